This design comes from an exercise in tuning for small area, a short achievable clock period and few clock cycles on the open sky130 flow, not from production work.
RTL that was checked went through simulation tests only; none was proved equivalent to the original.
Runs are listed by start time; runs that overlapped did not see each other's results, and the first one shown may already differ from the original design.
Some runs may be left out. An edit can pass the tests and still lose a function that they never use.
For runs 9, 12 to 19, 21, 25 and 28, only the layout was checked, not whether the RTL still works.
Power and IR drop assume default switching activity.

===== design/flow/constraint.sdc =====
create_clock -name core_clock -period 5.0 [get_ports {clk}]
set_input_delay 1.0000 -clock core_clock [delete_from_list [all_inputs] [get_ports {clk}]]
set_output_delay 1.0000 -clock core_clock [all_outputs]
set_load 0.01 [all_outputs]

===== design/flow/run.sh =====
#!/bin/bash
# synth_recipe.tcl (not shown) runs the flow's synth.tcl, then flattens the netlist and writes it again
# the make line also repeats each setting of config.mk as NAME=value (left out here)
make -C /OpenROAD-flow-scripts/flow DESIGN_CONFIG=/design/flow/config.mk WORK_HOME=/design/flow/orfs CLKGATE_MAP_FILE= SYNTH_SCRIPT=/design/flow/synth_recipe.tcl finish

===== design/flow/config.mk =====
export PLATFORM = sky130hd
export DESIGN_NAME = bubble_sort
export DESIGN_NICKNAME = bubble_sort
export VERILOG_FILES = /design/flow/design.v
export SDC_FILE = /design/flow/constraint.sdc
export NUM_CORES = 4
export LEC_CHECK = 0
export CAP_MARGIN = 20
export CORE_MARGIN = 2
export CORE_UTILIZATION = 40
export SLEW_MARGIN = 20

===== design/flow/design.v =====
module bubble_sort(
input clk,
input rst_n,
input [63:0] data,
input en,
output logic [7:0] data_o,
output logic [63:0] data_sort_o,  
output logic wr_en, 
output logic last
);
logic [7:0]L,H; 
logic [7:0]L_nxt,H_nxt;
logic [1:0] state;
logic [1:0] state_nxt;
logic last_nxt;
logic wr_en_nxt;
logic [63:0] data_o_nxt;
logic [7:0] A_nxt;
logic [7:0] A;
logic [7:0] B_nxt;
logic [7:0] B;
logic en_reg;
logic [7:0] _max_nxt;
logic [7:0] _max_;
logic [63:0] data_in;
logic [63:0] data_in_reg;
logic [63:0] data_reg;
logic [63:0] data_reg0,data_reg1;
logic rdy_nxt;
logic rdy;
assign data_sort_o=data_in_reg;
assign state_nxt[0]=(B_nxt>=A_nxt);
assign state_nxt[1]=B_nxt<A_nxt;
assign last_nxt=(_max_==8'd1)&&(H==_max_); 
assign rdy_nxt=en_reg?1'b0:(last)?1'b1:rdy;
always@(*) begin
  data_in=data_in_reg;
  H_nxt=H;
  L_nxt=L;
  wr_en_nxt=1'b0;
  data_o_nxt=data_o;
  _max_nxt=_max_;
  if(H!=_max_) begin
    case(state)
    2'b01:begin
            H_nxt=H+1'b1; L_nxt=L;   
          end
    2'b10:begin
            L_nxt=H;H_nxt=H+1'b1;
          end
    endcase
  end
  else begin 
            H_nxt=1'b1;L_nxt=0;_max_nxt=_max_-1;
            wr_en_nxt=1'b1;
      case(state)
      2'b01:begin  
              data_o_nxt=A;
              case(H)
              'd0:data_in[7:0]=A;
              'd1:data_in[15:8]=A;
              'd2:data_in[23:16]=A; 
              'd3:data_in[31:24]=A;
              'd4:data_in[39:32]=A;
              'd5:data_in[47:40]=A;
              'd6:data_in[55:48]=A;
              'd7:data_in[63:56]=A;
              endcase
              case(L)
               'd0:data_in[7:0]=B;              
               'd1:data_in[15:8]=B;
               'd2:data_in[23:16]=B;
               'd3:data_in[31:24]=B;
               'd4:data_in[39:32]=B;
               'd5:data_in[47:40]=B;
               'd6:data_in[55:48]=B;
               'd7:data_in[63:56]=B;
              endcase
            end
        2'b10: begin
              data_in=data_in_reg;
                data_o_nxt= B;              
              end
       endcase
       end
end
always@(*) begin
  case(L_nxt)
    'd0:A_nxt=data_in[7:0];
    'd1:A_nxt=data_in[15:8];
    'd2:A_nxt=data_in[23:16]; 
    'd3:A_nxt=data_in[31:24];
    'd4:A_nxt=data_in[39:32];
    'd5:A_nxt=data_in[47:40];
    'd6:A_nxt=data_in[55:48];
    'd7:A_nxt=data_in[63:56];
    default:A_nxt=8'h00;
  endcase
  case(H_nxt) 
     'd0:B_nxt=data_in[7:0];    
     'd1:B_nxt=data_in[15:8];
     'd2:B_nxt=data_in[23:16];
     'd3:B_nxt=data_in[31:24];
     'd4:B_nxt=data_in[39:32];
     'd5:B_nxt=data_in[47:40];
     'd6:B_nxt=data_in[55:48];
     'd7:B_nxt=data_in[63:56];
     default:B_nxt=8'h00;
  endcase
end
always@(posedge clk or  negedge rst_n) begin
  if(!rst_n) begin
    last<=1'b1;
    state<=2'd0;
    data_reg0<=64'd0;
    data_reg1<=64'd0;
    data_o<=64'd0;  
    H<=8'd1;
    L<=8'd0;
    _max_<=8'd7;
    A<=8'h0;
    B<=8'h0;
    wr_en<=1'b0;
    en_reg<=1'b0;
    rdy<=1'b1;
  end
  else begin
    en_reg<=en;
    rdy<=rdy_nxt;
    last<=rdy_nxt?last:last_nxt;
    data_reg0<=data;
    data_reg1<=data_reg0;
    data_o<=rdy?data_o:data_o_nxt; 
    wr_en<=(en_reg|rdy)?1'b0:wr_en_nxt;
    state<=en_reg?2'd0:state_nxt;
    H<=(en_reg)?8'd1:(rdy_nxt)?H:H_nxt;
    L<=(en_reg)?8'd0:(rdy_nxt)?L:L_nxt; 
    _max_<=(en_reg)?'d7:(rdy_nxt)?_max_:_max_nxt;
    A<=(rdy_nxt)?A:A_nxt;
    B<=(rdy_nxt)?B:B_nxt;
    data_in_reg<=(en_reg)?data_reg0:data_in;
  end 
end
endmodule

==> impl_metrics.toml, run 1 <==
[outcome]
status = "finished clean"

[cells_and_area]
final-seq-area_um2 = 4886
final_nets = 1204
stdcell_count = 1458
multiInputGateArea_um2 = 4604
syn2layout_area_growth_pct = 26.23
diodes = 0
post-route-util_pct = 51.16
nFillCells = 2250
drive_gt1_share_pct = 10.93

[clock_network]
cts_tree = "built"
clk-insertion-delay-late_ns = 0.45
numCtsBuffers = 17
numClockSinks = 182
cts_hold_buf = 0
htreeDepth = 4
root_buffer = "clkbuf_16"
cts.clk_slew.worst_paths_ns = 0.08
cts_max_path_buffers = 2

[setup_path]
worstSetupStartpointType = "register"
arrival_ns = 4.91
cp_cell_sequence = "or4b_1 > or2_0 > o22a_1 > o22ai_1 > a2bb2o_1 > nor2_1 > and2_1 > ha_1 > nor2b_1 > o21a_1 > o21a_1 > o21a_1 > o21ai_0 > a21oi_1 > a2111oi_0"
path_buf_inv = 0
cp.required_ns = 5.33
cpMostUsedCell = "o21a_1"
crit_slowest_cell = "or4b_1"
slowest_delay_ns = 0.69
crit_fanout = 9
cp-end-kind = "register"
worstSetupPathType = "reg -> reg"
crit_family = "compound AO/OA/AOI/OAI gates"

[drt]
wl_met3_um = 3380
wl_met1_um = 15620
ant_nets = 0
wl_met2_um = 17030
routed_wl_um = 37770
wire_per_inst_um = 25.90
highest_layer = "met5"
viasPerCell = 6.202
first_pass_iters = 9
drtIter0Drc = 1241
route.detailed.drc = 0
vias = 9043

[synth]
synth_top_area_share_pct = 28.60
synth_edf_count = 64
yosys.area.top_type = "dfrtp_1"
yosysUniqueCellTypes = 68
synth.area.top_cells = "dfrtp_1 29%, edfxtp_1 20%, nand2_1 3.8%"
post-synth-top-count-cell = "dfrtp_1"
syn_inst = 983
dominantRegCellSynth = "dfrtp_1"
synth_area_um2 = 9799
synth_common_cells = "112 x dfrtp_1, 100 x nand2_1, 87 x nor2_1"
synthArstFlopShare_pct = 64.84
syn_area_per_cell_um2 = 9.969
yosys_warnings = 1
ys_seq_elements = 182
seq_area_frac_synth_pct = 49.82
synth_nets = 1066

[timing]
fin_crit_ns = 4.583
slew_violations = 0
post-route-period-util_pct = 91.67
tns_ns = 0
worst_pin_slew_ns = 1.150
finalHoldViolations = 0
fmax_ghz = 0.2182
slew_headroom_pct = 23.25
clock_skew_ns = 0.01570
timing.final.ws_setup_ns = 0.4167
setup_viol = 0
rsz0062_at_grt = "false"

[grt]
overflow = 0
first_global_vias = 8763
antenna_found_initial = 1
grt_max_degree = 98
grt_pass1_wl_um = 55600
grt_usage_pct = 29.30

[placement]
io_buffers = 140
place_congestion = 1.026
placed_cells = 1424
dpl.hpwl_um = 27980
dp_slack_ns = 0.05180

[pwr]
power_density_nw_per_um2 = 474.5
finalPower_mw = 5.869
p_leak_nw = 4.773
peakVddDrop_v = 0.0002383

[floorplanning]
die_area_um2 = 25770
initial_utilization_pct = 40.53
coreArea_um2 = 24180
die-width_um = 160.5
die_y_um = 160.5
io-pin-count = 141
placementRows = 57

[run]
maxCapViolCount = 0

[worst_hold_path]
hold_path_class = "in -> async"
-- per-layer routing --
metal	vias to the layer above	track usage, %
met2	513	45.06
met5	-	0
met3	100	6.457
li1	3991	-
met1	4437	39.62
met4	2	13.68
-- cells by family after synthesis --
kind of cell	after synthesis	synth area share, %
compound gates	337	24.21
simple gates	313	15.83
flops	182	49.82
buf+inv	88	3.511
xor+xnor	27	2.413
mux	20	2.171
fa+ha+maj	16	2.043
-- what timing repair did --
action                     4_1_cts  5_1_grt
resized for setup                0        4
setup endpoints to repair        0        2
setup buffers                    0        2
-- per-stage QoR --
step	hold WS [ns]	area [um^2]
2_1_floorplan	0.4872	9799
3_3_place_gp	0.5034	11760
3_5_place_dp	0.5110	11760
4_1_cts	0.5249	12340
5_1_grt	0.5443	12370
6_report	0.5157	12370
-- cells in the final DEF (no fill, tap or decap), types with 8 or more instances in the layout --
master | Yosys | layout
a21oi_1 | 46 | 46
a221oi_1 | 9 | 9
a22o_1 | 12 | 12
a22oi_1 | 41 | 41
a2bb2oi_1 | 10 | 10
a31oi_1 | 9 | 9
buf_4 | 0 | 51
clkbuf_16 | 0 | 17
clkdlybuf4s50_1 | 0 | 139
dfrtp_1 | 112 | 111
edfxtp_1 | 64 | 64
ha_1 | 16 | 16
inv_1 | 13 | 13
mux2_2 | 10 | 10
mux2i_1 | 10 | 10
nand2_1 | 100 | 100
nand2b_1 | 9 | 9
nand3_1 | 20 | 19
nand4_1 | 8 | 8
nor2_1 | 87 | 87
nor3_1 | 23 | 22
nor3b_1 | 8 | 8
o21ai_0 | 74 | 73
o22a_1 | 34 | 34
o22ai_1 | 49 | 49
xnor2_1 | 15 | 15
xor2_1 | 12 | 12
-- power breakdown --
| part | switching [mW] | internal, mW | leakage, nW |
|---|---|---|---|
| registers | 0.495 | 1.73 | 2.08 |
| logic | 1.28 | 0.994 | 2.41 |
| clock network | 0.698 | 0.674 | 0.287 |
| total | 2.47 | 3.40 | 4.77 |
-- worst paths after layout --
| kind | from | to | slack [ns] | cells after the start |
|---|---|---|---|---|
| setup reg to reg | L[3] | state[1] | 0.42 | 15 |
| min in group core_clock | data_reg0[23] | data_in_reg[23] | 0.52 | 2 |
| hold / removal | rst_n | data_o[1] | 0.52 | 1 |
| max in group asynchronous | rst_n | en_reg | 3.65 | 2 |
| hold reg to reg | data_reg0[23] | data_in_reg[23] | 0.52 | 2 |
| setup / recovery | L[3] | state[1] | 0.42 | 15 |
-- layout make-up --
type                       count  share of cell area [%]
inverter                      13                  0.3945
multi-input combinational    713                   37.22
sequential                   182                   39.50
tap                          324                   3.277
clock inverter                14                   1.214
clock buffer                  18                   3.470
timing repair buffer         194                   14.92
Testbench counts, summed over its fixed seeds: cycles 49,600.
==> run 2: changes to the inputs <==
==> design/flow/design.v (replaced) <==
module bubble_sort(
input clk,
input rst_n,
input [63:0] data,
input en,
output logic [7:0] data_o,
output logic [63:0] data_sort_o,
output logic wr_en,
output logic last
);
logic [7:0] lo [4];      
logic [7:0] hi [4];      
logic [3:0] lov, hiv;    
logic [55:0] srt;        
logic [7:0] rem;         
logic [2:0] cnt;         
logic busy;
logic [7:0] pa [4], pb [4];
logic [3:0] ple;
always_comb
  for (int i = 0; i < 4; i++) begin
    pa[i] = data[16*i +: 8];
    pb[i] = data[16*i+8 +: 8];
    ple[i] = pa[i] <= pb[i];
  end
logic [8:0] key [4];
logic lt [4][4];
logic [3:0] win;
logic [7:0] m;
always_comb begin
  for (int i = 0; i < 4; i++) key[i] = {~lov[i], lo[i]};
  for (int i = 0; i < 4; i++)
    for (int j = 0; j < 4; j++)
      lt[i][j] = (i < j) ? (key[i] <= key[j]) : (key[i] < key[j]);
  for (int i = 0; i < 4; i++) begin
    win[i] = busy;
    for (int j = 0; j < 4; j++)
      if (j != i) win[i] = win[i] & lt[i][j];
  end
  m = 8'd0;
  for (int i = 0; i < 4; i++) m = m | (lo[i] & {8{win[i]}});
end
logic [7:0] lo_adv [4];
logic [7:0] rem_nxt;
always_comb begin
  rem_nxt = 8'd0;
  for (int i = 0; i < 4; i++) begin
    lo_adv[i] = win[i] ? hi[i] : lo[i];
    rem_nxt = rem_nxt | lo_adv[i];
  end
end
always_ff @(posedge clk) begin
  for (int i = 0; i < 4; i++) begin
    if (en) begin
      lo[i]  <= ple[i] ? pa[i] : pb[i];
      hi[i]  <= ple[i] ? pb[i] : pa[i];
      lov[i] <= 1'b1;
      hiv[i] <= 1'b1;
    end else if (win[i]) begin
      lo[i]  <= hi[i];
      hi[i]  <= 8'd0;
      lov[i] <= hiv[i];
      hiv[i] <= 1'b0;
    end
  end
  if (busy) srt <= {srt[47:0], m};
  rem <= rem_nxt;
  cnt <= en ? 3'd0 : cnt + 3'd1;
end
always_ff @(posedge clk or negedge rst_n)
  if (!rst_n) begin
    busy  <= 1'b0;
    wr_en <= 1'b0;
    last  <= 1'b1;
  end else begin
    busy  <= en | (busy & (cnt != 3'd6));
    wr_en <= busy;
    last  <= ~(en | (busy & (cnt != 3'd6)));
  end
assign data_o = srt[7:0];
assign data_sort_o = {srt, rem};
endmodule
==> run 2 against run 1 <==
Synthesized cell count shrank 31%. Largest power group unchanged. Count of clock-buffer cells in the layout grew 3. Sequential cell count shrank 40. Sequential share of layout area shrank 2.2 points. Sequential power is essentially flat. Maximum frequency grew 32%. Highest routed layer is now met4. Combinational power grew 37%. Largest cell class unchanged. Final area shrank 19%. Worst hold slack lost 0.077 ns. Register-to-register slack gained 1.1 ns. Critical path depth shrank 6. Routed wire length shrank 50%.
==> impl_metrics.toml, run 2 <==
[floorplanning]
die_y_um = 144.3
coreArea_um2 = 19400
die-width_um = 144.3
die_area_um2 = 20820
initial_utilization_pct = 40.58
io-pin-count = 141
placementRows = 51

[pwr]
p_leak_nw = 4.492
power.share.switching_pct = 39.18
power_density_nw_per_um2 = 650.0
power.switching_mw = 2.554
peakVddDrop_v = 0.0002294
comb_power_share_pct = 47.8
finalPower_mw = 6.519
seq_power_share_pct = 33.8
intPower_mw = 3.965
pwr-share-clk_pct = 18.4

[cells_and_area]
most-common-layout-cells = "139 x clkdlybuf4s50_1, 128 x mux2i_1, 88 x ha_1, 88 x edfxtp_1, 66 x inv_1"
stdcell_count = 1085
multiInputGateArea_um2 = 3717
regMostFlops = "srt"
diodes = 0
drive_gt1_share_pct = 5.366
nFillCells = 1778
largest_reg_flops = 56
final_nets = 962
final_common_cell = "clkdlybuf4s50_1"
syn2layout_area_growth_pct = 27.40
final-seq-area_um2 = 3741

[clock_network]
numClockSinks = 142
numCtsBuffers = 17
clk-insertion-delay-late_ns = 0.42
htreeDepth = 4
postCtsResizedCells = 0
cts_max_path_buffers = 2
post_cts_buffers = 0
cts_hold_buf = 0
cts.clk_slew.worst_paths_ns = 0.06
root_buffer = "clkbuf_16"
cts_tree = "built"

[drt]
ant_nets = 0
wire_per_inst_um = 17.54
route.detailed.drc = 0
routed_wl_um = 19030
viasPerCell = 5.184
drtIter0Drc = 295
vias = 5625
first_pass_iters = 6

[synth]
synth_area_um2 = 7873
post-synth-top-count-cell = "mux2i_1"
synth_nets = 830
syn_inst = 675
yosys.area.top_type = "edfxtp_1"
ys_seq_elements = 142
synth_top_area_share_pct = 33.57
seq_area_frac_synth_pct = 47.50
yosysUniqueCellTypes = 52
syn_area_per_cell_um2 = 11.66
synth_edf_count = 88
synth_common_cells = "128 x mux2i_1, 88 x edfxtp_1, 88 x ha_1"
synth.area.top_cells = "edfxtp_1 34%, mux2i_1 16%, ha_1 14%"
yosys_warnings = 8
dominantRegCellSynth = "edfxtp_1"
synthArstFlopShare_pct = 2.113

[grt]
grt_usage_pct = 18.98
grt_pass1_wl_um = 30060
antenna_found_initial = 0
first_global_vias = 5680
overflow = 0
grt_max_degree = 59

[timing]
fmax_ghz = 0.2887
slew_headroom_pct = 34.64
finalHoldViolations = 0
worst_pin_slew_ns = 0.9804
timing.final.ws_setup_ns = 1.537
post-route-period-util_pct = 69.27
fin_crit_ns = 3.463
setup_viol = 0
rsz0062_at_grt = "false"
clock_skew_ns = 0.007889
slew_violations = 0
tns_ns = 0

[setup_path]
arrival_ns = 3.74
crit_fanout = 20
r2r_slack_ns = 1.54
ff2ff_path_depth = 9
worstSetupStartpointType = "register"
r2r_end = "rem[2]"
cp.required_ns = 5.28
r2r-start = "lo[1][2]"
worstSetupPathType = "reg -> reg"
cp-end-kind = "register"

[placement]
dp_slack_ns = 1.240
dpl.hpwl_um = 14960
place_congestion = 0.8830
placed_cells = 1053
io_buffers = 140

[run]
maxCapViolCount = 0

[outcome]
status = "finished clean"

[worst_hold_path]
hold_start = "cnt[0]"
hold_depth = 1
hold_end = "cnt[0]"
hold_path_class = "reg -> reg"
[run 2: per-stage QoR]
step	instance area [um^2]	hold slack [ns]	util (%)
CTS	10030	0.4408	51.70
detailed placement	9472	0.4325	48.83
global route	10030	0.4461	51.70
global placement	9472	0.4109	48.83
floorplan	7873	0.4019	-
finish	10030	0.4389	51.70
[run 2: worst max-delay path by stage]
| stage | start | end | slack [ns] | cells after the start |
|---|---|---|---|---|
| 6_report | lo[1][2] | rem[2] | 1.54 | 9 |
| 5_1_grt | lo[1][2] | rem[0] | 1.30 | 9 |
| 4_1_cts | lo[0][6] | rem[0] | 1.55 | 9 |
| 3_5_place_dp | data[25] | hi[1][6] | 1.24 | 10 |
| 3_3_place_gp | data[13] | hi[0][1] | 1.33 | 10 |
| 2_1_floorplan | busy | hi[2][0] | 1.93 | 4 |
[run 2: worst max-delay path, stage by stage (launching register included)]
cell      delay (ns)
dfxtp_1         0.41
inv_1           0.09
ha_1            0.33
nor2_1          0.12
a211oi_1        0.08
o41ai_1         0.52
and3_1          0.26
and3_1          0.81
mux2i_1         0.53
nand4_1         0.18
[run 2: layer usage]
layer	part of all wire (%)	vias up	track usage, %
li1	-	2758	-
met1	46	2680	24.11
met2	47	164	31.80
met3	5.3	23	4.503
met4	2.4	0	6.438
met5	0	-	0
[run 2: kinds of logic after synthesis]
group | share of synthesized area, %
multiplexers | 16.27
AO/OA/AOI/OAI | 7.915
buffers and inverters | 5.277
flip-flops | 47.50
AND/OR/NAND/NOR | 8.932
adder cells (fa/ha/maj) | 13.99
XOR/XNOR | 0.1113
[run 2: power groups by stage]
stage	logic [mW]	registers, mW	clock network [mW]
2_1_floorplan	1.88	2.18	0
3_3_place_gp	3.06	2.22	0
3_5_place_dp	3.11	2.23	0
4_1_cts	3.13	2.21	1.22
5_1_grt	3.45	2.26	1.28
6_report	3.12	2.20	1.20
[run 2: layout make-up]
type	count	area share, %
flip-flops and latches	142	37.30
multi-input cells	435	37.06
repair buffers	145	14.30
clock buffers	21	4.391
well taps	265	3.306
inverters	66	2.470
clock inverters	11	1.173
Testbench counts for the RTL of run 2, summed over its fixed seeds: cycles 12,800.
==> run 3: changes to the inputs <==
==> design/flow/design.v (replaced) <==
module bubble_sort(
input clk,
input rst_n,
input [63:0] data,
input en,
output logic [7:0] data_o,
output logic [63:0] data_sort_o,
output logic wr_en,
output logic last
);
function automatic logic le8(input logic [7:0] x, input logic [7:0] y);
  logic [7:0] g, l;
  logic [3:0] g2, l2;
  logic [1:0] g4, l4;
  g = x & ~y;
  l = ~x & y;
  for (int k = 0; k < 4; k++) begin
    g2[k] = g[2*k+1] | (~l[2*k+1] & g[2*k]);
    l2[k] = l[2*k+1] | (~g[2*k+1] & l[2*k]);
  end
  for (int k = 0; k < 2; k++) begin
    g4[k] = g2[2*k+1] | (~l2[2*k+1] & g2[2*k]);
    l4[k] = l2[2*k+1] | (~g2[2*k+1] & l2[2*k]);
  end
  le8 = ~(g4[1] | (~l4[1] & g4[0]));
endfunction
logic [7:0] a [4];       
logic [7:0] b [4];
logic [3:0] sela;        
logic [3:0] h1;          
logic [3:0] e;           
logic [55:0] srt;        
logic [7:0] rem;         
logic [2:0] cnt;         
logic busy;
logic [7:0] hd [4];
always_comb
  for (int i = 0; i < 4; i++) hd[i] = sela[i] ? a[i] : b[i];
logic c [4][4];          
logic [3:0] win;
always_comb begin
  for (int i = 0; i < 4; i++)
    for (int j = 0; j < 4; j++)
      c[i][j] = e[j] | (~e[i] & le8(hd[i], hd[j]));
  for (int i = 0; i < 4; i++) begin
    win[i] = busy;
    for (int j = 0; j < 4; j++)
      if (j > i) win[i] = win[i] & c[i][j];
      else if (j < i) win[i] = win[i] & ~c[j][i];
  end
end
logic [7:0] m, rem_nxt;
always_comb begin
  m = 8'd0;
  rem_nxt = 8'd0;
  for (int i = 0; i < 4; i++) begin
    m = m | ({8{win[i] & sela[i]}} & a[i]) | ({8{win[i] & ~sela[i]}} & b[i]);
    rem_nxt = rem_nxt
      | ({8{(win[i] & ~h1[i] & ~sela[i]) | (~win[i] & ~e[i] & sela[i])}} & a[i])
      | ({8{(win[i] & ~h1[i] & sela[i]) | (~win[i] & ~e[i] & ~sela[i])}} & b[i]);
  end
end
always_ff @(posedge clk) begin
  for (int i = 0; i < 4; i++) begin
    if (!busy) begin
      a[i]    <= data[16*i +: 8];
      b[i]    <= data[16*i+8 +: 8];
      sela[i] <= le8(data[16*i +: 8], data[16*i+8 +: 8]);
      h1[i]   <= 1'b0;
      e[i]    <= 1'b0;
    end else if (win[i]) begin
      sela[i] <= ~sela[i];
      h1[i]   <= 1'b1;
      e[i]    <= h1[i];
    end
  end
  if (busy) srt <= {srt[47:0], m};
  if (busy && cnt == 3'd6) rem <= rem_nxt;
  cnt <= en ? 3'd0 : cnt + 3'd1;
end
always_ff @(posedge clk or negedge rst_n)
  if (!rst_n) begin
    busy  <= 1'b0;
    wr_en <= 1'b0;
    last  <= 1'b1;
  end else begin
    busy  <= en | (busy & (cnt != 3'd6));
    wr_en <= busy;
    last  <= ~(en | (busy & (cnt != 3'd6)));
  end
assign data_o = srt[7:0];
assign data_sort_o = {srt, rem};
endmodule
==> run 3 against run 2 <==
Routed wire length is 9.4% higher. Setup slack worse by 0.83 ns. Count of clock-buffer cells in the layout is 3 lower. Via count is 0.84% higher. Worst hold slack better by 0.015 ns. Sequential power is about 10% lower. Register-to-register slack worse by 0.83 ns. Maximum frequency is 19% lower. Largest cell class unchanged.
==> impl_metrics.toml, run 3 <==
[timing]
post-route-period-util_pct = 85.97
tns_ns = 0
slew_headroom_pct = 35.28
fin_crit_ns = 4.298
slew_violations = 0
timing.final.ws_setup_ns = 0.7016
rsz0062_at_grt = "false"
setup_viol = 0
fmax_ghz = 0.2326
finalHoldViolations = 0
worst_pin_slew_ns = 0.9672
clock_skew_ns = 0.009481

[synth]
dominantRegCellSynth = "edfxtp_1"
synthArstFlopShare_pct = 2.055
synth_top_area_share_pct = 53.61
yosys_warnings = 5
post-synth-top-count-cell = "edfxtp_1"
synth_nets = 654
ys_seq_elements = 146
seq_area_frac_synth_pct = 57.62
synth.area.top_cells = "edfxtp_1 54%, mux2i_1 5.1%, mux2_2 4.0%"
yosysUniqueCellTypes = 66
syn_inst = 585
yosys.area.top_type = "edfxtp_1"
syn_area_per_cell_um2 = 12.64
synth_area_um2 = 7393
synth_edf_count = 132
synth_common_cells = "132 x edfxtp_1, 38 x mux2i_1, 37 x o21ai_0"

[drt]
wl_met3_um = 1315
first_pass_iters = 5
wl_met1_um = 9085
viasPerCell = 5.811
highest_layer = "met4"
wire_per_inst_um = 21.32
vias = 5672
route.detailed.drc = 0
wl_met2_um = 9935
drtIter0Drc = 424
ant_nets = 0
routed_wl_um = 20810

[setup_path]
crit_fanout = 20
worstSetupPathType = "reg -> reg"
cp-end-kind = "register"
cp.required_ns = 5.12
arrival_ns = 4.42
worstSetupStartpointType = "register"

[worst_hold_path]
hold_path_class = "reg -> reg"

[clock_network]
cts.clk_slew.worst_paths_ns = 0.06
root_buffer = "clkbuf_16"
numCtsBuffers = 17
cts_hold_buf = 0
post_cts_buffers = 0
numClockSinks = 146
htreeDepth = 4
cts_tree = "built"
postCtsResizedCells = 0
cts_max_path_buffers = 2
clk-insertion-delay-late_ns = 0.42

[floorplanning]
die_area_um2 = 19590
coreArea_um2 = 18020
initial_utilization_pct = 41.02
die-width_um = 140.0
placementRows = 49
die_y_um = 140.0
io-pin-count = 141

[cells_and_area]
drive_gt1_share_pct = 12.72
nFillCells = 1566
largest_reg_flops = 56
diodes = 0
regMostFlops = "srt"
final_common_cell = "clkdlybuf4s50_1"
most-common-layout-cells = "140 x clkdlybuf4s50_1, 132 x edfxtp_1, 38 x mux2i_1"
final_nets = 803
syn2layout_area_growth_pct = 30.61

[grt]
antenna_found_initial = 0
grt_max_degree = 68
overflow = 0
grt_usage_pct = 21.40
first_global_vias = 5549
grt_pass1_wl_um = 31890

[placement]
io_buffers = 140
dp_slack_ns = 0.6720
place_congestion = 0.9488
dpl.hpwl_um = 15640

[outcome]
status = "finished clean"

[pwr]
p_leak_nw = 3.435
peakVddDrop_v = 0.0004296
power_density_nw_per_um2 = 528.7

[run]
maxCapViolCount = 0
==> run 3: stage by stage <==
stage	power [mW]	instances	area, um^2	hold WS [ns]	utilization [%]
after global routing	5.343	976	9657	0.4647	53.57
after detailed placement	3.825	944	9057	0.4366	50.25
after CTS	5.130	976	9657	0.4527	53.57
after global placement	3.808	944	9057	0.4261	50.25
final	5.106	976	9657	0.4539	53.57
after floorplan	2.921	585	7393	0.4154	-
==> run 3: critical path: stages, from the launching register on <==
cell	delay, ns
edfxtp_1	0.84
mux2i_1	0.37
a221oi_1	0.38
a311oi_1	0.09
maj3_2	0.35
a211oi_2	0.38
nor4_4	0.09
buf_4	0.24
and3b_1	0.28
a22o_1	0.26
a221oi_1	0.47
nand4_1	0.24
==> run 3: layout make-up <==
type | instances | area (um^2) | share of cell area (%)
inverters | 33 | 123.9 | 1.283
multi-input cells | 375 | 2826 | 29.27
clock inverters | 14 | 170.2 | 1.762
well taps | 229 | 286.5 | 2.967
repair buffers | 161 | 1559 | 16.14
flip-flops and latches | 146 | 4262 | 44.13
clock buffers | 18 | 429.2 | 4.444
==> run 3: worst paths after layout <==
path	cells after the start	slack (ns)	endpoint	from
max in group asynchronous	1	4.02	last	rst_n
max	11	0.70	rem[4]	sela[3]
min reg2reg	0	0.45	srt[40]	srt[32]
min	0	0.45	srt[40]	srt[32]
min in group asynchronous	1	0.76	busy	rst_n
max reg2reg	11	0.70	rem[4]	sela[3]
==> run 3: report_power, final <==
part | switching [mW] | internal, mW
Clock | 0.537 | 0.753
Combinational | 0.899 | 0.938
Sequential | 0.255 | 1.72
==> run 3: logic make-up (layout without fill, tap and decap cells) <==
kind of cell             Yosys count  count (layout)  share of synthesized area, %
AND/OR/NAND/NOR                  114             114                         8.885
buffers and inverters             64             226                         4.146
flip-flops                       146             146                         57.62
multiplexers                      66              66                         9.494
XOR/XNOR                           1               1                        0.1185
AO/OA/AOI/OAI                    164             164                         15.59
adder cells (fa/ha/maj)           30              30                         4.146
==> run 3: metal layers <==
layer | up-vias | GRT usage [%]
met2 | 262 | 35.20
met4 | 0 | 8.000
li1 | 2618 | -
met1 | 2760 | 27.99
met5 | - | 0
met3 | 32 | 4.581
Testbench counts for the RTL of run 3, summed over its fixed seeds: cycles 12,800.
==> run 4: changes to the inputs <==
--- a/design/flow/config.mk
+++ b/design/flow/config.mk
@@ -5,7 +5,9 @@
 export SDC_FILE = /design/flow/constraint.sdc
 export NUM_CORES = 4
 export LEC_CHECK = 0
+export ABC_CLOCK_PERIOD_IN_PS = 2200
 export CAP_MARGIN = 20
 export CORE_MARGIN = 2
 export CORE_UTILIZATION = 40
+export SETUP_SLACK_MARGIN = 2.8
 export SLEW_MARGIN = 20
==> run 4 against run 3 <==
Still clean. Worst hold slack lost 0.0065 ns. First-iteration DRC count grew 33%. Maximum frequency grew 25%. Die area is the same. Critical path type unchanged. Largest power group is now combinational logic.
==> impl_metrics.toml, run 4 <==
[setup_path]
cp-end-kind = "register"
arrival_ns = 3.73
path_buf_inv = 2
crit_slowest_cell = "nor3b_2"
worstSetupPathType = "reg -> reg"
worstSetupStartpointType = "register"
crit_family = "compound AO/OA/AOI/OAI gates"
slowest_delay_ns = 0.44
cp.required_ns = 5.29
cp_cell_sequence = "buf_6 > mux2_4 > a22oi_2 > a221oi_2 > a2bb2oi_2 > or3_4 > a2111oi_4 > o21ai_4 > buf_4 > nor3b_2 > o21ai_1 > nand4_1"
crit_fanout = 9

[cells_and_area]
largest_reg_flops = 56
post-route-util_pct = 62.56
drive_gt1_share_pct = 39.81
final_nets = 885
finalInstanceArea_um2 = 11280
regMostFlops = "srt"
syn2layout_area_growth_pct = 52.51
final_common_cell = "edfxtp_1"
nFillCells = 1378
diodes = 0
most-common-layout-cells = "132 x edfxtp_1, 64 x dlygate4sd2_1, 64 x buf_4"

[clock_network]
cts_tree = "built"
clk-insertion-delay-late_ns = 0.44
htreeDepth = 4
cts.clk_slew.worst_paths_ns = 0.06
cts_hold_buf = 0
numCtsBuffers = 17
root_buffer = "clkbuf_16"
cts_max_path_buffers = 2
numClockSinks = 146

[drt]
viasPerCell = 5.933
ant_nets = 0
vias = 6277
wire_per_inst_um = 22.24
drtIter0Drc = 563
route.detailed.drc = 0
routed_wl_um = 23530
first_pass_iters = 7

[grt]
grt_usage_pct = 23.49
antenna_found_initial = 0
overflow = 0
grt_max_degree = 68
first_global_vias = 6001
grt_pass1_wl_um = 35020

[synth]
yosys.area.top_type = "edfxtp_1"
syn_area_per_cell_um2 = 12.64
yosys_warnings = 5
yosysUniqueCellTypes = 66
synth_common_cells = "132 x edfxtp_1, 38 x mux2i_1, 37 x o21ai_0"
synth_edf_count = 132
post-synth-top-count-cell = "edfxtp_1"
synth.area.top_cells = "edfxtp_1 54%, mux2i_1 5.1%, mux2_2 4.0%"
synth_nets = 654
ys_seq_elements = 146
synth_top_area_share_pct = 53.61
syn_inst = 585
synth_area_um2 = 7393
synthArstFlopShare_pct = 2.055
seq_area_frac_synth_pct = 57.62
dominantRegCellSynth = "edfxtp_1"

[pwr]
power_density_nw_per_um2 = 532.0
p_leak_nw = 4.268
finalPower_mw = 5.998
peakVddDrop_v = 0.0003906

[worst_hold_path]
hold_path_class = "reg -> reg"

[placement]
dpl.hpwl_um = 16150
placedInstanceArea_um2 = 9387
io_buffers = 140
place_congestion = 0.9307

[timing]
setup_viol = 0
slew_violations = 0
finalHoldViolations = 0
fmax_ghz = 0.2901
post-route-period-util_pct = 68.93
finalHoldWorstSlack_ns = 0.4475
fin_crit_ns = 3.447
clock_skew_ns = 0.02141
worst_pin_slew_ns = 0.9191
rsz0062_at_grt = "true"
slew_headroom_pct = 38.73
tns_ns = 0

[floorplanning]
initial_utilization_pct = 41.02
placementRows = 49
io-pin-count = 141
die-width_um = 140.0
die_area_um2 = 19590
coreArea_um2 = 18020
die_y_um = 140.0

[run]
maxCapViolCount = 0

[outcome]
status = "finished clean"
[run 4: layout make-up]
| class | count | area (um^2) | area share, % |
|---|---|---|---|
| Timing Repair Buffer | 243 | 2281 | 20.23 |
| Multi-Input combinational cell | 375 | 3704 | 32.85 |
| Clock inverter | 14 | 173.9 | 1.542 |
| Clock buffer | 18 | 439.2 | 3.895 |
| Tap cell | 229 | 286.5 | 2.541 |
| Sequential cell | 146 | 4264 | 37.82 |
| Inverter | 33 | 127.6 | 1.132 |
[run 4: metal layers]
layer | global-route usage (%) | vias up | wire length, um
li1 | - | 2800 | -
met1 | 30.30 | 3049 | 9532
met2 | 38.28 | 360 | 11160
met3 | 4.957 | 68 | 1849
met4 | 10.63 | 0 | 995
met5 | 0 | - | 0
[run 4: power breakdown]
| group | internal (mW) | leakage (nW) | switching, mW |
|---|---|---|---|
| sequential | 1.72 | 1.41 | 0.233 |
| clock | 0.806 | 0.303 | 0.535 |
| combinational | 1.44 | 2.55 | 1.26 |
[run 4: cells by family after synthesis]
| kind of cell | after synthesis | share of synthesized area [%] |
|---|---|---|
| compound gates | 164 | 15.59 |
| flops | 146 | 57.62 |
| simple gates | 114 | 8.885 |
| mux | 66 | 9.494 |
| buf+inv | 64 | 4.146 |
| fa+ha+maj | 30 | 4.146 |
| xor+xnor | 1 | 0.1185 |
[run 4: stage by stage]
stage / setup slack (ns) / instances
2_1_floorplan: 1.605 / 585
3_3_place_gp: 0.6842 / 937
3_5_place_dp: 0.6774 / 937
4_1_cts: 1.600 / 1028
5_1_grt: 1.494 / 1058
6_report: 1.553 / 1058
[run 4: worst register-to-register path: stages (launching register included)]
cell       delay [ns]
edfxtp_1         0.43
buf_6            0.18
mux2_4           0.35
a22oi_2          0.18
a221oi_2         0.06
a2bb2oi_2        0.17
or3_4            0.41
a2111oi_4        0.40
o21ai_4          0.14
buf_4            0.19
nor3b_2          0.44
o21ai_1          0.20
nand4_1          0.14
[run 4: worst paths after layout]
kind	start	endpoint	slack [ns]	cells past startpoint
max	sela[1]	rem[7]	1.55	12
min	srt[27]	srt[35]	0.45	0
min reg2reg	srt[27]	srt[35]	0.45	0
max reg2reg	sela[1]	rem[7]	1.55	12
max in group asynchronous	rst_n	last	4.01	1
min in group asynchronous	rst_n	wr_en	0.76	1
[run 4: repair_timing]
| action | CTS | global route |
|---|---|---|
| setup endpoints to repair | 114 | 48 |
| setup buffers | 58 | 29 |
| resized for setup | 221 | 75 |
| pin swaps | 48 | 35 |
| cloned | 1 | 1 |
==> run 5: changes to the inputs <==
==> design/flow/flow/run.sh (new file) <==
#!/bin/bash
set -euo pipefail
export BUFFER_PORTS_ARGS="-buffer_cell sky130_fd_sc_hd__buf_1"
bash standard.sh > flow_standard.log 2>&1
==> design/flow/standard.sh (new file) <==
#!/bin/bash
# synth_recipe.tcl (not shown) runs the flow's synth.tcl, then flattens the netlist and writes it again
# the make line also repeats each setting of config.mk as NAME=value (left out here)
make -C /OpenROAD-flow-scripts/flow DESIGN_CONFIG=/design/flow/config.mk WORK_HOME=/design/flow/orfs CLKGATE_MAP_FILE= SYNTH_SCRIPT=/design/flow/synth_recipe.tcl "${@:-finish}"
==> design/flow/config.mk (replaced) <==
export PLATFORM = sky130hd
export DESIGN_NAME = bubble_sort
export DESIGN_NICKNAME = bubble_sort
export VERILOG_FILES = /design/flow/design.v
export SDC_FILE = /design/flow/constraint.sdc
export NUM_CORES = 4
export LEC_CHECK = 0
export CAP_MARGIN = 20
export CORE_MARGIN = 2
export CORE_UTILIZATION = 40
export SLEW_MARGIN = 20
removed: design/flow/run.sh
==> run 5 against run 4 <==
Maximum frequency down 21%. Count of clock-buffer cells in the layout up 1. Critical path depth down 1. Utilization down 14 points. Sequential power up 2%. Routed wire length down 10%. Largest cell class unchanged. Largest power group is now sequential cells.
==> impl_metrics.toml, run 5 <==
[setup_path]
cpMostUsedCell = "a221oi_1"
slowest_delay_ns = 0.97
crit_fanout = 23
cp.required_ns = 5.28
cp_cell_sequence = "mux2_2 > a221oi_1 > a311oi_1 > maj3_2 > a211oi_2 > o22ai_1 > nor3_2 > buf_4 > nor4bb_1 > a221oi_1 > nand4_1"
worstSetupPathType = "reg -> reg"
cp-end-kind = "register"
crit_slowest_cell = "edfxtp_1"
arrival_ns = 4.66
worstSetupStartpointType = "register"

[clock_network]
root_buffer = "clkbuf_16"
postCtsResizedCells = 0
cts_tree = "built"
post_cts_buffers = 0
cts.clk_slew.worst_paths_ns = 0.06
clk-insertion-delay-late_ns = 0.43
htreeDepth = 4
numClockSinks = 146
cts_max_path_buffers = 2
cts_hold_buf = 0
numCtsBuffers = 17

[timing]
tns_ns = 0
fmax_ghz = 0.2282
slew_violations = 0
setup_viol = 0
worst_pin_slew_ns = 1.025
fin_crit_ns = 4.383
finalHoldWorstSlack_ns = 0.3854
post-route-period-util_pct = 87.66
rsz0062_at_grt = "false"
clock_skew_ns = 0.007893
slew_headroom_pct = 31.38
finalHoldViolations = 0

[synth]
yosys_warnings = 5
yosys.area_share.simple_pct = 8.885
synthArstFlopShare_pct = 2.055
muxShareOfSynthArea_pct = 9.494
synth_top_family_by_area = "compound AO/OA/AOI/OAI gates"
synth_common_cells = "132 x edfxtp_1, 38 x mux2i_1, 37 x o21ai_0"
synth_nets = 654
seq_area_frac_synth_pct = 57.62
yosys.area.top_type = "edfxtp_1"
synth_area_um2 = 7393
post-synth-top-count-cell = "edfxtp_1"
syn_area_per_cell_um2 = 12.64
synth_adder_area_share_pct = 4.146
synth-xor-area-share_pct = 0.1185
synth_top_area_share_pct = 53.61
synth-compound-area-share_pct = 15.59
dominantRegCellSynth = "edfxtp_1"
syn_inst = 585
yosysUniqueCellTypes = 66
synth_edf_count = 132
synth.area.top_cells = "edfxtp_1 54%, mux2i_1 5.1%, mux2_2 4.0%"
ys_seq_elements = 146

[cells_and_area]
final_common_cell = "buf_1"
regMostFlops = "srt"
stdcell_count = 978
syn2layout_area_growth_pct = 19.02
final_nets = 805
drive_gt1_share_pct = 13.08
most-common-layout-cells = "140 x buf_1, 132 x edfxtp_1, 38 x mux2i_1"
diodes = 0
largest_reg_flops = 56

[grt]
overflow = 0
grt_pass1_wl_um = 31880
antenna_found_initial = 0
first_global_vias = 5378
grt_max_degree = 80
grt_usage_pct = 21.61

[pwr]
power_density_nw_per_um2 = 539.6
finalPower_mw = 4.749
peakVddDrop_v = 0.0004420
p_leak_nw = 3.076

[drt]
vias = 5759
ant_nets = 0
wire_per_inst_um = 21.57
viasPerCell = 5.889
drtIter0Drc = 556
routed_wl_um = 21100
first_pass_iters = 8
route.detailed.drc = 0

[worst_hold_path]
hold_path_class = "in -> async"

[placement]
place_congestion = 1.037
io_buffers = 140
placed_cells = 946
dpl.hpwl_um = 15800

[floorplanning]
placementRows = 49
coreArea_um2 = 18020
die-width_um = 140.0
io-pin-count = 141
initial_utilization_pct = 41.02
die_area_um2 = 19590
die_y_um = 140.0

[run]
maxCapViolCount = 0

[outcome]
status = "finished clean"
run 5: final cells by class:
cell class              count  area [um^2]
flip-flops and latches    146         4262
well taps                 229        286.5
clock buffers              19        452.9
fillers                  1656         9225
repair buffers            163        698.2
inverters                  33        123.9
clock inverters            13        150.1
multi-input cells         375         2826
run 5: worst max-delay path: cells and delay by family, from the launching register on:
kind	cells	cell delay, ns
flops	1	0.97
compound gates	5	1.14
simple gates	3	0.94
buf+inv	1	0.31
mux	1	0.52
fa+ha+maj	1	0.34
run 5: logic make-up (layout without fill, tap and decap cells):
kind of cell,count (synthesis),after routing
adder cells (fa/ha/maj),30,30
buffers and inverters,64,228
AO/OA/AOI/OAI,164,164
AND/OR/NAND/NOR,114,114
multiplexers,66,66
XOR/XNOR,1,1
flip-flops,146,146
run 5: worst paths after layout:
kind | cells past startpoint | to | from | slack, ns
hold / removal | 1 | busy | rst_n | 0.39
min in group core_clock | 1 | cnt[0] | cnt[0] | 0.45
setup reg to reg | 11 | rem[4] | sela[0] | 0.62
hold reg to reg | 1 | cnt[0] | cnt[0] | 0.45
setup / recovery | 11 | rem[4] | sela[0] | 0.62
max in group asynchronous | 1 | last | rst_n | 4.37
run 5: power breakdown:
part           switching, mW  leakage (nW)  internal [mW]
Combinational          0.868          1.37          0.592
Sequential             0.277          1.41           1.72
Clock                  0.518         0.291          0.768
Total                   1.66          3.08           3.09
run 5: layer usage:
metal / track usage [%] / routed length (um) / up-vias
met5: 0 / 0 / -
met4: 6.737 / 520 / 0
met3: 5.026 / 1913 / 38
li1: - / - / 2628
met2: 36.17 / 10160 / 326
met1: 28.02 / 8500 / 2767
run 5: through the flow:
step	utilization, %	setup slack (ns)	area, um^2
floorplan	-	0.5121	7393
global placement	45.47	0.7939	8197
detailed placement	45.47	0.7088	8197
CTS	48.82	0.6963	8800
global route	48.82	0.3648	8800
finish	48.82	0.6171	8800
==> run 6: changes to the inputs <==
==> design/flow/design.v (replaced) <==
module bubble_sort(
input clk,
input rst_n,
input [63:0] data,
input en,
output logic [7:0] data_o,
output logic [63:0] data_sort_o,
output logic wr_en,
output logic last
);
function automatic logic le8(input logic [7:0] x, input logic [7:0] y);
  logic [7:0] g, l;
  logic [3:0] g2, l2;
  logic [1:0] g4, l4;
  g = x & ~y;
  l = ~x & y;
  for (int k = 0; k < 4; k++) begin
    g2[k] = g[2*k+1] | (~l[2*k+1] & g[2*k]);
    l2[k] = l[2*k+1] | (~g[2*k+1] & l[2*k]);
  end
  for (int k = 0; k < 2; k++) begin
    g4[k] = g2[2*k+1] | (~l2[2*k+1] & g2[2*k]);
    l4[k] = l2[2*k+1] | (~g2[2*k+1] & l2[2*k]);
  end
  le8 = ~(g4[1] | (~l4[1] & g4[0]));
endfunction
logic [7:0] lo [4];      
logic [7:0] hi [4];      
logic [55:0] srt;        
logic [7:0] rem;         
logic [2:0] cnt;         
logic busy;
logic [7:0] pa [4], pb [4];
logic [3:0] ple;
always_comb
  for (int i = 0; i < 4; i++) begin
    pa[i] = data[16*i +: 8];
    pb[i] = data[16*i+8 +: 8];
    ple[i] = le8(pa[i], pb[i]);
  end
logic c [4][4];          
logic [3:0] win;
always_comb begin
  for (int i = 0; i < 4; i++)
    for (int j = 0; j < 4; j++)
      c[i][j] = le8(lo[i], lo[j]);
  for (int i = 0; i < 4; i++) begin
    win[i] = busy;
    for (int j = 0; j < 4; j++)
      if (j > i) win[i] = win[i] & c[i][j];
      else if (j < i) win[i] = win[i] & ~c[j][i];
  end
end
logic [7:0] m, rem_nxt;
always_comb begin
  m = 8'd0;
  rem_nxt = 8'hff;
  for (int i = 0; i < 4; i++) begin
    m = m | (lo[i] & {8{win[i]}});
    rem_nxt = rem_nxt & hi[i] & (lo[i] | {8{win[i]}});
  end
end
always_ff @(posedge clk) begin
  for (int i = 0; i < 4; i++)
    if (en) begin
      lo[i] <= ple[i] ? pa[i] : pb[i];
      hi[i] <= ple[i] ? pb[i] : pa[i];
    end else if (win[i]) begin
      lo[i] <= hi[i];
      hi[i] <= 8'hff;
    end
  if (busy) srt <= {srt[47:0], m};
  rem <= rem_nxt;
  cnt <= en ? 3'd0 : cnt + 3'd1;
end
always_ff @(posedge clk or negedge rst_n)
  if (!rst_n) begin
    busy  <= 1'b0;
    wr_en <= 1'b0;
    last  <= 1'b1;
  end else begin
    busy  <= en | (busy & (cnt != 3'd6));
    wr_en <= busy;
    last  <= ~(en | (busy & (cnt != 3'd6)));
  end
assign data_o = srt[7:0];
assign data_sort_o = {srt, rem};
endmodule
--- a/design/flow/config.mk
+++ b/design/flow/config.mk
@@ -8,4 +8,5 @@
 export CAP_MARGIN = 20
 export CORE_MARGIN = 2
 export CORE_UTILIZATION = 40
+export SETUP_SLACK_MARGIN = 2.5
 export SLEW_MARGIN = 20
==> run 6 against run 5 <==
Sequential power fell by 11%. Maximum frequency rose by 52%. Total power fell by 8.3%. Global-route usage fell by 2.4 points. Critical endpoint is now lo[3][3].
==> impl_metrics.toml, run 6 <==
[outcome]
status = "finished clean"

[drt]
routed_wl_um = 19010
viasPerCell = 5.488
ant_nets = 0
drtIter0Drc = 396
wire_per_inst_um = 17.36
first_pass_iters = 5
route.detailed.drc = 0
vias = 6009

[cells_and_area]
most-common-layout-cells = "124 x buf_1, 120 x edfxtp_1, 60 x buf_4"
stdcell_count = 1095
syn2layout_area_growth_pct = 33.86
final_nets = 922
regMostFlops = "srt"
drive_gt1_share_pct = 25.17
post-route-util_pct = 54.21
diodes = 0
largest_reg_flops = 56
final_common_cell = "buf_1"

[run]
maxCapViolCount = 0

[floorplanning]
die-width_um = 138.6
die_y_um = 138.6
placementRows = 49
io-pin-count = 141
die_area_um2 = 19220
coreArea_um2 = 17900
initial_utilization_pct = 40.49

[grt]
antenna_found_initial = 0
grt_pass1_wl_um = 29540
grt_usage_pct = 19.19
overflow = 0
first_global_vias = 5697
grt_max_degree = 59

[timing]
tns_ns = 0
rsz0062_at_grt = "true"
worst_pin_slew_ns = 1.000
slew_headroom_pct = 33.33
finalHoldViolations = 0
fin_crit_ns = 2.879
finalHoldWorstSlack_ns = 0.3769
slew_violations = 0
fmax_ghz = 0.3473
post-route-period-util_pct = 57.58
setup_viol = 0
clock_skew_ns = 0.007590

[clock_network]
cts.clk_slew.worst_paths_ns = 0.06
root_buffer = "clkbuf_16"
numClockSinks = 134
cts_max_path_buffers = 2
cts_tree = "built"
htreeDepth = 4
clk-insertion-delay-late_ns = 0.42
numCtsBuffers = 17

[synth]
synth_nets = 717
syn_area_per_cell_um2 = 11.19
synthArstFlopShare_pct = 2.239
synth_common_cells = "120 x edfxtp_1, 51 x nor2_1, 50 x nand2_1"
synth.area.top_cells = "edfxtp_1 50%, mux2i_1 5.0%, dfxtp_1 3.0%"
yosys_warnings = 6
synth_top_area_share_pct = 49.71
post-synth-top-count-cell = "edfxtp_1"
syn_inst = 648
synth_area_um2 = 7249
dominantRegCellSynth = "edfxtp_1"
seq_area_frac_synth_pct = 53.80
ys_seq_elements = 134
synth_edf_count = 120
yosysUniqueCellTypes = 73
yosys.area.top_type = "edfxtp_1"

[setup_path]
cp-end-kind = "register"
worstSetupPathType = "in -> reg"
cp.required_ns = 5.14
critPathLaunch = "data[56]"
crit_fanout = 6
arrival_ns = 3.02
worstSetupStartpointType = "input pin"
r2r-start = "lo[3][0]"

[pwr]
p_leak_nw = 3.786
power_density_nw_per_um2 = 448.5
peakVddDrop_v = 0.0003408
finalPower_mw = 4.353

[worst_hold_path]
hold_path_class = "in -> async"

[placement]
place_congestion = 0.8488
io_buffers = 140
placed_cells = 979
dpl.hpwl_um = 12670
==> run 6: final timing paths <==
kind	cells after the start	to	slack, ns
worst max register to register	8	lo[3][1]	2.25
worst min register to register	1	cnt[0]	0.44
worst min-delay path	1	wr_en	0.38
min in group core_clock	1	cnt[0]	0.44
max in group asynchronous	1	last	4.40
worst max-delay path	9	lo[3][3]	2.12
==> run 6: final cells by class <==
type | instances | area (um^2)
timing repair buffer | 222 | 1326
clock inverter | 12 | 175.2
tap | 229 | 286.5
sequential | 134 | 3901
fill | 1561 | 8198
inverter | 49 | 183.9
clock buffer | 20 | 466.7
multi-input combinational | 429 | 3364
==> run 6: repair_timing <==
item,CTS,global route
setup buffers,47,31
endpoints found under the setup margin,131,132
hold buffers,0,0
resized for setup,51,44
pin swaps,25,23
gates cloned,5,1
==> run 6: critical path: stages <==
cell and delay, ns:
buf_6 0.09, nand2b_4 0.12, maj3_2 0.29, maj3_2 0.29, maj3_2 0.35, o211ai_4 0.22
o311ai_2 0.25, mux2i_1 0.30, a21oi_1 0.09
==> run 6: metrics by stage <==
| stage | cell area [um^2] | setup WS (ns) |
|---|---|---|
| final | 9704 | 2.121 |
| after global routing | 9704 | 2.031 |
| after CTS | 9253 | 2.121 |
| after detailed placement | 7965 | 1.457 |
| after global placement | 7965 | 1.567 |
| after floorplan | 7408 | 1.906 |
==> run 6: cells by family (layout without fill, tap and decap cells) <==
family	Yosys count	count (layout)	share of synthesized area, %
multiplexers	36	36	4.971
adder cells (fa/ha/maj)	30	30	4.315
flip-flops	134	134	53.80
XOR/XNOR	1	1	0.1208
AO/OA/AOI/OAI	168	170	17.74
AND/OR/NAND/NOR	189	192	13.05
buffers and inverters	90	303	6.006
==> run 6: report_power, final <==
| part | internal [mW] | switching (mW) |
|---|---|---|
| sequential | 1.59 | 0.194 |
| combinational | 0.574 | 0.662 |
| clock | 0.871 | 0.457 |
==> run 6: per-layer routing <==
layer	vias to the layer above	wire length (um)	part of all wire, %	track usage (%)
met5	-	0	0	0
met4	0	757	4.0	9.835
met3	50	1098	5.8	3.971
met1	2862	8174	43	24.15
li1	2855	-	-	-
met2	242	8981	47	31.47
Testbench counts for the RTL of run 6, summed over its fixed seeds: cycles 12,800.
==> run 7: changes to the inputs <==
--- a/design/flow/config.mk
+++ b/design/flow/config.mk
@@ -5,6 +5,7 @@
 export SDC_FILE = /design/flow/constraint.sdc
 export NUM_CORES = 4
 export LEC_CHECK = 0
+export ABC_CLOCK_PERIOD_IN_PS = 1500
 export CAP_MARGIN = 20
 export CORE_MARGIN = 2
 export CORE_UTILIZATION = 40
==> run 7 against run 6 <==
Die area unchanged. Clock skew is the same. Non-clock buffer count unchanged. Synthesized cell count unchanged. Largest power group unchanged. Combinational power hardly changed. Clock power barely moved.
==> impl_metrics.toml, run 7 <==
[floorplanning]
die_y_um = 138.6
die_area_um2 = 19220
coreArea_um2 = 17900
die-width_um = 138.6
placementRows = 49
initial_utilization_pct = 40.49
io-pin-count = 141

[synth]
seq_area_frac_synth_pct = 53.80
yosys.area.top_type = "edfxtp_1"
ys_seq_elements = 134
post-synth-top-count-cell = "edfxtp_1"
yosysUniqueCellTypes = 73
synth_edf_count = 120
synthArstFlopShare_pct = 2.239
yosys_warnings = 6
synth_common_cells = "120 x edfxtp_1, 51 x nor2_1, 50 x nand2_1"
synth_nets = 717
syn_inst = 648
dominantRegCellSynth = "edfxtp_1"
syn_area_per_cell_um2 = 11.19
synth_top_area_share_pct = 49.71
synth_area_um2 = 7249
synth.area.top_cells = "edfxtp_1 50%, mux2i_1 5.0%, dfxtp_1 3.0%"

[cells_and_area]
final_nets = 922
syn2layout_area_growth_pct = 33.86
most-common-layout-cells = "124 x buf_1, 120 x edfxtp_1, 60 x buf_4"
diodes = 0
regMostFlops = "srt"
drive_gt1_share_pct = 25.17
largest_reg_flops = 56
final_common_cell = "buf_1"
finalInstanceArea_um2 = 9704

[grt]
overflow = 0
first_global_vias = 5697
grt_usage_pct = 19.19
grt_pass1_wl_um = 29540
antenna_found_initial = 0
grt_max_degree = 59

[pwr]
p_leak_nw = 3.786
power_density_nw_per_um2 = 448.5
finalPower_mw = 4.353
peakVddDrop_v = 0.0003408

[timing]
worst_pin_slew_ns = 1.000
clock_skew_ns = 0.007590
slew_headroom_pct = 33.33
post-route-period-util_pct = 57.58
timing.final.ws_setup_ns = 2.121
fin_crit_ns = 2.879
rsz0062_at_grt = "true"
finalHoldViolations = 0
fmax_ghz = 0.3473
finalHoldWorstSlack_ns = 0.3769
setup_viol = 0
slew_violations = 0
tns_ns = 0

[clock_network]
numCtsBuffers = 17
cts.clk_slew.worst_paths_ns = 0.06
numClockSinks = 134
clk-insertion-delay-late_ns = 0.42
cts_max_path_buffers = 2
htreeDepth = 4
root_buffer = "clkbuf_16"
cts_tree = "built"

[worst_hold_path]
hold_path_class = "in -> async"

[drt]
ant_nets = 0
viasPerCell = 5.488
routed_wl_um = 19010
drtIter0Drc = 396
first_pass_iters = 5
route.detailed.drc = 0
wire_per_inst_um = 17.36
vias = 6009

[setup_path]
r2r_slack_ns = 2.25
arrival_ns = 3.02
worstSetupPathType = "in -> reg"
ff2ff_path_depth = 8
worstSetupStartpointType = "input pin"
cp-end-kind = "register"
crit_fanout = 6
cp.required_ns = 5.14
r2r-start = "lo[3][0]"
r2r_end = "lo[3][1]"

[run]
maxCapViolCount = 0

[placement]
io_buffers = 140
placedInstanceArea_um2 = 7965
dpl.hpwl_um = 12670
place_congestion = 0.8488
dp_slack_ns = 1.457

[outcome]
status = "finished clean"
## run 7: cell counts after synthesis
Identical to the previous run, type by type.
## run 7: how the worst max path moves through the flow
stage	from	slack (ns)	cells after the start	endpoint
6_report	data[56]	2.12	9	lo[3][3]
5_1_grt	data[56]	2.03	10	hi[3][0]
4_1_cts	data[56]	2.12	10	hi[3][0]
3_5_place_dp	data[0]	1.46	9	lo[0][2]
3_3_place_gp	data[56]	1.57	9	lo[3][0]
2_1_floorplan	data[56]	1.91	9	hi[3][5]
## run 7: kinds of logic (layout without fill, tap and decap cells)
family,count (synthesis),count (layout),synth area share (%)
adder cells (fa/ha/maj),30,30,4.315
buffers and inverters,90,303,6.006
multiplexers,36,36,4.971
AND/OR/NAND/NOR,189,192,13.05
XOR/XNOR,1,1,0.1208
AO/OA/AOI/OAI,168,170,17.74
flip-flops,134,134,53.80
## run 7: layer usage
layer | vias up | global-route usage, % | part of all wire (%)
met5 | - | 0 | 0
met4 | 0 | 9.835 | 4.0
met3 | 50 | 3.971 | 5.8
met2 | 242 | 31.47 | 47
met1 | 2862 | 24.15 | 43
li1 | 2855 | - | -
## run 7: repair_timing
action,4_1_cts,5_1_grt
setup endpoints to repair,131,132
hold buffers,0,0
gates cloned,5,1
buffers inserted,47,31
pin swaps,25,23
gates resized for setup,51,44
hold endpoints to repair,0,0
## run 7: worst max-delay path, stage by stage
cell,delay (ns)
buf_6,0.09
nand2b_4,0.12
maj3_2,0.29
maj3_2,0.29
maj3_2,0.35
o211ai_4,0.22
o311ai_2,0.25
mux2i_1,0.30
a21oi_1,0.09
## run 7: cell type report
type                       instances  area (um^2)
clock buffer                      20        466.7
clock inverter                    12        175.2
fill                            1561         8198
inverter                          49        183.9
multi-input combinational        429         3364
sequential                       134         3901
tap                              229        286.5
timing repair buffer             222         1326
## run 7: stage by stage
| stage | utilization, % | instances |
|---|---|---|
| floorplan | - | 648 |
| global placement | 44.49 | 979 |
| detailed placement | 44.49 | 979 |
| CTS | 51.68 | 1063 |
| global route | 54.21 | 1095 |
| finish | 54.21 | 1095 |
## run 7: power by group
part           switching [mW]  leakage [nW]  internal (mW)
Sequential              0.194          1.35           1.59
Clock                   0.457         0.308          0.871
Combinational           0.662          2.13          0.574
Total                    1.31          3.79           3.04
==> run 8: changes to the inputs <==
==> design/flow/config.mk (replaced) <==
export PLATFORM = sky130hd
export DESIGN_NAME = bubble_sort
export DESIGN_NICKNAME = bubble_sort
export VERILOG_FILES = /design/flow/design.v
export SDC_FILE = /design/flow/constraint.sdc
export NUM_CORES = 4
export LEC_CHECK = 0
export CAP_MARGIN = 20
export CORE_MARGIN = 2
export CORE_UTILIZATION = 40
export SETUP_SLACK_MARGIN = 1.5
export SLEW_MARGIN = 20
==> run 8 against run 7 <==
Still clean. Non-clock buffer count fell by 76. Clock power barely moved. Final area fell by 13%. Sequential power barely moved. Clock skew rose by 0.0020 ns. First-iteration DRC count rose by 2.5%. Critical path type unchanged.
==> impl_metrics.toml, run 8 <==
[drt]
viasPerCell = 5.503
wire_per_inst_um = 17.02
routed_wl_um = 17220
ant_nets = 0
first_pass_iters = 5
drtIter0Drc = 406
route.detailed.drc = 0
vias = 5569

[cells_and_area]
final-seq-area_um2 = 3901
stdcell_count = 1012
post-route-util_pct = 47.43
diodes = 0
multiInputGateArea_um2 = 2914
largest_reg_flops = 56
nFillCells = 1663
syn2layout_area_growth_pct = 17.12
final_common_cell = "buf_1"
drive_gt1_share_pct = 8.174
most-common-layout-cells = "139 x buf_1, 120 x edfxtp_1, 51 x nor2_1"
final_nets = 841
regMostFlops = "srt"

[grt]
gr-usage-met3_pct = 4.040
grt.met1_usage_pct = 23.74
grt_pass1_wl_um = 27830
antenna_found_initial = 0
grt_busiest_layer = "met2"
grt_usage_pct = 18.00
overflow = 0
first_global_vias = 5335
met2_usage_pct = 28.92
grt_max_degree = 62

[floorplanning]
coreArea_um2 = 17900
die-width_um = 138.6
io-pin-count = 141
initial_utilization_pct = 40.49
die_area_um2 = 19220
die_y_um = 138.6
placementRows = 49

[synth]
synth_area_um2 = 7249
syn_area_per_cell_um2 = 11.19
synthArstFlopShare_pct = 2.239
syn_inst = 648
synth_edf_count = 120
yosys_warnings = 6
seq_area_frac_synth_pct = 53.80
dominantRegCellSynth = "edfxtp_1"
synth_top_area_share_pct = 49.71
yosys.area.top_type = "edfxtp_1"
ys_seq_elements = 134
synth_nets = 717
synth_common_cells = "120 x edfxtp_1, 51 x nor2_1, 50 x nand2_1"
yosysUniqueCellTypes = 73
post-synth-top-count-cell = "edfxtp_1"
synth.area.top_cells = "edfxtp_1 50%, mux2i_1 5.0%, dfxtp_1 3.0%"

[pwr]
seq_power_share_pct = 45.0
intPower_mw = 2.815
p_leak_nw = 3.178
peakVddDrop_v = 0.0002917
pwr-share-clk_pct = 33.1
comb_power_share_pct = 21.9
power.switching_mw = 1.187
power.share.switching_pct = 29.67
power_density_nw_per_um2 = 471.4

[timing]
tns_ns = 0
slew_headroom_pct = 43.95
fmax_ghz = 0.3090
worst_pin_slew_ns = 0.8387
post-route-period-util_pct = 64.73
slew_violations = 0
clock_skew_ns = 0.009542
rsz0062_at_grt = "false"
timing.final.ws_setup_ns = 1.763
setup_viol = 0
fin_crit_ns = 3.237
finalHoldViolations = 0

[placement]
dp_slack_ns = 1.386
place_congestion = 0.9094
placed_cells = 982
dpl.hpwl_um = 12790
io_buffers = 140

[setup_path]
worstSetupStartpointType = "input pin"
ff2ff_path_depth = 7
cp_cell_sequence = "buf_1 > nand2b_1 > maj3_1 > o221ai_1 > o311ai_0 > a221oi_2 > and2_1 > mux2i_1 > a21oi_1"
slowest_delay_ns = 0.63
r2r_slack_ns = 1.79
crit_slowest_cell = "and2_1"
arrival_ns = 3.38
r2r_end = "hi[2][4]"
crit_fanout = 15
worstSetupPathType = "in -> reg"
r2r-start = "lo[2][5]"
cp-end-kind = "register"
path_buf_inv = 1
crit_family = "compound AO/OA/AOI/OAI gates"
cp.required_ns = 5.15

[clock_network]
numCtsBuffers = 17
root_buffer = "clkbuf_16"
cts_hold_buf = 0
cts.clk_slew.worst_paths_ns = 0.06
cts_tree = "built"
clk-insertion-delay-late_ns = 0.42
postCtsResizedCells = 0
post_cts_buffers = 0
numClockSinks = 134
htreeDepth = 4
cts_max_path_buffers = 2

[worst_hold_path]
hold_path_class = "in -> async"

[run]
maxCapViolCount = 0

[outcome]
status = "finished clean"
==> run 8: area by class of cell <==
| type | count | share of cell area (%) |
|---|---|---|
| clock buffers | 17 | 5.010 |
| clock inverters | 13 | 2.446 |
| inverters | 49 | 2.166 |
| multi-input cells | 424 | 34.32 |
| flip-flops and latches | 134 | 45.95 |
| well taps | 229 | 3.375 |
| repair buffers | 146 | 6.734 |
==> run 8: power by group through the flow <==
stage / Sequential (mW) / Combinational, mW / Clock [mW]
2_1_floorplan: 1.85 / 0.544 / 0
3_3_place_gp: 1.81 / 0.869 / 0
3_5_place_dp: 1.83 / 0.879 / 0
4_1_cts: 1.80 / 0.881 / 1.35
5_1_grt: 1.84 / 0.968 / 1.40
6_report: 1.80 / 0.876 / 1.33
==> run 8: logic make-up (layout without fill, tap and decap cells) <==
logic type | count (synthesis) | in the layout | synth area share, %
buffers and inverters | 90 | 225 | 6.006
DFF | 134 | 134 | 53.80
AOI/OAI and AO/OA | 168 | 168 | 17.74
and+or+nand+nor | 189 | 189 | 13.05
muxes | 36 | 36 | 4.971
xor gates and xnor gates | 1 | 1 | 0.1208
adders and majority gates | 30 | 30 | 4.315
==> run 8: worst max path at each step <==
stage,to,start,depth (start not counted)
after floorplan,hi[0][0],data[8],10
after global placement,lo[0][0],data[8],9
after detailed placement,lo[0][0],data[8],9
after CTS,lo[0][4],data[8],9
after global routing,lo[2][3],lo[2][2],7
final,lo[0][4],data[8],9
==> run 8: per-layer routing <==
metal | vias to the layer above | wire, um
met4 | 0 | 478
met1 | 2648 | 7689
li1 | 2675 | -
met2 | 215 | 8048
met3 | 31 | 1006
met5 | - | 0
==> run 8: metrics by stage <==
stage | instance area [um^2] | total power [mW] | hold slack [ns]
finish | 8491 | 4.003 | 0.3763
detailed placement | 7858 | 2.704 | 0.4192
CTS | 8491 | 4.040 | 0.3559
global placement | 7858 | 2.677 | 0.4111
global route | 8491 | 4.207 | 0.3661
floorplan | 7249 | 2.396 | 0.4019
==> run 9: changes to the inputs <==
--- a/design/flow/design.v
+++ b/design/flow/design.v
@@ -24,26 +24,22 @@
   end
   le8 = ~(g4[1] | (~l4[1] & g4[0]));
 endfunction
-logic [7:0] lo [4];      
-logic [7:0] hi [4];      
+logic [7:0] x [4];       
+logic [7:0] y [4];
+logic [3:0] s;           
 logic [55:0] srt;        
 logic [7:0] rem;         
 logic [2:0] cnt;         
 logic busy;
-logic [7:0] pa [4], pb [4];
-logic [3:0] ple;
+logic [7:0] hd [4];
 always_comb
-  for (int i = 0; i < 4; i++) begin
-    pa[i] = data[16*i +: 8];
-    pb[i] = data[16*i+8 +: 8];
-    ple[i] = le8(pa[i], pb[i]);
-  end
+  for (int i = 0; i < 4; i++) hd[i] = s[i] ? x[i] : y[i];
 logic c [4][4];          
 logic [3:0] win;
 always_comb begin
   for (int i = 0; i < 4; i++)
     for (int j = 0; j < 4; j++)
-      c[i][j] = le8(lo[i], lo[j]);
+      c[i][j] = le8(hd[i], hd[j]);
   for (int i = 0; i < 4; i++) begin
     win[i] = busy;
     for (int j = 0; j < 4; j++)
@@ -56,19 +52,17 @@
   m = 8'd0;
   rem_nxt = 8'hff;
   for (int i = 0; i < 4; i++) begin
-    m = m | (lo[i] & {8{win[i]}});
-    rem_nxt = rem_nxt & hi[i] & (lo[i] | {8{win[i]}});
+    m = m | (hd[i] & {8{win[i]}});
+    rem_nxt = rem_nxt & (x[i] | {8{win[i] & s[i]}}) & (y[i] | {8{win[i] & ~s[i]}});
   end
 end
 always_ff @(posedge clk) begin
-  for (int i = 0; i < 4; i++)
-    if (en) begin
-      lo[i] <= ple[i] ? pa[i] : pb[i];
-      hi[i] <= ple[i] ? pb[i] : pa[i];
-    end else if (win[i]) begin
-      lo[i] <= hi[i];
-      hi[i] <= 8'hff;
-    end
+  for (int i = 0; i < 4; i++) begin
+    if (en || (win[i] && s[i]))  x[i] <= en ? data[16*i +: 8] : 8'hff;
+    if (en || (win[i] && !s[i])) y[i] <= en ? data[16*i+8 +: 8] : 8'hff;
+    if (en) s[i] <= le8(data[16*i +: 8], data[16*i+8 +: 8]);
+    else if (win[i]) s[i] <= ~s[i];
+  end
   if (busy) srt <= {srt[47:0], m};
   rem <= rem_nxt;
   cnt <= en ? 3'd0 : cnt + 3'd1;
--- a/design/flow/config.mk
+++ b/design/flow/config.mk
@@ -8,5 +8,5 @@
 export CAP_MARGIN = 20
 export CORE_MARGIN = 2
 export CORE_UTILIZATION = 40
-export SETUP_SLACK_MARGIN = 1.5
+export SETUP_SLACK_MARGIN = 2.5
 export SLEW_MARGIN = 20
==> run 9 against run 8 <==
Routed wire length grew 45%. Cell count grew 15%. Final area grew 29%. Area after synthesis grew 5.7%. First-iteration DRC count grew 51%. Die area grew 5.6%. Setup slack lost 0.062 ns. Critical path depth grew 3. Sequential cell count grew 4. Count of clock-buffer cells in the layout grew 2. Critical path type is now reg -> reg. Critical endpoint is now rem[6]. Highest routed layer unchanged.
==> impl_metrics.toml, run 9 <==
[outcome]
status = "finished clean"

[grt]
overflow = 0
first_global_vias = 6648
grt_max_degree = 72
grt_pass1_wl_um = 37000
grt_usage_pct = 23.97
antenna_found_initial = 0

[drt]
viasPerCell = 5.854
routed_wl_um = 24960
wire_per_inst_um = 21.38
route.detailed.drc = 0
ant_nets = 0
vias = 6832
drtIter0Drc = 613
first_pass_iters = 7

[synth]
synth_common_cells = "124 x edfxtp_1, 57 x nand2b_1, 52 x inv_1"
seq_area_frac_synth_pct = 52.44
yosysUniqueCellTypes = 64
dominantRegCellSynth = "edfxtp_1"
synth_nets = 741
post-synth-top-count-cell = "edfxtp_1"
syn_inst = 672
synth_area_um2 = 7666
ys_seq_elements = 138
synth.area.top_cells = "edfxtp_1 49%, nand2b_1 4.7%, mux2_2 3.4%"
yosys.area.top_type = "edfxtp_1"
synth_top_area_share_pct = 48.57
yosys_warnings = 5
synth_edf_count = 124
synthArstFlopShare_pct = 2.174
syn_area_per_cell_um2 = 11.41

[setup_path]
crit_fanout = 5
r2r-start = "s[0]"
slowest_delay_ns = 0.50
path_buf_inv = 4
cpMostUsedCell = "buf_4"
worstSetupStartpointType = "register"
r2r_slack_ns = 1.70
crit_slowest_cell = "edfxtp_1"
arrival_ns = 3.60
ff2ff_path_depth = 12
cp_cell_sequence = "buf_6 > buf_4 > mux2i_4 > buf_4 > a211oi_2 > o22ai_1 > maj3_2 > buf_4 > and2_2 > o41ai_1 > a22oi_1 > nor4_2"
crit_family = "compound AO/OA/AOI/OAI gates"
r2r_end = "rem[6]"
cp-end-kind = "register"
cp.required_ns = 5.30
worstSetupPathType = "reg -> reg"

[timing]
post-route-period-util_pct = 65.97
slew_violations = 0
worst_pin_slew_ns = 1.083
setup_viol = 0
fin_crit_ns = 3.299
tns_ns = 0
slew_headroom_pct = 27.32
rsz0062_at_grt = "true"
fmax_ghz = 0.3032
finalHoldWorstSlack_ns = 0.3706
finalHoldViolations = 0
clock_skew_ns = 0.01221

[cells_and_area]
final_common_cell = "buf_1"
syn2layout_area_growth_pct = 42.83
drive_gt1_share_pct = 35.48
final_nets = 989
regMostFlops = "srt"
most-common-layout-cells = "137 x buf_1, 124 x edfxtp_1, 90 x buf_4"
diodes = 0
largest_reg_flops = 56

[clock_network]
htreeDepth = 4
clk-insertion-delay-late_ns = 0.43
numCtsBuffers = 17
cts_max_path_buffers = 2
cts_tree = "built"
root_buffer = "clkbuf_16"
cts.clk_slew.worst_paths_ns = 0.06
numClockSinks = 138

[floorplanning]
die-width_um = 142.4
die_area_um2 = 20290
placementRows = 50
initial_utilization_pct = 40.85
coreArea_um2 = 18770
die_y_um = 142.4
io-pin-count = 141

[placement]
dpl.hpwl_um = 16470
place_congestion = 0.9905
io_buffers = 140

[pwr]
peakVddDrop_v = 0.0002647
power_density_nw_per_um2 = 485.4
p_leak_nw = 4.113

[worst_hold_path]
hold_path_class = "in -> async"

[run]
maxCapViolCount = 0
run 9: how the worst max path moves through the flow:
stage	start	endpoint	slack, ns	depth (start not counted)
2_1_floorplan	data[40]	s[2]	1.82	8
3_3_place_gp	s[0]	x[0][0]	0.86	7
3_5_place_dp	s[0]	x[0][0]	0.82	8
4_1_cts	s[0]	x[0][2]	1.80	8
5_1_grt	s[0]	rem[6]	1.62	12
6_report	s[0]	rem[6]	1.70	12
run 9: kinds of logic after synthesis:
family,synth area share (%)
and+or+nand+nor,13.66
AOI/OAI and AO/OA,16.62
DFF,52.44
buffers and inverters,6.006
muxes,7.671
adders and majority gates,3.493
xor gates and xnor gates,0.1143
run 9: worst reg2reg max path, cell delays in order (launching register included):
cell and delay [ns]:
edfxtp_1 0.50, buf_6 0.17, buf_4 0.13, mux2i_4 0.20, buf_4 0.17, a211oi_2 0.18, o22ai_1 0.12, maj3_2 0.36
buf_4 0.16, and2_2 0.25, o41ai_1 0.39, a22oi_1 0.18, nor4_2 0.36
run 9: final cells by class:
class | count | area (um^2)
inverter | 55 | 206.4
tap | 234 | 292.8
multi-input combinational | 443 | 4136
clock buffer | 19 | 452.9
fill | 1537 | 7819
timing repair buffer | 265 | 1698
sequential | 138 | 4021
clock inverter | 13 | 141.4
run 9: metal layers:
layer  global-route usage, %  vias up  part of all wire [%]
met5                       0        -                     0
met4                   11.31        0                   4.3
met3                   5.754       71                   8.0
met2                   39.37      372                    47
met1                   29.84     3286                    40
li1                        -     3103                     -
run 9: timing repair:
item                                    4_1_cts  5_1_grt
cloned                                        6        1
hold buffers                                  0        0
setup buffers                                74       36
gates resized for setup                      98       60
endpoints found under the setup margin       88       88
pin swaps                                    50       38
run 9: through the flow:
step	util, %	setup slack [ns]	cell area (um^2)	power (mW)	std cells
after floorplan	-	1.822	7925	2.796	672
after global placement	45.49	0.8555	8538	3.204	1018
after detailed placement	45.49	0.8176	8538	3.225	1018
after CTS	54.84	1.799	10290	4.979	1130
after global routing	58.34	1.617	10950	5.537	1167
final	58.34	1.701	10950	5.315	1167
run 9: power by group:
| part | switching [mW] | total (mW) | internal (mW) |
|---|---|---|---|
| sequential | 0.187 | 1.81 | 1.62 |
| combinational | 1.25 | 2.25 | 0.999 |
| clock | 0.501 | 1.26 | 0.763 |
==> run 10: changes to the inputs <==
--- a/design/flow/design.v
+++ b/design/flow/design.v
@@ -24,22 +24,26 @@
   end
   le8 = ~(g4[1] | (~l4[1] & g4[0]));
 endfunction
-logic [7:0] x [4];       
-logic [7:0] y [4];
-logic [3:0] s;           
+logic [7:0] lo [4];      
+logic [7:0] hi [4];      
 logic [55:0] srt;        
 logic [7:0] rem;         
 logic [2:0] cnt;         
 logic busy;
-logic [7:0] hd [4];
+logic [7:0] pa [4], pb [4];
+logic [3:0] ple;
 always_comb
-  for (int i = 0; i < 4; i++) hd[i] = s[i] ? x[i] : y[i];
+  for (int i = 0; i < 4; i++) begin
+    pa[i] = data[16*i +: 8];
+    pb[i] = data[16*i+8 +: 8];
+    ple[i] = le8(pa[i], pb[i]);
+  end
 logic c [4][4];          
 logic [3:0] win;
 always_comb begin
   for (int i = 0; i < 4; i++)
     for (int j = 0; j < 4; j++)
-      c[i][j] = le8(hd[i], hd[j]);
+      c[i][j] = le8(lo[i], lo[j]);
   for (int i = 0; i < 4; i++) begin
     win[i] = busy;
     for (int j = 0; j < 4; j++)
@@ -52,17 +56,19 @@
   m = 8'd0;
   rem_nxt = 8'hff;
   for (int i = 0; i < 4; i++) begin
-    m = m | (hd[i] & {8{win[i]}});
-    rem_nxt = rem_nxt & (x[i] | {8{win[i] & s[i]}}) & (y[i] | {8{win[i] & ~s[i]}});
+    m = m | (lo[i] & {8{win[i]}});
+    rem_nxt = rem_nxt & hi[i] & (lo[i] | {8{win[i]}});
   end
 end
 always_ff @(posedge clk) begin
-  for (int i = 0; i < 4; i++) begin
-    if (en || (win[i] && s[i]))  x[i] <= en ? data[16*i +: 8] : 8'hff;
-    if (en || (win[i] && !s[i])) y[i] <= en ? data[16*i+8 +: 8] : 8'hff;
-    if (en) s[i] <= le8(data[16*i +: 8], data[16*i+8 +: 8]);
-    else if (win[i]) s[i] <= ~s[i];
-  end
+  for (int i = 0; i < 4; i++)
+    if (en) begin
+      lo[i] <= ple[i] ? pa[i] : pb[i];
+      hi[i] <= ple[i] ? pb[i] : pa[i];
+    end else if (win[i]) begin
+      lo[i] <= hi[i];
+      hi[i] <= 8'hff;
+    end
   if (busy) srt <= {srt[47:0], m};
   rem <= rem_nxt;
   cnt <= en ? 3'd0 : cnt + 3'd1;
--- a/design/flow/config.mk
+++ b/design/flow/config.mk
@@ -8,5 +8,5 @@
 export CAP_MARGIN = 20
 export CORE_MARGIN = 2
 export CORE_UTILIZATION = 40
-export SETUP_SLACK_MARGIN = 2.5
+export SETUP_SLACK_MARGIN = 3.2
 export SLEW_MARGIN = 20
==> run 10 against run 9 <==
Still clean. Synthesized cell count decreased by 3.6%. Routed wire length fell by 19%. Via count is 9.3% lower. Sequential share of layout area grew 0.65 points. Utilization barely moved. Combinational power down 32%. Area after synthesis is 5.4% lower. Total power decreased by 12%. Largest cell class is now flip-flops and latches. Largest power group is now sequential cells.
==> impl_metrics.toml, run 10 <==
[drt]
route.detailed.drc = 0
routed_wl_um = 20330
first_pass_iters = 5
drtIter0Drc = 382
ant_nets = 0
viasPerCell = 5.484
wire_per_inst_um = 17.99
vias = 6197

[synth]
synthArstFlopShare_pct = 2.239
syn_inst = 648
synth_area_um2 = 7249
synth_common_cells = "120 x edfxtp_1, 51 x nor2_1, 50 x nand2_1"
yosysUniqueCellTypes = 73
dominantRegCellSynth = "edfxtp_1"
synth_nets = 717
post-synth-top-count-cell = "edfxtp_1"
synth_top_area_share_pct = 49.71
yosys_warnings = 6
ys_seq_elements = 134
synth_edf_count = 120
seq_area_frac_synth_pct = 53.80
synth.area.top_cells = "edfxtp_1 50%, mux2i_1 5.0%, dfxtp_1 3.0%"
yosys.area.top_type = "edfxtp_1"
syn_area_per_cell_um2 = 11.19

[clock_network]
numClockSinks = 134
cts.clk_slew.worst_paths_ns = 0.06
cts_tree = "built"
numCtsBuffers = 17
clk-insertion-delay-late_ns = 0.42
root_buffer = "clkbuf_16"
cts_max_path_buffers = 2
htreeDepth = 4

[floorplanning]
coreArea_um2 = 17900
die-width_um = 138.6
die_y_um = 138.6
io-pin-count = 141
placementRows = 49
die_area_um2 = 19220
initial_utilization_pct = 40.49

[cells_and_area]
drive_gt1_share_pct = 40.51
stdcell_count = 1130
largest_reg_flops = 56
post-route-util_pct = 58.34
most-common-layout-cells = "120 x edfxtp_1, 87 x buf_4, 52 x buf_1"
final_nets = 957
diodes = 0
regMostFlops = "srt"
final_common_cell = "edfxtp_1"
syn2layout_area_growth_pct = 44.06

[pwr]
power.share.switching_pct = 29.59
power_density_nw_per_um2 = 450.4
power.switching_mw = 1.392
peakVddDrop_v = 0.0003010
p_leak_nw = 4.307
pwr-share-clk_pct = 29.4
seq_power_share_pct = 37.9
intPower_mw = 3.312
comb_power_share_pct = 32.7

[placement]
placed_cells = 979
place_congestion = 0.8745
dpl.hpwl_um = 12720
io_buffers = 140
dp_slack_ns = 1.499

[grt]
grt_pass1_wl_um = 31370
first_global_vias = 5998
overflow = 0
grt_max_degree = 53
antenna_found_initial = 0
grt_usage_pct = 20.55

[timing]
fin_crit_ns = 2.859
fmax_ghz = 0.3497
finalHoldWorstSlack_ns = 0.3782
setup_viol = 0
finalHoldViolations = 0
clock_skew_ns = 0.01677
slew_headroom_pct = 60.00
rsz0062_at_grt = "true"
worst_pin_slew_ns = 0.6000
slew_violations = 0
tns_ns = 0
post-route-period-util_pct = 57.19
timing.final.ws_setup_ns = 2.141

[setup_path]
cp-end-kind = "register"
r2r-start = "lo[1][7]"
worstSetupStartpointType = "input pin"
cp.required_ns = 5.16
arrival_ns = 3.02
worstSetupPathType = "in -> reg"
crit_fanout = 4
critPathLaunch = "data[56]"

[worst_hold_path]
hold_path_class = "in -> async"

[run]
maxCapViolCount = 0

[outcome]
status = "finished clean"
run 10: per-layer routing:
metal	vias up	global-route usage (%)	part of all wire, %
li1	2939	-	-
met1	2971	25.59	43
met2	235	33.79	48
met3	52	4.213	4.8
met4	0	11.06	4.8
met5	-	0	0
run 10: per-stage QoR:
step / power, mW / cell area, um^2
after global placement: 2.715 / 8019
after floorplan: 2.451 / 7483
after global routing: 4.919 / 10440
after CTS: 4.522 / 9958
final: 4.704 / 10440
after detailed placement: 2.740 / 8019
run 10: kinds of logic (layout without fill, tap and decap cells):
logic type                 count (synthesis)  count (layout)  share of synthesized area [%]
AOI/OAI and AO/OA                        168             171                          17.74
xor gates and xnor gates                   1               1                         0.1208
adders and majority gates                 30              30                          4.315
buffers and inverters                     90             334                          6.006
DFF                                      134             134                          53.80
muxes                                     36              36                          4.971
and+or+nand+nor                          189             195                          13.05
run 10: power groups by stage:
| stage | clock [mW] | sequential [mW] | combinational (mW) |
|---|---|---|---|
| after global routing | 1.46 | 1.81 | 1.64 |
| after floorplan | 0 | 1.85 | 0.598 |
| after detailed placement | 0 | 1.82 | 0.916 |
| after CTS | 1.41 | 1.78 | 1.33 |
| final | 1.38 | 1.78 | 1.54 |
| after global placement | 0 | 1.81 | 0.906 |
run 10: final timing paths:
path	end	slack, ns	cells after the start
max in group asynchronous	last	4.40	1
min in group core_clock	cnt[0]	0.44	1
max	hi[3][6]	2.14	9
max reg2reg	rem[1]	2.29	10
min reg2reg	cnt[0]	0.44	1
min	busy	0.38	1
run 10: cell type report:
class	instances	area, um^2
clock buffers	26	596.8
clock inverters	6	92.59
fillers	1471	7458
inverters	49	188.9
multi-input cells	433	3667
flip-flops and latches	134	3904
well taps	229	286.5
repair buffers	253	1708
run 10: what timing repair did:
item | in CTS | in global routing
buffers inserted | 86 | 24
endpoints found under the setup margin | 216 | 215
cloned | 9 | 0
hold buffers | 0 | 0
resized for setup | 133 | 102
pin swaps | 40 | 38
run 10: critical path, cell delays in order:
cell and delay (ns):
buf_6 0.09, nand2b_4 0.12, maj3_2 0.28, maj3_2 0.30, maj3_2 0.37, o211ai_4 0.25
o311ai_2 0.25, mux2i_1 0.27, nand2_1 0.08
Testbench counts for the RTL of run 10, summed over its fixed seeds: cycles 12,800.
==> run 11: changes to the inputs <==
--- a/design/flow/config.mk
+++ b/design/flow/config.mk
@@ -8,5 +8,4 @@
 export CAP_MARGIN = 20
 export CORE_MARGIN = 2
 export CORE_UTILIZATION = 40
-export SETUP_SLACK_MARGIN = 3.2
 export SLEW_MARGIN = 20
==> run 11 against run 10 <==
Still clean on timing, DRC and antenna. Setup slack got worse by 0.38 ns. Register-to-register slack lost 0.50 ns. Routed wire length decreased by 15%. Maximum frequency down 12%. Count of clock-buffer cells in the layout fell by 9. Global-route usage fell by 2.5 points. Cell count down 10%. Sequential power hardly changed. Utilization is 11 points lower. Critical path type unchanged. Critical endpoint is now lo[0][4]. Largest cell class unchanged.
==> impl_metrics.toml, run 11 <==
[timing]
slew_headroom_pct = 43.95
slew_violations = 0
finalHoldViolations = 0
fmax_ghz = 0.3090
post-route-period-util_pct = 64.73
worst_pin_slew_ns = 0.8387
setup_viol = 0
fin_crit_ns = 3.237
rsz0062_at_grt = "false"
clock_skew_ns = 0.009542
finalHoldWorstSlack_ns = 0.3763
tns_ns = 0

[grt]
grt_max_degree = 62
grt.met1_usage_pct = 23.74
overflow = 0
met2_usage_pct = 28.92
grt_pass1_wl_um = 27830
grt_usage_pct = 18.00
first_global_vias = 5335
gr-usage-met3_pct = 4.040
antenna_found_initial = 0
grt_busiest_layer = "met2"

[floorplanning]
die_area_um2 = 19220
initial_utilization_pct = 40.49
die-width_um = 138.6
die_y_um = 138.6
coreArea_um2 = 17900
io-pin-count = 141
placementRows = 49

[setup_path]
worstSetupStartpointType = "input pin"
cp-end-kind = "register"
worstSetupPathType = "in -> reg"
crit_fanout = 15
arrival_ns = 3.38
cp.required_ns = 5.15

[synth]
post-synth-top-count-cell = "edfxtp_1"
dominantRegCellSynth = "edfxtp_1"
synthArstFlopShare_pct = 2.239
synth_edf_count = 120
yosys.area.top_type = "edfxtp_1"
yosysUniqueCellTypes = 73
synth_common_cells = "120 x edfxtp_1, 51 x nor2_1, 50 x nand2_1"
yosys_warnings = 6
synth_top_area_share_pct = 49.71
synth_area_um2 = 7249
seq_area_frac_synth_pct = 53.80
syn_inst = 648
syn_area_per_cell_um2 = 11.19
synth.area.top_cells = "edfxtp_1 50%, mux2i_1 5.0%, dfxtp_1 3.0%"
synth_nets = 717
ys_seq_elements = 134

[pwr]
power_density_nw_per_um2 = 471.4
peakVddDrop_v = 0.0002917
p_leak_nw = 3.178

[clock_network]
clk-insertion-delay-late_ns = 0.42
cts.clk_slew.worst_paths_ns = 0.06
postCtsResizedCells = 0
cts_hold_buf = 0
cts_tree = "built"
numCtsBuffers = 17
root_buffer = "clkbuf_16"
htreeDepth = 4
post_cts_buffers = 0
numClockSinks = 134
cts_max_path_buffers = 2

[placement]
place_congestion = 0.9094
io_buffers = 140
placed_cells = 982
placedInstanceArea_um2 = 7858
dpl.hpwl_um = 12790

[drt]
viasPerCell = 5.503
first_pass_iters = 5
drtIter0Drc = 406
route.detailed.drc = 0
vias = 5569
routed_wl_um = 17220
wire_per_inst_um = 17.02
ant_nets = 0

[cells_and_area]
nFillCells = 1663
stdcell_count = 1012
largest_reg_flops = 56
finalInstanceArea_um2 = 8491
final-seq-area_um2 = 3901
regMostFlops = "srt"
most-common-layout-cells = "139 x buf_1, 120 x edfxtp_1, 51 x nor2_1"
syn2layout_area_growth_pct = 17.12
final_nets = 841
drive_gt1_share_pct = 8.174
final_common_cell = "buf_1"
multiInputGateArea_um2 = 2914
diodes = 0

[run]
maxCapViolCount = 0

[worst_hold_path]
hold_path_class = "in -> async"

[outcome]
status = "finished clean"
run 11: cell counts after synthesis:
No cell type changed its count.
run 11: final cells by class:
cell class                      instances  area share (%)
Sequential cell                       134           45.95
Inverter                               49           2.166
Multi-Input combinational cell        424           34.32
Timing Repair Buffer                  146           6.734
Tap cell                              229           3.375
Clock inverter                         13           2.446
Clock buffer                           17           5.010
run 11: report_power, final:
| group | total (mW) | leakage [nW] | switching, mW | internal, mW |
|---|---|---|---|---|
| logic | 0.876 | 1.53 | 0.532 | 0.344 |
| registers | 1.80 | 1.35 | 0.206 | 1.59 |
| clock network | 1.33 | 0.298 | 0.449 | 0.877 |
| total | 4.00 | 3.18 | 1.19 | 2.82 |
run 11: logic make-up (layout without fill, tap and decap cells):
logic type               count (synthesis)  after routing  synth area share (%)
flip-flops                             134            134                 53.80
AO/OA/AOI/OAI                          168            168                 17.74
XOR/XNOR                                 1              1                0.1208
buffers and inverters                   90            225                 6.006
adder cells (fa/ha/maj)                 30             30                 4.315
AND/OR/NAND/NOR                        189            189                 13.05
multiplexers                            36             36                 4.971
run 11: metrics by stage:
| stage | utilization, % | total power [mW] | setup slack (ns) |
|---|---|---|---|
| after floorplan | - | 2.396 | 1.884 |
| after global placement | 43.89 | 2.677 | 1.483 |
| after detailed placement | 43.89 | 2.704 | 1.386 |
| after CTS | 47.43 | 4.040 | 1.817 |
| after global routing | 47.43 | 4.207 | 1.574 |
| final | 47.43 | 4.003 | 1.763 |
run 11: per-layer routing:
metal / share of wire, % / wire, um
met5: 0 / 0
met4: 2.8 / 478
met3: 5.8 / 1006
met2: 47 / 8048
met1: 45 / 7689
run 11: worst paths after layout:
path / start / to / slack [ns] / cells past startpoint
worst max-delay path: data[8] / lo[0][4] / 1.76 / 9
worst min-delay path: rst_n / wr_en / 0.38 / 1
worst max register to register: lo[2][5] / hi[2][4] / 1.79 / 7
worst min register to register: cnt[0] / cnt[0] / 0.43 / 1
max in group asynchronous: rst_n / last / 4.40 / 1
min in group core_clock: cnt[0] / cnt[0] / 0.43 / 1
run 11: worst max-delay path, stage by stage:
cell,delay [ns]
buf_1,0.10
nand2b_1,0.15
maj3_1,0.35
o221ai_1,0.16
o311ai_0,0.22
a221oi_2,0.41
and2_1,0.63
mux2i_1,0.26
a21oi_1,0.10
==> run 12: changes to the inputs <==
--- a/design/flow/design.v
+++ b/design/flow/design.v
@@ -9,20 +9,18 @@
 output logic last
 );
 function automatic logic le8(input logic [7:0] x, input logic [7:0] y);
-  logic [7:0] g, l;
-  logic [3:0] g2, l2;
-  logic [1:0] g4, l4;
+  logic [7:0] g, e;
+  logic gt;
   g = x & ~y;
-  l = ~x & y;
-  for (int k = 0; k < 4; k++) begin
-    g2[k] = g[2*k+1] | (~l[2*k+1] & g[2*k]);
-    l2[k] = l[2*k+1] | (~g[2*k+1] & l[2*k]);
+  e = ~(x ^ y);
+  gt = 1'b0;
+  for (int i = 0; i < 8; i++) begin
+    logic t;
+    t = g[i];
+    for (int j = i + 1; j < 8; j++) t = t & e[j];
+    gt = gt | t;
   end
-  for (int k = 0; k < 2; k++) begin
-    g4[k] = g2[2*k+1] | (~l2[2*k+1] & g2[2*k]);
-    l4[k] = l2[2*k+1] | (~g2[2*k+1] & l2[2*k]);
-  end
-  le8 = ~(g4[1] | (~l4[1] & g4[0]));
+  le8 = ~gt;
 endfunction
 logic [7:0] lo [4];      
 logic [7:0] hi [4];      
--- a/design/flow/config.mk
+++ b/design/flow/config.mk
@@ -8,4 +8,5 @@
 export CAP_MARGIN = 20
 export CORE_MARGIN = 2
 export CORE_UTILIZATION = 40
+export SETUP_SLACK_MARGIN = 2.8
 export SLEW_MARGIN = 20
==> run 12 against run 11 <==
Critical path depth stayed put. Sequential share of layout area fell by 10 points. Combinational power up 120%. Maximum frequency up 24%. Total power increased by 23%. Sequential cell count unchanged. Sequential power increased by 4%. Cell count is 9.2% higher. Routed wire length increased by 28%. Utilization up 14 points. Via count grew 12%. Final area rose by 28%.
==> impl_metrics.toml, run 12 <==
[synth]
synth_area_um2 = 7229
yosys.area.top_type = "edfxtp_1"
dominantRegCellSynth = "edfxtp_1"
yosys_warnings = 6
post-synth-top-count-cell = "edfxtp_1"
seq_area_frac_synth_pct = 53.95
syn_inst = 617
synth_top_area_share_pct = 49.84
synthArstFlopShare_pct = 2.239
syn_area_per_cell_um2 = 11.72
ys_seq_elements = 134
yosysUniqueCellTypes = 39
synth.area.top_cells = "edfxtp_1 50%, ha_1 12%, mux2i_1 5.0%"
synth_common_cells = "120 x edfxtp_1, 72 x ha_1, 54 x inv_1, 54 x nor2_1, 50 x a21oi_1"
synth_edf_count = 120
synth_nets = 756

[cells_and_area]
stdcell_count = 1105
drive_gt1_share_pct = 37.67
most-common-layout-cells = "120 x edfxtp_1, 112 x buf_1, 75 x buf_4"
regMostFlops = "srt"
largest_reg_flops = 56
diodes = 0
syn2layout_area_growth_pct = 50.48
final_common_cell = "edfxtp_1"
post-route-util_pct = 60.98
final_nets = 1002

[setup_path]
ff2ff_path_depth = 9
r2r_end = "rem[5]"
worstSetupStartpointType = "register"
arrival_ns = 2.92
cp.required_ns = 5.30
cp-end-kind = "register"
worstSetupPathType = "reg -> reg"
r2r-start = "lo[3][5]"
crit_fanout = 5
r2r_slack_ns = 2.38

[clock_network]
cts_tree = "built"
htreeDepth = 4
clk-insertion-delay-late_ns = 0.43
cts_hold_buf = 0
cts_max_path_buffers = 2
root_buffer = "clkbuf_16"
numCtsBuffers = 17
cts.clk_slew.worst_paths_ns = 0.06
numClockSinks = 134

[grt]
overflow = 0
grt_max_degree = 58
grt_pass1_wl_um = 32640
first_global_vias = 6113
antenna_found_initial = 0
grt_usage_pct = 21.76

[drt]
vias = 6237
viasPerCell = 5.644
ant_nets = 0
wire_per_inst_um = 20.03
routed_wl_um = 22130
route.detailed.drc = 0
first_pass_iters = 5
drtIter0Drc = 511

[floorplanning]
initial_utilization_pct = 40.52
placementRows = 49
coreArea_um2 = 17840
die_y_um = 138.4
die_area_um2 = 19170
die-width_um = 138.4
io-pin-count = 141

[timing]
post-route-period-util_pct = 52.36
setup_viol = 0
slew_violations = 0
rsz0062_at_grt = "true"
timing.final.ws_setup_ns = 2.382
finalHoldViolations = 0
fin_crit_ns = 2.618
worst_pin_slew_ns = 0.6429
tns_ns = 0
fmax_ghz = 0.3820
slew_headroom_pct = 57.14
clock_skew_ns = 0.01317

[pwr]
p_leak_nw = 4.139
peakVddDrop_v = 0.0002723
finalPower_mw = 4.919
power_density_nw_per_um2 = 452.2

[placement]
io_buffers = 140
place_congestion = 0.8815
dpl.hpwl_um = 13350
dp_slack_ns = 1.399
placed_cells = 954

[outcome]
status = "finished clean"

[run]
maxCapViolCount = 0

[worst_hold_path]
hold_path_class = "in -> async"
==> run 12: repair_timing <==
item / 4_1_cts / 5_1_grt
gates cloned: 13 / 3
gates resized for setup: 159 / 96
setup buffers: 77 / 26
pin swaps: 61 / 53
endpoints found under the setup margin: 144 / 144
==> run 12: where the power goes <==
part | switching, mW | total (mW) | internal, mW | leakage (nW)
Sequential | 0.229 | 1.87 | 1.64 | 1.35
Clock | 0.464 | 1.14 | 0.678 | 0.257
Combinational | 1.01 | 1.90 | 0.893 | 2.53
==> run 12: metrics by stage <==
stage | instance area [um^2] | hold WS (ns)
floorplan | 7649 | 0.4019
global placement | 8240 | 0.4116
detailed placement | 8240 | 0.4318
CTS | 10280 | 0.3589
global route | 10880 | 0.3672
finish | 10880 | 0.3710
==> run 12: worst max-delay path by stage <==
stage,start,endpoint,slack (ns)
final,lo[3][5],rem[5],2.38
after global routing,lo[3][2],rem[7],2.34
after CTS,lo[0][5],rem[1],2.54
after detailed placement,data[26],lo[1][6],1.40
after global placement,data[26],lo[1][2],1.48
after floorplan,data[9],lo[0][2],2.43
==> run 12: layout make-up <==
class,instances,area (um^2)
multi-input cells,407,4068
flip-flops and latches,134,3904
clock buffers,19,432.9
well taps,229,286.5
inverters,54,297.8
fillers,1364,6962
clock inverters,13,108.9
repair buffers,249,1782
==> run 12: cell families after synthesis <==
| logic type | after synthesis | share of synthesized area [%] |
|---|---|---|
| AOI/OAI and AO/OA | 142 | 13.34 |
| xor gates and xnor gates | 1 | 0.1212 |
| adders and majority gates | 72 | 12.46 |
| buffers and inverters | 88 | 5.400 |
| DFF | 134 | 53.95 |
| muxes | 36 | 4.984 |
| and+or+nand+nor | 144 | 9.744 |
==> run 12: layer usage <==
| metal | global-route usage, % | share of wire (%) | vias up |
|---|---|---|---|
| li1 | - | - | 2838 |
| met1 | 27.35 | 41 | 3032 |
| met2 | 36.37 | 49 | 292 |
| met3 | 5.161 | 6.2 | 75 |
| met4 | 8.700 | 3.7 | 0 |
| met5 | 0 | 0 | - |
==> run 12: critical path: stages, from the launching register on <==
cell and delay, ns:
edfxtp_1 0.48, inv_2 0.17, ha_4 0.24, a2111oi_4 0.28, nand2_1 0.14, o22ai_4 0.26, buf_6 0.14, and4_4 0.28
o22ai_2 0.11, nor4_4 0.38
==> run 13: changes to the inputs <==
--- a/design/flow/config.mk
+++ b/design/flow/config.mk
@@ -8,5 +8,4 @@
 export CAP_MARGIN = 20
 export CORE_MARGIN = 2
 export CORE_UTILIZATION = 40
-export SETUP_SLACK_MARGIN = 2.8
 export SLEW_MARGIN = 20
==> run 13 against run 12 <==
Still clean on timing, DRC and antenna. Clock skew decreased by 0.0025 ns. Synthesized cell count unchanged. Sequential power about the same. Count of clock-buffer cells in the layout decreased by 1. Maximum frequency decreased by 19%. Non-clock buffer count decreased by 106. First-iteration DRC count decreased by 47%. Sequential cell count unchanged. Critical path type unchanged. Highest routed layer unchanged.
==> impl_metrics.toml, run 13 <==
[clock_network]
postCtsResizedCells = 0
numClockSinks = 134
numCtsBuffers = 17
post_cts_buffers = 0
cts_max_path_buffers = 2
cts_hold_buf = 0
cts_tree = "built"
root_buffer = "clkbuf_16"
clk-insertion-delay-late_ns = 0.42
htreeDepth = 4
cts.clk_slew.worst_paths_ns = 0.06

[setup_path]
slowest_delay_ns = 0.69
ff2ff_path_depth = 6
crit_family = "simple AND/OR/NAND/NOR gates"
path_buf_inv = 0
cp-end-kind = "register"
worstSetupStartpointType = "register"
crit_fanout = 17
worstSetupPathType = "reg -> reg"
crit_slowest_cell = "and4b_1"
path_depth = 6
cp.required_ns = 5.08
arrival_ns = 3.31
cp_cell_sequence = "ha_1 > a2111oi_0 > nand2_1 > o22ai_2 > and4b_1 > or2_2"

[synth]
seq_area_frac_synth_pct = 53.95
synth_nets = 756
ys_seq_elements = 134
syn_area_per_cell_um2 = 11.72
yosys.area.top_type = "edfxtp_1"
post-synth-top-count-cell = "edfxtp_1"
synth_edf_count = 120
synth_top_area_share_pct = 49.84
synth_common_cells = "120 x edfxtp_1, 72 x ha_1, 54 x inv_1, 54 x nor2_1, 50 x a21oi_1"
yosysUniqueCellTypes = 39
syn_inst = 617
synth_area_um2 = 7229
synthArstFlopShare_pct = 2.239
dominantRegCellSynth = "edfxtp_1"
yosys_warnings = 6
synth.area.top_cells = "edfxtp_1 50%, ha_1 12%, mux2i_1 5.0%"

[pwr]
power_density_nw_per_um2 = 488.0
p_leak_nw = 3.313
peakVddDrop_v = 0.0004836
finalPower_mw = 4.131

[grt]
antenna_found_initial = 0
grt_usage_pct = 18.05
grt_pass1_wl_um = 27190
first_global_vias = 5225
overflow = 0
grt_max_degree = 57

[cells_and_area]
final_nets = 884
most-common-layout-cells = "139 x buf_1, 120 x edfxtp_1, 72 x ha_1"
drive_gt1_share_pct = 5.937
syn2layout_area_growth_pct = 17.08
post-route-util_pct = 47.44
finalInstanceArea_um2 = 8464
diodes = 0
nFillCells = 1633
final_common_cell = "buf_1"
regMostFlops = "srt"
stdcell_count = 987
largest_reg_flops = 56

[placement]
dp_slack_ns = 1.524
dpl.hpwl_um = 12830
placed_cells = 955
placedInstanceArea_um2 = 7879
io_buffers = 140
place_congestion = 0.9094

[drt]
viasPerCell = 5.348
route.detailed.drc = 0
routed_wl_um = 16990
vias = 5278
first_pass_iters = 5
ant_nets = 0
wire_per_inst_um = 17.21
drtIter0Drc = 272

[floorplanning]
die_area_um2 = 19170
initial_utilization_pct = 40.52
placementRows = 49
coreArea_um2 = 17840
die-width_um = 138.4
die_y_um = 138.4
io-pin-count = 141

[timing]
worst_pin_slew_ns = 1.074
tns_ns = 0
slew_headroom_pct = 28.38
fmax_ghz = 0.3090
rsz0062_at_grt = "false"
clock_skew_ns = 0.01070
slew_violations = 0
finalHoldViolations = 0
post-route-period-util_pct = 64.73
timing.final.ws_setup_ns = 1.763
setup_viol = 0
finalHoldWorstSlack_ns = 0.3772
fin_crit_ns = 3.237

[outcome]
status = "finished clean"

[run]
maxCapViolCount = 0

[worst_hold_path]
hold_path_class = "in -> async"
-- run 13: path summary, 6_finish.rpt --
check                      startpoint        to  slack (ns)
setup / recovery             lo[0][5]  lo[0][5]        1.76
hold / removal                  rst_n     wr_en        0.38
setup reg to reg             lo[0][5]  lo[0][5]        1.76
hold reg to reg                cnt[0]    cnt[0]        0.44
max in group asynchronous       rst_n      last        4.40
min in group core_clock        cnt[0]    cnt[0]        0.44
-- run 13: cells by family (layout without fill, tap and decap cells) --
kind of cell | Yosys count | count (layout) | share of synthesized area [%]
XOR/XNOR | 1 | 1 | 0.1212
adder cells (fa/ha/maj) | 72 | 72 | 12.46
buffers and inverters | 88 | 229 | 5.400
multiplexers | 36 | 36 | 4.984
AO/OA/AOI/OAI | 142 | 142 | 13.34
AND/OR/NAND/NOR | 144 | 144 | 9.744
flip-flops | 134 | 134 | 53.95
-- run 13: worst register-to-register path: stages (launching register included) --
cell and delay (ns):
edfxtp_1 0.51, ha_1 0.38, a2111oi_0 0.48, nand2_1 0.12
o22ai_2 0.23, and4b_1 0.69, or2_2 0.48
-- run 13: area by class of cell --
cell class,count,area (um^2),share of cell area (%)
clock buffers,18,429.2,5.070
repair buffers,143,549.3,6.489
well taps,229,286.5,3.385
clock inverters,14,133.9,1.582
inverters,54,202.7,2.395
multi-input cells,395,2962,34.99
flip-flops and latches,134,3901,46.09
-- run 13: routing by layer --
| layer | vias up | wire [um] | part of all wire (%) | track usage (%) |
|---|---|---|---|---|
| li1 | 2571 | - | - | - |
| met1 | 2460 | 7494 | 44 | 22.65 |
| met2 | 207 | 7958 | 47 | 29.42 |
| met3 | 40 | 970 | 5.7 | 4.226 |
| met4 | 0 | 564 | 3.3 | 8.969 |
| met5 | - | 0 | 0 | 0 |
-- run 13: where the power goes --
| part | leakage, nW | internal, mW | switching, mW |
|---|---|---|---|
| Sequential | 1.35 | 1.65 | 0.242 |
| Combinational | 1.70 | 0.390 | 0.670 |
| Clock | 0.268 | 0.727 | 0.455 |
| Total | 3.31 | 2.76 | 1.37 |
==> run 14: changes to the inputs <==
--- a/design/flow/config.mk
+++ b/design/flow/config.mk
@@ -8,4 +8,6 @@
 export CAP_MARGIN = 20
 export CORE_MARGIN = 2
 export CORE_UTILIZATION = 40
+export SETUP_SLACK_MARGIN = 2.0
 export SLEW_MARGIN = 20
+export TNS_END_PERCENT = 5
==> run 14 against run 13 <==
Synthesized cell count unchanged. Total power down 1.5%. Clock skew fell by 0.00072 ns. Setup slack improved by 0.32 ns. Routed wire length decreased by 0.21%. Largest cell class unchanged. Highest routed layer unchanged.
==> impl_metrics.toml, run 14 <==
[outcome]
status = "finished clean"

[setup_path]
r2r_end = "lo[3][0]"
r2r-start = "lo[0][5]"
crit_family = "simple AND/OR/NAND/NOR gates"
critPathCapture = "lo[3][0]"
path_depth = 6
cp.required_ns = 5.08
crit_slowest_cell = "nor4b_4"
crit_fanout = 17
cp-end-kind = "register"
ff2ff_path_depth = 6
worstSetupStartpointType = "register"
worstSetupPathType = "reg -> reg"
critPathLaunch = "lo[0][5]"
slowest_delay_ns = 0.78
cp_cell_sequence = "ha_1 > nand3_1 > a21oi_1 > o22ai_2 > nor4b_4 > or2_2"
path_buf_inv = 0
r2r_slack_ns = 2.08
arrival_ns = 3.00

[cells_and_area]
syn2layout_area_growth_pct = 17.22
largest_reg_flops = 56
most-common-layout-cells = "139 x buf_1, 120 x edfxtp_1, 72 x ha_1"
regMostFlops = "srt"
final_nets = 889
drive_gt1_share_pct = 6.684
final_common_cell = "buf_1"
diodes = 0
finalInstanceArea_um2 = 8474

[synth]
yosys.area.top_type = "edfxtp_1"
muxShareOfSynthArea_pct = 4.984
synth_edf_count = 120
synth.area.top_cells = "edfxtp_1 50%, ha_1 12%, mux2i_1 5.0%"
synth_top_family_by_area = "compound AO/OA/AOI/OAI gates"
synthArstFlopShare_pct = 2.239
synth_area_um2 = 7229
yosys.area_share.simple_pct = 9.744
seq_area_frac_synth_pct = 53.95
yosys_warnings = 6
synth_top_area_share_pct = 49.84
syn_inst = 617
synth-xor-area-share_pct = 0.1211
syn_area_per_cell_um2 = 11.72
synth_adder_area_share_pct = 12.46
post-synth-top-count-cell = "edfxtp_1"
yosysUniqueCellTypes = 39
synth-compound-area-share_pct = 13.34
synth_nets = 756
synth_common_cells = "120 x edfxtp_1, 72 x ha_1, 54 x inv_1, 54 x nor2_1, 50 x a21oi_1"
ys_seq_elements = 134
dominantRegCellSynth = "edfxtp_1"

[clock_network]
numClockSinks = 134
clk-insertion-delay-late_ns = 0.42
root_buffer = "clkbuf_16"
cts_tree = "built"
cts_max_path_buffers = 2
cts.clk_slew.worst_paths_ns = 0.05
numCtsBuffers = 17
cts_hold_buf = 0
htreeDepth = 4

[grt]
overflow = 0
antenna_found_initial = 0
first_global_vias = 5077
grt_pass1_wl_um = 27040
grt_max_degree = 37
grt_usage_pct = 17.95

[floorplanning]
placementRows = 49
initial_utilization_pct = 40.52
die_y_um = 138.4
die-width_um = 138.4
coreArea_um2 = 17840
die_area_um2 = 19170
io-pin-count = 141

[placement]
placedInstanceArea_um2 = 7894
dpl.hpwl_um = 12870
place_congestion = 0.8709
io_buffers = 140

[drt]
ant_nets = 0
wire_per_inst_um = 17.09
drtIter0Drc = 332
viasPerCell = 5.292
first_pass_iters = 5
route.detailed.drc = 0
vias = 5250
routed_wl_um = 16950

[pwr]
p_leak_nw = 3.325
power_density_nw_per_um2 = 480.4
peakVddDrop_v = 0.0002692

[timing]
setup_viol = 0
clock_skew_ns = 0.009987
fin_crit_ns = 2.919
fmax_ghz = 0.3426
tns_ns = 0
rsz0062_at_grt = "true"
slew_violations = 0
post-route-period-util_pct = 58.39
worst_pin_slew_ns = 0.8615
finalHoldViolations = 0
slew_headroom_pct = 42.32

[worst_hold_path]
hold_path_class = "in -> async"

[run]
maxCapViolCount = 0
run 14: cell counts after synthesis:
No cell type changed its count.
run 14: metal layers:
layer / GRT usage [%] / wire, um
met1: 23.49 / 7501
met2: 29.55 / 8185
met3: 4.364 / 960
met4: 5.747 / 305
met5: 0 / 0
run 14: cells by family after synthesis:
group                    count (synthesis)
multiplexers                            36
buffers and inverters                   88
adder cells (fa/ha/maj)                 72
AO/OA/AOI/OAI                          142
AND/OR/NAND/NOR                        144
XOR/XNOR                                 1
flip-flops                             134
run 14: what timing repair did:
action,4_1_cts,5_1_grt
gates resized for setup,3,2
endpoints found under the setup margin,40,70
buffers inserted,0,3
pin swaps,0,1
run 14: power by group:
part,switching [mW],internal [mW]
Combinational,0.664,0.403
Sequential,0.240,1.65
Clock,0.436,0.681
Total,1.34,2.73
run 14: worst min-delay path by stage:
stage | from | endpoint | slack [ns]
floorplan | cnt[0] | cnt[0] | 0.40
global placement | cnt[0] | cnt[0] | 0.41
detailed placement | srt[21] | srt[29] | 0.43
CTS | rst_n | wr_en | 0.36
global route | rst_n | wr_en | 0.38
finish | rst_n | wr_en | 0.38
run 14: through the flow:
stage          instances  hold slack [ns]  total power [mW]  setup slack [ns]  util (%)
2_1_floorplan        617           0.4019             2.582             2.297         -
3_3_place_gp         957           0.4126             2.922             1.639     44.25
3_5_place_dp         957           0.4323             2.962             1.522     44.25
4_1_cts              989           0.3585             4.096             1.945     47.23
5_1_grt              992           0.3758             4.314             1.982     47.50
6_report             992           0.3759             4.071             2.081     47.50
run 14: final cells by class:
class                      instances  area, um^2
timing repair buffer             148       586.8
clock buffer                      24       451.7
fill                            1668        9366
sequential                       134        3901
inverter                          54       202.7
clock inverter                     8       77.57
tap                              229       286.5
multi-input combinational        395        2968
==> run 15: changes to the inputs <==
--- a/design/flow/config.mk
+++ b/design/flow/config.mk
@@ -8,6 +8,6 @@
 export CAP_MARGIN = 20
 export CORE_MARGIN = 2
 export CORE_UTILIZATION = 40
-export SETUP_SLACK_MARGIN = 2.0
+export SETUP_SLACK_MARGIN = 2.4
 export SLEW_MARGIN = 20
 export TNS_END_PERCENT = 5
==> run 15 against run 14 <==
Still clean. Synthesized cell count unchanged. Setup slack improved by 0.26 ns. Global-route usage increased by 0.22 points. Sequential power about the same. Final area increased by 2.7%. Register-to-register slack improved by 0.26 ns. Largest power group unchanged.
==> impl_metrics.toml, run 15 <==
[outcome]
status = "finished clean"

[setup_path]
crit_slowest_cell = "edfxtp_1"
crit_family = "simple AND/OR/NAND/NOR gates"
cp.required_ns = 5.28
path_buf_inv = 1
cp-end-kind = "register"
worstSetupStartpointType = "register"
slowest_delay_ns = 0.43
cp_cell_sequence = "buf_4 > ha_1 > a2111oi_2 > nand2_1 > o22ai_2 > and4_4 > o22ai_1 > nor4_1"
arrival_ns = 2.94
worstSetupPathType = "reg -> reg"
crit_fanout = 14

[synth]
muxShareOfSynthArea_pct = 4.984
synth_top_area_share_pct = 49.84
yosysUniqueCellTypes = 39
synth_top_family_by_area = "compound AO/OA/AOI/OAI gates"
syn_area_per_cell_um2 = 11.72
post-synth-top-count-cell = "edfxtp_1"
yosys.area_share.simple_pct = 9.744
synth_nets = 756
synth-xor-area-share_pct = 0.1211
synthArstFlopShare_pct = 2.239
ys_seq_elements = 134
synth-compound-area-share_pct = 13.34
synth_adder_area_share_pct = 12.46
dominantRegCellSynth = "edfxtp_1"
syn_inst = 617
yosys.area.top_type = "edfxtp_1"
synth_area_um2 = 7229
seq_area_frac_synth_pct = 53.95
yosys_warnings = 6
synth_common_cells = "120 x edfxtp_1, 72 x ha_1, 54 x inv_1, 54 x nor2_1, 50 x a21oi_1"
synth_edf_count = 120
synth.area.top_cells = "edfxtp_1 50%, ha_1 12%, mux2i_1 5.0%"

[timing]
fin_crit_ns = 2.658
fmax_ghz = 0.3762
finalHoldViolations = 0
slew_violations = 0
rsz0062_at_grt = "true"
worst_pin_slew_ns = 0.7100
post-route-period-util_pct = 53.17
setup_viol = 0
clock_skew_ns = 0.01069
finalHoldWorstSlack_ns = 0.3754
slew_headroom_pct = 52.57
tns_ns = 0

[clock_network]
cts.clk_slew.worst_paths_ns = 0.05
root_buffer = "clkbuf_16"
cts_max_path_buffers = 2
clk-insertion-delay-late_ns = 0.42
numClockSinks = 134
cts_tree = "built"
numCtsBuffers = 17
htreeDepth = 4

[pwr]
pwr-share-clk_pct = 26.8
power.switching_mw = 1.384
power_density_nw_per_um2 = 480.3
p_leak_nw = 3.429
power.share.switching_pct = 33.11
finalPower_mw = 4.179
peakVddDrop_v = 0.0002698
comb_power_share_pct = 28.1
intPower_mw = 2.795
seq_power_share_pct = 45.1

[grt]
antenna_found_initial = 0
grt_usage_pct = 18.18
grt_pass1_wl_um = 27400
overflow = 0
grt_max_degree = 38
first_global_vias = 5110

[cells_and_area]
most-common-layout-cells = "139 x buf_1, 120 x edfxtp_1, 72 x ha_1"
syn2layout_area_growth_pct = 20.34
largest_reg_flops = 56
diodes = 0
final_nets = 909
nFillCells = 1659
regMostFlops = "srt"
final_common_cell = "buf_1"
drive_gt1_share_pct = 9.579

[drt]
drtIter0Drc = 364
ant_nets = 0
route.detailed.drc = 0
viasPerCell = 5.339
first_pass_iters = 6
vias = 5403
routed_wl_um = 17920
wire_per_inst_um = 17.70

[worst_hold_path]
hold_path_class = "in -> async"

[floorplanning]
die-width_um = 138.4
placementRows = 49
initial_utilization_pct = 40.52
die_area_um2 = 19170
io-pin-count = 141
die_y_um = 138.4
coreArea_um2 = 17840

[placement]
dpl.hpwl_um = 12870
place_congestion = 0.8709
io_buffers = 140

[run]
maxCapViolCount = 0
-- run 15: cell types whose count changed in the layout (fill, tap and decap cells not counted), sizes merged --
cell   previous run  this run
buf             148       162
or2               4         6
a21oi            54        58
-- run 15: power by group through the flow --
stage          clock network [mW]  registers (mW)  logic, mW
3_5_place_dp                    0            1.91       1.05
4_1_cts                      1.15            1.89       1.10
6_report                     1.12            1.88       1.17
5_1_grt                      1.20            1.92       1.30
3_3_place_gp                    0            1.90       1.02
2_1_floorplan                   0            1.93      0.656
-- run 15: final timing paths --
kind                       cells after the start  endpoint  slack (ns)  startpoint
min in group core_clock                        0   srt[29]        0.45     srt[21]
min reg2reg                                    0   srt[29]        0.45     srt[21]
max                                            8    rem[2]        2.34    lo[1][5]
max in group asynchronous                      1      last        4.40       rst_n
min                                            1     wr_en        0.38       rst_n
max reg2reg                                    8    rem[2]        2.34    lo[1][5]
-- run 15: final cells by class --
cell class                      count  area [um^2]  area share (%)
Tap cell                          229        286.5           3.294
Clock buffer                       24        451.7           5.192
Sequential cell                   134         3901           44.84
Inverter                           54        202.7           2.330
Timing Repair Buffer              162        729.5           8.385
Clock inverter                      8        77.57          0.8917
Multi-Input combinational cell    401         3050           35.06
-- run 15: worst reg2reg max path, delay by kind of cell (launching register included) --
family	cells	cell delay [ns]
AO/OA/AOI/OAI	3	0.65
adder cells (fa/ha/maj)	1	0.34
buffers and inverters	1	0.18
flip-flops	1	0.43
AND/OR/NAND/NOR	3	0.92
-- run 15: cells by family (layout without fill, tap and decap cells) --
kind of cell,count (synthesis),after routing
buffers and inverters,88,248
xor gates and xnor gates,1,1
AOI/OAI and AO/OA,142,146
and+or+nand+nor,144,146
DFF,134,134
adders and majority gates,72,72
muxes,36,36
-- run 15: stage by stage --
stage,worst slack (ns),instances,util (%),area (um^2)
5_1_grt,2.246,1012,48.76,8700
2_1_floorplan,2.297,617,-,7231
3_5_place_dp,1.522,957,44.25,7894
4_1_cts,2.063,996,47.67,8504
6_report,2.342,1012,48.76,8700
3_3_place_gp,1.639,957,44.25,7894
-- run 15: per-layer routing --
layer  global-route usage (%)  part of all wire, %
met5                        0                    0
met4                    5.639                  1.9
met3                    4.364                  6.2
met2                    29.89                   48
met1                    23.92                   43
-- run 15: what timing repair did --
item | in CTS | in global routing
endpoints found under the hold margin | 0 | 0
pin swaps | 2 | 5
buffers inserted | 6 | 11
cloned | 1 | 5
resized for setup | 8 | 12
hold buffers | 0 | 0
endpoints found under the setup margin | 128 | 137
==> run 16: changes to the inputs <==
--- a/design/flow/config.mk
+++ b/design/flow/config.mk
@@ -8,6 +8,6 @@
 export CAP_MARGIN = 20
 export CORE_MARGIN = 2
 export CORE_UTILIZATION = 40
-export SETUP_SLACK_MARGIN = 2.4
+export SETUP_SLACK_MARGIN = 2.8
 export SLEW_MARGIN = 20
 export TNS_END_PERCENT = 5
==> run 16 against run 15 <==
Still clean. Final area up 7.0%. Synthesized cell count unchanged. Die area unchanged. Largest cell class unchanged. Highest routed layer unchanged.
==> impl_metrics.toml, run 16 <==
[synth]
syn_area_per_cell_um2 = 11.72
synth_top_family_by_area = "compound AO/OA/AOI/OAI gates"
yosys.area_share.simple_pct = 9.744
dominantRegCellSynth = "edfxtp_1"
synth_common_cells = "120 x edfxtp_1, 72 x ha_1, 54 x inv_1, 54 x nor2_1, 50 x a21oi_1"
ys_seq_elements = 134
yosys.area.top_type = "edfxtp_1"
synthArstFlopShare_pct = 2.239
post-synth-top-count-cell = "edfxtp_1"
synth-xor-area-share_pct = 0.1211
synth_edf_count = 120
yosys_warnings = 6
yosysUniqueCellTypes = 39
synth_top_area_share_pct = 49.84
synth-compound-area-share_pct = 13.34
synth_nets = 756
muxShareOfSynthArea_pct = 4.984
synth_area_um2 = 7229
syn_inst = 617
synth.area.top_cells = "edfxtp_1 50%, ha_1 12%, mux2i_1 5.0%"
synth_adder_area_share_pct = 12.46
seq_area_frac_synth_pct = 53.95

[timing]
worst_pin_slew_ns = 0.8073
tns_ns = 0
slew_headroom_pct = 46.18
timing.final.ws_setup_ns = 2.485
post-route-period-util_pct = 50.29
rsz0062_at_grt = "true"
fin_crit_ns = 2.515
fmax_ghz = 0.3977
finalHoldViolations = 0
slew_violations = 0
clock_skew_ns = 0.01110
setup_viol = 0

[setup_path]
cp-end-kind = "register"
cp_cell_sequence = "buf_4 > ha_4 > a2111oi_2 > nand2_1 > o22ai_4 > and4_4 > o22ai_1 > nor4_2"
path_buf_inv = 1
crit_family = "simple AND/OR/NAND/NOR gates"
ff2ff_path_depth = 8
worstSetupPathType = "reg -> reg"
cp.required_ns = 5.31
slowest_delay_ns = 0.44
crit_slowest_cell = "edfxtp_1"
r2r-start = "lo[1][5]"
r2r_end = "rem[3]"
crit_fanout = 7
arrival_ns = 2.82
worstSetupStartpointType = "register"
r2r_slack_ns = 2.49

[cells_and_area]
syn2layout_area_growth_pct = 28.71
most-common-layout-cells = "131 x buf_1, 120 x edfxtp_1, 59 x ha_1"
final_common_cell = "buf_1"
drive_gt1_share_pct = 19.08
stdcell_count = 1031
post-route-util_pct = 52.16
diodes = 0
final_nets = 928
largest_reg_flops = 56
regMostFlops = "srt"

[placement]
placed_cells = 954
place_congestion = 0.8807
dpl.hpwl_um = 12870
io_buffers = 140
dp_slack_ns = 1.508

[grt]
gr-usage-met3_pct = 4.226
first_global_vias = 5523
overflow = 0
grt_max_degree = 64
met2_usage_pct = 32.31
grt_busiest_layer = "met2"
grt_usage_pct = 19.34
grt_pass1_wl_um = 29230
antenna_found_initial = 0
grt.met1_usage_pct = 24.64

[floorplanning]
placementRows = 49
initial_utilization_pct = 40.52
die_y_um = 138.4
die_area_um2 = 19170
die-width_um = 138.4
coreArea_um2 = 17840
io-pin-count = 141

[clock_network]
root_buffer = "clkbuf_16"
cts_tree = "built"
cts.clk_slew.worst_paths_ns = 0.06
htreeDepth = 4
cts_max_path_buffers = 2
cts_hold_buf = 0
clk-insertion-delay-late_ns = 0.43
numClockSinks = 134
numCtsBuffers = 17

[pwr]
p_leak_nw = 3.575
power_density_nw_per_um2 = 480.5
peakVddDrop_v = 0.0003172

[drt]
viasPerCell = 5.443
ant_nets = 0
vias = 5612
routed_wl_um = 18450
route.detailed.drc = 0
wire_per_inst_um = 17.90
drtIter0Drc = 376
first_pass_iters = 6

[run]
maxCapViolCount = 0

[worst_hold_path]
hold_path_class = "in -> async"

[outcome]
status = "finished clean"
-- run 16: cell counts after synthesis --
Identical to the previous run, type by type.
-- run 16: stage by stage --
step / area (um^2) / hold WS, ns / power, mW
after floorplan: 7437 / 0.4019 / 2.605
after global placement: 8050 / 0.4146 / 2.941
after detailed placement: 8050 / 0.4304 / 2.988
after CTS: 9200 / 0.3538 / 4.456
after global routing: 9305 / 0.3687 / 4.714
final: 9305 / 0.3667 / 4.472
-- run 16: worst max-delay path by stage --
| stage | endpoint | slack (ns) | cells after the start | from |
|---|---|---|---|---|
| floorplan | lo[0][2] | 2.43 | 9 | data[9] |
| global placement | lo[2][0] | 1.57 | 9 | data[41] |
| detailed placement | lo[0][5] | 1.51 | 9 | data[9] |
| CTS | lo[0][4] | 2.56 | 7 | lo[0][5] |
| global route | srt[5] | 2.45 | 10 | lo[0][5] |
| finish | rem[3] | 2.49 | 8 | lo[1][5] |
-- run 16: kinds of logic after synthesis --
logic type                 after synthesis
DFF                                    134
adders and majority gates               72
AOI/OAI and AO/OA                      142
muxes                                   36
xor gates and xnor gates                 1
and+or+nand+nor                        144
buffers and inverters                   88
-- run 16: area by class of cell --
cell class              instances  area [um^2]
fillers                      1555         8536
multi-input cells             405         3440
flip-flops and latches        134         3904
inverters                      54        250.2
clock buffers                  17        425.4
clock inverters                15        132.6
repair buffers                177        867.1
well taps                     229        286.5
-- run 16: per-layer routing --
metal	routed length, um	vias up	share of wire (%)
met5	0	-	0
met4	585	0	3.2
met3	1091	47	5.9
met2	8960	245	49
met1	7814	2635	42
li1	-	2685	-
-- run 16: worst register-to-register path, stage by stage (launching register included) --
cell and delay, ns:
edfxtp_1 0.44, buf_4 0.19, ha_4 0.22, a2111oi_2 0.29, nand2_1 0.15, o22ai_4 0.27
and4_4 0.35, o22ai_1 0.12, nor4_2 0.36
-- run 16: what timing repair did --
| item | CTS | global route |
|---|---|---|
| gates resized for setup | 50 | 14 |
| gates cloned | 8 | 2 |
| setup buffers | 32 | 3 |
| hold endpoints to repair | 0 | 0 |
| setup endpoints to repair | 144 | 144 |
| pin swaps | 24 | 10 |
-- run 16: where the power goes --
part | internal (mW) | switching (mW)
registers | 1.64 | 0.233
clock network | 0.654 | 0.517
logic | 0.607 | 0.817
==> run 17: changes to the inputs <==
--- a/design/flow/config.mk
+++ b/design/flow/config.mk
@@ -7,7 +7,8 @@
 export LEC_CHECK = 0
 export CAP_MARGIN = 20
 export CORE_MARGIN = 2
-export CORE_UTILIZATION = 40
-export SETUP_SLACK_MARGIN = 2.8
+export CORE_UTILIZATION = 60
+export CTS_BUF_LIST = sky130_fd_sc_hd__clkbuf_8
+export SETUP_SLACK_MARGIN = 2.6
 export SLEW_MARGIN = 20
 export TNS_END_PERCENT = 5
==> run 17 against run 16 <==
Utilization grew 27 points. Still clean on timing, DRC and antenna. Sequential power is essentially flat. Die area decreased by 32%.
==> impl_metrics.toml, run 17 <==
[timing]
rsz0062_at_grt = "true"
tns_ns = 0
finalHoldViolations = 0
slew_violations = 0
fmax_ghz = 0.3926
setup_viol = 0
post-route-period-util_pct = 50.94
slew_headroom_pct = 47.52
clock_skew_ns = 0.01288
fin_crit_ns = 2.547
worst_pin_slew_ns = 0.7872

[grt]
met2_usage_pct = 48.62
grt_pass1_wl_um = 28770
first_global_vias = 5608
grt.met1_usage_pct = 38.36
gr-usage-met3_pct = 6.323
overflow = 0
grt_busiest_layer = "met2"
grt_max_degree = 64
grt_usage_pct = 29.46
antenna_found_initial = 0

[setup_path]
critPathCapture = "rem[4]"
ff2ff_path_depth = 11
critPathLaunch = "lo[1][5]"
r2r-start = "lo[1][5]"
r2r_slack_ns = 2.45
r2r_end = "rem[4]"
arrival_ns = 2.86
cp.required_ns = 5.32
worstSetupStartpointType = "register"
cp-end-kind = "register"
crit_fanout = 7
worstSetupPathType = "reg -> reg"

[drt]
route.detailed.drc = 0
wire_per_inst_um = 20.13
viasPerCell = 6.104
routed_wl_um = 19550
vias = 5927
drtIter0Drc = 432
ant_nets = 0
first_pass_iters = 6

[floorplanning]
io-pin-count = 141
placementRows = 40
initial_utilization_pct = 60.95
die-width_um = 113.8
coreArea_um2 = 11860
die_area_um2 = 12940
die_y_um = 113.8

[pwr]
peakVddDrop_v = 0.0002111
power_density_nw_per_um2 = 467.4
pwr-share-clk_pct = 20.7
power.share.switching_pct = 34.70
intPower_mw = 2.867
seq_power_share_pct = 42.5
power.switching_mw = 1.524
comb_power_share_pct = 36.9
p_leak_nw = 3.646

[synth]
synthArstFlopShare_pct = 2.239
synth_common_cells = "120 x edfxtp_1, 72 x ha_1, 54 x inv_1, 54 x nor2_1, 50 x a21oi_1"
ys_seq_elements = 134
yosys.area_share.simple_pct = 9.744
seq_area_frac_synth_pct = 53.95
synth_top_area_share_pct = 49.84
syn_inst = 617
synth-compound-area-share_pct = 13.34
synth_edf_count = 120
muxShareOfSynthArea_pct = 4.984
yosysUniqueCellTypes = 39
synth-xor-area-share_pct = 0.1211
synth.area.top_cells = "edfxtp_1 50%, ha_1 12%, mux2i_1 5.0%"
dominantRegCellSynth = "edfxtp_1"
post-synth-top-count-cell = "edfxtp_1"
synth_nets = 756
synth_adder_area_share_pct = 12.46
yosys_warnings = 6
synth_top_family_by_area = "compound AO/OA/AOI/OAI gates"
syn_area_per_cell_um2 = 11.72
synth_area_um2 = 7229
yosys.area.top_type = "edfxtp_1"

[run]
maxCapViolCount = 0

[clock_network]
htreeDepth = 4
numClockSinks = 134
cts_tree = "built"
cts_max_path_buffers = 2
clk-insertion-delay-late_ns = 0.45
cts.clk_slew.worst_paths_ns = 0.07
numCtsBuffers = 17
root_buffer = "clkbuf_8"

[cells_and_area]
most-common-layout-cells = "133 x buf_1, 120 x edfxtp_1, 54 x ha_1"
final_nets = 950
drive_gt1_share_pct = 22.94
regMostFlops = "srt"
nFillCells = 743
syn2layout_area_growth_pct = 29.94
largest_reg_flops = 56
finalInstanceArea_um2 = 9394
final_common_cell = "buf_1"
diodes = 0

[outcome]
status = "finished clean"

[placement]
io_buffers = 140
dpl.hpwl_um = 12420
placedInstanceArea_um2 = 7891
place_congestion = 0.9119

[worst_hold_path]
hold_path_class = "in -> async"
run 17: worst min path at each step:
stage / slack [ns] / cells past startpoint / endpoint / startpoint
floorplan: 0.40 / 1 / cnt[0] / cnt[0]
global placement: 0.41 / 1 / cnt[0] / cnt[0]
detailed placement: 0.42 / 1 / cnt[0] / cnt[0]
CTS: 0.33 / 1 / busy / rst_n
global route: 0.34 / 1 / busy / rst_n
finish: 0.35 / 1 / busy / rst_n
run 17: per-layer routing:
| metal | vias to the layer above | routed length (um) | part of all wire (%) |
|---|---|---|---|
| met5 | - | 0 | 0 |
| met4 | 0 | 654 | 3.3 |
| met3 | 67 | 1647 | 8.4 |
| met2 | 323 | 9508 | 49 |
| met1 | 2816 | 7736 | 40 |
| li1 | 2721 | - | - |
run 17: cell families after synthesis:
| kind of cell | after synthesis |
|---|---|
| XOR/XNOR | 1 |
| flip-flops | 134 |
| multiplexers | 36 |
| AO/OA/AOI/OAI | 142 |
| buffers and inverters | 88 |
| AND/OR/NAND/NOR | 144 |
| adder cells (fa/ha/maj) | 72 |
run 17: timing repair:
action	in CTS	in global routing
setup buffers	45	15
hold buffers	0	0
gates resized for setup	63	52
pin swaps	32	23
endpoints found under the setup margin	144	144
cloned	8	0
run 17: power groups by stage:
stage / registers (mW) / logic, mW / clock network, mW
after floorplan: 1.93 / 0.672 / 0
after global placement: 1.88 / 1.03 / 0
after detailed placement: 1.90 / 1.06 / 0
after CTS: 1.86 / 1.46 / 0.912
after global routing: 1.90 / 1.74 / 0.950
final: 1.86 / 1.62 / 0.908
run 17: cell type report:
type	count	area (um^2)	area share, %
inverter	54	222.7	2.371
tap	147	183.9	1.958
timing repair buffer	201	1117	11.89
multi-input combinational	403	3565	37.95
clock inverter	13	140.1	1.492
clock buffer	19	261.5	2.784
sequential	134	3904	41.56
run 17: stage by stage:
stage	setup WS, ns	total power [mW]	util [%]	hold slack (ns)	cells
6_report	2.453	4.391	79.20	0.3488	971
5_1_grt	2.419	4.585	79.20	0.3445	971
4_1_cts	2.547	4.232	76.45	0.3299	956
3_5_place_dp	1.503	2.964	66.53	0.4196	871
3_3_place_gp	1.542	2.906	66.53	0.4106	871
2_1_floorplan	2.427	2.597	-	0.4019	617
run 17: worst max-delay path, stage by stage (launching register included):
cell and delay [ns]:
edfxtp_1 0.48, buf_4 0.18, buf_4 0.15, ha_1 0.29, inv_1 0.05, o21ai_2 0.19, o22ai_4 0.13, nor4_4 0.24
buf_6 0.18, buf_6 0.12, nor2_1 0.05, nor4_2 0.37
==> run 18: changes to the inputs <==
--- a/design/flow/design.v
+++ b/design/flow/design.v
@@ -25,9 +25,8 @@
 logic [7:0] lo [4];      
 logic [7:0] hi [4];      
 logic [55:0] srt;        
-logic [7:0] rem;         
 logic [2:0] cnt;         
-logic busy;
+logic busy;              
 logic [7:0] pa [4], pb [4];
 logic [3:0] ple;
 always_comb
@@ -49,13 +48,13 @@
       else if (j < i) win[i] = win[i] & ~c[j][i];
   end
 end
-logic [7:0] m, rem_nxt;
+logic [7:0] m, rem;
 always_comb begin
   m = 8'd0;
-  rem_nxt = 8'hff;
+  rem = 8'hff;
   for (int i = 0; i < 4; i++) begin
     m = m | (lo[i] & {8{win[i]}});
-    rem_nxt = rem_nxt & hi[i] & (lo[i] | {8{win[i]}});
+    rem = rem & lo[i];
   end
 end
 always_ff @(posedge clk) begin
@@ -68,19 +67,17 @@
       hi[i] <= 8'hff;
     end
   if (busy) srt <= {srt[47:0], m};
-  rem <= rem_nxt;
   cnt <= en ? 3'd0 : cnt + 3'd1;
 end
 always_ff @(posedge clk or negedge rst_n)
   if (!rst_n) begin
-    busy  <= 1'b0;
     wr_en <= 1'b0;
     last  <= 1'b1;
   end else begin
-    busy  <= en | (busy & (cnt != 3'd6));
     wr_en <= busy;
     last  <= ~(en | (busy & (cnt != 3'd6)));
   end
+assign busy = ~last;
 assign data_o = srt[7:0];
 assign data_sort_o = {srt, rem};
 endmodule
--- a/design/flow/config.mk
+++ b/design/flow/config.mk
@@ -7,8 +7,7 @@
 export LEC_CHECK = 0
 export CAP_MARGIN = 20
 export CORE_MARGIN = 2
-export CORE_UTILIZATION = 60
-export CTS_BUF_LIST = sky130_fd_sc_hd__clkbuf_8
-export SETUP_SLACK_MARGIN = 2.6
+export CORE_UTILIZATION = 40
+export SETUP_SLACK_MARGIN = 2.4
 export SLEW_MARGIN = 20
 export TNS_END_PERCENT = 5
==> run 18 against run 17 <==
Maximum frequency down 3.8%. Utilization is 31 points lower. Routed wire length up 2.5%. Clock skew is 0.00077 ns higher. Critical path depth is 5 lower. Via count is 8.4% higher. Critical endpoint is now hi[3][4]. Highest routed layer unchanged.
==> impl_metrics.toml, run 18 <==
[outcome]
status = "finished clean"

[drt]
vias = 6426
viasPerCell = 5.842
wire_per_inst_um = 18.21
ant_nets = 0
routed_wl_um = 20040
first_pass_iters = 5
route.detailed.drc = 0
drtIter0Drc = 429

[placement]
placedInstanceArea_um2 = 8539
place_congestion = 0.8886
io_buffers = 140
dpl.hpwl_um = 13910
dp_slack_ns = 1.657

[floorplanning]
die-width_um = 144.4
die_area_um2 = 20860
initial_utilization_pct = 40.67
placementRows = 51
io-pin-count = 141
die_y_um = 144.4
coreArea_um2 = 19400

[synth]
yosys.area.top_type = "edfxtp_1"
synthArstFlopShare_pct = 1.600
post-synth-top-count-cell = "edfxtp_1"
synth_nets = 850
seq_area_frac_synth_pct = 47.09
synth_common_cells = "120 x edfxtp_1, 79 x ha_1, 64 x o211ai_1"
syn_area_per_cell_um2 = 11.21
synth.area.top_cells = "edfxtp_1 46%, ha_1 13%, o211ai_1 6.1%"
dominantRegCellSynth = "edfxtp_1"
ys_seq_elements = 125
yosys_warnings = 6
yosysUniqueCellTypes = 42
synth_edf_count = 120
synth_top_area_share_pct = 45.68
synth_area_um2 = 7889
syn_inst = 704

[timing]
rsz0062_at_grt = "true"
clock_skew_ns = 0.01365
worst_pin_slew_ns = 0.8912
post-route-period-util_pct = 52.93
slew_violations = 0
fin_crit_ns = 2.646
setup_viol = 0
tns_ns = 0
fmax_ghz = 0.3779
finalHoldViolations = 0
timing.final.ws_setup_ns = 2.354
slew_headroom_pct = 40.46

[grt]
antenna_found_initial = 0
grt_usage_pct = 19.14
overflow = 0
first_global_vias = 5891
grt_pass1_wl_um = 30970
grt_max_degree = 73

[pwr]
p_leak_nw = 3.451
finalPower_mw = 4.726
power_density_nw_per_um2 = 502.9
peakVddDrop_v = 0.0002909

[setup_path]
cp.required_ns = 5.25
crit_fanout = 9
arrival_ns = 2.90
worstSetupStartpointType = "input pin"
critPathLaunch = "data[53]"
worstSetupPathType = "in -> reg"
cp-end-kind = "register"
r2r-start = "lo[2][4]"

[cells_and_area]
final_common_cell = "buf_1"
syn2layout_area_growth_pct = 19.13
final_nets = 969
most-common-layout-cells = "139 x buf_1, 120 x edfxtp_1, 78 x ha_1"
largest_reg_flops = 56
diodes = 0
regMostFlops = "srt"
finalInstanceArea_um2 = 9398
drive_gt1_share_pct = 11.14

[clock_network]
clk-insertion-delay-late_ns = 0.42
cts_tree = "built"
cts.clk_slew.worst_paths_ns = 0.06
root_buffer = "clkbuf_16"
numClockSinks = 125
htreeDepth = 4
cts_max_path_buffers = 2
numCtsBuffers = 17

[worst_hold_path]
hold_path_class = "in -> async"

[run]
maxCapViolCount = 0
[run 18: cell count changes after synthesis, sizes merged, moves of 32 or more]
cell     before  now
a21oi        54   17
a31oi         0   32
mux2i        36    0
nand2        45    9
nand3        10   47
nand4         7   56
nor2         54    5
nor2b         0   44
o2111ai       0   44
o211ai       32   64
[run 18: worst max-delay path, stage by stage]
cell       delay [ns]
buf_1            0.12
ha_1             0.37
a2111oi_0        0.59
and2_2           0.40
a21oi_2          0.18
o211ai_1         0.24
[run 18: what timing repair did]
| action | in CTS | in global routing |
|---|---|---|
| cloned | 2 | 1 |
| endpoints found under the setup margin | 135 | 136 |
| setup buffers | 5 | 4 |
| pin swaps | 4 | 7 |
| gates resized for setup | 16 | 30 |
| hold buffers | 0 | 0 |
[run 18: layout make-up]
cell class | count | area [um^2]
fillers | 1778 | 10000
multi-input cells | 471 | 3958
flip-flops and latches | 125 | 3715
repair buffers | 152 | 631.9
clock buffers | 17 | 425.4
well taps | 265 | 331.6
inverters | 56 | 214.0
clock inverters | 14 | 122.6
[run 18: power breakdown]
| group | switching (mW) | total, mW | internal, mW |
|---|---|---|---|
| combinational | 1.07 | 1.73 | 0.652 |
| clock | 0.461 | 1.14 | 0.679 |
| sequential | 0.246 | 1.86 | 1.61 |
| total | 1.78 | 4.73 | 2.95 |
[run 18: per-layer routing]
metal  up-vias  track usage (%)  share of wire, %
met3        34            3.808               6.5
met5         -                0                 0
met1      3034            27.12                46
met2       266            28.79                45
met4         0            7.460               2.3
li1       3092                -                 -
[run 18: logic make-up after synthesis]
logic type	count (synthesis)	share of synthesized area (%)
and+or+nand+nor	189	14.16
DFF	125	47.09
xor gates and xnor gates	1	0.1110
buffers and inverters	111	5.821
adders and majority gates	79	12.53
AOI/OAI and AO/OA	199	20.29
[run 18: stage by stage]
step | util [%] | hold slack, ns | std cells
2_1_floorplan | - | 0.4019 | 704
3_3_place_gp | 44.02 | 0.4165 | 1057
3_5_place_dp | 44.02 | 0.4344 | 1057
4_1_cts | 47.51 | 0.3434 | 1095
5_1_grt | 48.45 | 0.3467 | 1100
6_report | 48.45 | 0.3571 | 1100
[run 18: path summary, 6_finish.rpt]
check                      endpoint  slack [ns]  depth (start not counted)
min in group core_clock      cnt[0]        0.44                          1
min                           wr_en        0.36                          1
max in group asynchronous      last        4.43                          1
max reg2reg                lo[2][5]        2.40                          7
min reg2reg                  cnt[0]        0.44                          1
max                        hi[3][4]        2.35                          6
==> run 19: changes to the inputs <==
--- a/design/flow/config.mk
+++ b/design/flow/config.mk
@@ -7,7 +7,8 @@
 export LEC_CHECK = 0
 export CAP_MARGIN = 20
 export CORE_MARGIN = 2
-export CORE_UTILIZATION = 40
+export CORE_UTILIZATION = 60
+export CTS_BUF_LIST = sky130_fd_sc_hd__clkbuf_8
 export SETUP_SLACK_MARGIN = 2.4
 export SLEW_MARGIN = 20
 export TNS_END_PERCENT = 5
==> run 19 against run 18 <==
Worst hold slack worse by 0.033 ns. Critical path depth stayed put. Routed wire length is 4.9% lower. Die area is 33% lower. Clock skew is 0.0016 ns higher. Clock power is about 30% lower. Critical endpoint is now lo[1][2]. Largest power group unchanged. Highest routed layer unchanged.
==> impl_metrics.toml, run 19 <==
[floorplanning]
initial_utilization_pct = 62.01
coreArea_um2 = 12720
die_area_um2 = 14080
io-pin-count = 141
die-width_um = 118.7
die_y_um = 118.7
placementRows = 41

[drt]
drtIter0Drc = 421
route.detailed.drc = 0
vias = 6500
viasPerCell = 6.513
wire_per_inst_um = 19.09
ant_nets = 0
routed_wl_um = 19050
first_pass_iters = 5

[pwr]
p_leak_nw = 3.320
power_density_nw_per_um2 = 473.9
finalPower_mw = 4.218
peakVddDrop_v = 0.0002989

[setup_path]
worstSetupPathType = "in -> reg"
cp-end-kind = "register"
arrival_ns = 2.95
cp.required_ns = 5.17
crit_slowest_cell = "a2111oi_1"
r2r-start = "lo[0][5]"
cp_cell_sequence = "buf_1 > ha_1 > a2111oi_1 > nand2_2 > o2111ai_1 > nand3_1"
r2r_slack_ns = 2.36
ff2ff_path_depth = 5
slowest_delay_ns = 0.63
worstSetupStartpointType = "input pin"
crit_fanout = 16
r2r_end = "hi[0][7]"

[synth]
synth_nets = 850
yosys_warnings = 6
yosys.area.top_type = "edfxtp_1"
synth_common_cells = "120 x edfxtp_1, 79 x ha_1, 64 x o211ai_1"
yosysUniqueCellTypes = 42
syn_inst = 704
synth_edf_count = 120
synth.area.top_cells = "edfxtp_1 46%, ha_1 13%, o211ai_1 6.1%"
ys_seq_elements = 125
syn_area_per_cell_um2 = 11.21
synth_top_area_share_pct = 45.68
seq_area_frac_synth_pct = 47.09
synthArstFlopShare_pct = 1.600
post-synth-top-count-cell = "edfxtp_1"
dominantRegCellSynth = "edfxtp_1"
synth_area_um2 = 7889

[cells_and_area]
final_nets = 959
nFillCells = 1019
drive_gt1_share_pct = 8.838
largest_reg_flops = 56
regMostFlops = "srt"
diodes = 0
syn2layout_area_growth_pct = 12.83
final_common_cell = "buf_1"
most-common-layout-cells = "139 x buf_1, 120 x edfxtp_1, 79 x ha_1"

[timing]
post-route-period-util_pct = 55.71
setup_viol = 0
clock_skew_ns = 0.01521
fmax_ghz = 0.3590
slew_violations = 0
worst_pin_slew_ns = 0.7386
finalHoldViolations = 0
tns_ns = 0
slew_headroom_pct = 50.76
fin_crit_ns = 2.785
rsz0062_at_grt = "true"

[grt]
grt_pass1_wl_um = 30570
grt_max_degree = 70
grt_usage_pct = 27.44
antenna_found_initial = 0
overflow = 0
first_global_vias = 6085

[clock_network]
cts.clk_slew.worst_paths_ns = 0.07
root_buffer = "clkbuf_8"
htreeDepth = 4
clk-insertion-delay-late_ns = 0.45
cts_tree = "built"
numCtsBuffers = 17
cts_max_path_buffers = 2
cts_hold_buf = 0
numClockSinks = 125

[worst_hold_path]
hold_path_class = "in -> async"

[placement]
io_buffers = 140
place_congestion = 0.9848
dpl.hpwl_um = 13750

[run]
maxCapViolCount = 0

[outcome]
status = "finished clean"
[run 19: critical path, delay by kind of cell]
kind / cells / cell delay [ns]
fa+ha+maj: 1 / 0.38
simple gates: 2 / 0.53
compound gates: 2 / 0.91
buf+inv: 1 / 0.13
[run 19: cell type report]
| type | count | area (um^2) | area share, % |
|---|---|---|---|
| Clock buffer | 17 | 234.0 | 2.629 |
| Clock inverter | 15 | 122.6 | 1.378 |
| Inverter | 56 | 214.0 | 2.404 |
| Multi-Input combinational cell | 469 | 3841 | 43.15 |
| Sequential cell | 125 | 3715 | 41.73 |
| Tap cell | 172 | 215.2 | 2.418 |
| Timing Repair Buffer | 144 | 559.3 | 6.283 |
[run 19: worst max path at each step]
stage	from	to	cells after the start
3_5_place_dp	data[13]	lo[0][2]	7
3_3_place_gp	data[21]	lo[1][2]	6
4_1_cts	data[13]	hi[0][6]	7
5_1_grt	data[21]	lo[1][2]	6
2_1_floorplan	data[45]	hi[2][5]	7
6_report	data[21]	lo[1][2]	6
[run 19: layer usage]
| metal | up-vias | wire (um) | share of wire (%) | track usage (%) |
|---|---|---|---|---|
| met5 | - | 0 | 0 | 0 |
| met4 | 0 | 538 | 2.8 | 11.53 |
| met3 | 46 | 1463 | 7.7 | 6.274 |
| met2 | 325 | 9107 | 48 | 43.64 |
| met1 | 3064 | 7940 | 42 | 36.18 |
| li1 | 3065 | - | - | - |
[run 19: logic make-up after synthesis]
family	after synthesis	share of synthesized area [%]
compound gates	199	20.29
xor+xnor	1	0.1110
fa+ha+maj	79	12.53
buf+inv	111	5.821
flops	125	47.09
simple gates	189	14.16
[run 19: where the power goes]
part           leakage [nW]  internal (mW)  switching (mW)
clock                 0.177          0.389           0.408
combinational          1.85          0.582           0.987
sequential             1.29           1.61           0.240
total                  3.32           2.58            1.64
[run 19: per-stage QoR]
stage / cells / worst slack (ns) / util [%] / cell area, um^2 / hold slack (ns)
3_3_place_gp: 964 / 1.848 / 66.11 / 8411 / 0.4150
2_1_floorplan: 704 / 2.265 / - / 7893 / 0.4019
4_1_cts: 997 / 2.298 / 69.33 / 8820 / 0.3050
3_5_place_dp: 964 / 1.749 / 66.11 / 8411 / 0.4309
6_report: 998 / 2.215 / 69.96 / 8901 / 0.3238
5_1_grt: 998 / 2.123 / 69.96 / 8901 / 0.2988
[run 19: timing repair]
| item | in CTS | in global routing |
|---|---|---|
| setup endpoints to repair | 124 | 138 |
| cloned | 1 | 0 |
| pin swaps | 0 | 1 |
| buffers inserted | 0 | 1 |
| resized for setup | 9 | 20 |
==> run 20: changes to the inputs <==
--- a/design/flow/design.v
+++ b/design/flow/design.v
@@ -9,15 +9,15 @@
 output logic last
 );
 function automatic logic le8(input logic [7:0] x, input logic [7:0] y);
-  logic [7:0] g, e;
+  logic [7:0] g, l;
   logic gt;
   g = x & ~y;
-  e = ~(x ^ y);
+  l = ~x & y;
   gt = 1'b0;
   for (int i = 0; i < 8; i++) begin
     logic t;
     t = g[i];
-    for (int j = i + 1; j < 8; j++) t = t & e[j];
+    for (int j = i + 1; j < 8; j++) t = t & ~g[j] & ~l[j];
     gt = gt | t;
   end
   le8 = ~gt;
--- a/design/flow/config.mk
+++ b/design/flow/config.mk
@@ -5,6 +5,7 @@
 export SDC_FILE = /design/flow/constraint.sdc
 export NUM_CORES = 4
 export LEC_CHECK = 0
+export ABC_AREA = 1
 export CAP_MARGIN = 20
 export CORE_MARGIN = 2
 export CORE_UTILIZATION = 60
==> run 20 against run 19 <==
Still clean. Sequential cell count is the same. Combinational power is 44% lower. Worst hold slack gained 0.038 ns. First-iteration DRC count increased by 4.3%. Total power decreased by 18%. Setup slack gained 0.12 ns. Area after synthesis is 15% lower. Count of clock-buffer cells in the layout rose by 1. Sequential share of layout area increased by 6.7 points. Global-route usage fell by 1.9 points. Clock power is 3.3% higher. Register-to-register slack improved by 0.43 ns. Critical path type is now reg -> out. Highest routed layer unchanged.
==> impl_metrics.toml, run 20 <==
[outcome]
status = "finished clean"

[grt]
antenna_found_initial = 0
first_global_vias = 5030
grt_max_degree = 61
overflow = 0
grt_pass1_wl_um = 23390
grt_usage_pct = 25.56

[clock_network]
numCtsBuffers = 17
cts_tree = "built"
htreeDepth = 4
numClockSinks = 125
post_cts_buffers = 0
root_buffer = "clkbuf_8"
cts_hold_buf = 0
clk-insertion-delay-late_ns = 0.43
cts.clk_slew.worst_paths_ns = 0.07
cts_max_path_buffers = 2

[placement]
io_buffers = 140
place_congestion = 0.9125
dpl.hpwl_um = 10960

[timing]
worst_pin_slew_ns = 0.7033
tns_ns = 0
rsz0062_at_grt = "true"
fin_crit_ns = 2.669
finalHoldViolations = 0
slew_headroom_pct = 53.12
setup_viol = 0
post-route-period-util_pct = 53.39
clock_skew_ns = 0.008176
slew_violations = 0
fmax_ghz = 0.3746

[pwr]
power.share.switching_pct = 34.05
comb_power_share_pct = 25.7
power.switching_mw = 1.173
p_leak_nw = 3.471
pwr-share-clk_pct = 23.9
seq_power_share_pct = 50.4
power_density_nw_per_um2 = 448.9
finalPower_mw = 3.445
intPower_mw = 2.272
peakVddDrop_v = 0.0003568

[synth]
synth.area.top_cells = "edfxtp_1 54%, nand2_1 14%, inv_1 7.2%"
ys_seq_elements = 125
synth_common_cells = "244 x nand2_1, 128 x inv_1, 120 x edfxtp_1"
dominantRegCellSynth = "edfxtp_1"
syn_area_per_cell_um2 = 8.508
synth_nets = 855
seq_area_frac_synth_pct = 55.55
syn_inst = 786
synth_edf_count = 120
synth_top_area_share_pct = 53.88
yosys_warnings = 6
yosysUniqueCellTypes = 27
synthArstFlopShare_pct = 1.600
synth_area_um2 = 6688
post-synth-top-count-cell = "nand2_1"
yosys.area.top_type = "edfxtp_1"

[drt]
route.detailed.drc = 0
vias = 5708
wire_per_inst_um = 13.72
ant_nets = 0
first_pass_iters = 5
viasPerCell = 5.310
routed_wl_um = 14750
drtIter0Drc = 439

[cells_and_area]
drive_gt1_share_pct = 6.096
most-common-layout-cells = "242 x nand2_1, 140 x buf_1, 128 x inv_1"
nFillCells = 873
diodes = 0
final_common_cell = "nand2_1"
regMostFlops = "srt"
largest_reg_flops = 56
final_nets = 991
syn2layout_area_growth_pct = 14.74

[floorplanning]
die_y_um = 109.6
die_area_um2 = 12010
io-pin-count = 141
die-width_um = 109.6
placementRows = 38
coreArea_um2 = 10840
initial_utilization_pct = 61.69

[setup_path]
cp_cell_sequence = "inv_2 > nor4_1 > buf_1"
crit_slowest_cell = "edfxtp_1"
arrival_ns = 1.67
slowest_delay_ns = 0.47
worstSetupPathType = "reg -> out"
cp.required_ns = 4.00
worstSetupStartpointType = "register"
cp-end-kind = "primary output"
crit_fanout = 5

[worst_hold_path]
hold_path_class = "in -> async"

[run]
maxCapViolCount = 0
## run 20: logic make-up (layout without fill, tap and decap cells)
group	Yosys count	after routing	synth area share, %
simple gates	380	380	24.64
xor+xnor	1	1	0.1310
fa+ha+maj	2	2	0.3741
buf+inv	162	311	9.747
flops	125	125	55.55
compound gates	116	116	9.560
## run 20: timing repair
| item | 4_1_cts | 5_1_grt |
|---|---|---|
| gates resized for setup | 1 | 3 |
| endpoints found under the setup margin | 37 | 40 |
| gates cloned | 0 | 0 |
## run 20: stage by stage
step                      hold slack [ns]  cell area (um^2)  util, %  cells  setup WS [ns]
final                              0.3616              7674    70.79   1075          2.331
after global routing               0.3339              7674    70.79   1075          2.257
after CTS                          0.3251              7664    70.69   1075          2.335
after detailed placement           0.4344              7281    67.16   1043          1.858
after global placement             0.4283              7281    67.16   1043          1.938
after floorplan                    0.4019              6691        -    786          2.438
## run 20: cell type report
cell class,instances,area (um^2),area share [%]
clock buffers,18,247.7,3.228
repair buffers,145,563.0,7.337
inverters,134,506.7,6.604
clock inverters,14,128.9,1.679
multi-input cells,499,2337,30.46
well taps,140,175.2,2.283
flip-flops and latches,125,3715,48.41
## run 20: worst paths after layout
kind	start	endpoint	slack, ns	cells after the start
worst max-delay path	lo[0][1]	data_sort_o[1]	2.33	3
worst min register to register	srt[31]	srt[39]	0.45	0
worst max register to register	lo[2][1]	hi[2][1]	2.79	13
max in group asynchronous	rst_n	last	4.41	1
worst min-delay path	rst_n	wr_en	0.36	1
min in group core_clock	srt[31]	srt[39]	0.45	0
## run 20: critical path: cells and delay by family, from the launching register on
family        cells  cell delay (ns)
flops             1             0.47
simple gates      1             0.47
buf+inv           2             0.29
## run 20: power by group through the flow
stage	clock network, mW	logic (mW)	registers, mW
global placement	0	0.863	1.73
detailed placement	0	0.882	1.76
finish	0.823	0.885	1.74
CTS	0.842	0.887	1.74
floorplan	0	0.484	1.82
global route	0.888	1.01	1.78
## run 20: layer usage
| metal | vias up | track usage (%) | part of all wire [%] |
|---|---|---|---|
| met1 | 2561 | 33.61 | 44 |
| met3 | 31 | 6.283 | 7.1 |
| met5 | - | 0 | 0 |
| li1 | 2870 | - | - |
| met4 | 0 | 11.48 | 2.0 |
| met2 | 246 | 40.26 | 47 |
Testbench counts for the RTL of run 20, summed over its fixed seeds: cycles 12,800.
==> run 21: changes to the inputs <==
--- a/design/flow/design.v
+++ b/design/flow/design.v
@@ -59,12 +59,9 @@
 end
 always_ff @(posedge clk) begin
   for (int i = 0; i < 4; i++)
-    if (en) begin
-      lo[i] <= ple[i] ? pa[i] : pb[i];
-      hi[i] <= ple[i] ? pb[i] : pa[i];
-    end else if (win[i]) begin
-      lo[i] <= hi[i];
-      hi[i] <= 8'hff;
+    if (en || win[i]) begin
+      lo[i] <= last ? (ple[i] ? pa[i] : pb[i]) : hi[i];
+      hi[i] <= last ? (ple[i] ? pb[i] : pa[i]) : 8'hff;
     end
   if (busy) srt <= {srt[47:0], m};
   cnt <= en ? 3'd0 : cnt + 3'd1;
==> run 21 against run 20 <==
Non-clock buffer count down 1. Highest routed layer unchanged. First-iteration DRC count rose by 4.8%. Register-to-register slack worse by 0.21 ns. Count of clock-buffer cells in the layout shrank 1. Critical path depth is the same. Maximum frequency is 0.83% higher. Critical endpoint is now data_sort_o[3]. Largest cell class unchanged. Critical path type unchanged. Setup slack improved by 0.022 ns. Clock power is 19% higher. Area after synthesis rose by 0.64%.
==> impl_metrics.toml, run 21 <==
[synth]
yosys.area.top_type = "edfxtp_1"
syn_area_per_cell_um2 = 8.552
seq_area_frac_synth_pct = 55.20
synth_top_area_share_pct = 53.54
synth_nets = 856
post-synth-top-count-cell = "nand2_1"
yosys_warnings = 6
synth_common_cells = "244 x nand2_1, 120 x edfxtp_1, 120 x inv_1"
dominantRegCellSynth = "edfxtp_1"
yosysUniqueCellTypes = 31
synthArstFlopShare_pct = 1.600
syn_inst = 787
ys_seq_elements = 125
synth.area.top_cells = "edfxtp_1 54%, nand2_1 14%, inv_1 6.7%"
synth_area_um2 = 6730
synth_edf_count = 120

[cells_and_area]
syn2layout_area_growth_pct = 15.43
most-common-layout-cells = "243 x nand2_1, 140 x buf_1, 121 x inv_1"
final_nets = 991
nFillCells = 852
regMostFlops = "srt"
diodes = 0
drive_gt1_share_pct = 7.487
stdcell_count = 1075
largest_reg_flops = 56
final_common_cell = "nand2_1"

[floorplanning]
placementRows = 38
die_area_um2 = 12080
io-pin-count = 141
die-width_um = 109.9
coreArea_um2 = 10890
initial_utilization_pct = 61.81
die_y_um = 109.9

[drt]
viasPerCell = 5.313
first_pass_iters = 5
route.detailed.drc = 0
ant_nets = 0
wire_per_inst_um = 13.67
routed_wl_um = 14690
vias = 5711
drtIter0Drc = 460

[timing]
slew_headroom_pct = 45.03
worst_pin_slew_ns = 0.8245
post-route-period-util_pct = 52.95
fmax_ghz = 0.3777
rsz0062_at_grt = "true"
fin_crit_ns = 2.647
clock_skew_ns = 0.01194
tns_ns = 0
setup_viol = 0
finalHoldViolations = 0
slew_violations = 0

[pwr]
power_density_nw_per_um2 = 356.1
p_leak_nw = 3.367
peakVddDrop_v = 0.0002660

[grt]
first_global_vias = 5033
grt_max_degree = 77
grt_pass1_wl_um = 23270
antenna_found_initial = 0
grt_usage_pct = 25.14
overflow = 0

[outcome]
status = "finished clean"

[clock_network]
htreeDepth = 4
numClockSinks = 125
cts.clk_slew.worst_paths_ns = 0.08
root_buffer = "clkbuf_8"
cts_tree = "built"
cts_max_path_buffers = 2
cts_hold_buf = 0
clk-insertion-delay-late_ns = 0.43
numCtsBuffers = 17

[worst_hold_path]
hold_path_class = "in -> async"

[setup_path]
crit_family = "flip-flops"
ff2ff_path_depth = 13
crit_fanout = 6
worstSetupPathType = "reg -> out"
cp_cell_sequence = "inv_1 > nor4_1 > buf_1"
path_depth = 3
crit_slowest_cell = "edfxtp_1"
cp-end-kind = "primary output"
critPathLaunch = "lo[1][3]"
r2r_slack_ns = 2.58
r2r-start = "lo[2][1]"
slowest_delay_ns = 0.46
cp.required_ns = 4.00
critPathCapture = "data_sort_o[3]"
path_buf_inv = 2
r2r_end = "hi[2][5]"
worstSetupStartpointType = "register"
arrival_ns = 1.65

[placement]
place_congestion = 0.9150
placed_cells = 1042
io_buffers = 140
dpl.hpwl_um = 10780

[run]
maxCapViolCount = 0
## run 21: through the flow
stage / instance area, um^2 / total power [mW] / hold slack (ns) / utilization (%) / setup WS [ns]
after global placement: 7307 / 1.792 / 0.4125 / 67.11 / 2.327
after global routing: 7769 / 2.900 / 0.3307 / 71.35 / 2.235
after floorplan: 6738 / 1.656 / 0.4019 / - / 2.268
after detailed placement: 7307 / 1.811 / 0.4326 / 67.11 / 2.195
final: 7769 / 2.767 / 0.3433 / 71.35 / 2.353
after CTS: 7766 / 2.784 / 0.3256 / 71.33 / 2.338
## run 21: kinds of logic (layout without fill, tap and decap cells)
logic type      Yosys count  after routing  synth area share [%]
xor+xnor                  1              1                0.1302
simple gates            382            382                 25.08
flops                   125            125                 55.20
compound gates          117            117                 9.649
buf+inv                 160            308                 9.574
fa+ha+maj                 2              2                0.3718
## run 21: worst min-delay path by stage
stage / end / slack, ns / cells after the start
floorplan: cnt[0] / 0.40 / 1
global placement: cnt[0] / 0.41 / 1
detailed placement: srt[28] / 0.43 / 0
CTS: wr_en / 0.33 / 1
global route: wr_en / 0.33 / 1
finish: wr_en / 0.34 / 1
## run 21: timing repair
action / CTS / global route
buffers inserted: 1 / 0
setup endpoints to repair: 18 / 38
resized for setup: 2 / 1
## run 21: per-layer routing
metal | wire length (um) | track usage (%)
met2 | 6921 | 40.89
met1 | 6582 | 33.79
met5 | 0 | 0
met4 | 260 | 9.494
met3 | 928 | 4.386
## run 21: layout make-up
cell class | count | area, um^2 | share of cell area [%]
multi-input combinational | 502 | 2380 | 30.63
timing repair buffer | 144 | 555.5 | 7.151
tap | 140 | 175.2 | 2.255
sequential | 125 | 3719 | 47.87
clock buffer | 17 | 234.0 | 3.012
clock inverter | 15 | 207.7 | 2.674
inverter | 132 | 498.0 | 6.410
## run 21: where the power goes
part / switching, mW / leakage (nW) / internal [mW] / total, mW
sequential: 0.0655 / 1.08 / 1.31 / 1.37
clock: 0.430 / 0.228 / 0.553 / 0.982
combinational: 0.284 / 2.06 / 0.129 / 0.412
==> run 22: changes to the inputs <==
--- a/design/flow/design.v
+++ b/design/flow/design.v
@@ -59,9 +59,12 @@
 end
 always_ff @(posedge clk) begin
   for (int i = 0; i < 4; i++)
-    if (en || win[i]) begin
-      lo[i] <= last ? (ple[i] ? pa[i] : pb[i]) : hi[i];
-      hi[i] <= last ? (ple[i] ? pb[i] : pa[i]) : 8'hff;
+    if (en) begin
+      lo[i] <= ple[i] ? pa[i] : pb[i];
+      hi[i] <= ple[i] ? pb[i] : pa[i];
+    end else if (win[i]) begin
+      lo[i] <= hi[i];
+      hi[i] <= 8'hff;
     end
   if (busy) srt <= {srt[47:0], m};
   cnt <= en ? 3'd0 : cnt + 3'd1;
--- a/design/flow/config.mk
+++ b/design/flow/config.mk
@@ -10,6 +10,6 @@
 export CORE_MARGIN = 2
 export CORE_UTILIZATION = 60
 export CTS_BUF_LIST = sky130_fd_sc_hd__clkbuf_8
-export SETUP_SLACK_MARGIN = 2.4
+export SETUP_SLACK_MARGIN = 2.7
 export SLEW_MARGIN = 20
-export TNS_END_PERCENT = 5
+export TNS_END_PERCENT = 10
==> run 22 against run 21 <==
Via count rose by 5.1%. Worst hold slack got worse by 0.019 ns. Synthesized cell count fell by 0.13%. Critical path type unchanged. Critical endpoint is now data_sort_o[6]. Highest routed layer unchanged.
==> impl_metrics.toml, run 22 <==
[synth]
ys_seq_elements = 125
synth_top_area_share_pct = 53.88
muxShareOfSynthArea_pct = 0
post-synth-top-count-cell = "nand2_1"
yosys.area_share.simple_pct = 24.64
dominantRegCellSynth = "edfxtp_1"
synth_edf_count = 120
synth_area_um2 = 6688
synth_top_family_by_area = "simple AND/OR/NAND/NOR gates"
synthArstFlopShare_pct = 1.600
yosys.area.top_type = "edfxtp_1"
syn_inst = 786
synth-xor-area-share_pct = 0.1310
synth-compound-area-share_pct = 9.560
synth_adder_area_share_pct = 0.3742
synth.area.top_cells = "edfxtp_1 54%, nand2_1 14%, inv_1 7.2%"
synth_nets = 855
synth_common_cells = "244 x nand2_1, 128 x inv_1, 120 x edfxtp_1"
syn_area_per_cell_um2 = 8.508
yosysUniqueCellTypes = 27
yosys_warnings = 6
seq_area_frac_synth_pct = 55.55

[clock_network]
numClockSinks = 125
root_buffer = "clkbuf_8"
clk-insertion-delay-late_ns = 0.45
htreeDepth = 4
cts_tree = "built"
cts.clk_slew.worst_paths_ns = 0.07
cts_max_path_buffers = 2
numCtsBuffers = 17

[grt]
grt_pass1_wl_um = 25190
grt_usage_pct = 27.72
antenna_found_initial = 0
first_global_vias = 5361
grt_max_degree = 56
overflow = 0

[timing]
setup_viol = 0
slew_headroom_pct = 58.35
clock_skew_ns = 0.01135
fin_crit_ns = 2.428
tns_ns = 0
post-route-period-util_pct = 48.57
rsz0062_at_grt = "true"
worst_pin_slew_ns = 0.6248
fmax_ghz = 0.4118
slew_violations = 0
finalHoldViolations = 0

[pwr]
p_leak_nw = 3.694
finalPower_mw = 3.582
peakVddDrop_v = 0.0004440
power_density_nw_per_um2 = 443.4

[run]
maxCapViolCount = 0

[drt]
drtIter0Drc = 601
viasPerCell = 5.397
route.detailed.drc = 0
routed_wl_um = 16470
vias = 6002
ant_nets = 0
first_pass_iters = 6
wire_per_inst_um = 14.81

[cells_and_area]
nFillCells = 807
final_common_cell = "nand2_1"
regMostFlops = "srt"
syn2layout_area_growth_pct = 20.80
diodes = 0
final_nets = 1028
drive_gt1_share_pct = 12.76
most-common-layout-cells = "238 x nand2_1, 134 x buf_1, 120 x edfxtp_1"
largest_reg_flops = 56

[setup_path]
cp-end-kind = "primary output"
r2r_slack_ns = 2.69
crit_slowest_cell = "edfxtp_1"
cp.required_ns = 4.00
r2r-start = "lo[2][1]"
crit_fanout = 4
slowest_delay_ns = 0.45
arrival_ns = 1.43
r2r_end = "hi[2][7]"
worstSetupStartpointType = "register"
cp_cell_sequence = "inv_2 > nor4_2 > buf_2"
worstSetupPathType = "reg -> out"
ff2ff_path_depth = 13
critPathLaunch = "lo[3][6]"

[floorplanning]
die-width_um = 109.6
die_area_um2 = 12010
placementRows = 38
initial_utilization_pct = 61.69
coreArea_um2 = 10840
io-pin-count = 141
die_y_um = 109.6

[placement]
dpl.hpwl_um = 11080
io_buffers = 140
place_congestion = 0.9468

[outcome]
status = "finished clean"

[worst_hold_path]
hold_path_class = "in -> async"
-- run 22: cell count changes after synthesis, moves of 2 or more --
cell / previous run / this run
nand3_1: 63 / 67
inv_2: 9 / 3
o21ai_0: 34 / 29
o22ai_1: 37 / 39
nand2_2: 12 / 8
o21ai_1: 6 / 9
clkbuf_1: 3 / 7
buf_1: 6 / 4
inv_1: 120 / 128
buf_2: 11 / 8
-- run 22: worst max path at each step --
stage                           to  slack [ns]
floorplan                 hi[3][0]        2.53
global placement          hi[3][1]        2.18
detailed placement        hi[3][1]        2.10
CTS                       hi[3][1]        2.51
global route        data_sort_o[6]        2.50
finish              data_sort_o[6]        2.57
-- run 22: routing by layer --
metal | vias up | track usage (%) | share of wire (%)
li1 | 2951 | - | -
met3 | 56 | 8.002 | 8.1
met4 | 0 | 14.38 | 3.6
met1 | 2674 | 35.02 | 41
met5 | - | 0 | 0
met2 | 321 | 43.43 | 48
-- run 22: what timing repair did --
action | in CTS | in global routing
setup endpoints to repair | 85 | 121
buffers inserted | 27 | 11
hold buffers | 0 | 0
resized for setup | 26 | 14
pin swaps | 4 | 2
gates cloned | 0 | 0
-- run 22: power breakdown --
part           internal [mW]  leakage [nW]  switching (mW)
clock network          0.468         0.214           0.374
registers               1.55          1.30           0.183
logic                  0.342          2.18           0.669
total                   2.36          3.69            1.23
-- run 22: kinds of logic after synthesis --
| family | after synthesis |
|---|---|
| buffers and inverters | 162 |
| DFF | 125 |
| and+or+nand+nor | 380 |
| adders and majority gates | 2 |
| AOI/OAI and AO/OA | 116 |
| xor gates and xnor gates | 1 |
-- run 22: metrics by stage --
step                setup slack [ns]  std cells  instance area [um^2]  hold WS [ns]  util, %
global placement               2.184       1042                  7284        0.4121    67.20
detailed placement             2.096       1042                  7284        0.4251    67.20
global route                   2.505       1112                  8079        0.3082    74.53
floorplan                      2.528        786                  6703        0.4019        -
CTS                            2.509       1101                  7960        0.3016    73.43
finish                         2.572       1112                  8079        0.3239    74.53
-- run 22: worst max-delay path, delay by kind of cell (launching register included) --
kind          cells  cell delay, ns
flops             1            0.45
buf+inv           2            0.25
simple gates      1            0.29
-- run 22: cell type report --
| type | count | area, um^2 | area share [%] |
|---|---|---|---|
| sequential | 125 | 3715 | 45.98 |
| clock inverter | 12 | 103.9 | 1.285 |
| clock buffer | 20 | 275.3 | 3.407 |
| timing repair buffer | 182 | 860.8 | 10.66 |
| tap | 140 | 175.2 | 2.168 |
| inverter | 134 | 514.2 | 6.365 |
| multi-input combinational | 499 | 2435 | 30.14 |
Testbench counts for the RTL of run 22, summed over its fixed seeds: cycles 12,800.
==> run 23: changes to the inputs <==
==> design/flow/flow/run.sh (replaced) <==
#!/bin/bash
set -euo pipefail
export BUFFER_PORTS_ARGS="-buffer_cell sky130_fd_sc_hd__buf_1"
export CTS_ARGS="-sink_clustering_enable -repair_clock_nets -dont_use_dummy_load -buf_list sky130_fd_sc_hd__clkbuf_8"
bash standard.sh > flow_standard.log 2>&1
--- a/design/flow/config.mk
+++ b/design/flow/config.mk
@@ -12,4 +12,4 @@
 export CTS_BUF_LIST = sky130_fd_sc_hd__clkbuf_8
 export SETUP_SLACK_MARGIN = 2.7
 export SLEW_MARGIN = 20
-export TNS_END_PERCENT = 10
+export TNS_END_PERCENT = 25
==> run 23 against run 22 <==
Sequential power about the same. Sequential share of layout area up 0.56 points. Clock skew is 0.0034 ns higher. Non-clock buffer count increased by 3. Largest cell class unchanged. Count of clock-buffer cells in the layout shrank 3. Clock power decreased by 27%. Routed wire length down 0.67%. Highest routed layer unchanged. Combinational power barely moved. Sequential cell count unchanged. Worst hold slack improved by 0.0098 ns. First-iteration DRC count is 4.5% lower. Critical path type unchanged. Maximum frequency about the same. Critical endpoint unchanged.
==> impl_metrics.toml, run 23 <==
[timing]
clock_skew_ns = 0.01476
finalHoldViolations = 0
slew_headroom_pct = 57.94
tns_ns = 0
setup_viol = 0
post-route-period-util_pct = 48.60
fmax_ghz = 0.4115
slew_violations = 0
rsz0062_at_grt = "true"
fin_crit_ns = 2.430
finalHoldWorstSlack_ns = 0.3336
worst_pin_slew_ns = 0.6309

[clock_network]
cts_tree = "built"
numClockSinks = 125
root_buffer = "clkbuf_8"
cts.clk_slew.worst_paths_ns = 0.06
cts_max_path_buffers = 2
cts_hold_buf = 0
numCtsBuffers = 17
clk-insertion-delay-late_ns = 0.43
htreeDepth = 4

[pwr]
peakVddDrop_v = 0.0003335
power.share.switching_pct = 34.88
power_density_nw_per_um2 = 421.9
intPower_mw = 2.193
p_leak_nw = 3.624
pwr-share-clk_pct = 18.3
comb_power_share_pct = 30.4
power.switching_mw = 1.174
seq_power_share_pct = 51.3

[setup_path]
r2r-start = "lo[0][4]"
crit_slowest_cell = "edfxtp_1"
arrival_ns = 1.43
crit_fanout = 4
r2r_end = "lo[0][2]"
critPathLaunch = "lo[3][6]"
worstSetupStartpointType = "register"
cp-end-kind = "primary output"
cp_cell_sequence = "inv_2 > nor4_2 > buf_2"
r2r_slack_ns = 2.70
slowest_delay_ns = 0.46
worstSetupPathType = "reg -> out"
cp.required_ns = 4.00
ff2ff_path_depth = 12
critPathCapture = "data_sort_o[6]"

[synth]
synth.area.top_cells = "edfxtp_1 54%, nand2_1 14%, inv_1 7.2%"
syn_inst = 786
post-synth-top-count-cell = "nand2_1"
synth_common_cells = "244 x nand2_1, 128 x inv_1, 120 x edfxtp_1"
ys_seq_elements = 125
seq_area_frac_synth_pct = 55.55
yosysUniqueCellTypes = 27
synthArstFlopShare_pct = 1.600
synth_area_um2 = 6688
synth_edf_count = 120
syn_area_per_cell_um2 = 8.508
synth_nets = 855
yosys_warnings = 6
yosys.area.top_type = "edfxtp_1"
dominantRegCellSynth = "edfxtp_1"
synth_top_area_share_pct = 53.88

[cells_and_area]
drive_gt1_share_pct = 12.79
diodes = 0
nFillCells = 818
syn2layout_area_growth_pct = 19.35
final_nets = 1033
final_common_cell = "nand2_1"
regMostFlops = "srt"
largest_reg_flops = 56
most-common-layout-cells = "237 x nand2_1, 134 x buf_1, 120 x edfxtp_1"

[drt]
wire_per_inst_um = 14.84
vias = 6047
drtIter0Drc = 574
viasPerCell = 5.487
ant_nets = 0
routed_wl_um = 16350
route.detailed.drc = 0
first_pass_iters = 6

[floorplanning]
die_y_um = 109.6
io-pin-count = 141
placementRows = 38
coreArea_um2 = 10840
die_area_um2 = 12010
die-width_um = 109.6
initial_utilization_pct = 61.69

[grt]
first_global_vias = 5276
grt_pass1_wl_um = 25090
grt_usage_pct = 27.60
overflow = 0
gr-usage-met3_pct = 7.706
antenna_found_initial = 0
grt.met1_usage_pct = 35.53
met2_usage_pct = 43.65
grt_max_degree = 56
grt_busiest_layer = "met2"

[worst_hold_path]
hold_path_class = "in -> async"

[placement]
place_congestion = 0.9468
io_buffers = 140
dpl.hpwl_um = 11080

[outcome]
status = "finished clean"

[run]
maxCapViolCount = 0
-- run 23: worst min-delay path by stage --
stage / startpoint / to / slack (ns)
final: rst_n / wr_en / 0.33
after global routing: rst_n / wr_en / 0.31
after CTS: rst_n / wr_en / 0.31
after detailed placement: cnt[0] / cnt[0] / 0.43
after global placement: cnt[0] / cnt[0] / 0.41
after floorplan: cnt[0] / cnt[0] / 0.40
-- run 23: power by group through the flow --
stage	registers, mW	clock network (mW)	logic [mW]
2_1_floorplan	1.82	0	0.488
3_3_place_gp	1.73	0	0.859
3_5_place_dp	1.76	0	0.876
4_1_cts	1.73	0.633	0.970
5_1_grt	1.76	0.672	1.14
6_report	1.73	0.617	1.02
-- run 23: logic make-up after synthesis --
kind of cell	share of synthesized area (%)
flip-flops	55.55
adder cells (fa/ha/maj)	0.3741
AO/OA/AOI/OAI	9.560
AND/OR/NAND/NOR	24.64
XOR/XNOR	0.1310
buffers and inverters	9.747
-- run 23: per-stage QoR --
stage | total power, mW | cells | setup WS, ns | instance area (um^2) | utilization (%)
5_1_grt | 3.577 | 1102 | 2.471 | 7981 | 73.63
3_3_place_gp | 2.594 | 1042 | 2.184 | 7284 | 67.20
4_1_cts | 3.333 | 1089 | 2.495 | 7823 | 72.16
2_1_floorplan | 2.310 | 786 | 2.528 | 6703 | -
6_report | 3.367 | 1102 | 2.570 | 7981 | 73.63
3_5_place_dp | 2.638 | 1042 | 2.096 | 7284 | 67.20
-- run 23: layer usage --
layer | vias to the layer above | part of all wire (%)
met4 | 0 | 3.5
met2 | 328 | 48
li1 | 2940 | -
met1 | 2727 | 40
met3 | 52 | 9.0
met5 | - | 0
-- run 23: final cells by class --
| type | count | area, um^2 | share of cell area, % |
|---|---|---|---|
| Timing Repair Buffer | 185 | 883.3 | 11.07 |
| Timing Repair inverter | 1 | 5.005 | 0.06271 |
| Inverter | 134 | 514.2 | 6.443 |
| Sequential cell | 125 | 3715 | 46.54 |
| Clock buffer | 17 | 234.0 | 2.931 |
| Multi-Input combinational cell | 500 | 2455 | 30.76 |
| Tap cell | 140 | 175.2 | 2.195 |
-- run 23: critical path: cells and delay by family (launching register included) --
kind	cells	cell delay, ns
flops	1	0.46
buf+inv	2	0.26
simple gates	1	0.28
-- run 23: what timing repair did --
| action | in CTS | in global routing |
|---|---|---|
| gates cloned | 0 | 2 |
| gates resized for setup | 25 | 22 |
| pin swaps | 5 | 5 |
| setup endpoints to repair | 89 | 122 |
| buffers inserted | 30 | 11 |
==> run 24: changes to the inputs <==
--- a/design/flow/config.mk
+++ b/design/flow/config.mk
@@ -10,6 +10,6 @@
 export CORE_MARGIN = 2
 export CORE_UTILIZATION = 60
 export CTS_BUF_LIST = sky130_fd_sc_hd__clkbuf_8
-export SETUP_SLACK_MARGIN = 2.7
+export SETUP_SLACK_MARGIN = 3.0
 export SLEW_MARGIN = 20
-export TNS_END_PERCENT = 25
+export TNS_END_PERCENT = 10
==> run 24 against run 23 <==
Still clean. Sequential power is essentially flat. Worst hold slack better by 0.0084 ns. Setup slack improved by 0.0063 ns. Maximum frequency rose by 0.26%. Critical path depth did not move. Synthesized cell count is the same. Combinational power up 7%. Utilization increased by 1.2 points. Sequential cell count unchanged. Final area up 1.6%. Sequential share of layout area is 0.72 points lower. Via count increased by 0.46%.
==> impl_metrics.toml, run 24 <==
[outcome]
status = "finished clean"

[grt]
grt_pass1_wl_um = 25690
overflow = 0
first_global_vias = 5439
grt_max_degree = 51
grt_usage_pct = 27.98
antenna_found_initial = 0

[cells_and_area]
largest_reg_flops = 56
nFillCells = 765
multiInputGateArea_um2 = 2502
diodes = 0
most-common-layout-cells = "233 x nand2_1, 133 x buf_1, 120 x edfxtp_1"
final_nets = 1034
regMostFlops = "srt"
final_common_cell = "nand2_1"
syn2layout_area_growth_pct = 21.22
final-seq-area_um2 = 3715
drive_gt1_share_pct = 13.29

[setup_path]
crit_slowest_cell = "edfxtp_1"
crit_family = "flip-flops"
crit_fanout = 5
cp.required_ns = 4.00
r2r-start = "lo[3][2]"
critPathLaunch = "lo[1][2]"
arrival_ns = 1.42
path_buf_inv = 2
cp_cell_sequence = "inv_2 > nor4_4 > buf_2"
worstSetupStartpointType = "register"
slowest_delay_ns = 0.42
cp-end-kind = "primary output"
worstSetupPathType = "reg -> out"

[drt]
route.detailed.drc = 0
vias = 6075
first_pass_iters = 5
wire_per_inst_um = 14.88
viasPerCell = 5.508
routed_wl_um = 16420
drtIter0Drc = 519
ant_nets = 0

[run]
maxCapViolCount = 0

[timing]
setup_viol = 0
slew_headroom_pct = 66.89
fin_crit_ns = 2.424
fmax_ghz = 0.4126
tns_ns = 0
worst_pin_slew_ns = 0.4948
rsz0062_at_grt = "true"
finalHoldWorstSlack_ns = 0.3420
post-route-period-util_pct = 48.48
clock_skew_ns = 0.02000
finalHoldViolations = 0
slew_violations = 0

[synth]
yosysUniqueCellTypes = 27
synth_common_cells = "244 x nand2_1, 128 x inv_1, 120 x edfxtp_1"
post-synth-top-count-cell = "nand2_1"
synth.area.top_cells = "edfxtp_1 54%, nand2_1 14%, inv_1 7.2%"
dominantRegCellSynth = "edfxtp_1"
seq_area_frac_synth_pct = 55.55
synth_area_um2 = 6688
yosys_warnings = 6
yosys.area.top_type = "edfxtp_1"
ys_seq_elements = 125
syn_area_per_cell_um2 = 8.508
syn_inst = 786
synth_nets = 855
synth_top_area_share_pct = 53.88
synth_edf_count = 120
synthArstFlopShare_pct = 1.600

[floorplanning]
die_y_um = 109.6
coreArea_um2 = 10840
initial_utilization_pct = 61.69
io-pin-count = 141
die_area_um2 = 12010
die-width_um = 109.6
placementRows = 38

[clock_network]
cts_hold_buf = 0
htreeDepth = 4
root_buffer = "clkbuf_8"
numClockSinks = 125
clk-insertion-delay-late_ns = 0.43
cts_max_path_buffers = 2
cts.clk_slew.worst_paths_ns = 0.07
cts_tree = "built"
numCtsBuffers = 17

[placement]
place_congestion = 0.9289
io_buffers = 140
dpl.hpwl_um = 11160

[pwr]
p_leak_nw = 3.677
peakVddDrop_v = 0.0002821
power_density_nw_per_um2 = 424.2

[worst_hold_path]
hold_path_class = "in -> async"
## run 24: through the flow
step / setup WS, ns / std cells / cell area, um^2 / power, mW / utilization, %
after floorplan: 2.767 / 786 / 6800 / 2.338 / -
after global placement: 2.123 / 1041 / 7323 / 2.617 / 67.56
after detailed placement: 2.049 / 1041 / 7323 / 2.665 / 67.56
after CTS: 2.619 / 1097 / 8030 / 3.399 / 74.08
after global routing: 2.509 / 1103 / 8107 / 3.628 / 74.78
final: 2.576 / 1103 / 8107 / 3.439 / 74.78
## run 24: worst reg2reg max path, stage by stage (launching register included)
cell	delay, ns
edfxtp_1	0.43
buf_4	0.16
buf_4	0.12
buf_4	0.14
nand2_1	0.08
nand2_1	0.06
nor2_1	0.08
nand3_1	0.08
nand2_1	0.12
nand2_2	0.07
nand2_2	0.06
nand3_2	0.09
nor2_4	0.25
nand2_2	0.11
nand2_4	0.19
## run 24: worst paths after layout
| kind | slack, ns | depth (start not counted) | to |
|---|---|---|---|
| setup / recovery | 2.58 | 3 | data_sort_o[2] |
| hold / removal | 0.34 | 1 | wr_en |
| setup reg to reg | 2.64 | 14 | hi[3][5] |
| hold reg to reg | 0.44 | 0 | srt[49] |
| max in group asynchronous | 4.45 | 1 | last |
| min in group core_clock | 0.44 | 0 | srt[49] |
## run 24: area by class of cell
| cell class | count | area share (%) |
|---|---|---|
| sequential | 125 | 45.82 |
| multi-input combinational | 499 | 30.87 |
| timing repair buffer | 188 | 11.92 |
| inverter | 134 | 6.344 |
| clock buffer | 17 | 2.886 |
| tap | 140 | 2.161 |
## run 24: cell families after synthesis
family | count (synthesis) | share of synthesized area [%]
and+or+nand+nor | 380 | 24.64
buffers and inverters | 162 | 9.747
DFF | 125 | 55.55
AOI/OAI and AO/OA | 116 | 9.560
adders and majority gates | 2 | 0.3741
xor gates and xnor gates | 1 | 0.1310
## run 24: repair_timing
action | CTS | global route
cloned | 1 | 0
pin swaps | 7 | 3
setup buffers | 38 | 6
setup endpoints to repair | 159 | 173
gates resized for setup | 48 | 6
## run 24: layer usage
layer	GRT usage [%]	vias to the layer above	routed length, um
met3	4.920	63	1587
li1	-	2953	-
met2	46.03	348	7700
met1	36.21	2711	6561
met4	13.02	0	568
met5	0	-	0
## run 24: where the power goes
part | total, mW | switching, mW | internal [mW]
clock network | 0.621 | 0.323 | 0.298
logic | 1.09 | 0.707 | 0.381
registers | 1.73 | 0.184 | 1.55
==> run 25: changes to the inputs <==
--- a/design/flow/design.v
+++ b/design/flow/design.v
@@ -25,6 +25,7 @@
 logic [7:0] lo [4];      
 logic [7:0] hi [4];      
 logic [55:0] srt;        
+logic [7:0] rem;         
 logic [2:0] cnt;         
 logic busy;              
 logic [7:0] pa [4], pb [4];
@@ -48,18 +49,18 @@
       else if (j < i) win[i] = win[i] & ~c[j][i];
   end
 end
-logic [7:0] m, rem;
+logic [7:0] m, rem_nxt;
 always_comb begin
   m = 8'd0;
-  rem = 8'hff;
+  rem_nxt = 8'hff;
   for (int i = 0; i < 4; i++) begin
     m = m | (lo[i] & {8{win[i]}});
-    rem = rem & lo[i];
+    rem_nxt = rem_nxt & hi[i] & (lo[i] | {8{win[i]}});
   end
 end
 always_ff @(posedge clk) begin
   for (int i = 0; i < 4; i++)
-    if (en) begin
+    if (last) begin
       lo[i] <= ple[i] ? pa[i] : pb[i];
       hi[i] <= ple[i] ? pb[i] : pa[i];
     end else if (win[i]) begin
@@ -67,7 +68,8 @@
       hi[i] <= 8'hff;
     end
   if (busy) srt <= {srt[47:0], m};
-  cnt <= en ? 3'd0 : cnt + 3'd1;
+  if (busy && cnt == 3'd6) rem <= rem_nxt;
+  cnt <= last ? 3'd0 : cnt + 3'd1;
 end
 always_ff @(posedge clk or negedge rst_n)
   if (!rst_n) begin
--- a/design/flow/config.mk
+++ b/design/flow/config.mk
@@ -10,6 +10,6 @@
 export CORE_MARGIN = 2
 export CORE_UTILIZATION = 60
 export CTS_BUF_LIST = sky130_fd_sc_hd__clkbuf_8
-export SETUP_SLACK_MARGIN = 3.0
+export SETUP_SLACK_MARGIN = 2.7
 export SLEW_MARGIN = 20
 export TNS_END_PERCENT = 10
==> run 25 against run 24 <==
Largest power group is now combinational logic. Maximum frequency up 3.6%. Sequential power up 38%. Utilization down 5.2 points. Synthesized cell count up 12%. First-iteration DRC count rose by 14%. Die area is 8.6% higher. Via count is 7.4% higher. Register-to-register slack improved by 0.07 ns. Clock skew up 0.00055 ns. Count of clock-buffer cells in the layout did not move.
==> impl_metrics.toml, run 25 <==
[outcome]
status = "finished clean"

[cells_and_area]
largest_reg_flops = 56
drive_gt1_share_pct = 6.022
nFillCells = 979
syn2layout_area_growth_pct = 13.74
final_common_cell = "nand2_1"
multiInputGateArea_um2 = 2724
final_nets = 1084
final-seq-area_um2 = 3955
diodes = 0
regMostFlops = "srt"
most-common-layout-cells = "280 x nand2_1, 153 x nand3_1, 140 x buf_1"

[timing]
slew_violations = 0
finalHoldViolations = 0
fin_crit_ns = 2.341
rsz0062_at_grt = "true"
post-route-period-util_pct = 46.81
slew_headroom_pct = 38.88
worst_pin_slew_ns = 0.9134
setup_viol = 0
clock_skew_ns = 0.02055
timing.final.ws_setup_ns = 2.660
fmax_ghz = 0.4273
tns_ns = 0

[floorplanning]
placementRows = 40
io-pin-count = 141
initial_utilization_pct = 61.18
die_area_um2 = 13040
coreArea_um2 = 11910
die_y_um = 114.2
die-width_um = 114.2

[run]
maxCapViolCount = 0

[placement]
io_buffers = 140
dpl.hpwl_um = 13420
place_congestion = 1.060
dp_slack_ns = 1.939

[drt]
ant_nets = 0
vias = 6522
routed_wl_um = 18090
wire_per_inst_um = 15.60
first_pass_iters = 5
route.detailed.drc = 0
drtIter0Drc = 590
viasPerCell = 5.622

[clock_network]
cts_hold_buf = 0
cts.clk_slew.worst_paths_ns = 0.06
clk-insertion-delay-late_ns = 0.45
root_buffer = "clkbuf_8"
cts_tree = "built"
numCtsBuffers = 17
htreeDepth = 4
cts_max_path_buffers = 2
numClockSinks = 133

[synth]
synth_common_cells = "291 x nand2_1, 153 x nand3_1, 130 x inv_1"
synth.area.top_cells = "edfxtp_1 53%, nand2_1 15%, nand3_1 11%"
synth_nets = 951
yosys_warnings = 6
syn_inst = 882
ys_seq_elements = 133
post-synth-top-count-cell = "nand2_1"
yosys.area.top_type = "edfxtp_1"
synth_top_area_share_pct = 52.75
yosysUniqueCellTypes = 30
dominantRegCellSynth = "edfxtp_1"
synth_edf_count = 128
synth_area_um2 = 7287
seq_area_frac_synth_pct = 54.28
synthArstFlopShare_pct = 1.504
syn_area_per_cell_um2 = 8.262

[pwr]
power_density_nw_per_um2 = 663.5
p_leak_nw = 3.699
peakVddDrop_v = 0.0003651
finalPower_mw = 5.499

[setup_path]
worstSetupStartpointType = "register"
cp-end-kind = "primary output"
worstSetupPathType = "reg -> out"
cp.required_ns = 4.00
crit_fanout = 18
arrival_ns = 1.34

[grt]
first_global_vias = 5942
grt_pass1_wl_um = 28990
antenna_found_initial = 0
overflow = 0
grt_max_degree = 51
grt_usage_pct = 29.08

[worst_hold_path]
hold_path_class = "in -> async"
run 25: layer usage:
metal	part of all wire, %	vias up	global-route usage (%)
li1	-	3164	-
met3	8.6	58	6.406
met4	3.6	0	13.01
met5	0	-	0
met2	48	373	46.87
met1	40	2927	37.98
run 25: power breakdown:
part | switching [mW] | leakage [nW] | internal, mW
clock network | 0.330 | 0.122 | 0.297
logic | 1.70 | 2.33 | 0.792
registers | 0.405 | 1.25 | 1.97
total | 2.44 | 3.70 | 3.06
run 25: logic make-up (layout without fill, tap and decap cells):
| kind of cell | Yosys count | in the layout | synth area share [%] |
|---|---|---|---|
| DFF | 133 | 133 | 54.28 |
| AOI/OAI and AO/OA | 68 | 68 | 5.752 |
| buffers and inverters | 170 | 301 | 9.358 |
| adders and majority gates | 2 | 2 | 0.3434 |
| and+or+nand+nor | 508 | 508 | 30.15 |
| xor gates and xnor gates | 1 | 1 | 0.1202 |
run 25: final cells by class:
type                       count  area share (%)
multi-input combinational    579           32.87
sequential                   133           47.72
clock buffer                  17           2.823
timing repair buffer         147           8.122
inverter                     137           6.250
tap                          147           2.219
run 25: worst paths after layout:
| check | from | end | slack, ns | cells after the start |
|---|---|---|---|---|
| worst max-delay path | last | last | 2.66 | 2 |
| worst min-delay path | rst_n | wr_en | 0.33 | 1 |
| worst max register to register | lo[3][1] | hi[3][3] | 2.71 | 11 |
| worst min register to register | srt[23] | srt[31] | 0.43 | 0 |
| max in group asynchronous | rst_n | last | 4.46 | 1 |
| min in group core_clock | srt[23] | srt[31] | 0.43 | 0 |
run 25: timing repair:
item / in CTS / in global routing
resized for setup: 17 / 10
buffers inserted: 1 / 1
setup endpoints to repair: 137 / 132
cloned: 2 / 0
pin swaps: 0 / 1
run 25: stage by stage:
stage	util (%)	hold slack [ns]	cell area [um^2]	std cells
after floorplan	-	0.4019	7301	882
after global placement	65.98	0.4117	7859	1139
after detailed placement	65.98	0.4336	7859	1139
after CTS	69.10	0.3077	8230	1159
after global routing	69.58	0.3089	8288	1160
final	69.58	0.3316	8288	1160
run 25: critical path, stage by stage (launching register included):
cell	delay, ns
dfstp_2	0.57
buf_12	0.16
buf_1	0.16
==> run 26: changes to the inputs <==
--- a/design/flow/design.v
+++ b/design/flow/design.v
@@ -25,7 +25,6 @@
 logic [7:0] lo [4];      
 logic [7:0] hi [4];      
 logic [55:0] srt;        
-logic [7:0] rem;         
 logic [2:0] cnt;         
 logic busy;              
 logic [7:0] pa [4], pb [4];
@@ -49,18 +48,18 @@
       else if (j < i) win[i] = win[i] & ~c[j][i];
   end
 end
-logic [7:0] m, rem_nxt;
+logic [7:0] m, rem;
 always_comb begin
   m = 8'd0;
-  rem_nxt = 8'hff;
+  rem = 8'hff;
   for (int i = 0; i < 4; i++) begin
     m = m | (lo[i] & {8{win[i]}});
-    rem_nxt = rem_nxt & hi[i] & (lo[i] | {8{win[i]}});
+    rem = rem & lo[i];
   end
 end
 always_ff @(posedge clk) begin
   for (int i = 0; i < 4; i++)
-    if (last) begin
+    if (en) begin
       lo[i] <= ple[i] ? pa[i] : pb[i];
       hi[i] <= ple[i] ? pb[i] : pa[i];
     end else if (win[i]) begin
@@ -68,8 +67,7 @@
       hi[i] <= 8'hff;
     end
   if (busy) srt <= {srt[47:0], m};
-  if (busy && cnt == 3'd6) rem <= rem_nxt;
-  cnt <= last ? 3'd0 : cnt + 3'd1;
+  cnt <= en ? 3'd0 : cnt + 3'd1;
 end
 always_ff @(posedge clk or negedge rst_n)
   if (!rst_n) begin
==> run 26 against run 25 <==
Final area decreased by 4.3%. Cell count shrank 5.5%. Critical path depth up 1. Routed wire length decreased by 11%. Clock skew down 0.0055 ns. Total power shrank 39%. Utilization up 3.6 points. Critical path type unchanged. Highest routed layer unchanged.
==> impl_metrics.toml, run 26 <==
[drt]
first_pass_iters = 5
drtIter0Drc = 512
wire_per_inst_um = 14.77
ant_nets = 0
vias = 5929
routed_wl_um = 16190
viasPerCell = 5.410
route.detailed.drc = 0

[synth]
synthArstFlopShare_pct = 1.600
dominantRegCellSynth = "edfxtp_1"
ys_seq_elements = 125
synth_nets = 855
syn_area_per_cell_um2 = 8.508
synth_common_cells = "244 x nand2_1, 128 x inv_1, 120 x edfxtp_1"
yosys.area.top_type = "edfxtp_1"
synth_edf_count = 120
yosys_warnings = 6
yosysUniqueCellTypes = 27
post-synth-top-count-cell = "nand2_1"
synth_top_area_share_pct = 53.88
syn_inst = 786
seq_area_frac_synth_pct = 55.55
synth_area_um2 = 6688
synth.area.top_cells = "edfxtp_1 54%, nand2_1 14%, inv_1 7.2%"

[cells_and_area]
syn2layout_area_growth_pct = 18.65
drive_gt1_share_pct = 12.03
post-route-util_pct = 73.20
largest_reg_flops = 56
final_common_cell = "nand2_1"
finalInstanceArea_um2 = 7935
stdcell_count = 1096
regMostFlops = "srt"
most-common-layout-cells = "236 x nand2_1, 134 x buf_1, 120 x edfxtp_1"
final_nets = 1027
diodes = 0

[clock_network]
cts.clk_slew.worst_paths_ns = 0.06
root_buffer = "clkbuf_8"
numClockSinks = 125
htreeDepth = 4
cts_tree = "built"
clk-insertion-delay-late_ns = 0.44
cts_max_path_buffers = 2
numCtsBuffers = 17

[floorplanning]
die-width_um = 109.6
die_y_um = 109.6
die_area_um2 = 12010
initial_utilization_pct = 61.69
placementRows = 38
io-pin-count = 141
coreArea_um2 = 10840

[grt]
grt_usage_pct = 27.37
grt_pass1_wl_um = 24900
first_global_vias = 5234
antenna_found_initial = 0
grt_max_degree = 56
overflow = 0

[timing]
worst_pin_slew_ns = 0.6250
tns_ns = 0
slew_violations = 0
fmax_ghz = 0.4143
fin_crit_ns = 2.414
slew_headroom_pct = 58.34
post-route-period-util_pct = 48.28
setup_viol = 0
finalHoldViolations = 0
clock_skew_ns = 0.01501
finalHoldWorstSlack_ns = 0.3318
rsz0062_at_grt = "true"

[run]
maxCapViolCount = 0

[setup_path]
arrival_ns = 1.41
worstSetupPathType = "reg -> out"
cp-end-kind = "primary output"
crit_fanout = 4
worstSetupStartpointType = "register"
cp.required_ns = 4.00

[outcome]
status = "finished clean"

[placement]
place_congestion = 0.9468
io_buffers = 140
placedInstanceArea_um2 = 7284
dpl.hpwl_um = 11080
placed_cells = 1042

[pwr]
peakVddDrop_v = 0.0003373
p_leak_nw = 3.594
power_density_nw_per_um2 = 423.2

[worst_hold_path]
hold_path_class = "in -> async"
==> run 26: worst paths after layout <==
path / startpoint / end / slack (ns) / cells after the start
max reg2reg: lo[0][4] / lo[0][2] / 2.68 / 12
min in group core_clock: srt[40] / srt[48] / 0.44 / 0
max in group asynchronous: rst_n / last / 4.46 / 1
max: lo[0][1] / data_sort_o[1] / 2.59 / 3
min: rst_n / wr_en / 0.33 / 1
min reg2reg: srt[40] / srt[48] / 0.44 / 0
==> run 26: stage by stage <==
stage / setup WS (ns) / power [mW]
after detailed placement: 2.096 / 2.638
after floorplan: 2.528 / 2.310
after CTS: 2.495 / 3.326
after global placement: 2.184 / 2.594
final: 2.586 / 3.358
after global routing: 2.491 / 3.567
==> run 26: cell type report <==
type	instances	area, um^2
Clock buffer	17	234.0
Fill cell	828	2905
Inverter	134	516.7
Multi-Input combinational cell	500	2451
Sequential cell	125	3715
Tap cell	140	175.2
Timing Repair Buffer	179	838.3
Timing Repair inverter	1	5.005
==> run 26: where the power goes <==
part	switching, mW	internal [mW]
Clock	0.321	0.298
Sequential	0.182	1.55
Combinational	0.670	0.341
==> run 26: cell families (layout without fill, tap and decap cells) <==
family / Yosys count / count (layout) / synth area share, %
adders and majority gates: 2 / 2 / 0.3741
xor gates and xnor gates: 1 / 1 / 0.1310
AOI/OAI and AO/OA: 116 / 116 / 9.560
buffers and inverters: 162 / 331 / 9.747
and+or+nand+nor: 380 / 381 / 24.64
DFF: 125 / 125 / 55.55
==> run 26: repair_timing <==
| item | in CTS | in global routing |
|---|---|---|
| hold endpoints to repair | 0 | 0 |
| pin swaps | 4 | 5 |
| gates cloned | 0 | 2 |
| setup buffers | 26 | 9 |
| gates resized for setup | 21 | 24 |
| endpoints found under the setup margin | 89 | 122 |
| hold buffers | 0 | 0 |
==> run 26: critical path: stages (launching register included) <==
cell and delay [ns]:
edfxtp_1 0.44, inv_2 0.09, nor4_4 0.28, buf_2 0.18
==> run 26: routing by layer <==
layer  part of all wire, %  up-vias  GRT usage, %
li1                      -     2931             -
met1                    41     2676         35.57
met2                    48      283         43.08
met3                   8.1       39         7.528
met4                   2.7        0         12.03
met5                     0        -             0
Testbench counts for the RTL of run 26, summed over its fixed seeds: cycles 12,800.
==> run 27: changes to the inputs <==
==> design/flow/flow/run.sh (replaced) <==
#!/bin/bash
set -euo pipefail
export BUFFER_PORTS_ARGS="-buffer_cell sky130_fd_sc_hd__buf_1"
export CTS_ARGS="-sink_clustering_enable -repair_clock_nets -dont_use_dummy_load -buf_list sky130_fd_sc_hd__clkbuf_8 -sink_clustering_size 30 -sink_clustering_max_diameter 80"
bash standard.sh > flow_standard.log 2>&1
==> run 27 against run 26 <==
Area after synthesis stayed put. Non-clock buffer count did not move. Cell count stayed put. Via count unchanged. Sequential power hardly changed. Die area is the same. Sequential cell count unchanged. Utilization unchanged.
==> impl_metrics.toml, run 27 <==
[pwr]
power.share.switching_pct = 34.92
pwr-share-clk_pct = 18.4
comb_power_share_pct = 30.1
peakVddDrop_v = 0.0003373
p_leak_nw = 3.594
power_density_nw_per_um2 = 423.2
seq_power_share_pct = 51.5
power.switching_mw = 1.173
intPower_mw = 2.185

[clock_network]
root_buffer = "clkbuf_8"
cts_max_path_buffers = 2
numClockSinks = 125
cts.clk_slew.worst_paths_ns = 0.06
cts_hold_buf = 0
cts_tree = "built"
htreeDepth = 4
clk-insertion-delay-late_ns = 0.44
numCtsBuffers = 17

[cells_and_area]
drive_gt1_share_pct = 12.03
most-common-layout-cells = "236 x nand2_1, 134 x buf_1, 120 x edfxtp_1"
diodes = 0
post-route-util_pct = 73.20
largest_reg_flops = 56
stdcell_count = 1096
regMostFlops = "srt"
final_nets = 1027
final_common_cell = "nand2_1"
syn2layout_area_growth_pct = 18.65

[floorplanning]
die_y_um = 109.6
io-pin-count = 141
placementRows = 38
coreArea_um2 = 10840
die_area_um2 = 12010
die-width_um = 109.6
initial_utilization_pct = 61.69

[synth]
ys_seq_elements = 125
syn_area_per_cell_um2 = 8.508
synth_top_area_share_pct = 53.88
yosysUniqueCellTypes = 27
post-synth-top-count-cell = "nand2_1"
synthArstFlopShare_pct = 1.600
yosys_warnings = 6
synth_area_um2 = 6688
dominantRegCellSynth = "edfxtp_1"
synth.area.top_cells = "edfxtp_1 54%, nand2_1 14%, inv_1 7.2%"
seq_area_frac_synth_pct = 55.55
syn_inst = 786
synth_edf_count = 120
synth_common_cells = "244 x nand2_1, 128 x inv_1, 120 x edfxtp_1"
yosys.area.top_type = "edfxtp_1"
synth_nets = 855

[grt]
grt_pass1_wl_um = 24900
first_global_vias = 5234
overflow = 0
grt_max_degree = 56
antenna_found_initial = 0
grt_usage_pct = 27.37

[placement]
placed_cells = 1042
place_congestion = 0.9468
io_buffers = 140
dpl.hpwl_um = 11080

[timing]
slew_headroom_pct = 58.34
worst_pin_slew_ns = 0.6250
finalHoldViolations = 0
slew_violations = 0
post-route-period-util_pct = 48.28
clock_skew_ns = 0.01501
setup_viol = 0
fin_crit_ns = 2.414
rsz0062_at_grt = "true"
tns_ns = 0
fmax_ghz = 0.4143

[drt]
first_pass_iters = 5
viasPerCell = 5.410
wire_per_inst_um = 14.77
routed_wl_um = 16190
ant_nets = 0
vias = 5929
drtIter0Drc = 512
route.detailed.drc = 0

[setup_path]
crit_fanout = 4
crit_slowest_cell = "edfxtp_1"
cp_cell_sequence = "inv_2 > nor4_4 > buf_2"
cp-end-kind = "primary output"
arrival_ns = 1.41
worstSetupPathType = "reg -> out"
cp.required_ns = 4.00
slowest_delay_ns = 0.44
r2r_slack_ns = 2.68
worstSetupStartpointType = "register"

[outcome]
status = "finished clean"

[worst_hold_path]
hold_path_class = "in -> async"

[run]
maxCapViolCount = 0
==> run 27: path summary, 6_finish.rpt <==
check	from	end	cells after the start
min	rst_n	wr_en	1
max	lo[0][1]	data_sort_o[1]	3
max reg2reg	lo[0][4]	lo[0][2]	12
min reg2reg	srt[40]	srt[48]	0
max in group asynchronous	rst_n	last	1
min in group core_clock	srt[40]	srt[48]	0
==> run 27: power by group through the flow <==
stage               Sequential (mW)  Clock, mW  Combinational [mW]
floorplan                      1.82          0               0.488
CTS                            1.73      0.633               0.961
global route                   1.76      0.672                1.13
global placement               1.73          0               0.859
detailed placement             1.76          0               0.876
finish                         1.73      0.619                1.01
==> run 27: stage by stage <==
stage	hold WS [ns]	worst slack (ns)	power [mW]	area [um^2]
2_1_floorplan	0.4019	2.528	2.310	6703
3_3_place_gp	0.4121	2.184	2.594	7284
3_5_place_dp	0.4251	2.096	2.638	7284
4_1_cts	0.3084	2.495	3.326	7791
5_1_grt	0.3104	2.491	3.567	7935
6_report	0.3318	2.586	3.358	7935
==> run 27: cells by family after synthesis <==
family	Yosys count	synth area share, %
fa+ha+maj	2	0.3741
compound gates	116	9.560
flops	125	55.55
simple gates	380	24.64
xor+xnor	1	0.1310
buf+inv	162	9.747
==> run 27: repair_timing <==
action,in CTS,in global routing
setup buffers,26,9
pin swaps,4,5
resized for setup,21,24
endpoints found under the setup margin,89,122
gates cloned,0,2
==> run 27: per-layer routing <==
layer | vias up | GRT usage [%] | routed length (um)
met3 | 39 | 7.528 | 1315
met4 | 0 | 12.03 | 444
li1 | 2931 | - | -
met2 | 283 | 43.08 | 7775
met5 | - | 0 | 0
met1 | 2676 | 35.57 | 6657
==> run 27: area by class of cell <==
cell class,count,area [um^2]
inverters,134,516.7
fillers,828,2905
clock buffers,17,234.0
flip-flops and latches,125,3715
well taps,140,175.2
repair buffers,179,838.3
repair inverters,1,5.005
multi-input cells,500,2451
==> run 27: critical path, delay by kind of cell, from the launching register on <==
kind	cells	cell delay, ns
simple gates	1	0.28
flops	1	0.44
buf+inv	2	0.27
==> run 28: changes to the inputs <==
--- a/design/flow/design.v
+++ b/design/flow/design.v
@@ -22,8 +22,8 @@
   end
   le8 = ~gt;
 endfunction
-logic [7:0] lo [4];      
-logic [7:0] hi [4];      
+logic [7:0] nlo [4];     
+logic [7:0] nhi [4];     
 logic [55:0] srt;        
 logic [2:0] cnt;         
 logic busy;              
@@ -40,7 +40,7 @@
 always_comb begin
   for (int i = 0; i < 4; i++)
     for (int j = 0; j < 4; j++)
-      c[i][j] = le8(lo[i], lo[j]);
+      c[i][j] = le8(nlo[j], nlo[i]);
   for (int i = 0; i < 4; i++) begin
     win[i] = busy;
     for (int j = 0; j < 4; j++)
@@ -53,18 +53,18 @@
   m = 8'd0;
   rem = 8'hff;
   for (int i = 0; i < 4; i++) begin
-    m = m | (lo[i] & {8{win[i]}});
-    rem = rem & lo[i];
+    m = m | (~nlo[i] & {8{win[i]}});
+    rem = rem & ~nlo[i];
   end
 end
 always_ff @(posedge clk) begin
   for (int i = 0; i < 4; i++)
     if (en) begin
-      lo[i] <= ple[i] ? pa[i] : pb[i];
-      hi[i] <= ple[i] ? pb[i] : pa[i];
+      nlo[i] <= ~(ple[i] ? pa[i] : pb[i]);
+      nhi[i] <= ~(ple[i] ? pb[i] : pa[i]);
     end else if (win[i]) begin
-      lo[i] <= hi[i];
-      hi[i] <= 8'hff;
+      nlo[i] <= nhi[i];
+      nhi[i] <= 8'h00;
     end
   if (busy) srt <= {srt[47:0], m};
   cnt <= en ? 3'd0 : cnt + 3'd1;
==> design/flow/flow/run.sh (replaced) <==
#!/bin/bash
set -euo pipefail
export BUFFER_PORTS_ARGS="-buffer_cell sky130_fd_sc_hd__buf_1"
export CTS_ARGS="-sink_clustering_enable -repair_clock_nets -dont_use_dummy_load -buf_list sky130_fd_sc_hd__clkbuf_8"
bash standard.sh > flow_standard.log 2>&1
==> run 28 against run 27 <==
Clock power decreased by 2%. Count of clock-buffer cells in the layout stayed put. Critical path type unchanged. Largest cell class unchanged. Routed wire length down 3.4%. Global-route usage shrank 1.5 points.
==> impl_metrics.toml, run 28 <==
[synth]
synth-compound-area-share_pct = 9.326
synth.area.top_cells = "edfxtp_1 52%, nand2_1 13%, nand3_1 6.9%"
yosysUniqueCellTypes = 35
synthArstFlopShare_pct = 1.600
yosys_warnings = 6
muxShareOfSynthArea_pct = 0
dominantRegCellSynth = "edfxtp_1"
ys_seq_elements = 125
syn_inst = 816
synth_top_area_share_pct = 52.35
synth_nets = 885
yosys.area_share.simple_pct = 26.43
seq_area_frac_synth_pct = 53.97
synth_top_family_by_area = "simple AND/OR/NAND/NOR gates"
synth_common_cells = "237 x nand2_1, 120 x edfxtp_1, 109 x inv_1"
synth_edf_count = 120
synth_adder_area_share_pct = 0.3636
post-synth-top-count-cell = "nand2_1"
yosys.area.top_type = "edfxtp_1"
synth-xor-area-share_pct = 0.1272
syn_area_per_cell_um2 = 8.435
synth_area_um2 = 6883

[grt]
antenna_found_initial = 0
grt_usage_pct = 25.84
first_global_vias = 5612
overflow = 0
grt_pass1_wl_um = 25450
grt_max_degree = 58

[clock_network]
cts.clk_slew.worst_paths_ns = 0.06
numCtsBuffers = 17
htreeDepth = 4
clk-insertion-delay-late_ns = 0.43
numClockSinks = 125
cts_max_path_buffers = 2
cts_hold_buf = 0
root_buffer = "clkbuf_8"
cts_tree = "built"

[run]
maxCapViolCount = 0

[cells_and_area]
final-seq-area_um2 = 3715
syn2layout_area_growth_pct = 16.12
regMostFlops = "srt"
most-common-layout-cells = "233 x nand2_1, 139 x buf_1, 120 x edfxtp_1"
diodes = 0
drive_gt1_share_pct = 10.31
multiInputGateArea_um2 = 2634
final_common_cell = "nand2_1"
nFillCells = 920
final_nets = 1031
post-route-util_pct = 70.60
largest_reg_flops = 56
finalInstanceArea_um2 = 7993

[floorplanning]
initial_utilization_pct = 60.80
placementRows = 39
io-pin-count = 141
die_area_um2 = 12340
die_y_um = 111.1
die-width_um = 111.1
coreArea_um2 = 11320

[timing]
fmax_ghz = 0.4132
fin_crit_ns = 2.420
tns_ns = 0
post-route-period-util_pct = 48.40
worst_pin_slew_ns = 0.6479
setup_viol = 0
rsz0062_at_grt = "true"
finalHoldViolations = 0
slew_violations = 0
clock_skew_ns = 0.01843
slew_headroom_pct = 56.81

[setup_path]
arrival_ns = 1.42
r2r_slack_ns = 2.66
r2r-start = "nlo[1][1]"
crit_fanout = 2
path_buf_inv = 1
ff2ff_path_depth = 13
cp_cell_sequence = "nor4_4 > buf_1"
slowest_delay_ns = 0.51
r2r_end = "nhi[2][2]"
crit_slowest_cell = "edfxtp_1"
worstSetupPathType = "reg -> out"
cp-end-kind = "primary output"
cp.required_ns = 4.00
crit_family = "flip-flops"
worstSetupStartpointType = "register"

[placement]
placedInstanceArea_um2 = 7440
place_congestion = 0.9793
dpl.hpwl_um = 11570
io_buffers = 140

[drt]
vias = 5996
first_pass_iters = 5
drtIter0Drc = 540
route.detailed.drc = 0
ant_nets = 0
routed_wl_um = 15650
wire_per_inst_um = 14.19
viasPerCell = 5.436

[worst_hold_path]
hold_path_class = "in -> async"

[pwr]
p_leak_nw = 3.628
finalPower_mw = 3.393
power_density_nw_per_um2 = 424.5
peakVddDrop_v = 0.0003084

[outcome]
status = "finished clean"
-- run 28: layout make-up --
| type | count | area share, % |
|---|---|---|
| clock buffers | 17 | 2.927 |
| inverters | 129 | 6.152 |
| multi-input cells | 526 | 32.95 |
| flip-flops and latches | 125 | 46.48 |
| well taps | 143 | 2.239 |
| repair buffers | 163 | 9.252 |
-- run 28: kinds of logic (layout without fill, tap and decap cells) --
family | count (synthesis) | count (layout)
adder cells (fa/ha/maj) | 2 | 2
AND/OR/NAND/NOR | 417 | 417
AO/OA/AOI/OAI | 106 | 106
flip-flops | 125 | 125
buffers and inverters | 165 | 309
XOR/XNOR | 1 | 1
-- run 28: stage by stage --
stage	setup WS [ns]	hold WS (ns)	std cells
floorplan	2.617	0.4019	816
global placement	1.719	0.4108	1066
detailed placement	1.577	0.4307	1066
CTS	2.533	0.3151	1096
global route	2.517	0.3243	1103
finish	2.580	0.3485	1103
-- run 28: routing by layer --
| metal | share of wire, % | wire length [um] | GRT usage, % |
|---|---|---|---|
| met5 | 0 | 0 | 0 |
| met4 | 2.7 | 425 | 11.19 |
| met3 | 6.9 | 1075 | 5.577 |
| met2 | 49 | 7610 | 43.35 |
| met1 | 42 | 6538 | 32.57 |
-- run 28: worst reg2reg max path: stages, from the launching register on --
cell and delay, ns:
edfxtp_1 0.54, inv_2 0.17, nand2_1 0.06, nand2_1 0.07
clkinv_1 0.05, nor2_1 0.12, nand2_1 0.07, nand2_1 0.08
nand2_1 0.05, nand2_1 0.10, nand3_2 0.10, nor2_4 0.22
nand2_1 0.16, nand2_4 0.21
-- run 28: how the worst max path moves through the flow --
stage              start             end  depth (start not counted)
6_report       nlo[1][3]  data_sort_o[3]                          2
5_1_grt        nlo[0][4]  data_sort_o[4]                          2
4_1_cts        nlo[1][3]  data_sort_o[3]                          2
3_5_place_dp          en       nlo[3][0]                          3
3_3_place_gp          en       nlo[3][0]                          3
2_1_floorplan         en       nhi[0][0]                          4
-- run 28: what timing repair did --
| item | CTS | global route |
|---|---|---|
| gates resized for setup | 13 | 11 |
| setup buffers | 13 | 7 |
| pin swaps | 1 | 3 |
| endpoints found under the setup margin | 119 | 126 |
-- run 28: power breakdown --
group | switching (mW) | internal [mW]
clock network | 0.307 | 0.298
registers | 0.187 | 1.54
logic | 0.705 | 0.360
total | 1.20 | 2.19
==> run 29: changes to the inputs <==
--- a/design/flow/design.v
+++ b/design/flow/design.v
@@ -22,8 +22,8 @@
   end
   le8 = ~gt;
 endfunction
-logic [7:0] nlo [4];     
-logic [7:0] nhi [4];     
+logic [7:0] lo [4];      
+logic [7:0] hi [4];      
 logic [55:0] srt;        
 logic [2:0] cnt;         
 logic busy;              
@@ -40,7 +40,7 @@
 always_comb begin
   for (int i = 0; i < 4; i++)
     for (int j = 0; j < 4; j++)
-      c[i][j] = le8(nlo[j], nlo[i]);
+      c[i][j] = le8(lo[i], lo[j]);
   for (int i = 0; i < 4; i++) begin
     win[i] = busy;
     for (int j = 0; j < 4; j++)
@@ -53,18 +53,18 @@
   m = 8'd0;
   rem = 8'hff;
   for (int i = 0; i < 4; i++) begin
-    m = m | (~nlo[i] & {8{win[i]}});
-    rem = rem & ~nlo[i];
+    m = m | (lo[i] & {8{win[i]}});
+    rem = rem & lo[i];
   end
 end
 always_ff @(posedge clk) begin
   for (int i = 0; i < 4; i++)
     if (en) begin
-      nlo[i] <= ~(ple[i] ? pa[i] : pb[i]);
-      nhi[i] <= ~(ple[i] ? pb[i] : pa[i]);
+      lo[i] <= ple[i] ? pa[i] : pb[i];
+      hi[i] <= ple[i] ? pb[i] : pa[i];
     end else if (win[i]) begin
-      nlo[i] <= nhi[i];
-      nhi[i] <= 8'h00;
+      lo[i] <= hi[i];
+      hi[i] <= 8'hff;
     end
   if (busy) srt <= {srt[47:0], m};
   cnt <= en ? 3'd0 : cnt + 3'd1;
--- a/design/flow/config.mk
+++ b/design/flow/config.mk
@@ -10,6 +10,6 @@
 export CORE_MARGIN = 2
 export CORE_UTILIZATION = 60
 export CTS_BUF_LIST = sky130_fd_sc_hd__clkbuf_8
-export SETUP_SLACK_MARGIN = 2.7
+export SETUP_SLACK_MARGIN = 2.6
 export SLEW_MARGIN = 20
-export TNS_END_PERCENT = 10
+export TNS_END_PERCENT = 5
==> run 29 against run 28 <==
Still clean. Setup slack got worse by 0.067 ns. Clock power rose by 2%. Combinational power fell by 11%. Clock skew fell by 0.0040 ns. Critical path type unchanged. Largest power group unchanged.
==> impl_metrics.toml, run 29 <==
[outcome]
status = "finished clean"

[grt]
grt_usage_pct = 26.73
overflow = 0
first_global_vias = 5168
antenna_found_initial = 0
grt_pass1_wl_um = 24390
grt_max_degree = 56

[clock_network]
cts_hold_buf = 0
cts.clk_slew.worst_paths_ns = 0.06
numCtsBuffers = 17
cts_tree = "built"
clk-insertion-delay-late_ns = 0.44
htreeDepth = 4
numClockSinks = 125
cts_max_path_buffers = 2
root_buffer = "clkbuf_8"

[synth]
seq_area_frac_synth_pct = 55.55
synthArstFlopShare_pct = 1.600
syn_inst = 786
yosysUniqueCellTypes = 27
yosys.area.top_type = "edfxtp_1"
synth_edf_count = 120
ys_seq_elements = 125
dominantRegCellSynth = "edfxtp_1"
synth.area.top_cells = "edfxtp_1 54%, nand2_1 14%, inv_1 7.2%"
synth_area_um2 = 6688
synth_common_cells = "244 x nand2_1, 128 x inv_1, 120 x edfxtp_1"
syn_area_per_cell_um2 = 8.508
yosys_warnings = 6
post-synth-top-count-cell = "nand2_1"
synth_top_area_share_pct = 53.88
synth_nets = 855

[pwr]
power_density_nw_per_um2 = 426.0
p_leak_nw = 3.494
peakVddDrop_v = 0.0003278

[drt]
route.detailed.drc = 0
wl_met2_um = 7503
wire_per_inst_um = 14.47
routed_wl_um = 15580
ant_nets = 0
wl_met1_um = 6506
wl_met3_um = 1175
vias = 5787
first_pass_iters = 5
highest_layer = "met4"
viasPerCell = 5.373
drtIter0Drc = 534

[timing]
rsz0062_at_grt = "true"
post-route-period-util_pct = 49.75
fmax_ghz = 0.4020
clock_skew_ns = 0.01443
fin_crit_ns = 2.487
tns_ns = 0
setup_viol = 0
finalHoldWorstSlack_ns = 0.3272
finalHoldViolations = 0
slew_headroom_pct = 58.05
worst_pin_slew_ns = 0.6292
slew_violations = 0
timing.final.ws_setup_ns = 2.513

[floorplanning]
io-pin-count = 141
die_y_um = 109.6
die_area_um2 = 12010
initial_utilization_pct = 61.69
coreArea_um2 = 10840
placementRows = 38
die-width_um = 109.6

[placement]
dp_slack_ns = 2.096
place_congestion = 0.9468
dpl.hpwl_um = 11080
io_buffers = 140

[setup_path]
worstSetupPathType = "reg -> out"
crit_slowest_cell = "edfxtp_1"
r2r_slack_ns = 2.62
worstSetupStartpointType = "register"
cp_cell_sequence = "inv_1 > nor4_2 > buf_1"
cp-end-kind = "primary output"
cp.required_ns = 4.00
arrival_ns = 1.49
slowest_delay_ns = 0.46
crit_fanout = 4

[worst_hold_path]
hold_path_class = "in -> async"

[cells_and_area]
regMostFlops = "srt"
most-common-layout-cells = "239 x nand2_1, 138 x buf_1, 123 x inv_1"
final_common_cell = "nand2_1"
nFillCells = 849
final_nets = 1008
syn2layout_area_growth_pct = 15.77
largest_reg_flops = 56
diodes = 0
drive_gt1_share_pct = 8.218

[run]
maxCapViolCount = 0
-- run 29: where the power goes --
| group | internal [mW] | switching, mW | total (mW) | leakage (nW) |
|---|---|---|---|---|
| logic | 0.309 | 0.636 | 0.946 | 2.08 |
| registers | 1.55 | 0.187 | 1.73 | 1.30 |
| clock network | 0.297 | 0.321 | 0.618 | 0.122 |
-- run 29: critical path: cells and delay by family (launching register included) --
| family | cells | cell delay [ns] |
|---|---|---|
| DFF | 1 | 0.46 |
| buffers and inverters | 2 | 0.32 |
| and+or+nand+nor | 1 | 0.27 |
-- run 29: cell families after synthesis --
| family | share of synthesized area (%) |
|---|---|
| xor+xnor | 0.1310 |
| fa+ha+maj | 0.3741 |
| buf+inv | 9.747 |
| compound gates | 9.560 |
| simple gates | 24.64 |
| flops | 55.55 |
-- run 29: metrics by stage --
stage	cells	utilization, %	area, um^2	power [mW]
floorplan	786	-	6703	2.310
global placement	1042	67.20	7284	2.594
detailed placement	1042	67.20	7284	2.638
CTS	1071	70.56	7649	3.291
global route	1077	71.42	7742	3.511
finish	1077	71.42	7742	3.299
-- run 29: layout make-up --
cell class	instances	area, um^2	share of cell area (%)
Sequential cell	125	3715	47.98
Tap cell	140	175.2	2.262
Timing Repair Buffer	162	693.2	8.953
Inverter	134	510.5	6.593
Multi-Input combinational cell	499	2415	31.19
Clock buffer	17	234.0	3.022
-- run 29: routing by layer --
metal,up-vias,global-route usage [%]
li1,2883,-
met1,2609,34.63
met2,261,42.55
met3,34,7.113
met4,0,11.39
met5,-,0
-- run 29: final timing paths --
kind	start	endpoint	cells past startpoint
setup / recovery	lo[0][5]	data_sort_o[5]	3
hold reg to reg	cnt[0]	cnt[0]	1
min in group core_clock	cnt[0]	cnt[0]	1
max in group asynchronous	rst_n	last	1
hold / removal	rst_n	wr_en	1
setup reg to reg	lo[1][1]	hi[1][0]	11
-- run 29: timing repair --
item	4_1_cts	5_1_grt
gates resized for setup	10	11
pin swaps	2	0
setup buffers	12	6
endpoints found under the setup margin	60	128
Testbench counts for the RTL of run 29, summed over its fixed seeds: cycles 12,800.
==> run 30: changes to the inputs <==
--- a/design/flow/config.mk
+++ b/design/flow/config.mk
@@ -10,6 +10,6 @@
 export CORE_MARGIN = 2
 export CORE_UTILIZATION = 60
 export CTS_BUF_LIST = sky130_fd_sc_hd__clkbuf_8
-export SETUP_SLACK_MARGIN = 2.6
+export SETUP_SLACK_MARGIN = 2.55
 export SLEW_MARGIN = 20
-export TNS_END_PERCENT = 5
+export TNS_END_PERCENT = 10
==> run 30 against run 29 <==
Total power down 0.29%. First-iteration DRC count down 8.4%. Largest power group unchanged. Sequential cell count unchanged. Global-route usage did not move. Sequential power barely moved. Die area is the same. Setup slack got worse by 0.00068 ns.
==> impl_metrics.toml, run 30 <==
[drt]
drtIter0Drc = 489
ant_nets = 0
first_pass_iters = 5
viasPerCell = 5.385
wire_per_inst_um = 14.47
route.detailed.drc = 0
routed_wl_um = 15510
vias = 5773

[timing]
slew_headroom_pct = 57.63
post-route-period-util_pct = 49.76
fin_crit_ns = 2.488
tns_ns = 0
timing.final.ws_setup_ns = 2.512
clock_skew_ns = 0.01564
fmax_ghz = 0.4019
finalHoldViolations = 0
setup_viol = 0
rsz0062_at_grt = "true"
slew_violations = 0
worst_pin_slew_ns = 0.6356

[cells_and_area]
most-common-layout-cells = "239 x nand2_1, 137 x buf_1, 123 x inv_1"
nFillCells = 849
finalInstanceArea_um2 = 7700
syn2layout_area_growth_pct = 15.14
diodes = 0
regMostFlops = "srt"
final_common_cell = "nand2_1"
drive_gt1_share_pct = 7.725
stdcell_count = 1072
final-seq-area_um2 = 3715
largest_reg_flops = 56
final_nets = 1003
multiInputGateArea_um2 = 2409

[pwr]
finalPower_mw = 3.289
p_leak_nw = 3.474
peakVddDrop_v = 0.0003265
power_density_nw_per_um2 = 427.2

[setup_path]
worstSetupStartpointType = "register"
crit_family = "flip-flops"
cp.required_ns = 4.00
worstSetupPathType = "reg -> out"
arrival_ns = 1.49
cp-end-kind = "primary output"
crit_slowest_cell = "edfxtp_1"
crit_fanout = 4
slowest_delay_ns = 0.43
path_buf_inv = 2
cp_cell_sequence = "inv_1 > nor4_2 > buf_1"

[placement]
placed_cells = 1042
io_buffers = 140
dpl.hpwl_um = 11080
placedInstanceArea_um2 = 7284
dp_slack_ns = 2.096
place_congestion = 0.9468

[clock_network]
htreeDepth = 4
cts_tree = "built"
root_buffer = "clkbuf_8"
cts_max_path_buffers = 2
numClockSinks = 125
cts.clk_slew.worst_paths_ns = 0.07
clk-insertion-delay-late_ns = 0.44
numCtsBuffers = 17

[synth]
synth_edf_count = 120
post-synth-top-count-cell = "nand2_1"
synth_common_cells = "244 x nand2_1, 128 x inv_1, 120 x edfxtp_1"
yosysUniqueCellTypes = 27
dominantRegCellSynth = "edfxtp_1"
synth_nets = 855
syn_inst = 786
yosys.area.top_type = "edfxtp_1"
synthArstFlopShare_pct = 1.600
synth.area.top_cells = "edfxtp_1 54%, nand2_1 14%, inv_1 7.2%"
yosys_warnings = 6
syn_area_per_cell_um2 = 8.508
ys_seq_elements = 125
seq_area_frac_synth_pct = 55.55
synth_top_area_share_pct = 53.88
synth_area_um2 = 6688

[worst_hold_path]
hold_path_class = "in -> async"

[floorplanning]
die_y_um = 109.6
coreArea_um2 = 10840
initial_utilization_pct = 61.69
placementRows = 38
die-width_um = 109.6
io-pin-count = 141
die_area_um2 = 12010

[grt]
first_global_vias = 5148
antenna_found_initial = 0
grt_max_degree = 56
grt_pass1_wl_um = 24350
grt_usage_pct = 26.73
overflow = 0

[outcome]
status = "finished clean"

[run]
maxCapViolCount = 0
run 30: cell counts after synthesis:
No cell type changed its count.
run 30: routing by layer:
| layer | share of wire (%) | vias up | global-route usage, % |
|---|---|---|---|
| li1 | - | 2877 | - |
| met1 | 42 | 2603 | 34.70 |
| met2 | 48 | 255 | 42.37 |
| met3 | 7.5 | 38 | 7.291 |
| met4 | 2.7 | 0 | 11.30 |
| met5 | 0 | - | 0 |
run 30: cell type report:
class,instances,area share (%)
clock buffers,17,3.039
repair buffers,157,8.531
flip-flops and latches,125,48.25
inverters,134,6.630
multi-input cells,499,31.28
well taps,140,2.275
run 30: cells by family after synthesis:
logic type	after synthesis	synth area share, %
buffers and inverters	162	9.747
adders and majority gates	2	0.3741
xor gates and xnor gates	1	0.1310
DFF	125	55.55
AOI/OAI and AO/OA	116	9.560
and+or+nand+nor	380	24.64
run 30: stage by stage:
stage          hold WS (ns)  util [%]
5_1_grt              0.3088     71.03
3_3_place_gp         0.4121     67.20
6_report             0.3304     71.03
4_1_cts              0.3084     70.43
3_5_place_dp         0.4251     67.20
2_1_floorplan        0.4019         -
run 30: worst reg2reg max path, cell delays in order, from the launching register on:
cell and delay, ns:
edfxtp_1 0.44, inv_1 0.21, nand2_1 0.09, o21ai_0 0.10, nand2_1 0.09, nand2_1 0.07
nand2_1 0.05, nand2_1 0.08, nand2_1 0.06, nand2_1 0.13, nand3_2 0.15, o21ai_4 0.54
run 30: worst paths after layout:
| check | cells past startpoint | to | slack (ns) | start |
|---|---|---|---|---|
| min in group core_clock | 0 | srt[48] | 0.44 | srt[40] |
| max in group asynchronous | 1 | last | 4.46 | rst_n |
| worst max register to register | 11 | hi[1][0] | 2.62 | lo[1][1] |
| worst min register to register | 0 | srt[48] | 0.44 | srt[40] |
| worst max-delay path | 3 | data_sort_o[6] | 2.51 | lo[1][6] |
| worst min-delay path | 1 | wr_en | 0.33 | rst_n |
run 30: power breakdown:
group / total (mW) / internal, mW / switching [mW]
combinational: 0.934 / 0.302 / 0.632
sequential: 1.74 / 1.55 / 0.188
clock: 0.619 / 0.298 / 0.322
run 30: timing repair:
| action | CTS | global route |
|---|---|---|
| hold buffers | 0 | 0 |
| setup buffers | 10 | 3 |
| endpoints found under the setup margin | 44 | 109 |
| pin swaps | 1 | 0 |
| gates resized for setup | 11 | 10 |

-- static timing again, ports no longer ideal --
In the flow no input, the clock included, has a driving cell. The finished layouts below were timed again as built, in two steps.
Step 1: set_driving_cell puts a clkbuf_16 on clk and a buf_2 on each other input, an assumption about the parent block.
Step 2, shift: input delay + t, output delay - t, t = (earliest + latest rising clock arrival at the registers) / 2. This alone moves slack from input paths to output paths.
a / b / c = ideal / step 1 / step 2; a / b = the first two.
run	shift t [ns]	setup slack, ns	worst setup path at the end
run 1	0.493	0.417 / 0.417 / 0.417	register to register
run 2	0.458	1.537 / 1.537 / 1.249	input to register
run 3	0.462	0.702 / 0.702 / 0.667	input to register
run 4	0.477	1.553 / 1.553 / 1.400	input to register
run 5	0.469	0.617 / 0.617 / 0.617	register to register
run 6	0.458	2.121 / 2.128 / 1.670	input to register
run 7	0.458	2.121 / 2.128 / 1.670	input to register
run 8	0.453	1.763 / 1.783 / 1.330	input to register
run 9	0.468	1.701 / 1.701 / 1.596	input to register
run 10	0.456	2.141 / 2.152 / 1.697	input to register
run 11	0.453	1.763 / 1.783 / 1.330	input to register
run 12	0.462	2.382 / 2.382 / 2.089	input to register
run 13	0.453	1.763 / 1.763 / 1.498	input to register
run 14	0.453	2.081 / 2.081 / 1.805	input to register
run 15	0.454	2.342 / 2.342 / 1.944	input to register
run 16	0.465	2.485 / 2.485 / 2.127	input to register
run 17	0.480	2.453 / 2.453 / 2.043	input to register
run 18	0.460	2.354 / 2.374 / 1.915	input to register
run 19	0.486	2.215 / 2.231 / 1.745	input to register
run 20	0.468	2.331 / 2.292 / 2.070	input to register
run 21	0.460	2.353 / 2.316 / 2.146	input to register
run 22	0.479	2.572 / 2.534 / 2.203	input to register
run 23	0.465	2.570 / 2.533 / 2.377	input to register
run 24	0.458	2.576 / 2.539 / 2.336	input to register
run 25	0.481	2.659 / 2.620 / 2.262	input to register
run 26	0.467	2.586 / 2.550 / 2.334	input to register
run 27	0.467	2.586 / 2.550 / 2.334	input to register
run 28	0.455	2.580 / 2.541 / 2.291	input to register
run 29	0.471	2.513 / 2.476 / 2.093	input to register
run 30	0.469	2.512 / 2.476 / 2.102	input to register
After both steps every run listed still meets setup and hold. For run 19, which loses most, drivers alone change the setup slack by +0.016 ns; drivers and shift together by -0.470 ns.
